This is an optimization exercise on Yosys and OpenROAD, whose aim is small area, not a production implementation.
Where RTL was checked, it was by simulation tests only, not by an equivalence proof against the original.
The runs stand in the order in which they began. Some may have run side by side, so a run need not build on the results above it, and the first need not be the original design.
The series may have gaps, and a smaller design here may also do less where the tests do not look.
No functional check of the RTL was part of runs 2 to 6.
Power is estimated from default activity; no workload was simulated.

`design/flow/run.sh`:
```
#!/bin/bash
# synth_recipe.tcl (not shown) runs the flow's synth.tcl, then flattens the netlist and writes it again
# the make line also repeats each setting of config.mk as NAME=value (left out here)
make -C /OpenROAD-flow-scripts/flow DESIGN_CONFIG=/design/flow/config.mk WORK_HOME=/design/flow/orfs CLKGATE_MAP_FILE= SYNTH_SCRIPT=/design/flow/synth_recipe.tcl finish
```
`design/flow/constraint.sdc`:
```
create_clock -name core_clock -period 5.0 [get_ports {clk}]
set_input_delay 1.0000 -clock core_clock [delete_from_list [all_inputs] [get_ports {clk}]]
set_output_delay 1.0000 -clock core_clock [all_outputs]
set_load 0.01 [all_outputs]
```
`design/flow/design.v`:
```
module status_splitter (
    input [127:0] info_in_id0,
    input [127:0] info_in_id1,
    input [127:0] info_in_id2,
    input [127:0] info_in_id3,
    input         valid_in_id0,
    input         valid_in_id1,
    input         valid_in_id2,
    input         valid_in_id3,
    output        upstream_busy,
    output [63:0] info_type1_id0,
    output [63:0] info_type1_id1,
    output [63:0] info_type1_id2,
    output [63:0] info_type1_id3,
    output        valid_type1_id0,
    output        valid_type1_id1,
    output        valid_type1_id2,
    output        valid_type1_id3,
    output [63:0] info_type2_id0,
    output [63:0] info_type2_id1,
    output [63:0] info_type2_id2,
    output [63:0] info_type2_id3,
    output        valid_type2_id0,
    output        valid_type2_id1,
    output        valid_type2_id2,
    output        valid_type2_id3,
    input         module2_busy
);
    assign info_type1_id0 = info_in_id0[127:64];
    assign info_type2_id0 = info_in_id0[63:0];
    assign info_type1_id1 = info_in_id1[127:64];
    assign info_type2_id1 = info_in_id1[63:0];
    assign info_type1_id2 = info_in_id2[127:64];
    assign info_type2_id2 = info_in_id2[63:0];
    assign info_type1_id3 = info_in_id3[127:64];
    assign info_type2_id3 = info_in_id3[63:0];
    assign valid_type1_id0 = valid_in_id0;
    assign valid_type1_id1 = valid_in_id1;
    assign valid_type1_id2 = valid_in_id2;
    assign valid_type1_id3 = valid_in_id3;
    assign valid_type2_id0 = valid_in_id0;
    assign valid_type2_id1 = valid_in_id1;
    assign valid_type2_id2 = valid_in_id2;
    assign valid_type2_id3 = valid_in_id3;
    assign upstream_busy = module2_busy;
endmodule
module status_detect_module1 (
    input                  info_valid_id0,
    input                  info_valid_id1,
    input                  info_valid_id2,
    input                  info_valid_id3,
    input [63:0] sub_board_info_type1_id0,
    input [63:0] sub_board_info_type1_id1,
    input [63:0] sub_board_info_type1_id2,
    input [63:0] sub_board_info_type1_id3,
    output reg   [31:0]    out_free_mem_id0,       
    output reg   [31:0]    out_pending_tasks_id0,  
    output reg             out_info1_valid_id0,    
    output reg   [31:0]    out_free_mem_id1,       
    output reg   [31:0]    out_pending_tasks_id1,  
    output reg             out_info1_valid_id1,    
    output reg   [31:0]    out_free_mem_id2,       
    output reg   [31:0]    out_pending_tasks_id2,  
    output reg             out_info1_valid_id2,    
    output reg   [31:0]    out_free_mem_id3,       
    output reg   [31:0]    out_pending_tasks_id3,  
    output reg             out_info1_valid_id3,    
    input                  clk,             
    input                  rst_n           
);
always @(posedge clk or negedge rst_n) begin
    if (!rst_n) begin
        out_free_mem_id0 <= 32'd0;
        out_pending_tasks_id0 <= 32'd0;
        out_info1_valid_id0 <= 1'b0;
    end else if (info_valid_id0) begin
        out_free_mem_id0 <= {sub_board_info_type1_id0[63:32]};  
        out_pending_tasks_id0 <= sub_board_info_type1_id0[31:0];    
        out_info1_valid_id0 <= 1'b1;
    end else begin
        out_info1_valid_id0 <= 1'b0;  
    end
end
always @(posedge clk or negedge rst_n) begin
    if (!rst_n) begin
        out_free_mem_id1 <= 32'd0;
        out_pending_tasks_id1 <= 32'd0;
        out_info1_valid_id1 <= 1'b0;
    end else if (info_valid_id1) begin
        out_free_mem_id1 <= {sub_board_info_type1_id1[63:32]};  
        out_pending_tasks_id1 <= sub_board_info_type1_id1[31:0];    
        out_info1_valid_id1 <= 1'b1;
    end else begin
        out_info1_valid_id1 <= 1'b0;  
    end
end
always @(posedge clk or negedge rst_n) begin
    if (!rst_n) begin
        out_free_mem_id2 <= 32'd0;
        out_pending_tasks_id2 <= 32'd0;
        out_info1_valid_id2 <= 1'b0;
    end else if (info_valid_id2) begin
        out_free_mem_id2 <= {sub_board_info_type1_id2[63:32]};  
        out_pending_tasks_id2 <= sub_board_info_type1_id2[31:0];    
        out_info1_valid_id2 <= 1'b1;
    end else begin
        out_info1_valid_id2 <= 1'b0;  
    end
end
always @(posedge clk or negedge rst_n) begin
    if (!rst_n) begin
        out_free_mem_id3 <= 32'd0;
        out_pending_tasks_id3 <= 32'd0;
        out_info1_valid_id3 <= 1'b0;
    end else if (info_valid_id3) begin
        out_free_mem_id3 <= {sub_board_info_type1_id3[63:32]};  
        out_pending_tasks_id3 <= sub_board_info_type1_id3[31:0];    
        out_info1_valid_id3 <= 1'b1;
    end else begin
        out_info1_valid_id3 <= 1'b0;  
    end
end
endmodule
module status_detect_module2 (
    input [63:0] sub_board_info_type2_id0,
    input [63:0] sub_board_info_type2_id1,
    input [63:0] sub_board_info_type2_id2,
    input [63:0] sub_board_info_type2_id3,
    input        info_valid_id0,
    input        info_valid_id1,
    input        info_valid_id2,
    input        info_valid_id3,
    input        clear_counter,
    output       busy,
    output        threshold_reached,
    output reg          ctrl1_wr_start_id0,
    output reg [31:0]   ctrl1_wr_addr_id0,
    output reg [63:0]   ctrl1_wr_data_id0,
    input               ctrl1_wr_done_id0,
    output reg          ctrl1_wr_start_id1,
    output reg [31:0]   ctrl1_wr_addr_id1,
    output reg [63:0]   ctrl1_wr_data_id1,
    input               ctrl1_wr_done_id1,
    output reg          ctrl1_wr_start_id2,
    output reg [31:0]   ctrl1_wr_addr_id2,
    output reg [63:0]   ctrl1_wr_data_id2,
    input               ctrl1_wr_done_id2,
    output reg          ctrl1_wr_start_id3,
    output reg [31:0]   ctrl1_wr_addr_id3,
    output reg [63:0]   ctrl1_wr_data_id3,
    input               ctrl1_wr_done_id3,
    output reg          ctrl2_wr_start_id0,
    output reg [31:0]   ctrl2_wr_addr_id0,
    output reg [31:0]   ctrl2_wr_data_id0,
    input               ctrl2_wr_done_id0,
    output reg          ctrl2_wr_start_id1,
    output reg [31:0]   ctrl2_wr_addr_id1,
    output reg [31:0]   ctrl2_wr_data_id1,
    input               ctrl2_wr_done_id1,
    output reg          ctrl2_wr_start_id2,
    output reg [31:0]   ctrl2_wr_addr_id2,
    output reg [31:0]   ctrl2_wr_data_id2,
    input               ctrl2_wr_done_id2,
    output reg          ctrl2_wr_start_id3,
    output reg [31:0]   ctrl2_wr_addr_id3,
    output reg [31:0]   ctrl2_wr_data_id3,
    input               ctrl2_wr_done_id3,
    input               clk,
    input               rst_n
);
    parameter [31:0] DATA_BASE_ID0  = 32'hC000_0000;
    parameter [31:0] DATA_BASE_ID1  = 32'hC001_0000;
    parameter [31:0] DATA_BASE_ID2  = 32'hC002_0000;
    parameter [31:0] DATA_BASE_ID3  = 32'hC003_0000;
    parameter [31:0] COUNT_BASE_ID0 = 32'hC100_0000;
    parameter [31:0] COUNT_BASE_ID1 = 32'hC101_0000;
    parameter [31:0] COUNT_BASE_ID2 = 32'hC102_0000;
    parameter [31:0] COUNT_BASE_ID3 = 32'hC103_0000;
    parameter [31:0] THRESHOLD      = 32'd256;
    reg [31:0] write_addr_ptr_id0;
    reg [31:0] write_addr_ptr_id1;
    reg [31:0] write_addr_ptr_id2;
    reg [31:0] write_addr_ptr_id3;
    (*keep="yes"*)reg [8:0] task_count_id0;
    (*keep="yes"*)reg [8:0] task_count_id1;
    (*keep="yes"*)reg [8:0] task_count_id2;
    (*keep="yes"*)reg [8:0] task_count_id3;
    reg threshold_sent;
    assign threshold_reached = threshold_sent;
    localparam CH_IDLE           = 4'b0001;
    localparam CH_WAIT_DATA_DONE = 4'b0010;
    localparam CH_WAIT_CNT_DONE  = 4'b0100;
    localparam CH_UPDATE_DATA    = 4'b1000;
    reg [3:0] ch_state_id0;
    reg [3:0] ch_state_id1;
    reg [3:0] ch_state_id2;
    reg [3:0] ch_state_id3;
    assign busy = (ch_state_id0 != CH_IDLE) || (ch_state_id1 != CH_IDLE) || (ch_state_id2 != CH_IDLE) || (ch_state_id3 != CH_IDLE);
    always @(posedge clk or negedge rst_n) begin
        if (!rst_n) begin
            ch_state_id0 <= CH_IDLE;
            write_addr_ptr_id0 <= DATA_BASE_ID0;
            task_count_id0 <= 32'd0;
            ctrl1_wr_start_id0 <= 1'b0; ctrl1_wr_addr_id0 <= DATA_BASE_ID0; ctrl1_wr_data_id0 <= 64'd0;
            ctrl2_wr_start_id0 <= 1'b0; ctrl2_wr_addr_id0 <= COUNT_BASE_ID0; ctrl2_wr_data_id0 <= 32'd0;
        end else begin
            case (ch_state_id0)
                CH_IDLE: begin
                    ctrl1_wr_start_id0 <= 1'b0; ctrl2_wr_start_id0 <= 1'b0;
                    if (clear_counter) begin
                        ctrl2_wr_start_id0 <= 1'b1; ctrl2_wr_addr_id0 <= COUNT_BASE_ID0; ctrl2_wr_data_id0 <= 32'd0;
                        task_count_id0 <= 32'd0; write_addr_ptr_id0 <= DATA_BASE_ID0;
                        ch_state_id0 <= CH_WAIT_CNT_DONE;
                    end else if (info_valid_id0 && !threshold_sent) begin
                        ctrl1_wr_addr_id0 <= write_addr_ptr_id0; ctrl1_wr_data_id0 <= sub_board_info_type2_id0;ctrl1_wr_start_id0 <= 1'b1;
                        ch_state_id0 <= CH_WAIT_DATA_DONE;
                    end
                    else begin
                       ch_state_id0 <= ch_state_id0;
                    end
                end
                CH_WAIT_DATA_DONE: begin
                    ctrl1_wr_start_id0 <= 1'b1;
                    if (ctrl1_wr_done_id0) begin
                         ctrl1_wr_start_id0 <= 1'b0;
                        ch_state_id0 <= CH_UPDATE_DATA;
                    end else begin
                        ch_state_id0 <= ch_state_id0;
                    end
                end
                CH_UPDATE_DATA: begin
                    ctrl1_wr_start_id0 <= 1'b0;
                    write_addr_ptr_id0 <= write_addr_ptr_id0 + 32'd8;
                    task_count_id0 <= task_count_id0 + 1;
                    ctrl2_wr_addr_id0 <= COUNT_BASE_ID0; ctrl2_wr_data_id0 <= task_count_id0 + 1; 
                    ch_state_id0 <= CH_WAIT_CNT_DONE;
                end
                CH_WAIT_CNT_DONE: begin
                    ctrl2_wr_start_id0 <= 1'b1;
                    if (ctrl2_wr_done_id0) begin
                        ctrl2_wr_start_id0 <= 1'b0;
                        ch_state_id0 <= CH_IDLE;
                    end else begin
                        ch_state_id0 <= ch_state_id0;
                    end
                end
                default: ch_state_id0 <= CH_IDLE;
            endcase
        end
    end
    always @(posedge clk or negedge rst_n) begin
        if (!rst_n) begin
            ch_state_id1 <= CH_IDLE;
            write_addr_ptr_id1 <= DATA_BASE_ID1;
            task_count_id1 <= 32'd0;
            ctrl1_wr_start_id1 <= 1'b0; ctrl1_wr_addr_id1 <= DATA_BASE_ID1; ctrl1_wr_data_id1 <= 64'd0;
            ctrl2_wr_start_id1 <= 1'b0; ctrl2_wr_addr_id1 <= COUNT_BASE_ID1; ctrl2_wr_data_id1 <= 32'd0;
        end else begin
            case (ch_state_id1)
                CH_IDLE: begin
                    ctrl1_wr_start_id1 <= 1'b0; ctrl2_wr_start_id1 <= 1'b0;
                    if (clear_counter) begin
                        ctrl2_wr_start_id1 <= 1'b1; ctrl2_wr_addr_id1 <= COUNT_BASE_ID1; ctrl2_wr_data_id1 <= 32'd0;
                        task_count_id1 <= 32'd0; write_addr_ptr_id1 <= DATA_BASE_ID1;
                        ch_state_id1 <= CH_WAIT_CNT_DONE;
                    end else if (info_valid_id1 && !threshold_sent) begin
                        ctrl1_wr_addr_id1 <= write_addr_ptr_id1; ctrl1_wr_data_id1 <= sub_board_info_type2_id1;ctrl1_wr_start_id1 <= 1'b1;
                        ch_state_id1 <= CH_WAIT_DATA_DONE;
                    end else begin
                        ch_state_id1 <= ch_state_id1;
                    end
                end
                CH_WAIT_DATA_DONE: begin
                    ctrl1_wr_start_id1 <= 1'b1;
                    if (ctrl1_wr_done_id1) begin
                        ch_state_id1 <= CH_UPDATE_DATA;
                    end else begin
                        ch_state_id1 <= ch_state_id1;
                    end
                end
                CH_UPDATE_DATA: begin
                    ctrl1_wr_start_id1 <= 1'b0;
                    write_addr_ptr_id1 <= write_addr_ptr_id1 + 32'd8;
                    task_count_id1 <= task_count_id1 + 1;
                     ctrl2_wr_addr_id1 <= COUNT_BASE_ID1; ctrl2_wr_data_id1 <= task_count_id1 + 1; 
                    ch_state_id1 <= CH_WAIT_CNT_DONE;
                end
                CH_WAIT_CNT_DONE: begin
                    ctrl2_wr_start_id1 <= 1'b1;
                    if (ctrl2_wr_done_id1) begin
                        ctrl2_wr_start_id1 <= 1'b0;
                        ch_state_id1 <= CH_IDLE;
                    end else begin
                        ch_state_id1 <= ch_state_id1;
                    end
                end
                default: ch_state_id1 <= CH_IDLE;
            endcase
        end
    end
    always @(posedge clk or negedge rst_n) begin
        if (!rst_n) begin
            ch_state_id2 <= CH_IDLE;
            write_addr_ptr_id2 <= DATA_BASE_ID2;
            task_count_id2 <= 32'd0;
            ctrl1_wr_start_id2 <= 1'b0; ctrl1_wr_addr_id2 <= DATA_BASE_ID2; ctrl1_wr_data_id2 <= 64'd0;
            ctrl2_wr_start_id2 <= 1'b0; ctrl2_wr_addr_id2 <= COUNT_BASE_ID2; ctrl2_wr_data_id2 <= 32'd0;
        end else begin
            case (ch_state_id2)
                CH_IDLE: begin
                    ctrl1_wr_start_id2 <= 1'b0; ctrl2_wr_start_id2 <= 1'b0;
                    if (clear_counter) begin
                        ctrl2_wr_start_id2 <= 1'b1; ctrl2_wr_addr_id2 <= COUNT_BASE_ID2; ctrl2_wr_data_id2 <= 32'd0;
                        task_count_id2 <= 32'd0; write_addr_ptr_id2 <= DATA_BASE_ID2;
                        ch_state_id2 <= CH_WAIT_CNT_DONE;
                    end else if (info_valid_id2 && !threshold_sent) begin
                        ctrl1_wr_addr_id2 <= write_addr_ptr_id2; ctrl1_wr_data_id2 <= sub_board_info_type2_id2;ctrl1_wr_start_id2 <= 1'b1;
                        ch_state_id2 <= CH_WAIT_DATA_DONE;
                    end else begin
                        ch_state_id2 <= ch_state_id2;
                    end
                end
                CH_WAIT_DATA_DONE: begin
                    ctrl1_wr_start_id2 <= 1'b1;
                    if (ctrl1_wr_done_id2) begin
                        ch_state_id2 <= CH_UPDATE_DATA;
                    end else begin
                        ch_state_id2 <= ch_state_id2;
                    end
                end
                CH_UPDATE_DATA: begin
                    ctrl1_wr_start_id2 <= 1'b0;
                    write_addr_ptr_id2 <= write_addr_ptr_id2 + 32'd8;
                    task_count_id2 <= task_count_id2 + 1;
                     ctrl2_wr_addr_id2 <= COUNT_BASE_ID2; ctrl2_wr_data_id2 <= task_count_id2 + 1; 
                    ch_state_id2 <= CH_WAIT_CNT_DONE;
                end
                CH_WAIT_CNT_DONE: begin
                    ctrl2_wr_start_id2 <= 1'b1;
                    if (ctrl2_wr_done_id2) begin
                        ctrl2_wr_start_id2 <= 1'b0;
                        ch_state_id2 <= CH_IDLE;
                    end else begin
                        ch_state_id2 <= ch_state_id2;
                    end
                end
                default: ch_state_id2 <= CH_IDLE;
            endcase
        end
    end
    always @(posedge clk or negedge rst_n) begin
        if (!rst_n) begin
            ch_state_id3 <= CH_IDLE;
            write_addr_ptr_id3 <= DATA_BASE_ID3;
            task_count_id3 <= 32'd0;
            ctrl1_wr_start_id3 <= 1'b0; ctrl1_wr_addr_id3 <= DATA_BASE_ID3; ctrl1_wr_data_id3 <= 64'd0;
            ctrl2_wr_start_id3 <= 1'b0; ctrl2_wr_addr_id3 <= COUNT_BASE_ID3; ctrl2_wr_data_id3 <= 32'd0;
        end else begin
            case (ch_state_id3)
                CH_IDLE: begin
                    ctrl1_wr_start_id3 <= 1'b0; ctrl2_wr_start_id3 <= 1'b0;
                    if (clear_counter) begin
                        ctrl2_wr_start_id3 <= 1'b1; ctrl2_wr_addr_id3 <= COUNT_BASE_ID3; ctrl2_wr_data_id3 <= 32'd0;
                        task_count_id3 <= 32'd0; write_addr_ptr_id3 <= DATA_BASE_ID3;
                        ch_state_id3 <= CH_WAIT_CNT_DONE;
                    end else if (info_valid_id3 && !threshold_sent) begin
                        ctrl1_wr_addr_id3 <= write_addr_ptr_id3; ctrl1_wr_data_id3 <= sub_board_info_type2_id3;ctrl1_wr_start_id3 <= 1'b1;
                        ch_state_id3 <= CH_WAIT_DATA_DONE;
                    end else begin
                        ch_state_id3 <= ch_state_id3;
                    end
                end
                CH_WAIT_DATA_DONE: begin
                    ctrl1_wr_start_id3 <= 1'b1;
                    if (ctrl1_wr_done_id3) begin
                        ch_state_id3 <= CH_UPDATE_DATA;
                    end else begin
                        ch_state_id3 <= ch_state_id3;
                    end
                end
                CH_UPDATE_DATA: begin
                    ctrl1_wr_start_id3 <= 1'b0;
                    write_addr_ptr_id3 <= write_addr_ptr_id3 + 32'd8;
                    task_count_id3 <= task_count_id3 + 1;
                    ctrl2_wr_addr_id3 <= COUNT_BASE_ID3; ctrl2_wr_data_id3 <= task_count_id3 + 1;  
                    ch_state_id3 <= CH_WAIT_CNT_DONE;
                end
                CH_WAIT_CNT_DONE: begin
                    ctrl2_wr_start_id3 <= 1'b1;
                    if (ctrl2_wr_done_id3) begin
                        ctrl2_wr_start_id3 <= 1'b0;
                        ch_state_id3 <= CH_IDLE;
                    end else begin
                        ch_state_id3 <= ch_state_id3;
                    end
                end
                default: ch_state_id3 <= CH_IDLE;
            endcase
        end
    end
    wire inc_ch0 = (ch_state_id0 == CH_WAIT_DATA_DONE) && ctrl1_wr_done_id0 && !clear_counter;
    wire inc_ch1 = (ch_state_id1 == CH_WAIT_DATA_DONE) && ctrl1_wr_done_id1 && !clear_counter;
    wire inc_ch2 = (ch_state_id2 == CH_WAIT_DATA_DONE) && ctrl1_wr_done_id2 && !clear_counter;
    wire inc_ch3 = (ch_state_id3 == CH_WAIT_DATA_DONE) && ctrl1_wr_done_id3 && !clear_counter;
    wire [31:0] aggregated_next_sum = task_count_id0 + task_count_id1 + task_count_id2 + task_count_id3 +
                                      (inc_ch0?32'd1:32'd0) + (inc_ch1?32'd1:32'd0) + (inc_ch2?32'd1:32'd0) + (inc_ch3?32'd1:32'd0);
    always @(posedge clk or negedge rst_n) begin
        if (!rst_n) begin
            threshold_sent <= 1'b0;
        end else begin
            if (clear_counter) begin
                threshold_sent <= 1'b0;
            end else if (!threshold_sent && (aggregated_next_sum >= THRESHOLD)) begin
                threshold_sent <= 1'b1;
            end
            else begin
                threshold_sent <= threshold_sent;
            end
        end
    end
endmodule
module status_top (
    input  [127:0]      info_in_id0,
    input  [127:0]      info_in_id1,
    input  [127:0]      info_in_id2,
    input  [127:0]      info_in_id3,
    input               valid_in_id0,
    input               valid_in_id1,
    input               valid_in_id2,
    input               valid_in_id3,
    input               clear_counter,
    output [31:0]       out_free_mem_id0,
    output [31:0]       out_pending_tasks_id0,
    output              out_info1_valid_id0,
    output [31:0]       out_free_mem_id1,
    output [31:0]       out_pending_tasks_id1,
    output              out_info1_valid_id1,
    output [31:0]       out_free_mem_id2,
    output [31:0]       out_pending_tasks_id2,
    output              out_info1_valid_id2,
    output [31:0]       out_free_mem_id3,
    output [31:0]       out_pending_tasks_id3,
    output              out_info1_valid_id3,
    output              upstream_busy,
    output              threshold_reached,             
    output              ctrl1_wr_start_id0,
    output [31:0]       ctrl1_wr_addr_id0,
    output [63:0]       ctrl1_wr_data_id0,
    input               ctrl1_wr_done_id0,
    output              ctrl1_wr_start_id1,
    output [31:0]       ctrl1_wr_addr_id1,
    output [63:0]       ctrl1_wr_data_id1,
    input               ctrl1_wr_done_id1,
    output              ctrl1_wr_start_id2,
    output [31:0]       ctrl1_wr_addr_id2,
    output [63:0]       ctrl1_wr_data_id2,
    input               ctrl1_wr_done_id2,
    output              ctrl1_wr_start_id3,
    output [31:0]       ctrl1_wr_addr_id3,
    output [63:0]       ctrl1_wr_data_id3,
    input               ctrl1_wr_done_id3,
    output              ctrl2_wr_start_id0,
    output [31:0]       ctrl2_wr_addr_id0,
    output [31:0]       ctrl2_wr_data_id0,
    input               ctrl2_wr_done_id0,
    output              ctrl2_wr_start_id1,
    output [31:0]       ctrl2_wr_addr_id1,
    output [31:0]       ctrl2_wr_data_id1,
    input               ctrl2_wr_done_id1,
    output              ctrl2_wr_start_id2,
    output [31:0]       ctrl2_wr_addr_id2,
    output [31:0]       ctrl2_wr_data_id2,
    input               ctrl2_wr_done_id2,
    output              ctrl2_wr_start_id3,
    output [31:0]       ctrl2_wr_addr_id3,
    output [31:0]       ctrl2_wr_data_id3,
    input               ctrl2_wr_done_id3,
    input               clk,
    input               rst_n
);
    wire [63:0] info_type1_id0;
    wire [63:0] info_type1_id1;
    wire [63:0] info_type1_id2;
    wire [63:0] info_type1_id3;
    wire [63:0] info_type2_id0;
    wire [63:0] info_type2_id1;
    wire [63:0] info_type2_id2;
    wire [63:0] info_type2_id3;
    wire        valid_type1_id0;
    wire        valid_type1_id1;
    wire        valid_type1_id2;
    wire        valid_type1_id3;
    wire        valid_type2_id0;
    wire        valid_type2_id1;
    wire        valid_type2_id2;
    wire        valid_type2_id3;
    wire        module2_busy;
    status_splitter splitter_inst (
        .info_in_id0(info_in_id0),
        .info_in_id1(info_in_id1),
        .info_in_id2(info_in_id2),
        .info_in_id3(info_in_id3),
        .valid_in_id0(valid_in_id0),
        .valid_in_id1(valid_in_id1),
        .valid_in_id2(valid_in_id2),
        .valid_in_id3(valid_in_id3),
        .upstream_busy(upstream_busy),
        .info_type1_id0(info_type1_id0),
        .info_type1_id1(info_type1_id1),
        .info_type1_id2(info_type1_id2),
        .info_type1_id3(info_type1_id3),
        .valid_type1_id0(valid_type1_id0),
        .valid_type1_id1(valid_type1_id1),
        .valid_type1_id2(valid_type1_id2),
        .valid_type1_id3(valid_type1_id3),
        .info_type2_id0(info_type2_id0),
        .info_type2_id1(info_type2_id1),
        .info_type2_id2(info_type2_id2),
        .info_type2_id3(info_type2_id3),
        .valid_type2_id0(valid_type2_id0),
        .valid_type2_id1(valid_type2_id1),
        .valid_type2_id2(valid_type2_id2),
        .valid_type2_id3(valid_type2_id3),
        .module2_busy(module2_busy)
    );
    status_detect_module1 module1_inst (
        .info_valid_id0(valid_type1_id0),
        .info_valid_id1(valid_type1_id1),
        .info_valid_id2(valid_type1_id2),
        .info_valid_id3(valid_type1_id3),
        .sub_board_info_type1_id0(info_type1_id0),
        .sub_board_info_type1_id1(info_type1_id1),
        .sub_board_info_type1_id2(info_type1_id2),
        .sub_board_info_type1_id3(info_type1_id3),
        .out_free_mem_id0(out_free_mem_id0),
        .out_pending_tasks_id0(out_pending_tasks_id0),
        .out_info1_valid_id0(out_info1_valid_id0),
        .out_free_mem_id1(out_free_mem_id1),
        .out_pending_tasks_id1(out_pending_tasks_id1),
        .out_info1_valid_id1(out_info1_valid_id1),
        .out_free_mem_id2(out_free_mem_id2),
        .out_pending_tasks_id2(out_pending_tasks_id2),
        .out_info1_valid_id2(out_info1_valid_id2),
        .out_free_mem_id3(out_free_mem_id3),
        .out_pending_tasks_id3(out_pending_tasks_id3),
        .out_info1_valid_id3(out_info1_valid_id3),
        .clk(clk),
        .rst_n(rst_n)
    );
    status_detect_module2 module2_inst (
        .sub_board_info_type2_id0(info_type2_id0),
        .sub_board_info_type2_id1(info_type2_id1),
        .sub_board_info_type2_id2(info_type2_id2),
        .sub_board_info_type2_id3(info_type2_id3),
        .info_valid_id0(valid_type2_id0),
        .info_valid_id1(valid_type2_id1),
        .info_valid_id2(valid_type2_id2),
        .info_valid_id3(valid_type2_id3),
        .clear_counter(clear_counter),
        .busy(module2_busy),
        .threshold_reached(threshold_reached),
        .ctrl1_wr_start_id0(ctrl1_wr_start_id0), .ctrl1_wr_addr_id0(ctrl1_wr_addr_id0), .ctrl1_wr_data_id0(ctrl1_wr_data_id0), .ctrl1_wr_done_id0(ctrl1_wr_done_id0),
        .ctrl1_wr_start_id1(ctrl1_wr_start_id1), .ctrl1_wr_addr_id1(ctrl1_wr_addr_id1), .ctrl1_wr_data_id1(ctrl1_wr_data_id1), .ctrl1_wr_done_id1(ctrl1_wr_done_id1),
        .ctrl1_wr_start_id2(ctrl1_wr_start_id2), .ctrl1_wr_addr_id2(ctrl1_wr_addr_id2), .ctrl1_wr_data_id2(ctrl1_wr_data_id2), .ctrl1_wr_done_id2(ctrl1_wr_done_id2),
        .ctrl1_wr_start_id3(ctrl1_wr_start_id3), .ctrl1_wr_addr_id3(ctrl1_wr_addr_id3), .ctrl1_wr_data_id3(ctrl1_wr_data_id3), .ctrl1_wr_done_id3(ctrl1_wr_done_id3),
        .ctrl2_wr_start_id0(ctrl2_wr_start_id0), .ctrl2_wr_addr_id0(ctrl2_wr_addr_id0), .ctrl2_wr_data_id0(ctrl2_wr_data_id0), .ctrl2_wr_done_id0(ctrl2_wr_done_id0),
        .ctrl2_wr_start_id1(ctrl2_wr_start_id1), .ctrl2_wr_addr_id1(ctrl2_wr_addr_id1), .ctrl2_wr_data_id1(ctrl2_wr_data_id1), .ctrl2_wr_done_id1(ctrl2_wr_done_id1),
        .ctrl2_wr_start_id2(ctrl2_wr_start_id2), .ctrl2_wr_addr_id2(ctrl2_wr_addr_id2), .ctrl2_wr_data_id2(ctrl2_wr_data_id2), .ctrl2_wr_done_id2(ctrl2_wr_done_id2),
        .ctrl2_wr_start_id3(ctrl2_wr_start_id3), .ctrl2_wr_addr_id3(ctrl2_wr_addr_id3), .ctrl2_wr_data_id3(ctrl2_wr_data_id3), .ctrl2_wr_done_id3(ctrl2_wr_done_id3),
        .clk(clk),
        .rst_n(rst_n)
    );
endmodule
```
`design/flow/config.mk`:
```
export PLATFORM = sky130hd
export DESIGN_NAME = status_top
export DESIGN_NICKNAME = status_top
export VERILOG_FILES = /design/flow/design.v
export SDC_FILE = /design/flow/constraint.sdc
export NUM_CORES = 4
export LEC_CHECK = 0
export CAP_MARGIN = 20
export CORE_AREA = 6 6 554 554
export DIE_AREA = 0 0 560 560
export SLEW_MARGIN = 20
```
==> results.sh, run 1 <==
export IMPL_drv_cap=0
export IMPL_worstPathCellList="ha_1 -> inv_1 -> fa_1 -> nor2b_1 -> o21ai_0 -> a21boi_0 -> o21ai_0 -> nor2b_1 -> xnor2_1 -> fa_1 -> ha_1 -> ha_1 -> a211oi_1 -> o21ai_0 -> a21oi_1 -> xnor2_1 -> nor4b_1 -> a31oi_1"
export IMPL_yosys_register_bits=813
export IMPL_seq_area_frac_synth_pct=58.03
export IMPL_crit_arrival_ns=4.95
export IMPL_gp_congestion=0.8460
export IMPL_power_density_mw_per_mm2=484.0
export IMPL_place_ws_ns=0.1236
export IMPL_avgRoutedWirePerCell_um=26.89
export IMPL_dp_hpwl_um=199900
export IMPL_ys_flop_type="dfrtp_1"
export IMPL_hold_path_class="in -> async"
export IMPL_vdd_drop_max_v=0.0003126
export IMPL_p_seq_share_pct=34.8
export IMPL_slew_headroom_pct=30.47
export IMPL_timing_rr_start="module2_inst.task_count_id1[0]"
export IMPL_floorplan_initialDensity_pct=11.79
export IMPL_multi_input_area_sq_mm=0.01306
export IMPL_cts_made_buffers=112
export IMPL_fin_crit_sh_pct=85.62
export IMPL_vias=29410
export IMPL_viasPerCell=3.380
export IMPL_first_pass_iters=5
export IMPL_drive_gt1_share_pct=11.95
export IMPL_combPwrFrac_pct=33.1
export IMPL_routed_wirelength_um=233900
export IMPL_cp_data_required_time_ns=5.67
export IMPL_drc_errors=0
export IMPL_fillers=32870
export IMPL_worstMarginPinSlew_ns=1.040
export IMPL_grt_max_degree=144
export IMPL_numPortBuffers=1208
export IMPL_grt_pass1_vias=28560
export IMPL_internal_power_mw=17.52
export IMPL_synth_top_cell_by_area="dfrtp_1"
export IMPL_holdBufCountCts=0
export IMPL_regArea_sq_mm=0.02038
export IMPL_crit_fanout=6
export IMPL_cts_tree="done"
export IMPL_clockRootBuffer="clkbuf_16"
export IMPL_final_cell_mix="nand2_1, clkdlybuf4s50_1, dfrtp_1"
export IMPL_synthDistinctLibCells=60
export IMPL_clkPwrFrac_pct=32.2
export IMPL_yosys_top_cells_area="dfrtp_1, nand2_1, mux2_2"
export IMPL_core_area_sq_mm=0.2978
export IMPL_status="complete, no violations"
export IMPL_grt_first_pass_wirelength_um=298300
export IMPL_rows=200
export IMPL_h_tree_depth=3
export IMPL_p_switching_mw=9.197
export IMPL_areaGrowthSynthToFinish_pct=57.15
export IMPL_timing_hold_ws_ns=0.1347
export IMPL_slew_viol_final=0
export IMPL_critPathLaunch="module2_inst.task_count_id1[0]"
export IMPL_crit_type="reg -> reg"
export IMPL_grt_util_all_layers_pct=14.31
export IMPL_r2r_end="module2_inst.threshold_sent"
export IMPL_period_needed_ns=4.281
export IMPL_netlist_area_sq_mm=0.03512
export IMPL_cp_slowest_cell="fa_1"
export IMPL_io_pins=1437
export IMPL_rsz0062_at_grt="no"
export IMPL_crit_end="module2_inst.threshold_sent"
export IMPL_cp_slowest_stage_delay_ns=0.47
export IMPL_clk_latency_ns=0.89
export IMPL_syn_area_per_cell_sq_um=10.28
export IMPL_final_common_cell="nand2_1"
export IMPL_async_flop_share_pct=100.0
export IMPL_worst_slack_ns=0.7191
export IMPL_synth_edf_count=0
export IMPL_finClkSkew_ns=0.09562
export IMPL_setup_viol=0
export IMPL_postCtsSetupRepairBufs=0
export IMPL_overflow=0
export IMPL_tns_ns=0
export IMPL_yosys_area_top_type_share_pct=55.93
export IMPL_clockBufferDepth=4
export IMPL_postRouteAntennaNets=0
export IMPL_timing_final_hold_violations=0
export IMPL_startpoint_type="flop"
export IMPL_yosysWarnings=2
export IMPL_clock_sinks=813
export IMPL_critPathCaptureType="flop"
export IMPL_p_total_mw=26.72
export IMPL_antenna_found_initial=329
export IMPL_dieHeight_um=560
export IMPL_cellLeakagePower_nw=23.86
export IMPL_fin_nets=5175
export IMPL_dieArea_sq_mm=0.3136
export IMPL_rr_worst_depth=18
export IMPL_fmax_mhz=233.6
export IMPL_cts_reportedPaths_clkPinSlew_ns=0.06
export IMPL_rrSetupSlack_ns=0.72
export IMPL_drt_iter0_markers=1773
export IMPL_swShare_pct=34.43
export IMPL_die_width_um=560
export IMPL_syn_instance_count=3416
export IMPL_cts_resized_gates=0
[cell families after synthesis]
| family | Yosys count | synth area share, % |
|---|---|---|
| simple gates | 1553 | 18.32 |
| mux | 302 | 9.544 |
| flops | 813 | 58.03 |
| fa+ha+maj | 48 | 1.988 |
| buf+inv | 439 | 7.549 |
| xor+xnor | 23 | 0.5736 |
| other cells | 2 | 0.02138 |
| compound gates | 236 | 3.976 |
[worst max-delay path, delay by kind of cell (launching register included)]
family / cells / cell delay [ns]
AO/OA/AOI/OAI: 7 / 1.13
AND/OR/NAND/NOR: 3 / 0.54
flip-flops: 1 / 0.45
adder cells (fa/ha/maj): 5 / 1.65
XOR/XNOR: 2 / 0.31
buffers and inverters: 1 / 0.06
[cells in the mapped netlist (20+ instances only)]
| master | number |
|---|---|
| inv_1 | 20 |
| and3_1 | 30 |
| nor2_1 | 63 |
| nand3_1 | 89 |
| mux2i_1 | 39 |
| nand4_1 | 31 |
| clkbuf_1 | 148 |
| dfrtp_1 | 785 |
| nand2_1 | 1245 |
| o21ai_0 | 122 |
| a21oi_1 | 37 |
| ha_1 | 35 |
| buf_4 | 264 |
| mux2_2 | 263 |
| dfstp_2 | 28 |
[power by group through the flow]
stage          clock network (mW)  registers [mW]  logic [mW]
6_report                     8.59            9.29        8.83
5_1_grt                      9.13            9.51        9.52
4_1_cts                      8.95            9.31        9.25
3_5_place_dp                    0            9.40        9.22
3_3_place_gp                    0            9.36        9.13
2_1_floorplan                   0            9.97        2.39
[stage by stage]
stage / cell area, sq um / util (%) / instances
floorplan: 35970 / - / 3642
global placement: 51110 / 17.16 / 8424
detailed placement: 51140 / 17.17 / 8425
CTS: 55020 / 18.48 / 8632
global route: 55050 / 18.49 / 8645
finish: 55190 / 18.53 / 8701
[registers in the layout, indices dropped and copies added (netlist names), 29 cells and up]
name / cells
module2_inst.ctrl1_wr_addr_id1: 29
module2_inst.write_addr_ptr_id1: 29
module2_inst.ctrl1_wr_data_id3: 64
module2_inst.ctrl1_wr_data_id2: 64
module2_inst.ctrl1_wr_addr_id2: 29
module2_inst.ctrl1_wr_addr_id3: 29
module2_inst.ctrl1_wr_data_id0: 64
module2_inst.write_addr_ptr_id0: 29
module1_inst.out_pending_tasks_id1: 32
module2_inst.ctrl1_wr_data_id1: 64
module2_inst.ctrl1_wr_addr_id0: 29
module1_inst.out_pending_tasks_id2: 32
module1_inst.out_free_mem_id1: 32
module1_inst.out_pending_tasks_id0: 32
module2_inst.write_addr_ptr_id3: 29
module2_inst.write_addr_ptr_id2: 29
module1_inst.out_free_mem_id3: 32
module1_inst.out_free_mem_id0: 32
module1_inst.out_free_mem_id2: 32
module1_inst.out_pending_tasks_id3: 32
[metal layers]
metal / vias to the layer above / track usage, % / wire, um
li1: 13280 / - / -
met1: 13870 / 13.94 / 78180
met2: 1373 / 23.35 / 107000
met3: 566 / 11.57 / 39800
met4: 324 / 3.765 / 6887
met5: - / 0 / 2116
[area by class of cell]
cell class	count	share of cell area, %
multi-input cells	2390	23.65
diodes	69	0.3128
clock buffers	159	5.745
flip-flops and latches	813	36.92
well taps	3939	8.930
clock inverters	48	1.283
repair buffers	1263	23.01
inverters	20	0.1360
[worst min-delay path by stage]
stage / slack [ns] / depth (start not counted) / endpoint / startpoint
floorplan: 0.44 / 2 / module2_inst.ctrl1_wr_addr_id3[31] / module2_inst.write_addr_ptr_id3[31]
CTS: 0.09 / 1 / module1_inst.out_pending_tasks_id0[16] / rst_n
detailed placement: 0.45 / 2 / module2_inst.ctrl1_wr_addr_id1[16] / module2_inst.ctrl1_wr_addr_id1[16]
global placement: 0.45 / 2 / module2_inst.ctrl1_wr_addr_id2[31] / module2_inst.ctrl1_wr_addr_id2[31]
global route: 0.14 / 1 / module1_inst.out_pending_tasks_id0[16] / rst_n
finish: 0.13 / 1 / module2_inst.ctrl1_wr_data_id2[39] / rst_n
==> run 2: changes to the inputs <==
==> design/flow/design.v (replaced) <==
module status_splitter (
    input [127:0] info_in_id0,
    input [127:0] info_in_id1,
    input [127:0] info_in_id2,
    input [127:0] info_in_id3,
    input         valid_in_id0,
    input         valid_in_id1,
    input         valid_in_id2,
    input         valid_in_id3,
    output        upstream_busy,
    output [63:0] info_type1_id0,
    output [63:0] info_type1_id1,
    output [63:0] info_type1_id2,
    output [63:0] info_type1_id3,
    output        valid_type1_id0,
    output        valid_type1_id1,
    output        valid_type1_id2,
    output        valid_type1_id3,
    output [63:0] info_type2_id0,
    output [63:0] info_type2_id1,
    output [63:0] info_type2_id2,
    output [63:0] info_type2_id3,
    output        valid_type2_id0,
    output        valid_type2_id1,
    output        valid_type2_id2,
    output        valid_type2_id3,
    input         module2_busy
);
    assign info_type1_id0 = info_in_id0[127:64];
    assign info_type2_id0 = info_in_id0[63:0];
    assign info_type1_id1 = info_in_id1[127:64];
    assign info_type2_id1 = info_in_id1[63:0];
    assign info_type1_id2 = info_in_id2[127:64];
    assign info_type2_id2 = info_in_id2[63:0];
    assign info_type1_id3 = info_in_id3[127:64];
    assign info_type2_id3 = info_in_id3[63:0];
    assign valid_type1_id0 = valid_in_id0;
    assign valid_type1_id1 = valid_in_id1;
    assign valid_type1_id2 = valid_in_id2;
    assign valid_type1_id3 = valid_in_id3;
    assign valid_type2_id0 = valid_in_id0;
    assign valid_type2_id1 = valid_in_id1;
    assign valid_type2_id2 = valid_in_id2;
    assign valid_type2_id3 = valid_in_id3;
    assign upstream_busy = module2_busy;
endmodule
module status_detect_module1 (
    input                  info_valid_id0,
    input                  info_valid_id1,
    input                  info_valid_id2,
    input                  info_valid_id3,
    input [63:0] sub_board_info_type1_id0,
    input [63:0] sub_board_info_type1_id1,
    input [63:0] sub_board_info_type1_id2,
    input [63:0] sub_board_info_type1_id3,
    output reg   [31:0]    out_free_mem_id0,
    output reg   [31:0]    out_pending_tasks_id0,
    output reg             out_info1_valid_id0,
    output reg   [31:0]    out_free_mem_id1,
    output reg   [31:0]    out_pending_tasks_id1,
    output reg             out_info1_valid_id1,
    output reg   [31:0]    out_free_mem_id2,
    output reg   [31:0]    out_pending_tasks_id2,
    output reg             out_info1_valid_id2,
    output reg   [31:0]    out_free_mem_id3,
    output reg   [31:0]    out_pending_tasks_id3,
    output reg             out_info1_valid_id3,
    input                  clk,
    input                  rst_n
);
always @(posedge clk) begin
    {out_free_mem_id0, out_pending_tasks_id0} <= sub_board_info_type1_id0;
    {out_free_mem_id1, out_pending_tasks_id1} <= sub_board_info_type1_id1;
    {out_free_mem_id2, out_pending_tasks_id2} <= sub_board_info_type1_id2;
    {out_free_mem_id3, out_pending_tasks_id3} <= sub_board_info_type1_id3;
end
always @(posedge clk or negedge rst_n) begin
    if (!rst_n) begin
        out_info1_valid_id0 <= 1'b0;
        out_info1_valid_id1 <= 1'b0;
        out_info1_valid_id2 <= 1'b0;
        out_info1_valid_id3 <= 1'b0;
    end else begin
        out_info1_valid_id0 <= info_valid_id0;
        out_info1_valid_id1 <= info_valid_id1;
        out_info1_valid_id2 <= info_valid_id2;
        out_info1_valid_id3 <= info_valid_id3;
    end
end
endmodule
module status_channel #(
    parameter        FIRST      = 1'b0,
    parameter [31:0] DATA_BASE  = 32'hC000_0000,
    parameter [31:0] COUNT_BASE = 32'hC100_0000
) (
    input               clk,
    input               rst_n,
    input               info_valid,
    input      [63:0]   info,
    input               clear_counter,
    input               threshold_sent,
    input               wr1_done,
    input               wr2_done,
    output              wr1_start,
    output     [31:0]   wr1_addr,
    output reg [63:0]   wr1_data,
    output              wr2_start,
    output     [31:0]   wr2_addr,
    output     [31:0]   wr2_data,
    output     [8:0]    count,
    output              inc,
    output              busy
);
    reg        s2, s1, x;
    reg [28:0] ptr;
    wire idle   = !s2 && !s1 && !x;
    wire update = s1 && x;
    always @(posedge clk or negedge rst_n) begin
        if (!rst_n) begin
            s2 <= 1'b0; s1 <= 1'b0; x <= 1'b0;
        end else begin
            s1 <= (idle && !clear_counter && info_valid && !threshold_sent) || (s1 && !x);
            x  <= (idle && clear_counter) || (s1 && !x && wr1_done) || update || (s2 && x && !wr2_done);
            s2 <= (idle && clear_counter) || ((s2 || (!s1 && x)) && !wr2_done);
        end
    end
    always @(posedge clk or negedge rst_n) begin
        if (!rst_n)
            ptr <= DATA_BASE[31:3];
        else if (idle && clear_counter)
            ptr <= DATA_BASE[31:3];
        else if (update)
            ptr <= ptr + 29'd1;
    end
    always @(posedge clk)
        if (!s1) wr1_data <= info;
    assign wr1_start = FIRST ? (s1 && !x) : s1;
    assign wr1_addr  = {ptr, 3'b000};
    assign wr2_start = s2;
    assign wr2_addr  = COUNT_BASE;
    assign wr2_data  = {22'd0, s2 && !x && (ptr[8:0] == 9'd0), ptr[8:0]};
    assign count     = ptr[8:0];
    assign inc       = s1 && !x && wr1_done;
    assign busy      = s2 || s1 || x;
endmodule
module status_detect_module2 (
    input [63:0] sub_board_info_type2_id0,
    input [63:0] sub_board_info_type2_id1,
    input [63:0] sub_board_info_type2_id2,
    input [63:0] sub_board_info_type2_id3,
    input        info_valid_id0,
    input        info_valid_id1,
    input        info_valid_id2,
    input        info_valid_id3,
    input        clear_counter,
    output       busy,
    output       threshold_reached,
    output              ctrl1_wr_start_id0,
    output     [31:0]   ctrl1_wr_addr_id0,
    output     [63:0]   ctrl1_wr_data_id0,
    input               ctrl1_wr_done_id0,
    output              ctrl1_wr_start_id1,
    output     [31:0]   ctrl1_wr_addr_id1,
    output     [63:0]   ctrl1_wr_data_id1,
    input               ctrl1_wr_done_id1,
    output              ctrl1_wr_start_id2,
    output     [31:0]   ctrl1_wr_addr_id2,
    output     [63:0]   ctrl1_wr_data_id2,
    input               ctrl1_wr_done_id2,
    output              ctrl1_wr_start_id3,
    output     [31:0]   ctrl1_wr_addr_id3,
    output     [63:0]   ctrl1_wr_data_id3,
    input               ctrl1_wr_done_id3,
    output              ctrl2_wr_start_id0,
    output     [31:0]   ctrl2_wr_addr_id0,
    output     [31:0]   ctrl2_wr_data_id0,
    input               ctrl2_wr_done_id0,
    output              ctrl2_wr_start_id1,
    output     [31:0]   ctrl2_wr_addr_id1,
    output     [31:0]   ctrl2_wr_data_id1,
    input               ctrl2_wr_done_id1,
    output              ctrl2_wr_start_id2,
    output     [31:0]   ctrl2_wr_addr_id2,
    output     [31:0]   ctrl2_wr_data_id2,
    input               ctrl2_wr_done_id2,
    output              ctrl2_wr_start_id3,
    output     [31:0]   ctrl2_wr_addr_id3,
    output     [31:0]   ctrl2_wr_data_id3,
    input               ctrl2_wr_done_id3,
    input               clk,
    input               rst_n
);
    parameter [31:0] THRESHOLD = 32'd256;
    reg threshold_sent;
    assign threshold_reached = threshold_sent;
    wire [8:0] count_id0, count_id1, count_id2, count_id3;
    wire       inc_id0, inc_id1, inc_id2, inc_id3;
    wire       busy_id0, busy_id1, busy_id2, busy_id3;
    status_channel #(.FIRST(1'b1), .DATA_BASE(32'hC000_0000), .COUNT_BASE(32'hC100_0000)) ch0 (
        .clk(clk), .rst_n(rst_n),
        .info_valid(info_valid_id0), .info(sub_board_info_type2_id0),
        .clear_counter(clear_counter), .threshold_sent(threshold_sent),
        .wr1_done(ctrl1_wr_done_id0), .wr2_done(ctrl2_wr_done_id0),
        .wr1_start(ctrl1_wr_start_id0), .wr1_addr(ctrl1_wr_addr_id0), .wr1_data(ctrl1_wr_data_id0),
        .wr2_start(ctrl2_wr_start_id0), .wr2_addr(ctrl2_wr_addr_id0), .wr2_data(ctrl2_wr_data_id0),
        .count(count_id0), .inc(inc_id0), .busy(busy_id0)
    );
    status_channel #(.FIRST(1'b0), .DATA_BASE(32'hC001_0000), .COUNT_BASE(32'hC101_0000)) ch1 (
        .clk(clk), .rst_n(rst_n),
        .info_valid(info_valid_id1), .info(sub_board_info_type2_id1),
        .clear_counter(clear_counter), .threshold_sent(threshold_sent),
        .wr1_done(ctrl1_wr_done_id1), .wr2_done(ctrl2_wr_done_id1),
        .wr1_start(ctrl1_wr_start_id1), .wr1_addr(ctrl1_wr_addr_id1), .wr1_data(ctrl1_wr_data_id1),
        .wr2_start(ctrl2_wr_start_id1), .wr2_addr(ctrl2_wr_addr_id1), .wr2_data(ctrl2_wr_data_id1),
        .count(count_id1), .inc(inc_id1), .busy(busy_id1)
    );
    status_channel #(.FIRST(1'b0), .DATA_BASE(32'hC002_0000), .COUNT_BASE(32'hC102_0000)) ch2 (
        .clk(clk), .rst_n(rst_n),
        .info_valid(info_valid_id2), .info(sub_board_info_type2_id2),
        .clear_counter(clear_counter), .threshold_sent(threshold_sent),
        .wr1_done(ctrl1_wr_done_id2), .wr2_done(ctrl2_wr_done_id2),
        .wr1_start(ctrl1_wr_start_id2), .wr1_addr(ctrl1_wr_addr_id2), .wr1_data(ctrl1_wr_data_id2),
        .wr2_start(ctrl2_wr_start_id2), .wr2_addr(ctrl2_wr_addr_id2), .wr2_data(ctrl2_wr_data_id2),
        .count(count_id2), .inc(inc_id2), .busy(busy_id2)
    );
    status_channel #(.FIRST(1'b0), .DATA_BASE(32'hC003_0000), .COUNT_BASE(32'hC103_0000)) ch3 (
        .clk(clk), .rst_n(rst_n),
        .info_valid(info_valid_id3), .info(sub_board_info_type2_id3),
        .clear_counter(clear_counter), .threshold_sent(threshold_sent),
        .wr1_done(ctrl1_wr_done_id3), .wr2_done(ctrl2_wr_done_id3),
        .wr1_start(ctrl1_wr_start_id3), .wr1_addr(ctrl1_wr_addr_id3), .wr1_data(ctrl1_wr_data_id3),
        .wr2_start(ctrl2_wr_start_id3), .wr2_addr(ctrl2_wr_addr_id3), .wr2_data(ctrl2_wr_data_id3),
        .count(count_id3), .inc(inc_id3), .busy(busy_id3)
    );
    assign busy = busy_id0 || busy_id1 || busy_id2 || busy_id3;
    wire [11:0] aggregated_next_sum = count_id0 + count_id1 + count_id2 + count_id3 +
                                      inc_id0 + inc_id1 + inc_id2 + inc_id3;
    always @(posedge clk or negedge rst_n) begin
        if (!rst_n)
            threshold_sent <= 1'b0;
        else if (clear_counter)
            threshold_sent <= 1'b0;
        else if (aggregated_next_sum >= THRESHOLD)
            threshold_sent <= 1'b1;
    end
endmodule
module status_top (
    input  [127:0]      info_in_id0,
    input  [127:0]      info_in_id1,
    input  [127:0]      info_in_id2,
    input  [127:0]      info_in_id3,
    input               valid_in_id0,
    input               valid_in_id1,
    input               valid_in_id2,
    input               valid_in_id3,
    input               clear_counter,
    output [31:0]       out_free_mem_id0,
    output [31:0]       out_pending_tasks_id0,
    output              out_info1_valid_id0,
    output [31:0]       out_free_mem_id1,
    output [31:0]       out_pending_tasks_id1,
    output              out_info1_valid_id1,
    output [31:0]       out_free_mem_id2,
    output [31:0]       out_pending_tasks_id2,
    output              out_info1_valid_id2,
    output [31:0]       out_free_mem_id3,
    output [31:0]       out_pending_tasks_id3,
    output              out_info1_valid_id3,
    output              upstream_busy,
    output              threshold_reached,             
    output              ctrl1_wr_start_id0,
    output [31:0]       ctrl1_wr_addr_id0,
    output [63:0]       ctrl1_wr_data_id0,
    input               ctrl1_wr_done_id0,
    output              ctrl1_wr_start_id1,
    output [31:0]       ctrl1_wr_addr_id1,
    output [63:0]       ctrl1_wr_data_id1,
    input               ctrl1_wr_done_id1,
    output              ctrl1_wr_start_id2,
    output [31:0]       ctrl1_wr_addr_id2,
    output [63:0]       ctrl1_wr_data_id2,
    input               ctrl1_wr_done_id2,
    output              ctrl1_wr_start_id3,
    output [31:0]       ctrl1_wr_addr_id3,
    output [63:0]       ctrl1_wr_data_id3,
    input               ctrl1_wr_done_id3,
    output              ctrl2_wr_start_id0,
    output [31:0]       ctrl2_wr_addr_id0,
    output [31:0]       ctrl2_wr_data_id0,
    input               ctrl2_wr_done_id0,
    output              ctrl2_wr_start_id1,
    output [31:0]       ctrl2_wr_addr_id1,
    output [31:0]       ctrl2_wr_data_id1,
    input               ctrl2_wr_done_id1,
    output              ctrl2_wr_start_id2,
    output [31:0]       ctrl2_wr_addr_id2,
    output [31:0]       ctrl2_wr_data_id2,
    input               ctrl2_wr_done_id2,
    output              ctrl2_wr_start_id3,
    output [31:0]       ctrl2_wr_addr_id3,
    output [31:0]       ctrl2_wr_data_id3,
    input               ctrl2_wr_done_id3,
    input               clk,
    input               rst_n
);
    wire [63:0] info_type1_id0;
    wire [63:0] info_type1_id1;
    wire [63:0] info_type1_id2;
    wire [63:0] info_type1_id3;
    wire [63:0] info_type2_id0;
    wire [63:0] info_type2_id1;
    wire [63:0] info_type2_id2;
    wire [63:0] info_type2_id3;
    wire        valid_type1_id0;
    wire        valid_type1_id1;
    wire        valid_type1_id2;
    wire        valid_type1_id3;
    wire        valid_type2_id0;
    wire        valid_type2_id1;
    wire        valid_type2_id2;
    wire        valid_type2_id3;
    wire        module2_busy;
    status_splitter splitter_inst (
        .info_in_id0(info_in_id0),
        .info_in_id1(info_in_id1),
        .info_in_id2(info_in_id2),
        .info_in_id3(info_in_id3),
        .valid_in_id0(valid_in_id0),
        .valid_in_id1(valid_in_id1),
        .valid_in_id2(valid_in_id2),
        .valid_in_id3(valid_in_id3),
        .upstream_busy(upstream_busy),
        .info_type1_id0(info_type1_id0),
        .info_type1_id1(info_type1_id1),
        .info_type1_id2(info_type1_id2),
        .info_type1_id3(info_type1_id3),
        .valid_type1_id0(valid_type1_id0),
        .valid_type1_id1(valid_type1_id1),
        .valid_type1_id2(valid_type1_id2),
        .valid_type1_id3(valid_type1_id3),
        .info_type2_id0(info_type2_id0),
        .info_type2_id1(info_type2_id1),
        .info_type2_id2(info_type2_id2),
        .info_type2_id3(info_type2_id3),
        .valid_type2_id0(valid_type2_id0),
        .valid_type2_id1(valid_type2_id1),
        .valid_type2_id2(valid_type2_id2),
        .valid_type2_id3(valid_type2_id3),
        .module2_busy(module2_busy)
    );
    status_detect_module1 module1_inst (
        .info_valid_id0(valid_type1_id0),
        .info_valid_id1(valid_type1_id1),
        .info_valid_id2(valid_type1_id2),
        .info_valid_id3(valid_type1_id3),
        .sub_board_info_type1_id0(info_type1_id0),
        .sub_board_info_type1_id1(info_type1_id1),
        .sub_board_info_type1_id2(info_type1_id2),
        .sub_board_info_type1_id3(info_type1_id3),
        .out_free_mem_id0(out_free_mem_id0),
        .out_pending_tasks_id0(out_pending_tasks_id0),
        .out_info1_valid_id0(out_info1_valid_id0),
        .out_free_mem_id1(out_free_mem_id1),
        .out_pending_tasks_id1(out_pending_tasks_id1),
        .out_info1_valid_id1(out_info1_valid_id1),
        .out_free_mem_id2(out_free_mem_id2),
        .out_pending_tasks_id2(out_pending_tasks_id2),
        .out_info1_valid_id2(out_info1_valid_id2),
        .out_free_mem_id3(out_free_mem_id3),
        .out_pending_tasks_id3(out_pending_tasks_id3),
        .out_info1_valid_id3(out_info1_valid_id3),
        .clk(clk),
        .rst_n(rst_n)
    );
    status_detect_module2 module2_inst (
        .sub_board_info_type2_id0(info_type2_id0),
        .sub_board_info_type2_id1(info_type2_id1),
        .sub_board_info_type2_id2(info_type2_id2),
        .sub_board_info_type2_id3(info_type2_id3),
        .info_valid_id0(valid_type2_id0),
        .info_valid_id1(valid_type2_id1),
        .info_valid_id2(valid_type2_id2),
        .info_valid_id3(valid_type2_id3),
        .clear_counter(clear_counter),
        .busy(module2_busy),
        .threshold_reached(threshold_reached),
        .ctrl1_wr_start_id0(ctrl1_wr_start_id0), .ctrl1_wr_addr_id0(ctrl1_wr_addr_id0), .ctrl1_wr_data_id0(ctrl1_wr_data_id0), .ctrl1_wr_done_id0(ctrl1_wr_done_id0),
        .ctrl1_wr_start_id1(ctrl1_wr_start_id1), .ctrl1_wr_addr_id1(ctrl1_wr_addr_id1), .ctrl1_wr_data_id1(ctrl1_wr_data_id1), .ctrl1_wr_done_id1(ctrl1_wr_done_id1),
        .ctrl1_wr_start_id2(ctrl1_wr_start_id2), .ctrl1_wr_addr_id2(ctrl1_wr_addr_id2), .ctrl1_wr_data_id2(ctrl1_wr_data_id2), .ctrl1_wr_done_id2(ctrl1_wr_done_id2),
        .ctrl1_wr_start_id3(ctrl1_wr_start_id3), .ctrl1_wr_addr_id3(ctrl1_wr_addr_id3), .ctrl1_wr_data_id3(ctrl1_wr_data_id3), .ctrl1_wr_done_id3(ctrl1_wr_done_id3),
        .ctrl2_wr_start_id0(ctrl2_wr_start_id0), .ctrl2_wr_addr_id0(ctrl2_wr_addr_id0), .ctrl2_wr_data_id0(ctrl2_wr_data_id0), .ctrl2_wr_done_id0(ctrl2_wr_done_id0),
        .ctrl2_wr_start_id1(ctrl2_wr_start_id1), .ctrl2_wr_addr_id1(ctrl2_wr_addr_id1), .ctrl2_wr_data_id1(ctrl2_wr_data_id1), .ctrl2_wr_done_id1(ctrl2_wr_done_id1),
        .ctrl2_wr_start_id2(ctrl2_wr_start_id2), .ctrl2_wr_addr_id2(ctrl2_wr_addr_id2), .ctrl2_wr_data_id2(ctrl2_wr_data_id2), .ctrl2_wr_done_id2(ctrl2_wr_done_id2),
        .ctrl2_wr_start_id3(ctrl2_wr_start_id3), .ctrl2_wr_addr_id3(ctrl2_wr_addr_id3), .ctrl2_wr_data_id3(ctrl2_wr_data_id3), .ctrl2_wr_done_id3(ctrl2_wr_done_id3),
        .clk(clk),
        .rst_n(rst_n)
    );
endmodule
==> design/flow/flow/run.sh (new file) <==
#!/bin/bash
# Standard layout, with smaller port buffers and clock buffers.
export BUFFER_PORTS_ARGS="-buffer_cell sky130_fd_sc_hd__buf_1"
export CTS_ARGS="-sink_clustering_enable -repair_clock_nets -dont_use_dummy_load -buf_list sky130_fd_sc_hd__clkbuf_4"
bash standard.sh > standard.log 2>&1
==> design/flow/standard.sh (new file) <==
#!/bin/bash
# synth_recipe.tcl (not shown) runs the flow's synth.tcl, then flattens the netlist and writes it again
# the make line also repeats each setting of config.mk as NAME=value (left out here)
make -C /OpenROAD-flow-scripts/flow DESIGN_CONFIG=/design/flow/config.mk WORK_HOME=/design/flow/orfs CLKGATE_MAP_FILE= SYNTH_SCRIPT=/design/flow/synth_recipe.tcl "${@:-finish}"
--- a/design/flow/config.mk
+++ b/design/flow/config.mk
@@ -7,5 +7,5 @@
 export LEC_CHECK = 0
 export CAP_MARGIN = 20
-export CORE_AREA = 6 6 554 554
-export DIE_AREA = 0 0 560 560
+export CORE_AREA = 4 4 496 496
+export DIE_AREA = 0 0 500 500
 export SLEW_MARGIN = 20
removed: design/flow/run.sh
==> run 2 against run 1 <==
Still clean on timing, DRC and antenna. Synthesized area down 35%. Synthesized cell count down 53%. Via count down 29%. Largest cell class unchanged. Highest routed layer unchanged.
==> results.sh, run 2 <==
export IMPL_tns_ns=0
export IMPL_crit_type="reg -> reg"
export IMPL_power_density_mw_per_mm2=394.5
export IMPL_first_pass_iters=5
export IMPL_rsz0062_at_grt="no"
export IMPL_worst_slack_ns=0.7753
export IMPL_critPathCaptureType="flop"
export IMPL_netlist_area_sq_mm=0.02268
export IMPL_die_width_um=500
export IMPL_seq_area_frac_synth_pct=71.22
export IMPL_io_pins=1437
export IMPL_drive_gt1_share_pct=7.598
export IMPL_finClkSkew_ns=0.1421
export IMPL_synth_edf_count=256
export IMPL_routed_wirelength_um=197800
export IMPL_dp_cells=5952
export IMPL_async_flop_share_pct=20.62
export IMPL_synth_top_cell_by_area="edfxtp_1"
export IMPL_ys_flop_type="edfxtp_1"
export IMPL_synthDistinctLibCells=60
export IMPL_critPathLaunch="module2_inst.ch0.ptr[0]"
export IMPL_period_needed_ns=4.225
export IMPL_avgRoutedWirePerCell_um=28.87
export IMPL_fmax_mhz=236.7
export IMPL_vdd_drop_max_v=0.0001605
export IMPL_postRouteAntennaNets=0
export IMPL_timing_hold_ws_ns=0.2492
export IMPL_worstPathCellList="ha_1 -> inv_1 -> fa_1 -> nor2b_1 -> o21ai_0 -> a21oi_1 -> nor3_1 -> xnor2_1 -> fa_1 -> ha_1 -> ha_1 -> nor3_1 -> nand3b_1 -> o221a_2 -> o211ai_1 -> a31oi_1"
export IMPL_syn_instance_count=1608
export IMPL_cellLeakagePower_nw=13.59
export IMPL_antenna_found_initial=309
export IMPL_final_common_cell="buf_1"
export IMPL_overflow=0
export IMPL_cts_reportedPaths_clkPinSlew_ns=0.06
export IMPL_p_total_mw=14.73
export IMPL_setup_viol=0
export IMPL_fin_crit_sh_pct=84.49
export IMPL_dieHeight_um=500
export IMPL_place_ws_ns=0.8391
export IMPL_hold_path_class="in -> reg"
export IMPL_postCtsSetupRepairBufs=0
export IMPL_place_area_sq_mm=0.03008
export IMPL_areaGrowthSynthToFinish_pct=64.61
export IMPL_dieArea_sq_mm=0.2500
export IMPL_crit_arrival_ns=5.19
export IMPL_drt_iter0_markers=1263
export IMPL_crit_family="adder cells"
export IMPL_path_buf_inv=1
export IMPL_clockBufferDepth=3
export IMPL_fin_util_pct=15.51
export IMPL_startpoint_type="flop"
export IMPL_cp_slowest_stage_delay_ns=0.52
export IMPL_fin_cells=6852
export IMPL_yosysWarnings=6
export IMPL_crit_path_frequent_cell="ha_1"
export IMPL_status="complete, no violations"
export IMPL_grt_max_degree=94
export IMPL_grt_first_pass_wirelength_um=240500
export IMPL_cts_tree="done"
export IMPL_ys_top_cells_by_count="buf_4, dfxtp_1, edfxtp_1"
export IMPL_min_from="valid_in_id0"
export IMPL_grt_util_all_layers_pct=15.19
export IMPL_fin_nets=4078
export IMPL_drc_errors=0
export IMPL_vias=20850
export IMPL_grt_pass1_vias=20520
export IMPL_yosys_register_bits=645
export IMPL_viasPerCell=3.042
export IMPL_cts_made_buffers=209
export IMPL_cp_slowest_cell="dfrtp_1"
export IMPL_clock_sinks=645
export IMPL_drv_cap=0
export IMPL_slew_headroom_pct=32.16
export IMPL_final_cell_mix="buf_1, dlygate4sd3_1, dfxtp_1, edfxtp_1, conb_1"
export IMPL_floorplan_initialDensity_pct=9.422
export IMPL_timing_rr_start="module2_inst.ch0.ptr[0]"
export IMPL_crit_fanout=8
export IMPL_rows=180
export IMPL_syn_area_per_cell_sq_um=14.11
export IMPL_numPortBuffers=1208
export IMPL_worstMarginPinSlew_ns=1.018
export IMPL_gp_congestion=0.8057
export IMPL_dp_hpwl_um=175400
export IMPL_h_tree_depth=4
export IMPL_fillers=27170
export IMPL_slew_viol_final=0
export IMPL_yosysMostFrequentCell="buf_4"
export IMPL_timing_final_hold_violations=0
export IMPL_cp_data_required_time_ns=5.97
export IMPL_yosys_area_top_type_share_pct=33.89
export IMPL_clockRootBuffer="clkbuf_4"
export IMPL_core_area_sq_mm=0.2408
export IMPL_fin_area_sq_mm=0.03734
export IMPL_clk_latency_ns=1.23
export IMPL_yosys_top_cells_area="edfxtp_1, dfxtp_1, dfrtp_1"
-- run 2: cell count changes after synthesis, sizes merged, moves of 125 or more --
cell / delta
clkbuf: -125
dfrtp: -664
nand2: -1178
dfxtp: +256
mux2: -263
edfxtp: +256
-- run 2: logic make-up after synthesis --
| family | share of synthesized area [%] |
|---|---|
| AOI/OAI and AO/OA | 2.234 |
| xor gates and xnor gates | 4.054 |
| adders and majority gates | 3.078 |
| buffers and inverters | 10.15 |
| DFF | 71.22 |
| muxes | 0.08826 |
| other | 0.03311 |
| and+or+nand+nor | 9.140 |
-- run 2: final timing paths --
check / to / slack [ns] / cells past startpoint
setup / recovery: module2_inst.threshold_sent / 0.78 / 16
hold / removal: module1_inst.out_info1_valid_id0 / 0.25 / 1
setup reg to reg: module2_inst.threshold_sent / 0.78 / 16
hold reg to reg: module2_inst.ch0.ptr[27] / 0.56 / 2
max in group asynchronous: module2_inst.ch1.ptr[12] / 3.29 / 3
min in group asynchronous: module2_inst.ch0.ptr[26] / 0.51 / 2
-- run 2: layer usage --
layer,global-route usage [%],up-vias,routed length (um)
met2,26.13,1332,95890
met4,3.775,208,5288
met3,9.291,475,25640
met1,15.54,9722,69680
li1,-,9109,-
met5,0,-,1299
-- run 2: cell type report --
cell class / count / area, sq um / area share (%)
sequential: 645 / 16160 / 43.27
timing repair buffer: 1754 / 9963 / 26.68
multi-input combinational: 852 / 5094 / 13.64
tap: 3185 / 3985 / 10.67
clock buffer: 209 / 1569 / 4.202
antenna: 166 / 415.4 / 1.112
inverter: 41 / 158.9 / 0.4255
-- run 2: power by group --
group | internal [mW] | leakage (nW) | switching (mW) | total (mW)
registers | 6.48 | 6.56 | 0.400 | 6.88
clock network | 1.86 | 0.963 | 2.36 | 4.22
logic | 0.929 | 6.07 | 2.71 | 3.64
total | 9.26 | 13.6 | 5.47 | 14.7
-- run 2: timing repair --
action,in CTS,in global routing
endpoints found under the hold margin,558,0
resized for setup,0,0
hold buffers,525,0
==> run 3: changes to the inputs <==
--- a/design/flow/config.mk
+++ b/design/flow/config.mk
@@ -9,3 +9,4 @@
 export CORE_AREA = 4 4 496 496
 export DIE_AREA = 0 0 500 500
+export PLACE_DENSITY = 0.55
 export SLEW_MARGIN = 20
==> run 3 against run 2 <==
Synthesized cell count is the same. Sequential share of layout area barely moved. Critical endpoint unchanged. Flip-flop and latch count stayed put. Critical path type unchanged. Worst hold slack got worse by 0.044 ns. Still clean.
==> results.sh, run 3 <==
export IMPL_fmax_mhz=234.8
export IMPL_slew_headroom_pct=23.95
export IMPL_drc_errors=0
export IMPL_setup_viol=0
export IMPL_synthDistinctLibCells=60
export IMPL_overflow=0
export IMPL_cellLeakagePower_nw=13.59
export IMPL_netlist_area_sq_mm=0.02268
export IMPL_drive_gt1_share_pct=7.600
export IMPL_cts_reportedPaths_clkPinSlew_ns=0.06
export IMPL_areaGrowthSynthToFinish_pct=64.59
export IMPL_synth_top_cell_by_area="edfxtp_1"
export IMPL_worstMarginPinSlew_ns=1.141
export IMPL_crit_arrival_ns=5.30
export IMPL_rows=180
export IMPL_crit_path_frequent_cell="ha_1"
export IMPL_clk_latency_ns=1.19
export IMPL_dieArea_sq_mm=0.2500
export IMPL_ys_flop_type="edfxtp_1"
export IMPL_status="complete, no violations"
export IMPL_avgRoutedWirePerCell_um=28.39
export IMPL_startpoint_type="flop"
export IMPL_p_total_mw=14.70
export IMPL_syn_instance_count=1608
export IMPL_timing_final_hold_violations=0
export IMPL_grt_max_degree=96
export IMPL_grt_pass1_vias=20640
export IMPL_grt_util_all_layers_pct=14.96
export IMPL_worstPathCellList="ha_1 -> inv_1 -> fa_1 -> nor2b_1 -> o21ai_0 -> a21oi_1 -> nor3_1 -> xnor2_1 -> fa_1 -> ha_1 -> ha_1 -> nor3_1 -> nand2_1 -> o21ai_0 -> mux2i_1 -> a31oi_1"
export IMPL_cts_tree="done"
export IMPL_dp_hpwl_um=172100
export IMPL_rsz0062_at_grt="no"
export IMPL_ys_top_cells_by_count="buf_4, dfxtp_1, edfxtp_1"
export IMPL_yosys_register_bits=645
export IMPL_fin_util_pct=15.51
export IMPL_clockBufferDepth=3
export IMPL_viasPerCell=3.035
export IMPL_seq_area_frac_synth_pct=71.22
export IMPL_period_needed_ns=4.258
export IMPL_yosys_top_cells_area="edfxtp_1, dfxtp_1, dfrtp_1"
export IMPL_power_density_mw_per_mm2=393.7
export IMPL_yosysWarnings=6
export IMPL_hold_path_class="in -> reg"
export IMPL_routed_wirelength_um=194500
export IMPL_floorplan_initialDensity_pct=9.422
export IMPL_h_tree_depth=4
export IMPL_vias=20790
export IMPL_clockRootBuffer="clkbuf_4"
export IMPL_drt_iter0_markers=1243
export IMPL_final_common_cell="buf_1"
export IMPL_clock_sinks=645
export IMPL_grt_first_pass_wirelength_um=237600
export IMPL_cp_slowest_cell="dfrtp_1"
export IMPL_async_flop_share_pct=20.62
export IMPL_crit_fanout=8
export IMPL_yosysMostFrequentCell="buf_4"
export IMPL_final_cell_mix="buf_1, dlygate4sd3_1, dfxtp_1, edfxtp_1, conb_1"
export IMPL_gp_congestion=0.7756
export IMPL_cts_resized_gates=0
export IMPL_slew_viol_final=0
export IMPL_fin_crit_sh_pct=85.16
export IMPL_synth_edf_count=256
export IMPL_finClkSkew_ns=0.1094
export IMPL_dieHeight_um=500
export IMPL_drv_cap=0
export IMPL_postRouteAntennaNets=0
export IMPL_tns_ns=0
export IMPL_die_width_um=500
export IMPL_io_pins=1437
export IMPL_vdd_drop_max_v=0.0001652
export IMPL_cp_slowest_stage_delay_ns=0.53
export IMPL_crit_type="reg -> reg"
export IMPL_core_area_sq_mm=0.2408
export IMPL_syn_area_per_cell_sq_um=14.11
export IMPL_first_pass_iters=5
export IMPL_cp_data_required_time_ns=6.04
export IMPL_yosys_area_top_type_share_pct=33.89
export IMPL_cts_made_buffers=209
export IMPL_antenna_found_initial=318
export IMPL_critPathCaptureType="flop"
export IMPL_fin_nets=4077
export IMPL_numPortBuffers=1208
-- run 3: cell type report --
type	instances	area [sq um]
tap	3185	3985
timing repair buffer	1753	9953
antenna	166	415.4
fill	27200	203400
multi-input combinational	852	5099
sequential	645	16160
inverter	41	160.2
clock buffer	209	1569
-- run 3: repair_timing --
item / CTS / global route
hold buffers: 524 / 0
setup buffers: 0 / 0
hold endpoints to repair: 557 / 0
-- run 3: kinds of logic after synthesis --
family	Yosys count	synth area share (%)
xor gates and xnor gates	105	4.054
adders and majority gates	48	3.078
buffers and inverters	337	10.15
DFF	645	71.22
other	2	0.03311
muxes	2	0.08826
and+or+nand+nor	390	9.140
AOI/OAI and AO/OA	79	2.234
-- run 3: worst paths after layout --
check                                               from                          endpoint  slack (ns)  depth (start not counted)
min in group asynchronous                          rst_n          module2_inst.ch2.ptr[26]        0.49                          2
worst min-delay path                        valid_in_id3  module1_inst.out_info1_valid_id3        0.21                          1
max in group asynchronous                          rst_n           module2_inst.ch1.ptr[9]        3.41                          3
worst min register to register  module2_inst.ch0.ptr[27]          module2_inst.ch0.ptr[27]        0.56                          2
worst max register to register   module2_inst.ch0.ptr[0]       module2_inst.threshold_sent        0.74                         16
worst max-delay path             module2_inst.ch0.ptr[0]       module2_inst.threshold_sent        0.74                         16
-- run 3: report_power, final --
| part | switching, mW | internal, mW |
|---|---|---|
| clock | 2.36 | 1.86 |
| combinational | 2.68 | 0.930 |
| sequential | 0.395 | 6.48 |
-- run 3: critical path, delay by kind of cell, from the launching register on --
family | cells | cell delay [ns]
flip-flops | 1 | 0.53
multiplexers | 1 | 0.27
AO/OA/AOI/OAI | 4 | 0.75
AND/OR/NAND/NOR | 4 | 0.61
buffers and inverters | 1 | 0.06
adder cells (fa/ha/maj) | 5 | 1.70
XOR/XNOR | 1 | 0.23
-- run 3: layer usage --
layer  track usage (%)  vias up  part of all wire, %
met5                 0        -                 0.69
met4             4.441      216                  3.0
met3             8.825      456                   12
met2             25.20     1297                   48
met1             15.66     9720                   36
li1                  -     9105                    -
-- run 3: through the flow --
step / setup WS, ns / instance area, sq um / std cells / hold WS, ns
2_1_floorplan: 0.7823 / 23530 / 1834 / 0.5145
3_3_place_gp: 1.066 / 30080 / 5952 / 0.5153
3_5_place_dp: 0.8542 / 30090 / 5952 / 0.5270
4_1_cts: 0.3026 / 36900 / 6685 / 0.01770
5_1_grt: 0.4771 / 37180 / 6788 / 0.03091
6_report: 0.7419 / 37340 / 6851 / 0.2056
==> run 4: changes to the inputs <==
--- a/design/flow/design.v
+++ b/design/flow/design.v
@@ -100,4 +100,5 @@
     input               clear_counter,
     input               threshold_sent,
+    input               fresh,
     input               wr1_done,
     input               wr2_done,
@@ -125,11 +126,11 @@
         end
     end
-    always @(posedge clk or negedge rst_n) begin
-        if (!rst_n)
+    always @(posedge clk) begin
+        if (fresh || (idle && clear_counter))
             ptr <= DATA_BASE[31:3];
-        else if (idle && clear_counter)
-            ptr <= DATA_BASE[31:3];
-        else if (update)
-            ptr <= ptr + 29'd1;
+        else if (update) begin
+            ptr[8:0] <= ptr[8:0] + 9'd1;
+            if (&ptr[8:0]) ptr[28:9] <= ptr[28:9] + 20'd1;
+        end
     end
     always @(posedge clk)
@@ -191,7 +192,7 @@
     input               rst_n
 );
-    parameter [31:0] THRESHOLD = 32'd256;
     reg threshold_sent;
     assign threshold_reached = threshold_sent;
+    reg fresh;
     wire [8:0] count_id0, count_id1, count_id2, count_id3;
     wire       inc_id0, inc_id1, inc_id2, inc_id3;
@@ -200,5 +201,5 @@
         .clk(clk), .rst_n(rst_n),
         .info_valid(info_valid_id0), .info(sub_board_info_type2_id0),
-        .clear_counter(clear_counter), .threshold_sent(threshold_sent),
+        .clear_counter(clear_counter), .threshold_sent(threshold_sent), .fresh(fresh),
         .wr1_done(ctrl1_wr_done_id0), .wr2_done(ctrl2_wr_done_id0),
         .wr1_start(ctrl1_wr_start_id0), .wr1_addr(ctrl1_wr_addr_id0), .wr1_data(ctrl1_wr_data_id0),
@@ -209,5 +210,5 @@
         .clk(clk), .rst_n(rst_n),
         .info_valid(info_valid_id1), .info(sub_board_info_type2_id1),
-        .clear_counter(clear_counter), .threshold_sent(threshold_sent),
+        .clear_counter(clear_counter), .threshold_sent(threshold_sent), .fresh(fresh),
         .wr1_done(ctrl1_wr_done_id1), .wr2_done(ctrl2_wr_done_id1),
         .wr1_start(ctrl1_wr_start_id1), .wr1_addr(ctrl1_wr_addr_id1), .wr1_data(ctrl1_wr_data_id1),
@@ -218,5 +219,5 @@
         .clk(clk), .rst_n(rst_n),
         .info_valid(info_valid_id2), .info(sub_board_info_type2_id2),
-        .clear_counter(clear_counter), .threshold_sent(threshold_sent),
+        .clear_counter(clear_counter), .threshold_sent(threshold_sent), .fresh(fresh),
         .wr1_done(ctrl1_wr_done_id2), .wr2_done(ctrl2_wr_done_id2),
         .wr1_start(ctrl1_wr_start_id2), .wr1_addr(ctrl1_wr_addr_id2), .wr1_data(ctrl1_wr_data_id2),
@@ -227,5 +228,5 @@
         .clk(clk), .rst_n(rst_n),
         .info_valid(info_valid_id3), .info(sub_board_info_type2_id3),
-        .clear_counter(clear_counter), .threshold_sent(threshold_sent),
+        .clear_counter(clear_counter), .threshold_sent(threshold_sent), .fresh(fresh),
         .wr1_done(ctrl1_wr_done_id3), .wr2_done(ctrl2_wr_done_id3),
         .wr1_start(ctrl1_wr_start_id3), .wr1_addr(ctrl1_wr_addr_id3), .wr1_data(ctrl1_wr_data_id3),
@@ -234,12 +235,20 @@
     );
     assign busy = busy_id0 || busy_id1 || busy_id2 || busy_id3;
-    wire [11:0] aggregated_next_sum = count_id0 + count_id1 + count_id2 + count_id3 +
-                                      inc_id0 + inc_id1 + inc_id2 + inc_id3;
+    wire [8:0] pair_a = count_id0[7:0] + count_id1[7:0] + inc_id0;
+    wire [8:0] pair_b = count_id2[7:0] + count_id3[7:0] + inc_id1;
+    wire [9:0] low_sum = pair_a + pair_b + inc_id2 + inc_id3;
+    wire sum_reached = count_id0[8] | count_id1[8] | count_id2[8] | count_id3[8] | low_sum[9] | low_sum[8];
+    always @(posedge clk or negedge rst_n) begin
+        if (!rst_n)
+            fresh <= 1'b1;
+        else
+            fresh <= 1'b0;
+    end
     always @(posedge clk or negedge rst_n) begin
         if (!rst_n)
             threshold_sent <= 1'b0;
-        else if (clear_counter)
+        else if (clear_counter || fresh)
             threshold_sent <= 1'b0;
-        else if (aggregated_next_sum >= THRESHOLD)
+        else if (sum_reached)
             threshold_sent <= 1'b1;
     end
==> design/flow/flow/run.sh (replaced) <==
#!/bin/bash
# Standard layout, with smaller port buffers and a leaner clock tree.
export BUFFER_PORTS_ARGS="-buffer_cell sky130_fd_sc_hd__buf_1"
export CTS_ARGS="-sink_clustering_enable -repair_clock_nets -dont_use_dummy_load -sink_clustering_size 30 -sink_clustering_max_diameter 100"
bash standard.sh > standard.log 2>&1
--- a/design/flow/config.mk
+++ b/design/flow/config.mk
@@ -9,4 +9,3 @@
 export CORE_AREA = 4 4 496 496
 export DIE_AREA = 0 0 500 500
-export PLACE_DENSITY = 0.55
 export SLEW_MARGIN = 20
==> run 4 against run 3 <==
Non-clock buffer count decreased by 526. Combinational power decreased by 26%. Count of clock-buffer cells in the layout shrank 149. Synthesized cell count up 1.9%. Synthesized area decreased by 2.4%. Still clean. First-iteration DRC count decreased by 13%. Design area down 17%. Sequential share of layout area rose by 6.8 points. Fmax is 21% higher. Die area stayed put.
==> results.sh, run 4 <==
export IMPL_status="complete, no violations"
export IMPL_postCtsSetupRepairBufs=0
export IMPL_overflow=0
export IMPL_syn_area_per_cell_sq_um=13.50
export IMPL_die_width_um=500
export IMPL_grt_util_all_layers_pct=13.09
export IMPL_cp_slowest_cell="nor3_1"
export IMPL_worstPathCellList="nor3_1 -> nand4_1 -> buf_1"
export IMPL_cp_slowest_stage_delay_ns=0.61
export IMPL_io_pins=1437
export IMPL_dieHeight_um=500
export IMPL_worstMarginPinSlew_ns=1.063
export IMPL_gp_congestion=0.8500
export IMPL_cellLeakagePower_nw=10.37
export IMPL_tns_ns=0
export IMPL_wl_met3_um=28900
export IMPL_drv_cap=0
export IMPL_netlist_area_sq_mm=0.02213
export IMPL_synth_top_cell_by_area="edfxtp_1"
export IMPL_timing_final_hold_violations=0
export IMPL_fillers=27390
export IMPL_seq_area_frac_synth_pct=70.42
export IMPL_grt_pass1_vias=17760
export IMPL_period_needed_ns=3.530
export IMPL_grt_max_degree=65
export IMPL_dieArea_sq_mm=0.2500
export IMPL_startpoint_type="flop"
export IMPL_h_tree_depth=2
export IMPL_cts_resized_gates=0
export IMPL_final_common_cell="buf_1"
export IMPL_path_buf_inv=1
export IMPL_slew_headroom_pct=29.14
export IMPL_rsz0062_at_grt="no"
export IMPL_holdBufCountCts=0
export IMPL_power_density_mw_per_mm2=439.3
export IMPL_syn_instance_count=1639
export IMPL_cts_reportedPaths_clkPinSlew_ns=0.11
export IMPL_timing_hold_ws_ns=0.3403
export IMPL_ys_flop_type="dfxtp_1"
export IMPL_vdd_drop_max_v=0.0003211
export IMPL_fmax_mhz=283.3
export IMPL_finClkSkew_ns=0.09277
export IMPL_cts_tree="done"
export IMPL_routed_wirelength_um=173100
export IMPL_yosysWarnings=6
export IMPL_p_total_mw=13.69
export IMPL_avgRoutedWirePerCell_um=28.42
export IMPL_antenna_found_initial=312
export IMPL_vias=18420
export IMPL_fin_nets=3417
export IMPL_async_flop_share_pct=2.786
export IMPL_grt_first_pass_wirelength_um=207100
export IMPL_critPathCaptureType="output port"
export IMPL_floorplan_initialDensity_pct=9.193
export IMPL_yosys_area_top_type_share_pct=34.73
export IMPL_clockBufferDepth=3
export IMPL_slew_viol_final=0
export IMPL_dp_hpwl_um=154000
export IMPL_crit_type="reg -> out"
export IMPL_setup_viol=0
export IMPL_first_pass_iters=5
export IMPL_dr_max_layer_used="met5"
export IMPL_viasPerCell=3.025
export IMPL_drc_errors=0
export IMPL_yosysMostFrequentCell="dfxtp_1"
export IMPL_yosys_top_cells_area="edfxtp_1, dfxtp_1, buf_4"
export IMPL_fin_crit_sh_pct=70.59
export IMPL_postRouteAntennaNets=0
export IMPL_cp_data_required_time_ns=4.00
export IMPL_crit_family="simple AND/OR/NAND/NOR gates"
export IMPL_ys_top_cells_by_count="dfxtp_1, buf_4, edfxtp_1"
export IMPL_drt_met1_wl_um=51500
export IMPL_wl_met2_um=81530
export IMPL_yosys_register_bits=646
export IMPL_crit_fanout=12
export IMPL_drive_gt1_share_pct=3.482
export IMPL_rows=180
export IMPL_numPortBuffers=1208
export IMPL_areaGrowthSynthToFinish_pct=40.76
export IMPL_synthDistinctLibCells=47
export IMPL_clock_sinks=646
export IMPL_core_area_sq_mm=0.2408
export IMPL_drt_iter0_markers=1086
export IMPL_cts_made_buffers=60
export IMPL_clockRootBuffer="clkbuf_16"
export IMPL_crit_arrival_ns=2.53
export IMPL_clk_latency_ns=0.73
export IMPL_hold_path_class="in -> async"
export IMPL_final_cell_mix="buf_1, dfxtp_1, edfxtp_1"
export IMPL_synth_edf_count=256
-- run 4: worst paths after layout --
check | end | slack (ns) | startpoint | cells past startpoint
worst max-delay path | upstream_busy | 1.47 | module2_inst.ch1.s1 | 3
worst min register to register | module2_inst.ch0.ptr[10] | 0.51 | module2_inst.ch0.ptr[10] | 2
worst max register to register | module2_inst.threshold_sent | 1.83 | module2_inst.ch3.ptr[7] | 10
worst min-delay path | module1_inst.out_info1_valid_id0 | 0.34 | rst_n | 1
max in group asynchronous | module1_inst.out_info1_valid_id2 | 4.00 | rst_n | 1
min in group core_clock | module1_inst.out_free_mem_id2[8] | 0.34 | info_in_id2[104] | 1
-- run 4: metal layers --
| layer | vias to the layer above | GRT usage [%] |
|---|---|---|
| met3 | 548 | 10.26 |
| met2 | 1368 | 22.13 |
| met1 | 8522 | 11.23 |
| met4 | 254 | 6.106 |
| li1 | 7732 | - |
| met5 | - | 0 |
-- run 4: worst reg2reg max path: stages, from the launching register on --
cell      delay (ns)
dfxtp_1         0.53
inv_1           0.10
fa_1            0.50
inv_1           0.06
fa_1            0.45
ha_1            0.31
ha_1            0.32
nand4_1         0.13
a211oi_1        0.32
nor4_1          0.10
nor4_1          0.25
-- run 4: cell families after synthesis --
group | share of synthesized area (%)
AO/OA/AOI/OAI | 4.149
XOR/XNOR | 1.345
adder cells (fa/ha/maj) | 3.120
buffers and inverters | 11.05
flip-flops | 70.42
multiplexers | 0.5427
other | 0.03393
AND/OR/NAND/NOR | 9.339
-- run 4: report_power, final --
| group | leakage (nW) | switching [mW] | total (mW) | internal (mW) |
|---|---|---|---|---|
| clock | 0.740 | 2.11 | 4.19 | 2.08 |
| combinational | 3.69 | 2.14 | 2.67 | 0.534 |
| sequential | 5.94 | 0.369 | 6.83 | 6.46 |
| total | 10.4 | 4.62 | 13.7 | 9.07 |
-- run 4: area by class of cell --
cell class                      count  area [sq um]  share of cell area, %
Antenna cell                       62         155.1                 0.4980
Inverter                           73         279.0                 0.8956
Multi-Input combinational cell    837          4966                  15.94
Clock buffer                       60          1501                  4.819
Timing Repair Buffer             1227          4682                  15.03
Tap cell                         3185          3985                  12.79
Sequential cell                   646         15590                  50.03
-- run 4: through the flow --
stage          utilization, %  cell area (sq um)  setup WS (ns)  std cells
6_report                12.94              31150          1.470       6090
5_1_grt                 12.89              31030          1.192       6042
4_1_cts                 12.88              31000          1.156       6028
3_5_place_dp            12.25              29500          1.425       5968
3_3_place_gp            12.25              29500          1.444       5968
2_1_floorplan               -              22990          1.506       1866
==> run 5: changes to the inputs <==
==> design/flow/flow/run.sh (replaced) <==
#!/bin/bash
# Standard layout, with smaller port buffers and a leaner clock tree.
export BUFFER_PORTS_ARGS="-buffer_cell sky130_fd_sc_hd__buf_1"
export CTS_ARGS="-sink_clustering_enable -repair_clock_nets -dont_use_dummy_load -root_buf sky130_fd_sc_hd__clkbuf_16 -buf_list sky130_fd_sc_hd__clkbuf_8 -sink_clustering_size 20 -sink_clustering_max_diameter 80"
bash standard.sh > standard.log 2>&1
==> run 5 against run 4 <==
Largest power group unchanged. Critical path type unchanged. Synthesized area is the same. Largest cell class unchanged. Count of clock-buffer cells in the layout grew 20. Non-clock buffer count is the same.
==> results.sh, run 5 <==
export IMPL_grt_util_all_layers_pct=13.15
export IMPL_synth_xor_xnor_area_share_pct=1.345
export IMPL_use_met3_pct=10.44
export IMPL_areaGrowthSynthToFinish_pct=39.30
export IMPL_timing_hold_ws_ns=0.3956
export IMPL_dp_hpwl_um=154000
export IMPL_crit_arrival_ns=2.47
export IMPL_ys_top_cells_by_count="dfxtp_1, buf_4, edfxtp_1"
export IMPL_fin_crit_sh_pct=69.33
export IMPL_synth_mux_area_share_pct=0.5427
export IMPL_fmax_mhz=288.5
export IMPL_clockBufferDepth=3
export IMPL_worst_slack_ns=1.534
export IMPL_critPathCaptureType="output port"
export IMPL_viasPerCell=3.038
export IMPL_period_needed_ns=3.466
export IMPL_rows=180
export IMPL_holdBufCountCts=0
export IMPL_worstMarginPinSlew_ns=1.043
export IMPL_fin_util_pct=12.81
export IMPL_use_met2_pct=22.15
export IMPL_dieArea_sq_mm=0.2500
export IMPL_drive_gt1_share_pct=4.156
export IMPL_synth_adder_area_share_pct=3.120
export IMPL_yosysWarnings=6
export IMPL_fin_cells=6101
export IMPL_crit_type="reg -> out"
export IMPL_drt_iter0_markers=1189
export IMPL_grt_max_degree=65
export IMPL_cellLeakagePower_nw=10.25
export IMPL_die_width_um=500
export IMPL_yosys_top_cells_area="edfxtp_1, dfxtp_1, buf_4"
export IMPL_synth_top_cell_by_area="edfxtp_1"
export IMPL_clockRootBuffer="clkbuf_16"
export IMPL_routed_wirelength_um=173500
export IMPL_tns_ns=0
export IMPL_grt_met1_usage_pct=11.29
export IMPL_synth_top_family_by_area="buffers and inverters"
export IMPL_postRouteAntennaNets=0
export IMPL_cts_made_buffers=80
export IMPL_place_area_sq_mm=0.02950
export IMPL_dieHeight_um=500
export IMPL_cts_resized_gates=0
export IMPL_crit_fanout=12
export IMPL_core_area_sq_mm=0.2408
export IMPL_drv_cap=0
export IMPL_status="complete, no violations"
export IMPL_final_common_cell="buf_1"
export IMPL_cts_reportedPaths_clkPinSlew_ns=0.11
export IMPL_yosysMostFrequentCell="dfxtp_1"
export IMPL_vdd_drop_max_v=0.0002475
export IMPL_ys_flop_type="dfxtp_1"
export IMPL_timing_final_hold_violations=0
export IMPL_fin_nets=3437
export IMPL_synthDistinctLibCells=47
export IMPL_synth_compound_area_share_pct=4.149
export IMPL_busiest_layer="met2"
export IMPL_cts_tree="done"
export IMPL_postCtsSetupRepairBufs=0
export IMPL_synth_edf_count=256
export IMPL_grt_pass1_vias=17800
export IMPL_avgRoutedWirePerCell_um=28.43
export IMPL_fin_area_sq_mm=0.03083
export IMPL_antenna_found_initial=313
export IMPL_cp_data_required_time_ns=4.00
export IMPL_synthSimpleGateAreaFrac_pct=9.339
export IMPL_overflow=0
export IMPL_syn_instance_count=1639
export IMPL_yosys_area_top_type_share_pct=34.73
export IMPL_yosys_register_bits=646
export IMPL_drc_errors=0
export IMPL_place_ws_ns=1.425
export IMPL_grt_first_pass_wirelength_um=207300
export IMPL_gp_congestion=0.8500
export IMPL_clk_latency_ns=0.68
export IMPL_netlist_area_sq_mm=0.02213
export IMPL_io_pins=1437
export IMPL_dp_cells=5968
export IMPL_vias=18530
export IMPL_h_tree_depth=3
export IMPL_final_cell_mix="buf_1, dfxtp_1, edfxtp_1"
export IMPL_startpoint_type="flop"
export IMPL_async_flop_share_pct=2.786
export IMPL_numPortBuffers=1208
export IMPL_p_total_mw=13.15
export IMPL_floorplan_initialDensity_pct=9.193
export IMPL_slew_viol_final=0
export IMPL_setup_viol=0
export IMPL_hold_path_class="in -> reg"
export IMPL_syn_area_per_cell_sq_um=13.50
export IMPL_power_density_mw_per_mm2=426.4
export IMPL_rsz0062_at_grt="no"
export IMPL_first_pass_iters=5
export IMPL_finClkSkew_ns=0.06994
export IMPL_clock_sinks=646
export IMPL_seq_area_frac_synth_pct=70.42
export IMPL_slew_headroom_pct=30.45
[run 5: cell type report]
class	count	area, sq um
Fill cell	27430	209900
Antenna cell	53	132.6
Clock buffer	80	1202
Tap cell	3185	3985
Timing Repair Buffer	1227	4682
Multi-Input combinational cell	837	4966
Inverter	73	279.0
Sequential cell	646	15590
[run 5: kinds of logic after synthesis]
family	Yosys count
DFF	646
buffers and inverters	383
and+or+nand+nor	362
AOI/OAI and AO/OA	155
adders and majority gates	45
xor gates and xnor gates	34
muxes	12
other	2
[run 5: where the power goes]
part           leakage (nW)  internal (mW)  switching (mW)
clock network         0.622           1.58            2.07
logic                  3.69          0.534            2.14
registers              5.94           6.45           0.368
[run 5: per-layer routing]
metal | vias up | share of wire (%)
li1 | 7758 | -
met1 | 8556 | 30
met2 | 1379 | 47
met3 | 575 | 17
met4 | 264 | 5.6
met5 | - | 0.95
[run 5: worst max-delay path: stages (launching register included)]
cell and delay, ns:
dfrtp_1 0.54, nor3_1 0.58, nand4_1 0.29, buf_1 0.35
[run 5: path summary, 6_finish.rpt]
path                       slack (ns)  cells after the start                          endpoint                     start
max in group asynchronous        3.91                      1               module2_inst.ch3.s2                     rst_n
min                              0.40                      1  module1_inst.out_free_mem_id2[8]          info_in_id2[104]
max reg2reg                      1.77                     10       module2_inst.threshold_sent   module2_inst.ch3.ptr[7]
max                              1.53                      3                     upstream_busy       module2_inst.ch1.s1
min reg2reg                      0.51                      2          module2_inst.ch3.ptr[26]  module2_inst.ch3.ptr[26]
min in group asynchronous        0.43                      1  module1_inst.out_info1_valid_id3                     rst_n
==> run 6: changes to the inputs <==
--- a/design/flow/design.v
+++ b/design/flow/design.v
@@ -126,12 +126,14 @@
         end
     end
-    always @(posedge clk) begin
-        if (fresh || (idle && clear_counter))
-            ptr <= DATA_BASE[31:3];
-        else if (update) begin
-            ptr[8:0] <= ptr[8:0] + 9'd1;
-            if (&ptr[8:0]) ptr[28:9] <= ptr[28:9] + 20'd1;
+    wire [29:0] carry;
+    assign carry[0] = update;
+    genvar i;
+    generate
+        for (i = 0; i < 29; i = i + 1) begin : g_carry
+            assign carry[i+1] = carry[i] & ptr[i];
         end
-    end
+    endgenerate
+    always @(posedge clk)
+        ptr <= (fresh || (idle && clear_counter)) ? DATA_BASE[31:3] : ptr ^ carry[28:0];
     always @(posedge clk)
         if (!s1) wr1_data <= info;
==> design/flow/flow/run.sh (replaced) <==
#!/bin/bash
# Standard layout, with smaller port buffers and a leaner clock tree.
export BUFFER_PORTS_ARGS="-buffer_cell sky130_fd_sc_hd__buf_1"
export CTS_ARGS="-sink_clustering_enable -repair_clock_nets -dont_use_dummy_load -root_buf sky130_fd_sc_hd__clkbuf_16 -buf_list sky130_fd_sc_hd__clkbuf_8 -sink_clustering_size 16 -sink_clustering_max_diameter 60"

bash standard.sh > standard.log 2>&1
==> run 6 against run 5 <==
The layout now fails its checks (negative setup slack). Synthesized cell count fell by 21%. Power increased by 3.5%. Critical path type is now reg -> reg. Clock power rose by 9.9%. Sequential share of layout area shrank 1.2 points. Clock skew rose by 0.024 ns. Non-clock buffer count rose by 11. Worst hold slack worse by 0.041 ns. Worst setup slack lost 1.8 ns. Largest cell class unchanged. Flip-flop and latch count is the same. Core utilization up 0.30 points. Wire length rose by 4.1%. Fmax decreased by 34%. Largest power group unchanged.
==> results.sh, run 6 <==
export IMPL_final_cell_mix="buf_1, dfxtp_1, edfxtp_1"
export IMPL_dp_cells=5662
export IMPL_final_common_cell="buf_1"
export IMPL_yosysMostFrequentCell="dfxtp_1"
export IMPL_timing_final_hold_violations=0
export IMPL_cts_reportedPaths_clkPinSlew_ns=0.09
export IMPL_ys_flop_type="dfxtp_1"
export IMPL_rows=180
export IMPL_vdd_drop_max_v=0.0002194
export IMPL_failed_checks="negative setup slack"
export IMPL_clockRootBuffer="clkbuf_16"
export IMPL_worstMarginPinSlew_ns=0.8747
export IMPL_cp_slowest_stage_delay_ns=0.38
export IMPL_overflow=0
export IMPL_core_area_sq_mm=0.2408
export IMPL_crit_family="adder cells"
export IMPL_crit_type="reg -> reg"
export IMPL_fin_nets=3253
export IMPL_avgRoutedWirePerCell_um=31.03
export IMPL_ys_top_cells_by_count="dfxtp_1, buf_4, edfxtp_1"
export IMPL_cts_tree="done"
export IMPL_h_tree_depth=3
export IMPL_grt_first_pass_wirelength_um=210800
export IMPL_finClkSkew_ns=0.09388
export IMPL_setup_viol=12
export IMPL_io_pins=1437
export IMPL_crit_fanout=2
export IMPL_fmax_mhz=190.7
export IMPL_grt_max_degree=53
export IMPL_numPortBuffers=1208
export IMPL_dp_hpwl_um=164200
export IMPL_critPathCaptureType="flop"
export IMPL_synthDistinctLibCells=35
export IMPL_grt_util_all_layers_pct=13.83
export IMPL_rrSetupSlack_ns=-0.25
export IMPL_routed_wirelength_um=180600
export IMPL_fin_crit_sh_pct=104.9
export IMPL_crit_path_frequent_cell="ha_4"
export IMPL_cp_data_required_time_ns=5.56
export IMPL_first_pass_iters=5
export IMPL_clock_sinks=646
export IMPL_slew_viol_final=0
export IMPL_clockBufferDepth=3
export IMPL_drt_iter0_markers=835
export IMPL_timing_hold_ws_ns=0.3550
export IMPL_yosys_area_top_type_share_pct=36.79
export IMPL_yosysWarnings=6
export IMPL_path_buf_inv=0
export IMPL_dieHeight_um=500
export IMPL_floorplan_initialDensity_pct=8.679
export IMPL_worst_slack_ns=-0.2451
export IMPL_drv_cap=0
export IMPL_die_width_um=500
export IMPL_dieArea_sq_mm=0.2500
export IMPL_yosys_top_cells_area="edfxtp_1, dfxtp_1, buf_4"
export IMPL_drc_errors=0
export IMPL_status="complete, but fails checks"
export IMPL_yosys_register_bits=646
export IMPL_viasPerCell=2.712
export IMPL_power_density_mw_per_mm2=431.3
export IMPL_rsz0062_at_grt="yes"
export IMPL_fin_cells=5821
export IMPL_cellLeakagePower_nw=10.99
export IMPL_vias=15790
export IMPL_hold_path_class="in -> reg"
export IMPL_syn_area_per_cell_sq_um=16.15
export IMPL_clk_latency_ns=0.70
export IMPL_cp_slowest_cell="dfrtp_1"
export IMPL_seq_area_frac_synth_pct=74.59
export IMPL_antenna_found_initial=309
export IMPL_gp_congestion=0.8225
export IMPL_postRouteAntennaNets=0
export IMPL_netlist_area_sq_mm=0.02090
export IMPL_areaGrowthSynthToFinish_pct=51.06
export IMPL_synth_top_cell_by_area="edfxtp_1"
export IMPL_synth_edf_count=256
export IMPL_grt_pass1_vias=15490
export IMPL_drive_gt1_share_pct=10.51
export IMPL_startpoint_type="flop"
export IMPL_slew_headroom_pct=41.69
export IMPL_period_needed_ns=5.245
export IMPL_crit_arrival_ns=5.81
export IMPL_syn_instance_count=1294
export IMPL_async_flop_share_pct=2.786
export IMPL_cts_made_buffers=98
export IMPL_holdBufCountCts=0
[run 6: cell types whose count changed in the layout (fill, tap and decap cells not counted), sizes merged, moves of 21 or more]
| cell | before | now |
|---|---|---|
| o31ai | 34 | 0 |
| and4 | 24 | 0 |
| nand2 | 59 | 14 |
| a21oi | 71 | 9 |
| inv | 69 | 9 |
| nand3 | 43 | 2 |
| nand4 | 39 | 1 |
| xnor2 | 25 | 4 |
| and2 | 11 | 108 |
| or3 | 24 | 0 |
| or4 | 41 | 2 |
| ha | 28 | 128 |
| nor2 | 55 | 13 |
| o21ai | 27 | 5 |
[run 6: report_power, final]
group	switching, mW	leakage (nW)	internal, mW
Sequential	0.246	5.93	6.46
Combinational	2.31	4.31	0.588
Clock	2.13	0.751	1.88
[run 6: layer usage]
layer	share of wire, %	GRT usage (%)
met1	29	11.85
met2	49	24.12
met3	17	11.44
met4	3.5	3.954
met5	0.93	0
[run 6: cell families (layout without fill, tap and decap cells)]
family,count (synthesis),after routing,synth area share [%]
compound gates,31,31,0.9580
fa+ha+maj,145,145,9.293
other cells,2,286,0.03594
flops,646,646,74.59
xor+xnor,5,5,0.2096
simple gates,176,176,4.940
buf+inv,289,1347,9.970
[run 6: layout make-up]
class	count	area, sq um
Sequential cell	646	15590
Inverter	11	46.29
Clock buffer	98	1450
Multi-Input combinational cell	586	5589
Antenna cell	57	142.6
Timing Repair Buffer	1238	4761
Fill cell	27300	209200
Tap cell	3185	3985
[run 6: path summary, 6_finish.rpt]
| kind | cells after the start | endpoint | start |
|---|---|---|---|
| max in group asynchronous | 1 | module2_inst.ch2.s1 | rst_n |
| min in group asynchronous | 1 | module2_inst.ch0.s2 | rst_n |
| worst max register to register | 31 | module2_inst.ch2.ptr[28] | module2_inst.ch2.x |
| worst max-delay path | 31 | module2_inst.ch2.ptr[28] | module2_inst.ch2.x |
| worst min-delay path | 1 | module1_inst.out_free_mem_id1[11] | info_in_id1[107] |
| worst min register to register | 2 | module2_inst.ch0.ptr[28] | module2_inst.ch0.ptr[28] |
[run 6: metrics by stage]
stage               util [%]  power (mW)  setup TNS [ns]  setup slack (ns)  area (sq um)
global route           13.07       14.38          -3.166           -0.3920         31460
CTS                    13.03       14.16          -2.081           -0.2479         31370
detailed placement     12.40       9.899          -2.054           -0.2509         29860
floorplan                  -       7.994         -0.9348           -0.1518         23170
finish                 13.11       13.61          -1.957           -0.2451         31560
global placement       12.40       9.875          -1.438           -0.2277         29860
[run 6: what timing repair did]
| item | in CTS | in global routing |
|---|---|---|
| pin swaps | 1 | 2 |
| cloned | 0 | 0 |
| setup buffers | 2 | 2 |
| gates resized for setup | 8 | 3 |
| endpoints found under the setup margin | 12 | 14 |
==> run 7: changes to the inputs <==
--- a/design/flow/design.v
+++ b/design/flow/design.v
@@ -126,14 +126,22 @@
         end
     end
-    wire [29:0] carry;
-    assign carry[0] = update;
+    reg         carry_hi;
+    wire [9:0]  carry_lo;
+    wire [20:0] carry_up;
+    assign carry_lo[0] = update;
+    assign carry_up[0] = carry_hi;
     genvar i;
     generate
-        for (i = 0; i < 29; i = i + 1) begin : g_carry
-            assign carry[i+1] = carry[i] & ptr[i];
+        for (i = 0; i < 9; i = i + 1) begin : g_carry_lo
+            assign carry_lo[i+1] = carry_lo[i] & ptr[i];
+        end
+        for (i = 0; i < 20; i = i + 1) begin : g_carry_up
+            assign carry_up[i+1] = carry_up[i] & ptr[i+9];
         end
     endgenerate
-    always @(posedge clk)
-        ptr <= (fresh || (idle && clear_counter)) ? DATA_BASE[31:3] : ptr ^ carry[28:0];
+    always @(posedge clk) begin
+        carry_hi <= carry_lo[9];
+        ptr <= (fresh || (idle && clear_counter)) ? DATA_BASE[31:3] : ptr ^ {carry_up[19:0], carry_lo[8:0]};
+    end
     always @(posedge clk)
         if (!s1) wr1_data <= info;
==> design/flow/flow/run.sh (replaced) <==
#!/bin/bash
# Standard layout, with smaller port buffers, a leaner clock tree and tie
# cells shared between neighbouring constant outputs.
export FLOW_FLOW_DIR=$(pwd)/flow
export BUFFER_PORTS_ARGS="-buffer_cell sky130_fd_sc_hd__buf_1"
export CTS_ARGS="-sink_clustering_enable -repair_clock_nets -dont_use_dummy_load -root_buf sky130_fd_sc_hd__clkbuf_16 -buf_list sky130_fd_sc_hd__clkbuf_8 -sink_clustering_size 16 -sink_clustering_max_diameter 60"
export POST_GLOBAL_PLACE_TCL=$FLOW_FLOW_DIR/post_gpl.tcl
bash standard.sh > standard.log 2>&1
==> design/flow/flow/merge_ties.tcl (new file) <==
# Share tie cells between constant output ports that lie close together on
# the die's edge: each tie cell then drives a few nearby ports (its HI and
# LO pins both used) instead of one port each.
proc merge_ties { max_span max_ports } {
  set block [ord::get_db_block]
  set ports {}
  foreach inst [$block getInsts] {
    if { [[$inst getMaster] getName] ne "sky130_fd_sc_hd__conb_1" } { continue }
    foreach it [$inst getITerms] {
      set net [$it getNet]
      if { $net eq "NULL" } { continue }
      set mt [$it getMTerm]
      if { [$mt getSigType] ne "SIGNAL" } { continue }
      set pin [$mt getName]
      # only nets that are a tie pin and output ports
      if { [llength [$net getITerms]] != 1 } { continue }
      foreach bt [$net getBTerms] {
        set bb [$bt getBBox]
        set x [expr {([$bb xMin] + [$bb xMax]) / 2}]
        set y [expr {([$bb yMin] + [$bb yMax]) / 2}]
        lappend ports [list $bt $pin $inst $net $x $y]
      }
    }
  }
  set die [$block getDieArea]
  set W [$die xMax]
  set H [$die yMax]
  # position along the perimeter
  set keyed {}
  foreach p $ports {
    lassign $p bt pin inst net x y
    set d [list $x [expr {$H - $y}] [expr {$W - $x}] $y]
    set side [lsearch $d [tcl::mathfunc::min {*}$d]]
    switch $side {
      0 { set t [expr {$y}] }
      1 { set t [expr {$H + $x}] }
      2 { set t [expr {$H + $W + ($H - $y)}] }
      3 { set t [expr {2 * $H + $W + ($W - $x)}] }
    }
    lappend keyed [list $t {*}$p]
  }
  set keyed [lsort -real -index 0 $keyed]
  set span [expr {int($max_span * [$block getDbUnitsPerMicron])}]
  set clusters {}
  set cur {}
  set t0 0
  foreach k $keyed {
    set t [lindex $k 0]
    if { [llength $cur] > 0 && ($t - $t0 > $span || [llength $cur] >= $max_ports) } {
      lappend clusters $cur
      set cur {}
    }
    if { [llength $cur] == 0 } { set t0 $t }
    lappend cur $k
  }
  if { [llength $cur] > 0 } { lappend clusters $cur }
  set removed 0
  foreach c $clusters {
    set keeper [lindex $c 0 3]
    set knet(HI) ""
    set knet(LO) ""
    foreach it [$keeper getITerms] {
      set n [$it getNet]
      if { $n ne "NULL" } { set knet([[$it getMTerm] getName]) $n }
    }
    foreach k $c {
      lassign $k t bt pin inst net x y
      if { $inst eq $keeper } { continue }
      if { $knet($pin) eq "" } {
        # give the keeper's unused pin this member's net
        $bt disconnect
        [$keeper findITerm $pin] connect $net
        $bt connect $net
        [$inst findITerm $pin] disconnect
        set knet($pin) $net
      } else {
        $bt disconnect
        $bt connect $knet($pin)
        [$inst findITerm $pin] disconnect
        if { [llength [$net getITerms]] == 0 && [llength [$net getBTerms]] == 0 } {
          odb::dbNet_destroy $net
        }
      }
      set used 0
      foreach it [$inst getITerms] {
        if { [[$it getMTerm] getSigType] eq "SIGNAL" && [$it getNet] ne "NULL" } { set used 1 }
      }
      if { !$used } {
        odb::dbInst_destroy $inst
        incr removed
      }
    }
  }
  puts "merge_ties: [llength $ports] tie-driven ports in [llength $clusters] groups, removed $removed tie cells"
}
==> design/flow/flow/post_gpl.tcl (new file) <==
source $::env(FLOW_FLOW_DIR)/merge_ties.tcl
merge_ties 40 16
==> run 7 against run 6 <==
Now clean on timing, DRC and antenna. First-iteration DRC count increased by 11%. Clock skew increased by 0.0046 ns. Fmax increased by 14%. Count of clock-buffer cells in the layout increased by 7. Critical path depth decreased by 11. Design area decreased by 6.5%. Core utilization decreased by 0.85 points. Sequential share of layout area increased by 3.7 points. Clock power increased by 4%. Sequential power increased by 0.9%. Worst setup slack improved by 0.66 ns. Critical path type unchanged. Critical endpoint is now module2_inst.ch3.ptr[27].
==> results.sh, run 7 <==
export IMPL_cts_reportedPaths_clkPinSlew_ns=0.09
export IMPL_dp_cells=5477
export IMPL_syn_area_per_cell_sq_um=15.85
export IMPL_dieHeight_um=500
export IMPL_place_ws_ns=0.4379
export IMPL_crit_path_frequent_cell="ha_1"
export IMPL_tns_ns=0
export IMPL_async_flop_share_pct=2.769
export IMPL_first_pass_iters=5
export IMPL_p_total_mw=13.49
export IMPL_worstMarginPinSlew_ns=1.059
export IMPL_netlist_area_sq_mm=0.02116
export IMPL_vdd_drop_max_v=0.0002198
export IMPL_status="complete, no violations"
export IMPL_finClkSkew_ns=0.09844
export IMPL_fmax_mhz=218.2
export IMPL_viasPerCell=2.734
export IMPL_drv_cap=0
export IMPL_avgRoutedWirePerCell_um=32.28
export IMPL_grt_pass1_vias=15700
export IMPL_fin_nets=3081
export IMPL_place_area_sq_mm=0.02779
export IMPL_floorplan_initialDensity_pct=8.790
export IMPL_areaGrowthSynthToFinish_pct=39.44
export IMPL_startpoint_type="flop"
export IMPL_die_width_um=500
export IMPL_h_tree_depth=3
export IMPL_synthDistinctLibCells=39
export IMPL_ys_top_cells_by_count="dfxtp_1, buf_4, edfxtp_1"
export IMPL_period_needed_ns=4.583
export IMPL_rsz0062_at_grt="no"
export IMPL_timing_final_hold_violations=0
export IMPL_worst_slack_ns=0.4175
export IMPL_seq_area_frac_synth_pct=74.03
export IMPL_power_density_mw_per_mm2=457.1
export IMPL_yosysMostFrequentCell="dfxtp_1"
export IMPL_rr_worst_depth=20
export IMPL_cts_resized_gates=0
export IMPL_drc_errors=0
export IMPL_dp_hpwl_um=164100
export IMPL_synth_top_cell_by_area="edfxtp_1"
export IMPL_routed_wirelength_um=182400
export IMPL_slew_viol_final=0
export IMPL_core_area_sq_mm=0.2408
export IMPL_fin_crit_sh_pct=91.65
export IMPL_cts_made_buffers=105
export IMPL_synth_edf_count=256
export IMPL_dieArea_sq_mm=0.2500
export IMPL_cp_data_required_time_ns=5.49
export IMPL_grt_first_pass_wirelength_um=213300
export IMPL_vias=15450
export IMPL_yosys_register_bits=650
export IMPL_rows=180
export IMPL_cts_tree="done"
export IMPL_overflow=0
export IMPL_final_common_cell="buf_1"
export IMPL_postCtsSetupRepairBufs=0
export IMPL_hold_path_class="in -> async"
export IMPL_crit_fanout=2
export IMPL_yosys_top_cells_area="edfxtp_1, dfxtp_1, buf_4"
export IMPL_io_pins=1437
export IMPL_syn_instance_count=1335
export IMPL_yosys_area_top_type_share_pct=36.32
export IMPL_clockRootBuffer="clkbuf_16"
export IMPL_critPathCaptureType="flop"
export IMPL_setup_viol=0
export IMPL_fin_cells=5651
export IMPL_cp_slowest_stage_delay_ns=0.36
export IMPL_drt_iter0_markers=924
export IMPL_ys_flop_type="dfxtp_1"
export IMPL_holdBufCountCts=0
export IMPL_postRouteAntennaNets=0
export IMPL_numPortBuffers=1208
export IMPL_grt_max_degree=66
export IMPL_grt_util_all_layers_pct=14.01
export IMPL_clock_sinks=650
export IMPL_slew_headroom_pct=29.38
export IMPL_cp_slowest_cell="or3_1"
export IMPL_yosysWarnings=6
export IMPL_cellLeakagePower_nw=10.57
export IMPL_clockBufferDepth=3
export IMPL_antenna_found_initial=310
export IMPL_drive_gt1_share_pct=5.423
export IMPL_worstPathCellList="ha_1 -> ha_1 -> ha_1 -> ha_1 -> ha_1 -> ha_1 -> ha_1 -> ha_1 -> ha_1 -> ha_1 -> ha_1 -> ha_1 -> ha_1 -> ha_1 -> ha_1 -> ha_1 -> ha_1 -> ha_1 -> ha_1 -> or3_1"
export IMPL_clk_latency_ns=0.71
export IMPL_fin_area_sq_mm=0.02951
export IMPL_final_cell_mix="buf_1, dfxtp_1, edfxtp_1"
export IMPL_fillers=27410
export IMPL_crit_arrival_ns=5.07
export IMPL_crit_type="reg -> reg"
-- run 7: cell types whose count changed in the layout (fill, tap and decap cells not counted), sizes merged, moves of 4 or more --
cell | before | now
dfxtp | 372 | 376
nor2 | 13 | 17
clkbuf | 99 | 105
diode | 57 | 69
inv | 9 | 45
buf | 1237 | 1215
or3 | 0 | 5
nand2b | 8 | 4
conb | 229 | 24
-- run 7: logic make-up (layout without fill, tap and decap cells) --
logic type / after synthesis / in the layout / synth area share [%]
AOI/OAI and AO/OA: 30 / 30 / 0.9813
xor gates and xnor gates: 6 / 6 / 0.2483
adders and majority gates: 145 / 145 / 9.176
buffers and inverters: 328 / 1368 / 10.55
DFF: 650 / 650 / 74.03
muxes: 2 / 2 / 0.1064
other: 2 / 93 / 0.03549
and+or+nand+nor: 172 / 172 / 4.872
-- run 7: per-layer routing --
| metal | GRT usage [%] | vias up | part of all wire [%] |
|---|---|---|---|
| li1 | - | 6399 | - |
| met1 | 11.68 | 7112 | 29 |
| met4 | 4.799 | 252 | 3.9 |
| met2 | 23.89 | 1192 | 48 |
| met5 | 0 | - | 0.95 |
| met3 | 12.31 | 496 | 18 |
-- run 7: layout make-up --
cell class / count / area (sq um) / area share [%]
inverters: 48 / 186.4 / 0.6318
multi-input cells: 379 / 3366 / 11.41
diodes: 69 / 172.7 / 0.5851
repair buffers: 1215 / 4587 / 15.54
well taps: 3185 / 3985 / 13.50
flip-flops and latches: 650 / 15670 / 53.09
clock buffers: 105 / 1546 / 5.241
-- run 7: path summary, 6_finish.rpt --
| path | startpoint | endpoint | slack (ns) |
|---|---|---|---|
| worst min register to register | module2_inst.ch3.ptr[28] | module2_inst.ch3.ptr[28] | 0.51 |
| worst max register to register | module2_inst.ch3.ptr[9] | module2_inst.ch3.ptr[27] | 0.42 |
| max in group asynchronous | rst_n | module1_inst.out_info1_valid_id3 | 4.28 |
| worst min-delay path | rst_n | module2_inst.ch3.s2 | 0.33 |
| min in group core_clock | info_in_id3[127] | module1_inst.out_free_mem_id3[31] | 0.35 |
| worst max-delay path | module2_inst.ch3.ptr[9] | module2_inst.ch3.ptr[27] | 0.42 |
-- run 7: stage by stage --
stage	hold WS [ns]	utilization [%]
floorplan	0.5088	-
global placement	0.4725	11.86
detailed placement	0.4838	11.54
CTS	0.2452	12.18
global route	0.2723	12.20
finish	0.3332	12.26
-- run 7: worst max-delay path: cells and delay by family, from the launching register on --
kind | cells | cell delay (ns)
fa+ha+maj | 19 | 3.72
simple gates | 1 | 0.36
flops | 1 | 0.31
-- run 7: report_power, final --
part | switching, mW | total (mW) | internal [mW] | leakage, nW
logic | 2.05 | 2.54 | 0.496 | 3.80
registers | 0.324 | 6.76 | 6.43 | 5.97
clock network | 2.19 | 4.19 | 2.00 | 0.802
==> run 8: changes to the inputs <==
==> design/flow/flow/run.sh (replaced) <==
#!/bin/bash
# Standard layout, with smaller port buffers, a leaner clock tree and tie
# cells shared between neighbouring constant outputs.
export FLOW_FLOW_DIR=$(pwd)/flow
export BUFFER_PORTS_ARGS="-buffer_cell sky130_fd_sc_hd__buf_1"
export CTS_ARGS="-sink_clustering_enable -repair_clock_nets -dont_use_dummy_load -root_buf sky130_fd_sc_hd__clkbuf_16 -buf_list {sky130_fd_sc_hd__clkbuf_4 sky130_fd_sc_hd__clkbuf_8} -sink_clustering_size 12 -sink_clustering_max_diameter 50"
export POST_GLOBAL_PLACE_TCL=$FLOW_FLOW_DIR/post_gpl.tcl
bash standard.sh > standard.log 2>&1
==> run 8 against run 7 <==
Combinational power about the same. Critical path depth is the same. Cell count grew 0.35%. Count of clock-buffer cells in the layout is 15 higher. Sequential share of layout area is 0.39 points lower. Register-to-register slack lost 0.02 ns. Still clean. Flip-flop and latch count unchanged. Largest cell class unchanged. Clock skew is 0.0045 ns lower.
==> results.sh, run 8 <==
export IMPL_cts_made_buffers=120
export IMPL_finClkSkew_ns=0.09392
export IMPL_rsz0062_at_grt="no"
export IMPL_crit_type="reg -> reg"
export IMPL_cts_reportedPaths_clkPinSlew_ns=0.08
export IMPL_io_pins=1437
export IMPL_core_area_sq_mm=0.2408
export IMPL_busiest_layer="met2"
export IMPL_viasPerCell=2.748
export IMPL_syn_area_per_cell_sq_um=15.85
export IMPL_seq_area_frac_synth_pct=74.03
export IMPL_grt_max_degree=66
export IMPL_crit_arrival_ns=5.12
export IMPL_path_buf_inv=0
export IMPL_grt_met1_usage_pct=11.62
export IMPL_cp_slowest_cell="or3_1"
export IMPL_ys_flop_type="dfxtp_1"
export IMPL_fin_nets=3096
export IMPL_clk_latency_ns=0.73
export IMPL_grt_pass1_vias=15860
export IMPL_use_met3_pct=12.40
export IMPL_cp_slowest_stage_delay_ns=0.36
export IMPL_clockRootBuffer="clkbuf_16"
export IMPL_floorplan_initialDensity_pct=8.790
export IMPL_startpoint_type="flop"
export IMPL_final_cell_mix="buf_1, dfxtp_1, edfxtp_1"
export IMPL_status="complete, no violations"
export IMPL_period_needed_ns=4.607
export IMPL_avgRoutedWirePerCell_um=32.14
export IMPL_clock_sinks=650
export IMPL_drt_iter0_markers=974
export IMPL_yosysWarnings=6
export IMPL_tns_ns=0
export IMPL_cp_data_required_time_ns=5.51
export IMPL_cellLeakagePower_nw=10.68
export IMPL_synth_top_cell_by_area="edfxtp_1"
export IMPL_synthDistinctLibCells=39
export IMPL_routed_wirelength_um=182300
export IMPL_die_width_um=500
export IMPL_antenna_found_initial=308
export IMPL_async_flop_share_pct=2.769
export IMPL_ys_top_cells_by_count="dfxtp_1, buf_4, edfxtp_1"
export IMPL_dieArea_sq_mm=0.2500
export IMPL_yosys_top_cells_area="edfxtp_1, dfxtp_1, buf_4"
export IMPL_yosysMostFrequentCell="dfxtp_1"
export IMPL_setup_viol=0
export IMPL_crit_fanout=2
export IMPL_syn_instance_count=1335
export IMPL_dp_hpwl_um=164100
export IMPL_crit_path_frequent_cell="ha_1"
export IMPL_dieHeight_um=500
export IMPL_yosys_area_top_type_share_pct=36.32
export IMPL_overflow=0
export IMPL_final_common_cell="buf_1"
export IMPL_netlist_area_sq_mm=0.02116
export IMPL_worstMarginPinSlew_ns=1.049
export IMPL_worstPathCellList="ha_1 -> ha_1 -> ha_1 -> ha_1 -> ha_1 -> ha_1 -> ha_1 -> ha_1 -> ha_1 -> ha_1 -> ha_1 -> ha_1 -> ha_1 -> ha_1 -> ha_1 -> ha_1 -> ha_1 -> ha_1 -> ha_1 -> or3_1"
export IMPL_clockBufferDepth=3
export IMPL_vias=15580
export IMPL_fmax_mhz=217.1
export IMPL_holdBufCountCts=0
export IMPL_hold_path_class="in -> async"
export IMPL_yosys_register_bits=650
export IMPL_slew_headroom_pct=30.07
export IMPL_fillers=27360
export IMPL_grt_first_pass_wirelength_um=213200
export IMPL_h_tree_depth=3
export IMPL_cts_resized_gates=0
export IMPL_drive_gt1_share_pct=6.012
export IMPL_critPathCaptureType="flop"
export IMPL_synth_edf_count=256
export IMPL_postCtsSetupRepairBufs=0
export IMPL_first_pass_iters=4
export IMPL_areaGrowthSynthToFinish_pct=40.48
export IMPL_crit_family="adder cells"
export IMPL_postRouteAntennaNets=0
export IMPL_slew_viol_final=0
export IMPL_drc_errors=0
export IMPL_fin_util_pct=12.35
export IMPL_drv_cap=0
export IMPL_use_met2_pct=23.75
export IMPL_grt_util_all_layers_pct=14.00
export IMPL_cts_tree="done"
export IMPL_timing_final_hold_violations=0
export IMPL_numPortBuffers=1208
export IMPL_fin_crit_sh_pct=92.14
export IMPL_vdd_drop_max_v=0.0002198
export IMPL_power_density_mw_per_mm2=464.3
export IMPL_rows=180
run 8: cell counts after synthesis:
No cell type changed its count.
run 8: where the power goes:
group	switching [mW]	internal [mW]
combinational	2.06	0.496
clock	2.24	2.24
sequential	0.323	6.44
total	4.63	9.18
run 8: cells by family (layout without fill, tap and decap cells):
logic type | after synthesis | in the layout | synth area share (%)
adder cells (fa/ha/maj) | 145 | 145 | 9.176
AND/OR/NAND/NOR | 172 | 172 | 4.872
multiplexers | 2 | 2 | 0.1064
XOR/XNOR | 6 | 6 | 0.2483
AO/OA/AOI/OAI | 30 | 30 | 0.9813
buffers and inverters | 328 | 1383 | 10.55
flip-flops | 650 | 650 | 74.03
other | 2 | 98 | 0.03549
run 8: layout make-up:
class | instances | area (sq um) | area share, %
sequential | 650 | 15670 | 52.70
timing repair buffer | 1215 | 4587 | 15.43
tap | 3185 | 3985 | 13.40
multi-input combinational | 379 | 3366 | 11.32
clock buffer | 120 | 1753 | 5.896
inverter | 48 | 186.4 | 0.6271
antenna | 74 | 185.2 | 0.6229
run 8: metrics by stage:
stage	hold slack (ns)	worst slack [ns]	cell area (sq um)	cells	power [mW]
final	0.3329	0.3932	29730	5671	13.80
after global routing	0.2703	0.2139	29590	5614	14.56
after global placement	0.4725	0.5683	28550	5682	9.607
after CTS	0.2339	0.3108	29540	5597	14.34
after floorplan	0.5088	0.8654	22010	1562	7.894
after detailed placement	0.4838	0.4379	27790	5477	9.631
run 8: path summary, 6_finish.rpt:
path	slack [ns]	cells past startpoint	to	startpoint
setup / recovery	0.39	20	module2_inst.ch3.ptr[27]	module2_inst.ch3.ptr[9]
hold / removal	0.33	2	module1_inst.out_info1_valid_id1	rst_n
setup reg to reg	0.39	20	module2_inst.ch3.ptr[27]	module2_inst.ch3.ptr[9]
hold reg to reg	0.51	2	module2_inst.ch3.ptr[28]	module2_inst.ch3.ptr[28]
max in group asynchronous	4.32	2	module1_inst.out_info1_valid_id3	rst_n
min in group core_clock	0.34	1	module1_inst.out_free_mem_id3[31]	info_in_id3[127]
run 8: metal layers:
layer / vias up / part of all wire [%]
li1: 6432 / -
met1: 7132 / 28
met2: 1238 / 48
met3: 521 / 19
met4: 260 / 4.1
met5: - / 0.90
==> run 9: changes to the inputs <==
==> design/flow/flow/run.sh (replaced) <==
#!/bin/bash
# Standard layout, with smaller port buffers, a leaner clock tree and tie
# cells shared between neighbouring constant outputs.
export FLOW_FLOW_DIR=$(pwd)/flow
export BUFFER_PORTS_ARGS="-buffer_cell sky130_fd_sc_hd__buf_1"
export CTS_ARGS="-sink_clustering_enable -repair_clock_nets -dont_use_dummy_load -root_buf sky130_fd_sc_hd__clkbuf_16 -buf_list sky130_fd_sc_hd__clkbuf_8 -sink_clustering_size 24 -sink_clustering_max_diameter 40"
export POST_GLOBAL_PLACE_TCL=$FLOW_FLOW_DIR/post_gpl.tcl
bash standard.sh > standard.log 2>&1
--- a/design/flow/config.mk
+++ b/design/flow/config.mk
@@ -7,5 +7,5 @@
 export LEC_CHECK = 0
 export CAP_MARGIN = 20
-export CORE_AREA = 4 4 496 496
+export CORE_AREA = 150 150 350 350
 export DIE_AREA = 0 0 500 500
 export SLEW_MARGIN = 20
==> run 9 against run 8 <==
Worst setup slack better by 0.32 ns. Flip-flop and latch count did not move. Synthesized cell count unchanged. Largest cell class unchanged. Critical path type unchanged. Clock power is 31% lower. Clock skew decreased by 0.057 ns. Global-route usage rose by 7.8 points. Non-clock buffer count down 2. Critical path depth did not move. Design area fell by 13%. Core utilization increased by 54 points. Register-to-register slack improved by 0.32 ns.
==> results.sh, run 9 <==
export IMPL_worst_slack_ns=0.7158
export IMPL_final_cell_mix="buf_1, dfxtp_1, edfxtp_1"
export IMPL_first_pass_iters=7
export IMPL_fin_util_pct=66.36
export IMPL_h_tree_depth=3
export IMPL_crit_path_frequent_cell="ha_1"
export IMPL_async_flop_share_pct=2.769
export IMPL_yosysWarnings=6
export IMPL_grt_util_all_layers_pct=21.78
export IMPL_crit_cells=20
export IMPL_fmax_mhz=233.4
export IMPL_syn_instance_count=1335
export IMPL_cts_made_buffers=70
export IMPL_drc_errors=0
export IMPL_cts_resized_gates=0
export IMPL_io_pins=1437
export IMPL_crit_arrival_ns=4.70
export IMPL_viasPerCell=5.795
export IMPL_dieArea_sq_mm=0.2500
export IMPL_yosys_top_cells_area="edfxtp_1, dfxtp_1, buf_4"
export IMPL_synth_edf_count=256
export IMPL_areaGrowthSynthToFinish_pct=22.31
export IMPL_syn_area_per_cell_sq_um=15.85
export IMPL_vdd_drop_max_v=0.0003073
export IMPL_ys_flop_type="dfxtp_1"
export IMPL_fillers=3194
export IMPL_multi_input_area_sq_mm=0.003372
export IMPL_clockBufferDepth=3
export IMPL_seq_area_frac_synth_pct=74.03
export IMPL_regArea_sq_mm=0.01567
export IMPL_path_buf_inv=0
export IMPL_clockRootBuffer="clkbuf_16"
export IMPL_synthDistinctLibCells=39
export IMPL_yosys_area_top_type_share_pct=36.32
export IMPL_place_ws_ns=0.7059
export IMPL_grt_first_pass_wirelength_um=359400
export IMPL_fin_crit_sh_pct=85.68
export IMPL_final_common_cell="buf_1"
export IMPL_core_area_sq_mm=0.03901
export IMPL_cp_slowest_cell="dfxtp_1"
export IMPL_p_total_mw=13.19
export IMPL_die_width_um=500
export IMPL_clock_sinks=650
export IMPL_synth_top_cell_by_area="edfxtp_1"
export IMPL_clk_latency_ns=0.56
export IMPL_grt_pass1_vias=14880
export IMPL_crit_type="reg -> reg"
export IMPL_fin_nets=3050
export IMPL_drv_cap=0
export IMPL_drive_gt1_share_pct=3.934
export IMPL_rsz0062_at_grt="no"
export IMPL_worstPathCellList="ha_1 -> ha_1 -> ha_1 -> ha_1 -> ha_1 -> ha_1 -> ha_1 -> ha_1 -> ha_1 -> ha_1 -> ha_1 -> ha_1 -> ha_1 -> ha_1 -> ha_1 -> ha_1 -> ha_1 -> ha_1 -> ha_1 -> or3_1"
export IMPL_place_area_sq_mm=0.02443
export IMPL_timing_final_hold_violations=0
export IMPL_startpoint_type="flop"
export IMPL_tns_ns=0
export IMPL_routed_wirelength_um=327300
export IMPL_rrSetupSlack_ns=0.72
export IMPL_netlist_area_sq_mm=0.02116
export IMPL_cts_tree="done"
export IMPL_yosysMostFrequentCell="dfxtp_1"
export IMPL_numPortBuffers=1208
export IMPL_cp_slowest_stage_delay_ns=0.33
export IMPL_rows=72
export IMPL_slew_headroom_pct=34.85
export IMPL_antenna_found_initial=498
export IMPL_ys_top_cells_by_count="dfxtp_1, buf_4, edfxtp_1"
export IMPL_overflow=0
export IMPL_holdBufCountCts=0
export IMPL_worstMarginPinSlew_ns=0.9812
export IMPL_finClkSkew_ns=0.03669
export IMPL_period_needed_ns=4.284
export IMPL_status="complete, no violations"
export IMPL_critPathCaptureType="flop"
export IMPL_yosys_register_bits=650
export IMPL_crit_fanout=2
export IMPL_vias=17580
export IMPL_setup_viol=0
export IMPL_crit_family="adder cells"
export IMPL_hold_path_class="in -> async"
export IMPL_postCtsSetupRepairBufs=0
export IMPL_postRouteAntennaNets=0
export IMPL_grt_max_degree=66
export IMPL_rr_worst_depth=20
export IMPL_dp_hpwl_um=313400
export IMPL_power_density_mw_per_mm2=509.5
export IMPL_fin_area_sq_mm=0.02588
export IMPL_avgRoutedWirePerCell_um=107.9
export IMPL_drt_iter0_markers=2029
export IMPL_dieHeight_um=500
export IMPL_cts_reportedPaths_clkPinSlew_ns=0.09
export IMPL_cellLeakagePower_nw=10.32
export IMPL_floorplan_initialDensity_pct=54.25
export IMPL_cp_data_required_time_ns=5.42
export IMPL_slew_viol_final=0
==> run 9: changes by cell type in the layout (fill, tap and decap cells not counted), sizes merged <==
cell and delta:
clkbuf -49, inv +3, clkinv -3, buf -3, conb +4, diode +78
==> run 9: worst register-to-register path, stage by stage (launching register included) <==
cell	delay, ns
dfxtp_1	0.33
ha_1	0.20
ha_1	0.18
ha_1	0.18
ha_1	0.18
ha_1	0.18
ha_1	0.18
ha_1	0.18
ha_1	0.18
ha_1	0.18
ha_1	0.18
ha_1	0.17
ha_1	0.18
ha_1	0.18
ha_1	0.18
ha_1	0.18
ha_1	0.18
ha_1	0.17
ha_1	0.18
ha_1	0.26
or3_1	0.33
==> run 9: final timing paths <==
path | startpoint | to
worst max-delay path | module2_inst.ch2.ptr[9] | module2_inst.ch2.ptr[27]
worst min-delay path | rst_n | module1_inst.out_info1_valid_id3
worst max register to register | module2_inst.ch2.ptr[9] | module2_inst.ch2.ptr[27]
worst min register to register | module2_inst.ch2.ptr[28] | module2_inst.ch2.ptr[28]
max in group asynchronous | rst_n | module2_inst.fresh
min in group core_clock | module2_inst.ch2.ptr[28] | module2_inst.ch2.ptr[28]
==> run 9: cell families after synthesis <==
group,after synthesis,share of synthesized area (%)
xor gates and xnor gates,6,0.2483
buffers and inverters,328,10.55
muxes,2,0.1064
and+or+nand+nor,172,4.872
other,2,0.03549
adders and majority gates,145,9.176
AOI/OAI and AO/OA,30,0.9813
DFF,650,74.03
==> run 9: metrics by stage <==
step	hold slack (ns)	cells
floorplan	0.5088	1562
global placement	0.4865	3013
detailed placement	0.4851	2812
CTS	0.3964	2882
global route	0.4184	2981
finish	0.4159	3034
==> run 9: final cells by class <==
type / count / share of cell area, %
antenna: 152 / 1.469
clock buffer: 70 / 4.113
inverter: 48 / 0.6961
multi-input combinational: 383 / 13.03
sequential: 650 / 60.52
tap: 518 / 2.504
timing repair buffer: 1213 / 17.67
==> run 9: report_power, final <==
part           total [mW]  internal (mW)  switching [mW]
combinational        3.39          0.487            2.90
sequential           6.71           6.42           0.290
clock                3.08           1.41            1.67
total                13.2           8.32            4.87
==> run 9: metal layers <==
layer	vias up	share of wire, %	GRT usage, %
li1	6423	-	-
met1	7783	21	12.97
met4	452	3.2	6.070
met3	958	24	27.09
met5	-	0.91	0
met2	1966	51	38.72
==> run 10: changes to the inputs <==
--- a/design/flow/design.v
+++ b/design/flow/design.v
@@ -126,9 +126,9 @@
         end
     end
-    reg         carry_hi;
+    wire        count_zero = (ptr[8:0] == 9'd0);
     wire [9:0]  carry_lo;
     wire [20:0] carry_up;
     assign carry_lo[0] = update;
-    assign carry_up[0] = carry_hi;
+    assign carry_up[0] = !s2 && !s1 && x && count_zero;
     genvar i;
     generate
@@ -140,8 +140,6 @@
         end
     endgenerate
-    always @(posedge clk) begin
-        carry_hi <= carry_lo[9];
+    always @(posedge clk)
         ptr <= (fresh || (idle && clear_counter)) ? DATA_BASE[31:3] : ptr ^ {carry_up[19:0], carry_lo[8:0]};
-    end
     always @(posedge clk)
         if (!s1) wr1_data <= info;
@@ -150,5 +148,5 @@
     assign wr2_start = s2;
     assign wr2_addr  = COUNT_BASE;
-    assign wr2_data  = {22'd0, s2 && !x && (ptr[8:0] == 9'd0), ptr[8:0]};
+    assign wr2_data  = {22'd0, s2 && !x && count_zero, ptr[8:0]};
     assign count     = ptr[8:0];
     assign inc       = s1 && !x && wr1_done;
==> design/flow/flow/run.sh (replaced) <==
#!/bin/bash
# Standard layout, with smaller port buffers, a leaner clock tree and tie
# cells shared between neighbouring constant outputs.
export FLOW_FLOW_DIR=$(pwd)/flow
export BUFFER_PORTS_ARGS="-buffer_cell sky130_fd_sc_hd__buf_1"
export CTS_ARGS="-sink_clustering_enable -repair_clock_nets -dont_use_dummy_load -root_buf sky130_fd_sc_hd__clkbuf_16 -buf_list sky130_fd_sc_hd__clkbuf_8 -sink_clustering_size 16 -sink_clustering_max_diameter 60"
export POST_GLOBAL_PLACE_TCL=$FLOW_FLOW_DIR/post_gpl.tcl
bash standard.sh > standard.log 2>&1
==> design/flow/flow/post_gpl.tcl (replaced) <==
source $::env(FLOW_FLOW_DIR)/merge_ties.tcl
merge_ties 20 4
==> run 10 against run 9 <==
Via count rose by 1.8%. Register-to-register slack lost 0.35 ns. Wire length grew 5.0%. Clock power decreased by 18%. Flip-flop and latch count fell by 4. Core utilization decreased by 0.50 points. Global-route usage grew 1.1 points. Synthesized cell count shrank 2.1%. Fmax shrank 7.6%. Design area fell by 0.75%. Largest cell class unchanged. Largest power group unchanged.
==> results.sh, run 10 <==
export IMPL_yosys_register_bits=646
export IMPL_fin_util_pct=65.86
export IMPL_drt_iter0_markers=2381
export IMPL_timing_rr_start="module2_inst.ch1.s2"
export IMPL_setup_viol=0
export IMPL_areaGrowthSynthToFinish_pct=22.72
export IMPL_crit_type="reg -> reg"
export IMPL_slew_headroom_pct=32.78
export IMPL_critPathCaptureType="flop"
export IMPL_rsz0062_at_grt="no"
export IMPL_drv_cap=0
export IMPL_die_width_um=500
export IMPL_grt_max_degree=66
export IMPL_startpoint_type="flop"
export IMPL_status="complete, no violations"
export IMPL_cts_made_buffers=47
export IMPL_numPortBuffers=1208
export IMPL_overflow=0
export IMPL_cellLeakagePower_nw=10.36
export IMPL_cp_data_required_time_ns=5.44
export IMPL_crit_fanout=6
export IMPL_seq_area_frac_synth_pct=74.45
export IMPL_ys_flop_type="dfxtp_1"
export IMPL_viasPerCell=5.867
export IMPL_fmax_mhz=215.6
export IMPL_vdd_drop_max_v=0.0003255
export IMPL_async_flop_share_pct=2.786
export IMPL_fin_cells=3051
export IMPL_dp_cells=2861
export IMPL_final_cell_mix="buf_1, dfxtp_1, edfxtp_1"
export IMPL_rrSetupSlack_ns=0.36
export IMPL_synth_edf_count=256
export IMPL_ys_top_cells_by_count="dfxtp_1, buf_4, edfxtp_1"
export IMPL_dp_hpwl_um=329400
export IMPL_place_ws_ns=0.3924
export IMPL_grt_util_all_layers_pct=22.85
export IMPL_period_needed_ns=4.638
export IMPL_worst_slack_ns=0.3617
export IMPL_clk_latency_ns=0.57
export IMPL_synthDistinctLibCells=42
export IMPL_drive_gt1_share_pct=4.142
export IMPL_holdBufCountCts=0
export IMPL_timing_final_hold_violations=0
export IMPL_finClkSkew_ns=0.04554
export IMPL_power_density_mw_per_mm2=511.1
export IMPL_fin_crit_sh_pct=92.77
export IMPL_yosysWarnings=6
export IMPL_final_common_cell="buf_1"
export IMPL_cts_tree="done"
export IMPL_antenna_found_initial=491
export IMPL_cp_slowest_cell="dfrtp_1"
export IMPL_rows=72
export IMPL_p_switching_mw=5.166
export IMPL_internal_power_mw=7.963
export IMPL_yosysMostFrequentCell="dfxtp_1"
export IMPL_syn_instance_count=1307
export IMPL_io_pins=1437
export IMPL_worstMarginPinSlew_ns=1.012
export IMPL_clockBufferDepth=3
export IMPL_yosys_area_top_type_share_pct=36.72
export IMPL_netlist_area_sq_mm=0.02093
export IMPL_first_pass_iters=5
export IMPL_clockRootBuffer="clkbuf_16"
export IMPL_h_tree_depth=2
export IMPL_rr_worst_depth=23
export IMPL_cts_resized_gates=0
export IMPL_postCtsSetupRepairBufs=0
export IMPL_drc_errors=0
export IMPL_p_total_mw=13.13
export IMPL_clkPwrFrac_pct=19.2
export IMPL_fin_nets=3075
export IMPL_grt_first_pass_wirelength_um=376700
export IMPL_tns_ns=0
export IMPL_cts_reportedPaths_clkPinSlew_ns=0.10
export IMPL_r2r_end="module2_inst.ch1.ptr[27]"
export IMPL_syn_area_per_cell_sq_um=16.02
export IMPL_dieArea_sq_mm=0.2500
export IMPL_hold_path_class="in -> async"
export IMPL_floorplan_initialDensity_pct=53.67
export IMPL_crit_end="module2_inst.ch1.ptr[27]"
export IMPL_swShare_pct=39.35
export IMPL_postRouteAntennaNets=0
export IMPL_worstPathCellList="nor2_1 -> nand2_1 -> nor2_1 -> ha_1 -> ha_1 -> ha_1 -> ha_1 -> ha_1 -> ha_1 -> ha_1 -> ha_1 -> ha_1 -> ha_1 -> ha_1 -> ha_1 -> ha_1 -> ha_1 -> ha_1 -> ha_1 -> ha_1 -> ha_1 -> ha_1 -> or3_1"
export IMPL_crit_path_frequent_cell="ha_1"
export IMPL_clock_sinks=646
export IMPL_grt_pass1_vias=15300
export IMPL_core_area_sq_mm=0.03901
export IMPL_p_seq_share_pct=51.3
export IMPL_synth_top_cell_by_area="edfxtp_1"
export IMPL_yosys_top_cells_area="edfxtp_1, dfxtp_1, buf_4"
export IMPL_combPwrFrac_pct=29.4
export IMPL_slew_viol_final=0
export IMPL_avgRoutedWirePerCell_um=112.7
export IMPL_crit_arrival_ns=5.07
export IMPL_critPathLaunch="module2_inst.ch1.s2"
export IMPL_vias=17900
export IMPL_cp_slowest_stage_delay_ns=0.46
export IMPL_dieHeight_um=500
export IMPL_routed_wirelength_um=343800
run 10: cell types whose count changed after synthesis, sizes merged, moves of 3 or more:
cell and change:
and2 -3, nand3 +6, xor2 +3, ha -4, inv -34, buf -4, nor3 +10, clkbuf +3
dfxtp -4, nand2b +3, nor4 -5
run 10: cells by family after synthesis:
logic type	after synthesis	share of synthesized area (%)
buffers and inverters	293	10.05
adders and majority gates	141	9.037
xor gates and xnor gates	9	0.3766
DFF	646	74.45
AOI/OAI and AO/OA	27	0.7710
and+or+nand+nor	189	5.272
other	2	0.03587
run 10: cell type report:
class | instances | area [sq um]
flip-flops and latches | 646 | 15590
fillers | 3201 | 13320
repair buffers | 1250 | 4851
multi-input cells | 433 | 3491
clock buffers | 47 | 703.2
well taps | 518 | 648.1
diodes | 143 | 357.8
inverters | 14 | 52.55
run 10: per-layer routing:
layer  part of all wire, %  GRT usage, %  vias up
met1                    22         14.37     7957
met5                  0.90             0        -
met4                   3.2         6.529      452
met2                    49         39.59     2096
met3                    24         28.40      971
li1                      -             -     6423
run 10: per-stage QoR:
stage / area, sq um / hold WS [ns]
2_1_floorplan: 21790 / 0.4894
3_3_place_gp: 25240 / 0.4736
3_5_place_dp: 24630 / 0.4863
4_1_cts: 25330 / 0.4034
5_1_grt: 25560 / 0.4262
6_report: 25690 / 0.4109
run 10: power groups by stage:
stage	Combinational, mW	Sequential (mW)	Clock (mW)
2_1_floorplan	0.789	7.27	0
3_3_place_gp	4.11	6.81	0
3_5_place_dp	4.11	6.85	0
4_1_cts	4.12	6.73	2.56
5_1_grt	4.13	6.81	2.78
6_report	3.86	6.74	2.53
run 10: how the worst min path moves through the flow:
stage	to	slack, ns	cells past startpoint
5_1_grt	module2_inst.ch2.x	0.43	1
3_5_place_dp	module2_inst.ch0.ptr[28]	0.49	2
3_3_place_gp	module2_inst.ch0.ptr[28]	0.47	2
6_report	module2_inst.ch2.x	0.41	1
2_1_floorplan	module2_inst.ch0.s1	0.49	1
4_1_cts	module2_inst.ch2.x	0.40	1
run 10: worst max-delay path, delay by kind of cell (launching register included):
kind	cells	cell delay (ns)
AND/OR/NAND/NOR	4	0.57
flip-flops	1	0.46
adder cells (fa/ha/maj)	19	3.51
==> run 11: changes to the inputs <==
==> design/flow/flow/post_gpl.tcl (replaced) <==
source $::env(FLOW_FLOW_DIR)/merge_ties.tcl
merge_ties 30 6
==> run 11 against run 10 <==
Clock power is essentially flat. Sequential share of layout area grew 0.13 points. Synthesized area is the same.
==> results.sh, run 11 <==
export IMPL_status="complete, no violations"
export IMPL_clockRootBuffer="clkbuf_16"
export IMPL_p_total_mw=13.09
export IMPL_r2r_end="module2_inst.ch1.ptr[27]"
export IMPL_avgRoutedWirePerCell_um=111.6
export IMPL_crit_fanout=6
export IMPL_io_pins=1437
export IMPL_grt_pass1_vias=15410
export IMPL_areaGrowthSynthToFinish_pct=22.46
export IMPL_slew_headroom_pct=30.52
export IMPL_fin_util_pct=65.72
export IMPL_floorplan_initialDensity_pct=53.67
export IMPL_vdd_drop_max_v=0.0003629
export IMPL_postRouteAntennaNets=0
export IMPL_overflow=0
export IMPL_final_cell_mix="buf_1, dfxtp_1, edfxtp_1"
export IMPL_fin_cells=3040
export IMPL_drv_cap=0
export IMPL_grt_max_degree=66
export IMPL_worstMarginPinSlew_ns=1.046
export IMPL_h_tree_depth=2
export IMPL_final_common_cell="buf_1"
export IMPL_syn_area_per_cell_sq_um=16.02
export IMPL_fin_crit_sh_pct=92.20
export IMPL_yosys_top_cells_area="edfxtp_1, dfxtp_1, buf_4"
export IMPL_finClkSkew_ns=0.04483
export IMPL_holdBufCountCts=0
export IMPL_cts_reportedPaths_clkPinSlew_ns=0.10
export IMPL_crit_arrival_ns=5.05
export IMPL_synthDistinctLibCells=42
export IMPL_yosys_register_bits=646
export IMPL_setup_viol=0
export IMPL_tns_ns=0
export IMPL_crit_type="reg -> reg"
export IMPL_rsz0062_at_grt="no"
export IMPL_startpoint_type="flop"
export IMPL_rrSetupSlack_ns=0.39
export IMPL_synth_top_cell_by_area="edfxtp_1"
export IMPL_cts_made_buffers=47
export IMPL_routed_wirelength_um=339400
export IMPL_cts_tree="done"
export IMPL_syn_instance_count=1307
export IMPL_die_width_um=500
export IMPL_critPathCaptureType="flop"
export IMPL_dieArea_sq_mm=0.2500
export IMPL_dieHeight_um=500
export IMPL_drc_errors=0
export IMPL_drt_iter0_markers=2075
export IMPL_cellLeakagePower_nw=10.29
export IMPL_rr_worst_depth=23
export IMPL_clk_latency_ns=0.58
export IMPL_p_switching_mw=5.123
export IMPL_core_area_sq_mm=0.03901
export IMPL_slew_viol_final=0
export IMPL_cts_resized_gates=0
export IMPL_ys_top_cells_by_count="dfxtp_1, buf_4, edfxtp_1"
export IMPL_grt_first_pass_wirelength_um=373000
export IMPL_p_seq_share_pct=51.5
export IMPL_antenna_found_initial=489
export IMPL_vias=17970
export IMPL_dp_hpwl_um=325100
export IMPL_rows=72
export IMPL_timing_hold_ws_ns=0.4129
export IMPL_clock_sinks=646
export IMPL_numPortBuffers=1208
export IMPL_dp_cells=2840
export IMPL_yosysMostFrequentCell="dfxtp_1"
export IMPL_internal_power_mw=7.963
export IMPL_first_pass_iters=5
export IMPL_fmax_mhz=216.9
export IMPL_yosysWarnings=6
export IMPL_postCtsSetupRepairBufs=0
export IMPL_power_density_mw_per_mm2=510.5
export IMPL_hold_path_class="in -> async"
export IMPL_viasPerCell=5.910
export IMPL_cp_data_required_time_ns=5.44
export IMPL_clkPwrFrac_pct=19.2
export IMPL_ys_flop_type="dfxtp_1"
export IMPL_drive_gt1_share_pct=4.179
export IMPL_fillers=3238
export IMPL_seq_area_frac_synth_pct=74.45
export IMPL_synth_edf_count=256
export IMPL_async_flop_share_pct=2.786
export IMPL_yosys_area_top_type_share_pct=36.72
export IMPL_combPwrFrac_pct=29.3
export IMPL_netlist_area_sq_mm=0.02093
export IMPL_grt_util_all_layers_pct=22.56
export IMPL_timing_final_hold_violations=0
export IMPL_fin_nets=3053
export IMPL_period_needed_ns=4.610
export IMPL_timing_rr_start="module2_inst.ch1.s2"
export IMPL_swShare_pct=39.15
export IMPL_clockBufferDepth=3
run 11: cell counts after synthesis:
Identical to the previous run, type by type.
run 11: logic make-up (layout without fill, tap and decap cells):
logic type	after synthesis	after routing	share of synthesized area, %
xor gates and xnor gates	9	9	0.3766
adders and majority gates	141	141	9.037
DFF	646	646	74.45
buffers and inverters	293	1311	10.05
AOI/OAI and AO/OA	27	27	0.7710
other	2	199	0.03587
and+or+nand+nor	189	189	5.272
run 11: final cells by class:
type / instances / area, sq um / share of cell area, %
Inverter: 14 / 52.55 / 0.2050
Tap cell: 518 / 648.1 / 2.528
Timing Repair Buffer: 1250 / 4851 / 18.92
Antenna cell: 153 / 382.9 / 1.493
Clock buffer: 47 / 703.2 / 2.743
Multi-Input combinational cell: 412 / 3412 / 13.31
Sequential cell: 646 / 15590 / 60.80
run 11: layer usage:
| metal | vias up | share of wire, % | GRT usage (%) | routed length [um] |
|---|---|---|---|---|
| li1 | 6416 | - | - | - |
| met1 | 8130 | 22 | 13.63 | 75780 |
| met2 | 1974 | 49 | 38.15 | 166100 |
| met3 | 1008 | 24 | 29.07 | 81980 |
| met4 | 438 | 3.7 | 8.551 | 12620 |
| met5 | - | 0.86 | 0 | 2924 |
run 11: worst max path at each step:
stage,startpoint,to,cells past startpoint
3_3_place_gp,module2_inst.ch0.x,module2_inst.ch0.ptr[27],22
4_1_cts,module2_inst.ch1.s2,module2_inst.ch1.ptr[27],23
6_report,module2_inst.ch1.s2,module2_inst.ch1.ptr[27],23
5_1_grt,module2_inst.ch1.s2,module2_inst.ch1.ptr[27],23
2_1_floorplan,module2_inst.ch0.ptr[7],module2_inst.ch0.ptr[27],23
3_5_place_dp,module2_inst.ch0.x,module2_inst.ch0.ptr[27],22
run 11: power groups by stage:
stage	clock [mW]	sequential, mW	combinational, mW
after floorplan	0	7.27	0.789
after global placement	0	6.81	4.11
after detailed placement	0	6.85	4.10
after CTS	2.55	6.74	4.11
after global routing	2.77	6.81	4.11
final	2.51	6.75	3.83
run 11: metrics by stage:
step / worst slack [ns] / cell area, sq um
after detailed placement: 0.4203 / 24550
final: 0.3900 / 25640
after CTS: 0.3770 / 25250
after global placement: 0.5033 / 25240
after global routing: 0.09943 / 25540
after floorplan: 0.5313 / 21790
run 11: critical path: stages (launching register included):
cell     delay (ns)
dfrtp_1        0.45
nor2_1         0.10
nand2_1        0.08
nor2_1         0.05
ha_1           0.18
ha_1           0.18
ha_1           0.17
ha_1           0.18
ha_1           0.18
ha_1           0.18
ha_1           0.18
ha_1           0.18
ha_1           0.18
ha_1           0.18
ha_1           0.18
ha_1           0.18
ha_1           0.17
ha_1           0.17
ha_1           0.18
ha_1           0.18
ha_1           0.18
ha_1           0.17
ha_1           0.26
or3_1          0.33
==> run 12: changes to the inputs <==
--- a/design/flow/flow/run.sh
+++ b/design/flow/flow/run.sh
@@ -6,3 +6,4 @@
 export CTS_ARGS="-sink_clustering_enable -repair_clock_nets -dont_use_dummy_load -root_buf sky130_fd_sc_hd__clkbuf_16 -buf_list sky130_fd_sc_hd__clkbuf_8 -sink_clustering_size 16 -sink_clustering_max_diameter 60"
 export POST_GLOBAL_PLACE_TCL=$FLOW_FLOW_DIR/post_gpl.tcl
+export GPL_KEEP_OVERFLOW=0
 bash standard.sh > standard.log 2>&1
==> run 12 against run 11 <==
The layout now fails its checks (antenna violations). First-iteration DRC count grew 2.0%. Core utilization decreased by 0.63 points. Wire length increased by 0.56%. Non-clock buffer count down 36. Critical path depth stayed put. Sequential power is essentially flat. Register-to-register slack lost 0.13 ns.
==> results.sh, run 12 <==
export IMPL_status="complete, but fails checks"
export IMPL_failed_checks="antenna violations"
export IMPL_worst_slack_ns=0.2587
export IMPL_floorplan_initialDensity_pct=53.67
export IMPL_cellLeakagePower_nw=10.14
export IMPL_yosysWarnings=6
export IMPL_fmax_mhz=210.9
export IMPL_async_flop_share_pct=2.786
export IMPL_clk_latency_ns=0.57
export IMPL_synth_mux_area_share_pct=0
export IMPL_netlist_area_sq_mm=0.02093
export IMPL_final_common_cell="buf_1"
export IMPL_synth_top_cell_by_area="edfxtp_1"
export IMPL_antenna_found_initial=505
export IMPL_tns_ns=0
export IMPL_startpoint_type="flop"
export IMPL_clkPwrFrac_pct=19.2
export IMPL_grt_pass1_vias=15170
export IMPL_dieArea_sq_mm=0.2500
export IMPL_holdBufCountCts=0
export IMPL_die_width_um=500
export IMPL_critPathCaptureType="flop"
export IMPL_fillers=3234
export IMPL_numPortBuffers=1208
export IMPL_fin_crit_sh_pct=94.83
export IMPL_synth_edf_count=256
export IMPL_crit_type="reg -> reg"
export IMPL_crit_fanout=5
export IMPL_syn_area_per_cell_sq_um=16.02
export IMPL_final_cell_mix="buf_1, dfxtp_1, edfxtp_1"
export IMPL_p_switching_mw=5.174
export IMPL_multi_input_area_sq_mm=0.003421
export IMPL_io_pins=1437
export IMPL_routed_wirelength_um=341300
export IMPL_worstMarginPinSlew_ns=0.9809
export IMPL_yosys_area_top_type_share_pct=36.72
export IMPL_cts_made_buffers=47
export IMPL_drv_cap=0
export IMPL_clock_sinks=646
export IMPL_synth_xor_xnor_area_share_pct=0.3765
export IMPL_grt_util_all_layers_pct=22.74
export IMPL_slew_headroom_pct=34.87
export IMPL_rsz0062_at_grt="no"
export IMPL_cts_reportedPaths_clkPinSlew_ns=0.10
export IMPL_rows=72
export IMPL_synthSimpleGateAreaFrac_pct=5.272
export IMPL_synth_compound_area_share_pct=0.7710
export IMPL_drc_errors=0
export IMPL_h_tree_depth=2
export IMPL_synthDistinctLibCells=42
export IMPL_finClkSkew_ns=0.04729
export IMPL_avgRoutedWirePerCell_um=114.8
export IMPL_swShare_pct=39.30
export IMPL_viasPerCell=6.014
export IMPL_grt_first_pass_wirelength_um=374700
export IMPL_timing_rr_start="module2_inst.ch1.ptr[5]"
export IMPL_hold_path_class="in -> async"
export IMPL_synth_adder_area_share_pct=9.037
export IMPL_fin_nets=3017
export IMPL_p_seq_share_pct=51.4
export IMPL_yosys_register_bits=646
export IMPL_ys_flop_type="dfxtp_1"
export IMPL_postRouteAntennaNets=1
export IMPL_vdd_drop_max_v=0.0003354
export IMPL_first_pass_iters=6
export IMPL_seq_area_frac_synth_pct=74.45
export IMPL_cp_data_required_time_ns=5.45
export IMPL_slew_viol_final=0
export IMPL_drt_iter0_markers=2117
export IMPL_synth_top_family_by_area="buffers and inverters"
export IMPL_power_density_mw_per_mm2=518.5
export IMPL_areaGrowthSynthToFinish_pct=21.29
export IMPL_place_ws_ns=0.2592
export IMPL_clockRootBuffer="clkbuf_16"
export IMPL_setup_viol=0
export IMPL_crit_arrival_ns=5.19
export IMPL_dieHeight_um=500
export IMPL_timing_final_hold_violations=0
export IMPL_critPathLaunch="module2_inst.ch1.ptr[5]"
export IMPL_timing_hold_ws_ns=0.3989
export IMPL_period_needed_ns=4.741
export IMPL_internal_power_mw=7.990
export IMPL_syn_instance_count=1307
export IMPL_vias=17880
export IMPL_overflow=0
export IMPL_cts_resized_gates=0
export IMPL_grt_max_degree=63
export IMPL_drive_gt1_share_pct=2.829
export IMPL_regArea_sq_mm=0.01559
export IMPL_yosys_top_cells_area="edfxtp_1, dfxtp_1, buf_4"
export IMPL_clockBufferDepth=3
export IMPL_combPwrFrac_pct=29.4
export IMPL_core_area_sq_mm=0.03901
export IMPL_dp_hpwl_um=327700
export IMPL_ys_top_cells_by_count="dfxtp_1, buf_4, edfxtp_1"
export IMPL_postCtsSetupRepairBufs=0
export IMPL_cts_tree="done"
export IMPL_yosysMostFrequentCell="dfxtp_1"
run 12: cell types whose count changed in the layout (fill, tap and decap cells not counted), moves of 2 or more:
| cell | before | now |
|---|---|---|
| nor2_1 | 19 | 17 |
| inv_4 | 0 | 4 |
| inv_2 | 4 | 0 |
| buf_4 | 42 | 0 |
| nor2_2 | 0 | 2 |
| diode_2 | 153 | 122 |
| buf_16 | 0 | 3 |
run 12: final cells by class:
cell class                      count  share of cell area (%)
Sequential cell                   646                   61.39
Timing Repair Buffer             1214                   18.37
Multi-Input combinational cell    412                   13.47
Clock buffer                       47                   2.769
Tap cell                          518                   2.553
Antenna cell                      122                   1.202
Inverter                           14                  0.2464
run 12: worst max-delay path: stages (launching register included):
cell,delay (ns)
dfxtp_1,0.49
nor4_1,0.11
nand3_1,0.14
nor2_1,0.07
ha_1,0.18
ha_1,0.19
ha_1,0.19
ha_1,0.19
ha_1,0.18
ha_1,0.17
ha_1,0.17
ha_1,0.18
ha_1,0.17
ha_1,0.17
ha_1,0.18
ha_1,0.18
ha_1,0.18
ha_1,0.17
ha_1,0.18
ha_1,0.18
ha_1,0.18
ha_1,0.18
ha_1,0.26
or3_1,0.33
run 12: logic make-up after synthesis:
| group | count (synthesis) |
|---|---|
| compound gates | 27 |
| xor+xnor | 9 |
| fa+ha+maj | 141 |
| buf+inv | 293 |
| flops | 646 |
| other cells | 2 |
| simple gates | 189 |
run 12: worst paths after layout:
check | end | slack (ns) | cells past startpoint
max reg2reg | module2_inst.ch1.ptr[27] | 0.26 | 23
min | module1_inst.out_info1_valid_id2 | 0.40 | 1
min in group core_clock | module2_inst.ch0.ptr[28] | 0.50 | 2
min reg2reg | module2_inst.ch0.ptr[28] | 0.50 | 2
max | module2_inst.ch1.ptr[27] | 0.26 | 23
max in group asynchronous | module2_inst.ch0.s1 | 4.17 | 1
run 12: power groups by stage:
stage / registers [mW] / clock network (mW) / logic (mW)
final: 6.77 / 2.53 / 3.87
after global placement: 6.90 / 0 / 4.04
after CTS: 6.76 / 2.56 / 4.15
after floorplan: 7.27 / 0 / 0.789
after global routing: 6.84 / 2.78 / 4.12
after detailed placement: 6.88 / 0 / 4.15
run 12: metal layers:
| metal | global-route usage [%] | vias to the layer above | wire, um |
|---|---|---|---|
| li1 | - | 6299 | - |
| met1 | 14.74 | 7945 | 78770 |
| met2 | 39.61 | 2087 | 168800 |
| met3 | 27.30 | 1062 | 79120 |
| met4 | 6.194 | 488 | 11270 |
| met5 | 0 | - | 3312 |
run 12: through the flow:
stage	cells	instance area [sq um]	utilization (%)	power [mW]
after floorplan	1534	21790	-	8.056
after global placement	2981	24920	63.88	10.94
after detailed placement	2804	24380	62.51	11.02
after CTS	2851	25090	64.31	13.47
after global routing	2924	25270	64.78	13.74
final	2973	25390	65.09	13.16
==> run 13: changes to the inputs <==
--- a/design/flow/flow/run.sh
+++ b/design/flow/flow/run.sh
@@ -6,4 +6,4 @@
 export CTS_ARGS="-sink_clustering_enable -repair_clock_nets -dont_use_dummy_load -root_buf sky130_fd_sc_hd__clkbuf_16 -buf_list sky130_fd_sc_hd__clkbuf_8 -sink_clustering_size 16 -sink_clustering_max_diameter 60"
 export POST_GLOBAL_PLACE_TCL=$FLOW_FLOW_DIR/post_gpl.tcl
-export GPL_KEEP_OVERFLOW=0
+export REMOVE_ABC_BUFFERS=1
 bash standard.sh > standard.log 2>&1
--- a/design/flow/config.mk
+++ b/design/flow/config.mk
@@ -9,3 +9,4 @@
 export CORE_AREA = 150 150 350 350
 export DIE_AREA = 0 0 500 500
+export GPL_TIMING_DRIVEN = 0
 export SLEW_MARGIN = 20
==> run 13 against run 12 <==
Count of clock-buffer cells in the layout rose by 2. Clock skew increased by 0.012 ns. Critical endpoint unchanged. The run now finishes clean. Core utilization increased by 0.36 points. Clock power is essentially flat. Critical path type unchanged.
==> results.sh, run 13 <==
export IMPL_grt_max_degree=65
export IMPL_path_buf_inv=0
export IMPL_wl_met2_um=168400
export IMPL_crit_family="adder cells"
export IMPL_yosysMostFrequentCell="dfxtp_1"
export IMPL_vias=17470
export IMPL_cts_tree="done"
export IMPL_vdd_drop_max_v=0.0003416
export IMPL_synthDistinctLibCells=42
export IMPL_worstPathCellList="nor4_1 -> nand3_1 -> nor2_1 -> ha_1 -> ha_1 -> ha_1 -> ha_1 -> ha_1 -> ha_1 -> ha_1 -> ha_1 -> ha_1 -> ha_1 -> ha_1 -> ha_1 -> ha_1 -> ha_1 -> ha_1 -> ha_1 -> ha_1 -> ha_1 -> ha_1 -> or3_1"
export IMPL_synth_edf_count=256
export IMPL_wl_met3_um=79630
export IMPL_clk_latency_ns=0.57
export IMPL_rows=72
export IMPL_cts_resized_gates=0
export IMPL_status="complete, no violations"
export IMPL_yosys_top_cells_area="edfxtp_1, dfxtp_1, buf_4"
export IMPL_floorplan_initialDensity_pct=53.67
export IMPL_dieHeight_um=500
export IMPL_crit_fanout=5
export IMPL_regArea_sq_mm=0.01561
export IMPL_dieArea_sq_mm=0.2500
export IMPL_synth_top_cell_by_area="edfxtp_1"
export IMPL_power_density_mw_per_mm2=511.5
export IMPL_rsz0062_at_grt="no"
export IMPL_overflow=0
export IMPL_multi_input_area_sq_mm=0.003421
export IMPL_rr_worst_depth=23
export IMPL_clockBufferDepth=3
export IMPL_grt_util_all_layers_pct=22.27
export IMPL_cp_slowest_stage_delay_ns=0.53
export IMPL_holdBufCountCts=0
export IMPL_core_area_sq_mm=0.03901
export IMPL_startpoint_type="flop"
export IMPL_first_pass_iters=6
export IMPL_seq_area_frac_synth_pct=74.45
export IMPL_ys_flop_type="dfxtp_1"
export IMPL_postRouteAntennaNets=0
export IMPL_period_needed_ns=4.797
export IMPL_fin_crit_sh_pct=95.94
export IMPL_hold_path_class="in -> async"
export IMPL_crit_path_frequent_cell="ha_1"
export IMPL_timing_rr_start="module2_inst.ch1.ptr[5]"
export IMPL_numPortBuffers=1208
export IMPL_tns_ns=0
export IMPL_antenna_found_initial=502
export IMPL_critPathCaptureType="flop"
export IMPL_yosys_area_top_type_share_pct=36.72
export IMPL_crit_type="reg -> reg"
export IMPL_fmax_mhz=208.5
export IMPL_ys_top_cells_by_count="dfxtp_1, buf_4, edfxtp_1"
export IMPL_dp_hpwl_um=320600
export IMPL_cts_reportedPaths_clkPinSlew_ns=0.10
export IMPL_drt_iter0_markers=1850
export IMPL_drt_met1_wl_um=71760
export IMPL_yosysWarnings=6
export IMPL_fin_util_pct=65.45
export IMPL_h_tree_depth=2
export IMPL_cp_data_required_time_ns=5.42
export IMPL_viasPerCell=5.806
export IMPL_drv_cap=0
export IMPL_yosys_register_bits=646
export IMPL_routed_wirelength_um=334700
export IMPL_drc_errors=0
export IMPL_cp_slowest_cell="dfxtp_1"
export IMPL_syn_area_per_cell_sq_um=16.02
export IMPL_rrSetupSlack_ns=0.20
export IMPL_worstMarginPinSlew_ns=1.126
export IMPL_cts_made_buffers=49
export IMPL_syn_instance_count=1307
export IMPL_fillers=3131
export IMPL_io_pins=1437
export IMPL_postCtsSetupRepairBufs=0
export IMPL_grt_first_pass_wirelength_um=366200
export IMPL_async_flop_share_pct=2.786
export IMPL_clockRootBuffer="clkbuf_16"
export IMPL_final_common_cell="buf_1"
export IMPL_netlist_area_sq_mm=0.02093
export IMPL_fin_nets=3020
export IMPL_setup_viol=0
export IMPL_clock_sinks=646
export IMPL_r2r_end="module2_inst.ch1.ptr[27]"
export IMPL_avgRoutedWirePerCell_um=111.2
export IMPL_finClkSkew_ns=0.05916
export IMPL_slew_headroom_pct=25.24
export IMPL_dr_max_layer_used="met5"
export IMPL_cellLeakagePower_nw=10.16
export IMPL_drive_gt1_share_pct=3.469
export IMPL_areaGrowthSynthToFinish_pct=21.96
export IMPL_grt_pass1_vias=14930
export IMPL_crit_arrival_ns=5.22
export IMPL_die_width_um=500
export IMPL_slew_viol_final=0
export IMPL_final_cell_mix="buf_1, dfxtp_1, edfxtp_1"
export IMPL_timing_final_hold_violations=0
==> run 13: cell counts after synthesis <==
Identical to the previous run, type by type.
==> run 13: logic make-up after synthesis <==
logic type      Yosys count  share of synthesized area (%)
fa+ha+maj               141                          9.037
xor+xnor                  9                         0.3766
buf+inv                 293                          10.05
simple gates            189                          5.272
other cells               2                        0.03587
compound gates           27                         0.7710
flops                   646                          74.45
==> run 13: worst max-delay path by stage <==
stage | startpoint | to | cells after the start
finish | module2_inst.ch1.ptr[5] | module2_inst.ch1.ptr[27] | 23
global route | module2_inst.ch1.s1 | module2_inst.ch1.ptr[27] | 23
CTS | module2_inst.ch0.ptr[6] | module2_inst.ch0.ptr[27] | 23
detailed placement | module2_inst.ch0.ptr[6] | module2_inst.ch0.ptr[27] | 23
global placement | module2_inst.ch0.ptr[6] | module2_inst.ch0.ptr[27] | 23
floorplan | module2_inst.ch0.ptr[7] | module2_inst.ch0.ptr[27] | 23
==> run 13: power breakdown <==
group          internal (mW)  switching, mW
registers               6.45          0.323
logic                  0.599           3.12
clock network          0.976           1.59
total                   8.03           5.03
==> run 13: metrics by stage <==
stage	setup slack, ns	instance area, sq um	total power [mW]	instances	hold WS [ns]
after global routing	0.003109	25400	13.67	2957	0.4032
after detailed placement	0.05221	24380	10.89	2804	0.4666
after global placement	0.1119	24920	10.80	2981	0.4712
final	0.2028	25530	13.06	3009	0.4091
after CTS	0.008460	25120	13.40	2853	0.4840
after floorplan	0.4676	19730	7.887	1255	0.4894
==> run 13: area by class of cell <==
type / instances / share of cell area [%]
sequential: 646 / 61.14
antenna: 156 / 1.529
tap: 518 / 2.539
clock buffer: 49 / 2.862
inverter: 14 / 0.2450
timing repair buffer: 1214 / 18.28
multi-input combinational: 412 / 13.40
==> run 13: per-layer routing <==
| metal | GRT usage [%] | vias to the layer above |
|---|---|---|
| li1 | - | 6357 |
| met1 | 13.30 | 7702 |
| met2 | 39.79 | 1965 |
| met3 | 27.55 | 1019 |
| met4 | 5.892 | 428 |
| met5 | 0 | - |
==> run 13: worst register-to-register path: cells and delay by family (launching register included) <==
family / cells / cell delay, ns
adders and majority gates: 19 / 3.52
and+or+nand+nor: 4 / 0.67
DFF: 1 / 0.53
==> run 14: changes to the inputs <==
==> design/flow/flow/run.sh (replaced) <==
#!/bin/bash
# Standard layout, with smaller port buffers, a leaner clock tree and tie
# cells shared between neighbouring constant outputs.
export FLOW_FLOW_DIR=$(pwd)/flow
export BUFFER_PORTS_ARGS="-buffer_cell sky130_fd_sc_hd__buf_1"
export CTS_ARGS="-sink_clustering_enable -repair_clock_nets -dont_use_dummy_load -buf_list sky130_fd_sc_hd__clkbuf_16 -sink_clustering_size 30 -sink_clustering_max_diameter 80"
export POST_GLOBAL_PLACE_TCL=$FLOW_FLOW_DIR/post_gpl.tcl
export REMOVE_ABC_BUFFERS=1
bash standard.sh > standard.log 2>&1
==> run 14 against run 13 <==
First-iteration DRC count grew 9.8%. Cell count decreased by 0.90%. Critical path type unchanged. Critical endpoint unchanged. Synthesized cell count unchanged. Core utilization down 0.055 points. Worst hold slack lost 0.061 ns. Largest power group unchanged. Combinational power is essentially flat. Critical path depth did not move. Flip-flop and latch count is the same.
==> results.sh, run 14 <==
export IMPL_yosysMostFrequentCell="dfxtp_1"
export IMPL_clockBufferDepth=3
export IMPL_cellLeakagePower_nw=10.14
export IMPL_rows=72
export IMPL_fmax_mhz=209.9
export IMPL_regArea_sq_mm=0.01561
export IMPL_startpoint_type="flop"
export IMPL_areaGrowthSynthToFinish_pct=21.86
export IMPL_drt_iter0_markers=2032
export IMPL_dieHeight_um=500
export IMPL_yosysWarnings=6
export IMPL_seq_area_frac_synth_pct=74.45
export IMPL_worstMarginPinSlew_ns=1.082
export IMPL_drc_errors=0
export IMPL_overflow=0
export IMPL_critPathLaunch="module2_inst.ch1.ptr[7]"
export IMPL_worstPathCellList="nor2_1 -> nand3_1 -> nor2_1 -> ha_1 -> ha_1 -> ha_1 -> ha_1 -> ha_1 -> ha_1 -> ha_1 -> ha_1 -> ha_1 -> ha_1 -> ha_1 -> ha_1 -> ha_1 -> ha_1 -> ha_1 -> ha_1 -> ha_1 -> ha_1 -> ha_1 -> or3_1"
export IMPL_slew_viol_final=0
export IMPL_cp_slowest_stage_delay_ns=0.51
export IMPL_combPwrFrac_pct=28.5
export IMPL_fin_crit_sh_pct=95.28
export IMPL_clkPwrFrac_pct=19.6
export IMPL_period_needed_ns=4.764
export IMPL_p_seq_share_pct=51.9
export IMPL_timing_rr_start="module2_inst.ch1.ptr[7]"
export IMPL_floorplan_initialDensity_pct=53.67
export IMPL_syn_area_per_cell_sq_um=16.02
export IMPL_critPathCaptureType="flop"
export IMPL_grt_max_degree=65
export IMPL_io_pins=1437
export IMPL_crit_type="reg -> reg"
export IMPL_fillers=3175
export IMPL_syn_instance_count=1307
export IMPL_synthDistinctLibCells=42
export IMPL_cts_resized_gates=0
export IMPL_crit_path_frequent_cell="ha_1"
export IMPL_first_pass_iters=5
export IMPL_yosys_area_top_type_share_pct=36.72
export IMPL_tns_ns=0
export IMPL_fin_nets=3000
export IMPL_cp_data_required_time_ns=5.43
export IMPL_crit_arrival_ns=5.20
export IMPL_postCtsSetupRepairBufs=0
export IMPL_clk_latency_ns=0.63
export IMPL_postRouteAntennaNets=0
export IMPL_async_flop_share_pct=2.786
export IMPL_multi_input_area_sq_mm=0.003421
export IMPL_fin_util_pct=65.40
export IMPL_vias=17410
export IMPL_finClkSkew_ns=0.08095
export IMPL_yosys_top_cells_area="edfxtp_1, dfxtp_1, buf_4"
export IMPL_final_common_cell="buf_1"
export IMPL_yosys_register_bits=646
export IMPL_crit_fanout=5
export IMPL_clockRootBuffer="clkbuf_16"
export IMPL_viasPerCell=5.840
export IMPL_grt_first_pass_wirelength_um=365500
export IMPL_numPortBuffers=1208
export IMPL_swShare_pct=38.08
export IMPL_cp_slowest_cell="dfxtp_1"
export IMPL_timing_final_hold_violations=0
export IMPL_grt_util_all_layers_pct=22.20
export IMPL_h_tree_depth=1
export IMPL_final_cell_mix="buf_1, dfxtp_1, edfxtp_1"
export IMPL_drv_cap=0
export IMPL_hold_path_class="in -> async"
export IMPL_slew_headroom_pct=28.19
export IMPL_avgRoutedWirePerCell_um=112.0
export IMPL_power_density_mw_per_mm2=512.2
export IMPL_clock_sinks=646
export IMPL_dieArea_sq_mm=0.2500
export IMPL_netlist_area_sq_mm=0.02093
export IMPL_synth_edf_count=256
export IMPL_cts_made_buffers=29
export IMPL_synth_top_cell_by_area="edfxtp_1"
export IMPL_die_width_um=500
export IMPL_p_total_mw=13.07
export IMPL_holdBufCountCts=0
export IMPL_antenna_found_initial=507
export IMPL_ys_flop_type="dfxtp_1"
export IMPL_routed_wirelength_um=333900
export IMPL_core_area_sq_mm=0.03901
export IMPL_grt_pass1_vias=14740
export IMPL_vdd_drop_max_v=0.0003859
export IMPL_ys_top_cells_by_count="dfxtp_1, buf_4, edfxtp_1"
export IMPL_dp_hpwl_um=320600
export IMPL_setup_viol=0
export IMPL_rsz0062_at_grt="no"
export IMPL_internal_power_mw=8.090
export IMPL_drive_gt1_share_pct=2.765
export IMPL_dp_cells=2804
export IMPL_cts_tree="done"
export IMPL_p_switching_mw=4.976
export IMPL_cts_reportedPaths_clkPinSlew_ns=0.11
export IMPL_fin_cells=2982
export IMPL_status="complete, no violations"
## run 14: power groups by stage
stage / Sequential [mW] / Combinational (mW) / Clock (mW)
floorplan: 7.29 / 0.599 / 0
detailed placement: 6.89 / 4.00 / 0
finish: 6.78 / 3.72 / 2.56
global route: 6.85 / 4.00 / 2.81
CTS: 6.78 / 4.01 / 2.61
global placement: 6.93 / 3.88 / 0
## run 14: worst paths after layout
check,end,slack (ns),cells after the start
worst min-delay path,module2_inst.ch3.s2,0.35,1
worst min register to register,module2_inst.ch1.ptr[28],0.50,2
worst max register to register,module2_inst.ch1.ptr[27],0.24,23
max in group asynchronous,module2_inst.threshold_sent,4.23,1
min in group core_clock,module1_inst.out_pending_tasks_id1[26],0.45,1
worst max-delay path,module2_inst.ch1.ptr[27],0.24,23
## run 14: worst max-delay path: cells and delay by family, from the launching register on
family / cells / cell delay [ns]
and+or+nand+nor: 4 / 0.65
adders and majority gates: 19 / 3.51
DFF: 1 / 0.51
## run 14: stage by stage
stage	setup WS [ns]	area (sq um)	hold slack, ns
after floorplan	0.4676	19730	0.4894
after global placement	0.1119	24920	0.4712
after detailed placement	0.05221	24380	0.4666
after CTS	0.01221	25110	0.4275
after global routing	0.002183	25370	0.3514
final	0.2362	25510	0.3486
## run 14: layer usage
metal / vias up / share of wire, % / track usage, % / routed length, um
li1: 6308 / - / - / -
met2: 1960 / 51 / 39.55 / 168800
met1: 7656 / 22 / 13.27 / 72360
met5: - / 0.97 / 0.2817 / 3249
met3: 1014 / 23 / 27.42 / 78160
met4: 476 / 3.4 / 6.168 / 11350
## run 14: logic make-up after synthesis
group / share of synthesized area (%)
AOI/OAI and AO/OA: 0.7710
and+or+nand+nor: 5.272
adders and majority gates: 9.037
buffers and inverters: 10.05
xor gates and xnor gates: 0.3766
other: 0.03587
DFF: 74.45
## run 14: final cells by class
class                      count  share of cell area (%)
antenna                      149                   1.462
tap                          518                   2.541
sequential                   646                   61.20
clock buffer                  29                   2.845
multi-input combinational    412                   13.41
inverter                      14                  0.2452
timing repair buffer        1214                   18.30
==> run 15: changes to the inputs <==
==> design/flow/flow/run.sh (replaced) <==
#!/bin/bash
# Standard layout, with smaller port buffers, a leaner clock tree and tie
# cells shared between neighbouring constant outputs.
export FLOW_FLOW_DIR=$(pwd)/flow
export BUFFER_PORTS_ARGS="-buffer_cell sky130_fd_sc_hd__buf_1"
export CTS_ARGS="-sink_clustering_enable -repair_clock_nets -dont_use_dummy_load -root_buf sky130_fd_sc_hd__clkbuf_16 -buf_list sky130_fd_sc_hd__clkbuf_8 -sink_clustering_size 16 -sink_clustering_max_diameter 60"
export POST_GLOBAL_PLACE_TCL=$FLOW_FLOW_DIR/post_gpl.tcl
export REMOVE_ABC_BUFFERS=1
bash standard.sh > standard.log 2>&1
--- a/design/flow/config.mk
+++ b/design/flow/config.mk
@@ -7,5 +7,5 @@
 export LEC_CHECK = 0
 export CAP_MARGIN = 20
-export CORE_AREA = 150 150 350 350
+export CORE_AREA = 140 140 360 360
 export DIE_AREA = 0 0 500 500
 export GPL_TIMING_DRIVEN = 0
==> run 15 against run 14 <==
Synthesized area unchanged. Design area increased by 0.60%. Clock power increased by 2%. Cell count increased by 4.0%. Fmax increased by 0.67%. Synthesized cell count unchanged. Via count decreased by 1.5%. Register-to-register slack improved by 0.03 ns. Sequential power about the same. Critical endpoint is now module2_inst.ch0.ptr[27]. Sequential share of layout area decreased by 0.34 points. Core utilization decreased by 12 points.
==> results.sh, run 15 <==
export IMPL_rows=80
export IMPL_dr_max_layer_used="met5"
export IMPL_yosys_register_bits=646
export IMPL_wl_met2_um=158300
export IMPL_wl_met3_um=69850
export IMPL_yosys_area_top_type_share_pct=36.72
export IMPL_fillers=4294
export IMPL_synth_top_cell_by_area="edfxtp_1"
export IMPL_timing_final_hold_violations=0
export IMPL_crit_fanout=5
export IMPL_areaGrowthSynthToFinish_pct=22.59
export IMPL_cts_reportedPaths_clkPinSlew_ns=0.09
export IMPL_drv_cap=0
export IMPL_dieHeight_um=500
export IMPL_rrSetupSlack_ns=0.27
export IMPL_slew_headroom_pct=28.85
export IMPL_dp_hpwl_um=301600
export IMPL_clk_latency_ns=0.59
export IMPL_fin_area_sq_mm=0.02566
export IMPL_clockBufferDepth=3
export IMPL_yosysMostFrequentCell="dfxtp_1"
export IMPL_tns_ns=0
export IMPL_final_common_cell="buf_1"
export IMPL_clock_sinks=646
export IMPL_crit_type="reg -> reg"
export IMPL_grt_util_all_layers_pct=21.13
export IMPL_dp_cells=2899
export IMPL_synth_edf_count=256
export IMPL_timing_rr_start="module2_inst.ch0.ptr[0]"
export IMPL_power_density_mw_per_mm2=506.3
export IMPL_holdBufCountCts=0
export IMPL_multi_input_area_sq_mm=0.003413
export IMPL_vias=17150
export IMPL_fmax_mhz=211.3
export IMPL_r2r_end="module2_inst.ch0.ptr[27]"
export IMPL_cp_data_required_time_ns=5.42
export IMPL_ys_flop_type="dfxtp_1"
export IMPL_status="complete, no violations"
export IMPL_fin_crit_sh_pct=94.64
export IMPL_p_total_mw=12.99
export IMPL_die_width_um=500
export IMPL_setup_viol=0
export IMPL_cts_tree="done"
export IMPL_period_needed_ns=4.732
export IMPL_io_pins=1437
export IMPL_critPathCaptureType="flop"
export IMPL_drt_met1_wl_um=74870
export IMPL_fin_cells=3102
export IMPL_drc_errors=0
export IMPL_cts_made_buffers=51
export IMPL_hold_path_class="in -> async"
export IMPL_place_area_sq_mm=0.02449
export IMPL_synthDistinctLibCells=42
export IMPL_clkPwrFrac_pct=20.2
export IMPL_p_seq_share_pct=52.1
export IMPL_dieArea_sq_mm=0.2500
export IMPL_first_pass_iters=7
export IMPL_overflow=0
export IMPL_swShare_pct=37.98
export IMPL_h_tree_depth=2
export IMPL_internal_power_mw=8.057
export IMPL_core_area_sq_mm=0.04775
export IMPL_routed_wirelength_um=315600
export IMPL_startpoint_type="flop"
export IMPL_drive_gt1_share_pct=3.812
export IMPL_antenna_found_initial=510
export IMPL_final_cell_mix="buf_1, dfxtp_1, edfxtp_1"
export IMPL_yosysWarnings=6
export IMPL_syn_area_per_cell_sq_um=16.02
export IMPL_rr_worst_depth=23
export IMPL_syn_instance_count=1307
export IMPL_ys_top_cells_by_count="dfxtp_1, buf_4, edfxtp_1"
export IMPL_grt_first_pass_wirelength_um=347000
export IMPL_avgRoutedWirePerCell_um=101.8
export IMPL_regArea_sq_mm=0.01562
export IMPL_grt_max_degree=65
export IMPL_postRouteAntennaNets=0
export IMPL_timing_hold_ws_ns=0.4238
export IMPL_crit_arrival_ns=5.15
export IMPL_seq_area_frac_synth_pct=74.45
export IMPL_netlist_area_sq_mm=0.02093
export IMPL_viasPerCell=5.530
export IMPL_vdd_drop_max_v=0.0003407
export IMPL_async_flop_share_pct=2.786
export IMPL_fin_nets=3018
export IMPL_clockRootBuffer="clkbuf_16"
export IMPL_cellLeakagePower_nw=10.17
export IMPL_slew_viol_final=0
export IMPL_yosys_top_cells_area="edfxtp_1, dfxtp_1, buf_4"
export IMPL_worstMarginPinSlew_ns=1.072
export IMPL_finClkSkew_ns=0.06928
export IMPL_floorplan_initialDensity_pct=43.84
export IMPL_grt_pass1_vias=14660
export IMPL_combPwrFrac_pct=27.7
export IMPL_numPortBuffers=1208
export IMPL_p_switching_mw=4.935
export IMPL_drt_iter0_markers=2373
export IMPL_rsz0062_at_grt="no"
[run 15: cell counts after synthesis]
No cell type changed its count.
[run 15: timing repair]
| item | in CTS | in global routing |
|---|---|---|
| buffers inserted | 0 | 0 |
| setup endpoints to repair | 0 | 4 |
| hold endpoints to repair | 0 | 0 |
| gates resized for setup | 0 | 22 |
[run 15: power by group through the flow]
stage	Clock (mW)	Combinational [mW]	Sequential, mW
global placement	0	3.80	6.92
finish	2.62	3.60	6.77
global route	2.86	3.92	6.86
floorplan	0	0.599	7.29
CTS	2.69	3.91	6.77
detailed placement	0	3.91	6.88
[run 15: how the worst max path moves through the flow]
stage | endpoint | slack (ns) | start
finish | module2_inst.ch0.ptr[27] | 0.27 | module2_inst.ch0.ptr[0]
CTS | module2_inst.ch0.ptr[27] | 0.02 | module2_inst.ch0.ptr[7]
global placement | module2_inst.ch0.ptr[27] | 0.10 | module2_inst.ch0.ptr[7]
global route | module2_inst.ch2.ptr[28] | 0.01 | module2_inst.ch2.ptr[3]
floorplan | module2_inst.ch0.ptr[27] | 0.47 | module2_inst.ch0.ptr[7]
detailed placement | module2_inst.ch0.ptr[27] | 0.09 | module2_inst.ch0.ptr[7]
[run 15: metrics by stage]
stage          setup WS (ns)  utilization, %
2_1_floorplan         0.4676               -
3_3_place_gp          0.1003           52.44
3_5_place_dp         0.08837           51.30
4_1_cts              0.02296           52.89
5_1_grt             0.009988           53.39
6_report              0.2680           53.75
[run 15: metal layers]
| metal | track usage [%] | vias up |
|---|---|---|
| li1 | - | 6343 |
| met1 | 14.25 | 7638 |
| met2 | 37.59 | 1832 |
| met3 | 23.63 | 913 |
| met4 | 5.188 | 428 |
| met5 | 0 | - |
[run 15: cells by family after synthesis]
logic type	after synthesis	share of synthesized area, %
xor gates and xnor gates	9	0.3766
adders and majority gates	141	9.037
AOI/OAI and AO/OA	27	0.7710
DFF	646	74.45
and+or+nand+nor	189	5.272
buffers and inverters	293	10.05
other	2	0.03587
[run 15: final cells by class]
class	count	area share (%)
flip-flops and latches	646	60.86
repair buffers	1214	18.16
multi-input cells	410	13.30
well taps	615	2.999
clock buffers	51	2.955
diodes	152	1.482
inverters	14	0.2438
[run 15: worst max-delay path, stage by stage, from the launching register on]
cell and delay [ns]:
dfxtp_2 0.44, nor3_1 0.08, nand3_1 0.12, nor4_1 0.08, ha_1 0.19, ha_1 0.19, ha_1 0.18, ha_1 0.18
ha_1 0.18, ha_1 0.18, ha_1 0.18, ha_1 0.18, ha_1 0.18, ha_1 0.17, ha_1 0.18, ha_1 0.18
ha_1 0.18, ha_1 0.18, ha_1 0.18, ha_1 0.19, ha_1 0.18, ha_1 0.19, ha_1 0.26, or3_1 0.33

## afterwards: timing with drivers on the ports
The results above use ideal ports. As a check the final layouts listed here were re-extracted and re-timed, cells and wires unchanged. Step 1: set_driving_cell puts a clkbuf_16 on clk and a buf_2 on each other input, an assumption about the parent block. Step 2 also shifts input and output timing later by t, the mid clock arrival at the registers, as if the neighbouring blocks saw the same clock. a / b / c = no drivers / after step 1 / after step 2; a / b = the first two.
| run | t, ns | slack for setup (ns) | worst slew at a driven data input, ns |
|---|---|---|---|
| run 1 | 0.895 | 0.719 / 0.705 / -0.051 | 0.29 |
| run 2 | 1.215 | 0.775 / 0.775 / 0.135 | 0.16 |
| run 3 | 1.230 | 0.742 / 0.742 / 0.233 | 0.14 |
| run 4 | 0.756 | 1.470 / 1.404 / 1.495 | 0.36 |
| run 5 | 0.711 | 1.534 / 1.465 / 1.483 | 0.37 |
| run 6 | 0.746 | -0.245 / -0.245 / -0.245 | 0.32 |
| run 7 | 0.761 | 0.417 / 0.417 / 0.417 | 0.35 |
| run 8 | 0.760 | 0.393 / 0.393 / 0.393 | 0.34 |
| run 9 | 0.619 | 0.716 / 0.716 / 0.716 | 0.41 |
| run 10 | 0.627 | 0.362 / 0.362 / 0.362 | 0.45 |
| run 11 | 0.624 | 0.390 / 0.390 / 0.390 | 0.42 |
| run 12 | 0.632 | 0.259 / 0.259 / 0.259 | 0.46 |
| run 13 | 0.617 | 0.203 / 0.203 / 0.203 | 0.47 |
| run 14 | 0.661 | 0.236 / 0.236 / 0.236 | 0.45 |
| run 15 | 0.624 | 0.268 / 0.268 / 0.268 | 0.44 |
With both steps, setup timing fails in run 1, where it was met with ideal ports. For run 1, which loses most, drivers alone change the setup slack by -0.014 ns; drivers and shift together by -0.770 ns.
